Background: an optimization exercise with open tools, aiming at small area. Do not read the settings as production practice. RTL that was checked went through simulation tests only; none was proved equivalent to the original. The runs stand in the order in which they began. Some may have run side by side, so a run need not build on the results above it, and the first need not be the original design. Some runs may be left out. An edit can pass the tests and still lose a function that they never use. Function not checked in runs 11, 12 and 18: the RTL went through the layout flow alone. In runs 17 to 19 the design's own scripts or RTL, not TritonCTS, make the clock network. The clock input has no modelled driver; a real chip could not lean on it and would need a root buffer or a full tree.

==> design.v <==
`timescale 1ns / 100ps
module top(
     input wire clk, reset,
     input wire start, si,
     output wire [3:0] an,
     output wire [7:0] sseg
    );
wire [4:0] dig3_in, dig2_in, dig1_in, dig0_in;
wire [4:0] dig3_out, dig2_out, dig1_out, dig0_out;
LF_counter top_unit
(.clk(clk), .reset(reset), .start(start), .si(si),
.dig3(dig3_in), .dig2(dig2_in), .dig1(dig1_in), .dig0(dig0_in));
my_register register_unit
(.clk(clk), .reset(reset), .data3_in(dig3_in), .data2_in(dig2_in), .data1_in(dig1_in), .data0_in(dig0_in), 
.data3_out(dig3_out), .data2_out(dig2_out), .data1_out(dig1_out), .data0_out(dig0_out));
seg7 seg7_unit
(.clk(clk), .reset(reset), .sseg(sseg), .an(an),
.in3(dig3_out), .in2(dig2_out), .in1(dig1_out), .in0(dig0_out));  
endmodule
`timescale 1ns / 100ps
module LF_counter(
     input wire clk, reset,
     input wire start, si,
     output wire [4:0] dig3, dig2, dig1, dig0
    );
reg [2:0] state_reg, state_next;
wire [15:0] prd;
wire [19:0] dvnd, dvsr, quo;
reg prd_start, div_start, b2b_start, adj_start;
wire prd_done_tick, div_done_tick, b2b_done_tick, adj_done_tick;
wire [3:0]  bcd10, bcd9, bcd8, bcd7, bcd6, bcd5, bcd4, bcd3, bcd2, bcd1, bcd0;
localparam [2:0] idle = 3'b000,
                 count = 3'b001,
                 frq = 3'b010,
                 b2b = 3'b011,
                 adjust = 3'b100;
counter counter_unit
(.clk(clk), .reset(reset), .start(prd_start), .si(si), .ready(),
.done_tick(prd_done_tick), .prd(prd));
division #(.W(20), .CBIT(6)) div_unit
(.clk(clk), .reset(reset), .start(div_start), .dvnd(dvnd), .dvsr(dvsr),
.quo(quo), .rmd(), .ready(), .done_tick(div_done_tick));
BCD b2b_unit
(.clk(clk), .reset(reset), .start(b2b_start), .bin(quo[19:0]), .ready(),
.done_tick(b2b_done_tick), .bcd10(bcd10), .bcd9(bcd9), .bcd8(bcd8), .bcd7(bcd7), .bcd6(bcd6), 
.bcd5(bcd5), .bcd4(bcd4),  .bcd3(bcd3), .bcd2(bcd2), .bcd1(bcd1), .bcd0(bcd0));
adjust adjust_unit
(.clk(clk), .reset(reset), .bcd10(bcd10), .bcd9(bcd9), .bcd8(bcd8), .bcd7(bcd7), .bcd6(bcd6),
.bcd5(bcd5), .bcd4(bcd4),  .bcd3(bcd3), .bcd2(bcd2), .bcd1(bcd1), .bcd0(bcd0), .done_tick(adj_done_tick), .start(adj_start),
.dig3(dig3), .dig2(dig2), .dig1(dig1), .dig0(dig0));
assign dvnd = 20'd1000000;  
assign dvsr =  prd;
always @(posedge clk)
  if (reset)
    state_reg <= idle;
  else
    state_reg <= state_next;
always @*
  begin
    state_next = state_reg;
    prd_start = 1'b0;
    div_start = 1'b0;
    b2b_start = 1'b0;
    adj_start = 1'b0;
      case (state_reg)
        idle: if (start) begin
              prd_start = 1'b1;
              state_next = count; end
        count: if (prd_done_tick) begin
               div_start = 1'b1;
               state_next = frq; end
        frq: if (div_done_tick) begin
             b2b_start = 1'b1;
             state_next = b2b; end
        b2b: if (b2b_done_tick) begin
             adj_start = 1'b1;
             state_next = adjust; end
        adjust: if (adj_done_tick)
                state_next = idle;
        default: state_next = idle;
      endcase
  end 
endmodule
`timescale 1ns / 100ps
module counter(
    input wire clk, reset,
    input wire start, si,
    output reg ready, done_tick,
    output wire [19:0] prd
    );
localparam [15:0] MAX_COUNTER_NUMBER = 50;  
reg [1:0] state_reg, state_next;
reg [6:0] t_reg, t_next;  
reg [19:0] p_reg, p_next;  
reg delay_reg;
wire edg;   
localparam [1:0] idle = 2'b00,
                 waite = 2'b01, 
                 count = 2'b10,
                 done = 2'b11;
always @(posedge clk)
  if (reset)
    begin
      state_reg <= idle;
      t_reg <= 0;
      p_reg <= 0;
      delay_reg <= 0;
    end
  else
    begin
      state_reg <= state_next;
      t_reg <= t_next;
      p_reg <= p_next;
      delay_reg <= si; 
    end
 assign edg = ~delay_reg & si;
always @*
  begin
    state_next = state_reg;
    ready = 1'b0;
    done_tick = 1'b0;
    t_next = t_reg;
    p_next = p_reg;
    case (state_reg)
      idle: begin ready = 1'b1;
              if (start == 1)
                state_next = waite;
            end
      waite: if (edg == 1) begin  
             state_next = count;
             t_next = 0;
             p_next = 0; end
      count: if (edg == 1)  
               state_next = done;
             else begin  
               t_next = t_reg + 1;
                 if (t_reg == MAX_COUNTER_NUMBER - 1) begin
                   t_next = 0;
                   p_next = p_reg + 1; end
               end
       done: begin done_tick = 1'b1;
               state_next = idle; end
       default: state_next = idle;
     endcase
  end
assign prd = p_reg;
endmodule
`timescale 1ns / 100ps
module division
#(
parameter W = 8,
         CBIT = 4  
 )
(
    input wire clk, reset,
    input wire start,
    input wire [W-1:0] dvsr, dvnd,
    output reg ready, done_tick,
    output wire [W-1:0] quo, rmd
    );
reg [1:0] state_reg, state_next;
reg [W-1:0] rh_reg, rh_next, rl_reg, rl_next, rh_tmp;
reg [W-1:0] d_reg, d_next;
reg [CBIT-1:0] n_reg, n_next;
reg q_bit;
localparam [1:0] idle = 2'b00,
                 op = 2'b01,
                 last = 2'b10,
                 done = 2'b11;
always @(posedge clk)
  if (reset)
    begin
      state_reg <= idle;
      rh_reg <= 0;
      rl_reg <= 0;
      n_reg <= 0;
      d_reg <= 0;
    end
  else
    begin
      state_reg <= state_next;
      rh_reg <= rh_next;
      rl_reg <= rl_next;
      d_reg <= d_next;
      n_reg <= n_next;
    end
always @*
  begin
    ready = 1'b0;
    done_tick = 1'b0;
    state_next = state_reg;
    n_next = n_reg;
    d_next = d_reg;
    rh_next = rh_reg;
    rl_next = rl_reg;
    case (state_reg)
      idle: begin ready = 1'b1;
              if (start) begin
                rh_next = 0;
                rl_next = dvnd;  
                d_next = dvsr;  
                n_next = W;  
                state_next = op; end end
      op: begin  
          rl_next = {rl_reg [W-2:0], q_bit};
          rh_next = {rh_tmp [W-2:0], rl_reg[W-1]};
          n_next = n_reg - 1;
            if (n_reg == 1) state_next = last;
          end
      last: begin
              rl_next = {rl_reg[W-2:0], q_bit};
              rh_next = rh_tmp;
              state_next = done; end
      done: begin 
              done_tick = 1'b1;
              state_next = idle; end
      default: state_next = idle;
   endcase
  end
always @*
  if (rh_reg >= d_reg) begin
    rh_tmp = rh_reg - d_reg;
    q_bit = 1'b1; end
  else begin
    rh_tmp = rh_reg;
    q_bit = 1'b0; end
assign quo = rl_reg;
assign rmd = rh_reg;
endmodule
`timescale 1ns / 100ps
module BCD(
    input wire [19:0] bin,
    input wire clk, reset, start,
    output reg ready, done_tick,
    output wire [3:0] bcd10, bcd9, bcd8, bcd7, bcd6, bcd5, bcd4, bcd3, bcd2, bcd1, bcd0
    );
reg [19:0] p2s_reg, p2s_next;  
reg [1:0] state_reg, state_next;
reg [3:0] bcd10_reg, bcd9_reg, bcd8_reg, bcd7_reg, bcd6_reg, bcd5_reg, bcd4_reg, bcd3_reg, bcd2_reg, bcd1_reg, bcd0_reg;
wire [3:0] bcd10_tmp, bcd9_tmp, bcd8_tmp, bcd7_tmp, bcd6_tmp, bcd5_tmp, bcd4_tmp, bcd3_tmp, bcd2_tmp, bcd1_tmp, bcd0_tmp;
reg [3:0] bcd10_next, bcd9_next, bcd8_next, bcd7_next, bcd6_next, bcd5_next, bcd4_next, bcd3_next, bcd2_next, bcd1_next, bcd0_next;
reg [6:0] n_reg, n_next;  
 localparam [1:0] idle = 2'b00,
                  op = 2'b01,
                  done = 2'b10;
always @(posedge clk)
  begin
    if (reset)
      begin
        p2s_reg <= 0;
        state_reg <= idle;
        n_reg <= 0;
        bcd10_reg <= 0;
        bcd9_reg <= 0;
        bcd8_reg <= 0;
        bcd7_reg <= 0;
        bcd6_reg <= 0;
        bcd5_reg <= 0;
        bcd4_reg <= 0;
        bcd3_reg <= 0;
        bcd2_reg <= 0;
        bcd1_reg <= 0;
        bcd0_reg <= 0;
      end
    else
      begin
         p2s_reg <= p2s_next;
         state_reg <= state_next;
         n_reg <= n_next;
         bcd10_reg <= bcd10_next;
         bcd9_reg <= bcd9_next;
         bcd8_reg <= bcd8_next;
         bcd7_reg <= bcd7_next;
         bcd6_reg <= bcd6_next;
         bcd5_reg <= bcd5_next;
         bcd4_reg <= bcd4_next;
         bcd3_reg <= bcd3_next;
         bcd2_reg <= bcd2_next;
         bcd1_reg <= bcd1_next;
         bcd0_reg <= bcd0_next;
       end
   end
always @*
  begin
    state_next = state_reg;
    p2s_next = p2s_reg;
    n_next = n_reg;
    bcd10_next = bcd10_reg;
    bcd9_next = bcd9_reg;
    bcd8_next = bcd8_reg;
    bcd7_next = bcd7_reg;
    bcd6_next = bcd6_reg;
    bcd5_next = bcd5_reg;
    bcd4_next = bcd4_reg;
    bcd3_next = bcd3_reg;
    bcd2_next = bcd2_reg;
    bcd1_next = bcd1_reg;
    bcd0_next = bcd0_reg;
    ready = 1'b0;
    done_tick = 1'b0;
      case (state_reg)
        idle: begin ready = 1'b1;
               if (start == 1'b1) begin
               state_next = op;
               n_next = 6'b010100;  
               bcd10_next = 0;
               bcd9_next = 0;
               bcd8_next = 0;
               bcd7_next = 0;
               bcd6_next = 0;
               bcd5_next = 0;
               bcd4_next = 0;
               bcd3_next = 0;
               bcd2_next = 0;
               bcd1_next = 0;
               bcd0_next = 0;
               p2s_next = bin; end end
        op: begin p2s_next = p2s_reg << 1;
            bcd0_next = {bcd0_tmp [2:0], p2s_reg [19]};
            bcd1_next = {bcd1_tmp [2:0], bcd0_tmp [3]};
            bcd2_next = {bcd2_tmp [2:0], bcd1_tmp [3]};
            bcd3_next = {bcd3_tmp [2:0], bcd2_tmp [3]};
            bcd4_next = {bcd4_tmp [2:0], bcd3_tmp [3]};
            bcd5_next = {bcd5_tmp [2:0], bcd4_tmp [3]};
            bcd6_next = {bcd6_tmp [2:0], bcd5_tmp [3]};
            bcd7_next = {bcd7_tmp [2:0], bcd6_tmp [3]};
            bcd8_next = {bcd8_tmp [2:0], bcd7_tmp [3]};
            bcd9_next = {bcd9_tmp [2:0], bcd8_tmp [3]};
            bcd10_next = {bcd10_tmp [2:0], bcd9_tmp [3]};
            n_next = n_reg - 1;
              if (n_next == 0)
                state_next = done;
            end
        done: begin done_tick = 1'b1;
              state_next = idle; end
        default: state_next = idle;
      endcase
  end
assign bcd0_tmp = (bcd0_reg > 4) ? bcd0_reg + 3 : bcd0_reg;
assign bcd1_tmp = (bcd1_reg > 4) ? bcd1_reg + 3 : bcd1_reg;
assign bcd2_tmp = (bcd2_reg > 4) ? bcd2_reg + 3 : bcd2_reg;
assign bcd3_tmp = (bcd3_reg > 4) ? bcd3_reg + 3 : bcd3_reg;
assign bcd4_tmp = (bcd4_reg > 4) ? bcd4_reg + 3 : bcd4_reg;
assign bcd5_tmp = (bcd5_reg > 4) ? bcd5_reg + 3 : bcd5_reg;
assign bcd6_tmp = (bcd6_reg > 4) ? bcd6_reg + 3 : bcd6_reg;
assign bcd7_tmp = (bcd7_reg > 4) ? bcd7_reg + 3 : bcd7_reg;
assign bcd8_tmp = (bcd8_reg > 4) ? bcd8_reg + 3 : bcd8_reg;
assign bcd9_tmp = (bcd9_reg > 4) ? bcd9_reg + 3 : bcd9_reg;
assign bcd10_tmp = (bcd10_reg > 4) ? bcd10_reg + 3 : bcd10_reg;
assign bcd10 = bcd10_reg;
assign bcd9 = bcd9_reg;
assign bcd8 = bcd8_reg;
assign bcd7 = bcd7_reg;
assign bcd6 = bcd6_reg;
assign bcd5 = bcd5_reg;
assign bcd4 = bcd4_reg;
assign bcd3 = bcd3_reg;
assign bcd2 = bcd2_reg;
assign bcd1 = bcd1_reg;
assign bcd0 = bcd0_reg;
endmodule
`timescale 1ns / 100ps
module adjust(
    input wire clk, reset,
    input wire start,
    input wire [3:0] bcd10, bcd9, bcd8, bcd7, bcd6, bcd5, bcd4, bcd3, bcd2, bcd1, bcd0,
    output wire [4:0] dig3, dig2, dig1, dig0,
    output reg done_tick, ready
    );
reg [1:0] state_reg, state_next;
reg [4:0] bcd10_reg, bcd9_reg, bcd8_reg, bcd7_reg, bcd6_reg, bcd5_reg, bcd4_reg, bcd3_reg, bcd2_reg, bcd1_reg, bcd0_reg;
reg [4:0] bcd10_next, bcd9_next, bcd8_next, bcd7_next, bcd6_next, bcd5_next, bcd4_next, bcd3_next, bcd2_next, bcd1_next, bcd0_next;
localparam [1:0] idle = 2'b00,
                 op = 2'b01,
                 done = 2'b10;
always @(posedge clk)
  if (reset)
    begin
      state_reg <= 0;
      bcd0_reg <= 0;
      bcd1_reg <= 0;
      bcd2_reg <= 0;
      bcd3_reg <= 0;
      bcd4_reg <= 0;
      bcd5_reg <= 0;
      bcd6_reg <= 0;
      bcd7_reg <= 0;
      bcd8_reg <= 0;
      bcd9_reg <= 0;
      bcd10_reg <= 0;
    end
  else
    begin
      state_reg <= state_next;
      bcd0_reg <= bcd0_next;
      bcd1_reg <= bcd1_next;
      bcd2_reg <= bcd2_next;
      bcd3_reg <= bcd3_next;
      bcd4_reg <= bcd4_next;
      bcd5_reg <= bcd5_next;
      bcd6_reg <= bcd6_next;
      bcd7_reg <= bcd7_next;
      bcd8_reg <= bcd8_next;
      bcd9_reg <= bcd9_next;
      bcd10_reg <= bcd10_next;
    end
always @*
  begin
    state_next = state_reg;
    bcd0_next = bcd0_reg;
    bcd1_next = bcd1_reg;
    bcd2_next = bcd2_reg;
    bcd3_next = bcd3_reg;
    bcd4_next = bcd4_reg;
    bcd5_next = bcd5_reg;
    bcd6_next = bcd6_reg;
    bcd7_next = bcd7_reg;
    bcd8_next = bcd8_reg;
    bcd9_next = bcd9_reg;
    bcd10_next = bcd10_reg;
    done_tick = 1'b0;
    ready = 1'b0;
      case (state_reg) idle: begin ready = 1'b1;
                               if (start == 1'b1) begin
                               bcd0_next = {1'b1, bcd0};
                               bcd1_next = {1'b0, bcd1};
                               bcd2_next = {1'b0, bcd2};
                               bcd3_next = {1'b0, bcd3};
                               bcd4_next = {1'b0, bcd4};
                               bcd5_next = {1'b0, bcd5};
                               bcd6_next = {1'b0, bcd6};
                               bcd7_next = {1'b0, bcd7};
                               bcd8_next = {1'b0, bcd8};
                               bcd9_next = {1'b0, bcd9};
                               bcd10_next = {1'b0, bcd10};
                               state_next = op; end
                             else state_next = idle; end
                       op: if (bcd10_next == 0) begin
                             {bcd10_next, bcd9_next, bcd8_next, bcd7_next, bcd6_next, bcd5_next, bcd4_next, bcd3_next, bcd2_next, bcd1_next, bcd0_next} =
                             {bcd10_next, bcd9_next, bcd8_next, bcd7_next, bcd6_next, bcd5_next, bcd4_next, bcd3_next, bcd2_next, bcd1_next, bcd0_next} << 5;
                             end
                           else
                             state_next = done;
                      done: begin done_tick = 1'b1;
                            state_next = idle; end
                      default: state_next = idle;
        endcase
  end
assign dig3 = bcd10_reg;
assign dig2 = bcd9_reg;
assign dig1 = bcd8_reg;
assign dig0 = bcd7_reg; 
endmodule
`timescale 1ns / 100ps
module my_register(
    input wire clk, reset,
    input wire [4:0] data3_in, data2_in, data1_in, data0_in,
    output reg [4:0] data3_out, data2_out, data1_out, data0_out
    );
always @(posedge clk)
  if (reset)
    begin
      data3_out <= 0; 
      data2_out <= 0;  
      data1_out <= 0;  
      data0_out <= 0;
    end
  else
    begin
      data3_out <= data3_in;   
      data2_out <= data2_in; 
      data1_out <= data1_in; 
      data0_out <= data0_in;   
    end
endmodule
`timescale 1ns / 100ps
module seg7(
    input wire clk, reset,
    input wire [4:0] in3, in2, in1, in0,
    output reg [3:0] an,  
    output reg [7:0] sseg  
    );
localparam N = 18;
reg [N-1:0] q_reg;
wire [N-1:0] q_next;
reg [3:0] hex_in;
wire [3:0] digit3, digit2, digit1, digit0;
wire  dot3, dot2, dot1, dot0;
reg dot;
assign digit3 = in3 [3:0];
assign digit2 = in2 [3:0];
assign digit1 = in1 [3:0];
assign digit0 = in0 [3:0];
assign dot3 = in3 [4];
assign dot2 = in2 [4];
assign dot1 = in1 [4];
assign dot0 = in0 [4];
always @(posedge clk)
  if (reset)
    q_reg <= 0; 
  else
    q_reg <= q_next;
assign q_next = q_reg + 1;
always @*
begin
  case (q_reg[N-1:N-2])
    2'b00:
      begin
        an = 4'b1110;
        hex_in = digit0;
        dot = dot0;
      end
    2'b01:
      begin
        an = 4'b1101;
        hex_in = digit1;
        dot = dot1;
      end
    2'b10:
      begin
        an = 4'b1011;
        hex_in = digit2;
        dot = dot2;
      end
    default:
      begin
        an = 4'b0111;
        hex_in = digit3;
        dot = dot3;
      end
    endcase
end
always @*
  begin
    case (hex_in)
      4'h0: sseg [6:0] = 7'b1111110;
      4'h1: sseg [6:0] = 7'b0110000;
      4'h2: sseg [6:0] = 7'b1101101;
      4'h3: sseg [6:0] = 7'b1111001;
      4'h4: sseg [6:0] = 7'b0110011;
      4'h5: sseg [6:0] = 7'b1011011;
      4'h6: sseg [6:0] = 7'b1011111;
      4'h7: sseg [6:0] = 7'b1110000;
      4'h8: sseg [6:0] = 7'b1111111;
      4'h9: sseg [6:0] = 7'b1111011;
      4'ha: sseg [6:0] = 7'b1110111;
      4'hb: sseg [6:0] = 7'b0011111;
      4'hc: sseg [6:0] = 7'b1001110;
      4'hd: sseg [6:0] = 7'b0111101;
      4'he: sseg [6:0] = 7'b1001111;
      default: sseg [6:0] =  7'b1000111;  
    endcase
    sseg[7] = dot;
  end
endmodule
==> run.sh <==
#!/bin/bash
# synth_recipe.tcl (not shown) runs the flow's synth.tcl, then flattens the netlist and writes it again
# the make line also repeats each setting of config.mk as NAME=value (left out here)
make -C /OpenROAD-flow-scripts/flow DESIGN_CONFIG=/design/flow/config.mk WORK_HOME=/design/flow/orfs CLKGATE_MAP_FILE= SYNTH_SCRIPT=/design/flow/synth_recipe.tcl finish
==> config.mk <==
export PLATFORM = sky130hd
export DESIGN_NAME = top
export DESIGN_NICKNAME = top
export VERILOG_FILES = /design/flow/design.v
export SDC_FILE = /design/flow/constraint.sdc
export NUM_CORES = 4
export LEC_CHECK = 0
export CAP_MARGIN = 20
export CORE_MARGIN = 2
export CORE_UTILIZATION = 40
export SLEW_MARGIN = 20
==> constraint.sdc <==
create_clock -name core_clock -period 10.0 [get_ports {clk}]
set_input_delay 2.0000 -clock core_clock [delete_from_list [all_inputs] [get_ports {clk}]]
set_output_delay 2.0000 -clock core_clock [all_outputs]
set_load 0.01 [all_outputs]
==> flow_summary.json, run 1 <==
{
  "antenna-diode-count": 0,
  "r2r_end": "top_unit.div_unit.rh_reg[15]",
  "syn_inst": 1523,
  "first_pass_iters": 5,
  "cap_violations": 0,
  "yosysTopAreaCell": "dfxtp_1",
  "synth.most_common_cell": "dfxtp_1",
  "yosys-top-cells-count": "dfxtp_1, nand2_1, nor2_1",
  "maxSlewHeadroom": 0.329,
  "status": "finished clean",
  "drt-initial-drc-count": 666,
  "wirelength_um": 26500,
  "synthSimpleGateAreaFrac": 0.214,
  "min_period_over_period": 0.522,
  "fin_tns_setup_ns": 0,
  "worstSkewPairLatency_ns": 0.56,
  "ff2ff_path_depth": 11,
  "r2r_slack_ns": 6.68,
  "synth_compound_area_frac": 0.191,
  "ant_nets": 0,
  "synthAdderAreaFrac": 0.0525,
  "grt_pass1_vias": 9666,
  "drc": 0,
  "num_rows": 64,
  "ys.flop_type": "dfxtp_1",
  "muxShareOfSynthArea": 0.0360,
  "antenna_found_initial": 0,
  "post-cts-setup-buffers": 0,
  "start_util": 0.408,
  "hold_path.class": "flop to flop",
  "finalSetupViolations": 0,
  "ys_ff_latch": 261,
  "cts_resized": 0,
  "async_flop_share": 0,
  "crit_path_end": "sseg[3]",
  "clk_pin_slew_ns": 0.06,
  "ys_seq_area_frac": 0.417,
  "gp_congestion": 0.820,
  "wl_per_cell_um": 13.9,
  "finClkSkew_ns": 0.0136,
  "drive_above_1_share": 0.0570,
  "worstSetupPathType": "flop to output port",
  "grt_overflow_total": 0,
  "drv_slew": 0,
  "cts_buffers": 29,
  "timing.fmax_mhz": 192,
  "crit_start": "seg7_unit.q_reg[16]",
  "dieHeight_um": 181,
  "vias_per_cell": 5.37,
  "io_buffers": 15,
  "synthTopCellsByArea": "dfxtp_1, nand2_1, nor2_1, ha_1, a21oi_1",
  "hold_violations": 0,
  "place_area_sq_um": 12900,
  "rsz0062_at_grt": "no",
  "core_sq_um": 30700,
  "postLayoutCellArea_sq_um": 13900,
  "synth_top_family_by_area": "simple AND/OR/NAND/NOR gates",
  "holdBufCountCts": 0,
  "grt_max_degree": 86,
  "die_w_um": 181,
  "synthXorXnorAreaFrac": 0.0356,
  "synth_cell_types": 72,
  "syn-num-nets": 1579,
  "avgSynthCellArea_sq_um": 8.23,
  "cts_tree": "yes",
  "numClockSinks": 261,
  "dp_hpwl_um": 17000,
  "area_delta_synth_final_pct": 11.2,
  "synth_top_cell_area_share": 0.417,
  "clock-root-buffer": "clkbuf_16",
  "whs_ns": 0.453,
  "finalNetCount": 1544,
  "synth_area_sq_um": 12500,
  "reg2reg_from": "top_unit.div_unit.rh_reg[0]",
  "htreeDepth": 1,
  "grt_usage": 0.162,
  "grt_pass1_wl_um": 46200,
  "dr_total_vias": 10224,
  "hp-start": "top_unit.div_unit.d_reg[7]",
  "die_area_sq_um": 32800,
  "pin_count": 16,
  "worst_setup_path_end_kind": "output port",
  "cp-start-kind": "flop",
  "yosys_warnings": 8,
  "max_slew.worst_pin.slew_ns": 1.01,
  "path_max_fanout": 11,
  "synth_edf_count": 0,
  "critPathRequiredTime_ns": 8.00,
  "min_period_ns": 5.22,
  "cp.arrival_ns": 3.22,
  "clockBufferDepth": 3,
  "n_fill_cell": 3053
}
==> area by class of cell <==
type / count / area [sq um] / share of cell area
clock buffer: 38 / 800 / 0.0574
clock inverter: 13 / 230 / 0.0165
inverter: 77 / 289 / 0.0207
multi-input combinational: 1093 / 6670 / 0.478
sequential: 261 / 5230 / 0.375
tap: 396 / 495 / 0.0355
timing repair buffer: 26 / 234 / 0.0168
==> metrics by stage <==
step	util	setup WS [ns]	std cells
final	0.453	4.78	1904
after CTS	0.453	4.72	1904
after global routing	0.453	4.60	1904
after floorplan	-	6.00	1523
after global placement	0.420	5.36	1853
after detailed placement	0.420	5.33	1853
==> critical path, cell delays in order (launching register included) <==
cell,delay (ns)
dfxtp_1,0.63
mux4_2,0.65
ha_1,0.32
inv_1,0.05
mux4_2,0.44
inv_1,0.06
clkdlybuf4s50_1,0.52
==> cell families (layout without fill, tap and decap cells) <==
kind of cell / count (synthesis) / count (layout)
muxes: 36 / 36
buffers and inverters: 169 / 154
and+or+nand+nor: 584 / 584
DFF: 261 / 261
xor gates and xnor gates: 51 / 51
adders and majority gates: 52 / 52
AOI/OAI and AO/OA: 370 / 370
==> worst min-delay path by stage <==
stage / to / slack, ns / cells past startpoint
floorplan: seg7_unit.q_reg[0] / 0.43 / 1
CTS: top_unit.div_unit.d_reg[15] / 0.45 / 2
global placement: seg7_unit.q_reg[0] / 0.44 / 1
finish: top_unit.div_unit.d_reg[7] / 0.45 / 2
global route: top_unit.b2b_unit.p2s_reg[10] / 0.48 / 2
detailed placement: top_unit.div_unit.d_reg[15] / 0.45 / 2
==> metal layers <==
metal / wire length [um] / GRT usage
met5: 0 / 0
met4: 385 / 0.0377
met3: 885 / 0.0230
met2: 11800 / 0.269
met1: 13400 / 0.223
==> placed cells by master, fill, tap and decap left out, types with 6 or more instances in the layout <==
master             n
nor2b_1           24
a31oi_1            7
nor3_1            34
and3_1             8
nand2_1          206
nor2_1           171
a21oi_1          117
buf_4             11
mux4_2             7
a22oi_1           48
dfxtp_1          261
bufinv_16          6
or3_1             27
clkinv_2           6
ha_1              51
clkbuf_16         29
a21o_1             6
o21a_1             7
a311oi_1          46
nand3b_1           7
mux2i_1           26
clkdlybuf4s50_1   14
o21ai_0           76
xor2_1            22
nand2b_1          11
xnor2_1           29
nor3b_1            9
nand3_1           38
a2bb2oi_1         16
inv_1             77
nand4_1           14
Power of run 1 is not shown: the default activity estimate is doubtful for this run.
==> inputs of run 2 (changes only) <==
==> design.v (replaced) <==
`timescale 1ns / 100ps
module top(
     input wire clk, reset,
     input wire start, si,
     output reg [3:0] an,
     output reg [7:0] sseg
    );
localparam [2:0] IDLE = 3'd0, WAIT = 3'd1, CNT = 3'd2, FIN = 3'd3,
                 DIV = 3'd4, PAD = 3'd5;
reg [2:0] state;
reg [17:0] scan;           
reg si_d;
reg [5:0] t;               
reg z;                     
reg pend;                  
reg c;                     
reg s;                     
reg d;                     
reg [15:0] p;              
reg [15:0] r;              
reg [15:0] dsp;            
reg [1:0] dotp;            
wire [3:0] ph = scan[3:0];
wire ph0 = (ph == 4'd0);
wire ph15 = (ph == 4'd15);
wire edg = si & ~si_d;
wire div = (state == DIV);
wire first = (t == 6'd0);
wire tick = (state == CNT) & ~edg & (t == 6'd49);
wire le1 = z | (p[15:1] == 15'd0);
wire le10 = (p[15:4] == 12'd0) & (p[3:0] <= 4'd10);
wire le100 = (p[15:7] == 9'd0) & (p[6:0] <= 7'd100);
wire pz = z | (p == 16'd0);
wire [19:0] dvnd = le1 ? 20'd1000 : le10 ? 20'd10000 : le100 ? 20'd100000 : 20'd1000000;
wire [19:0] zq = 20'd1048;   
wire [4:0] bi = 5'd19 - t[4:0];
wire sub = div & ~s;
wire rb = r[0] & ~(div & first);
wire pb = p[0] & ~z;
wire a = div & (ph0 ? dvnd[bi] : d);
wire bx = pb ^ sub;
wire cin = ph0 ? (div ? sub : pend) : c;
wire sum = a ^ bx ^ cin;
wire cout = (a & bx) | (a & cin) | (bx & cin);
wire sgn = rb ^ sub ^ cout;    
wire q = pz ? zq[bi] : ~sgn;
function [3:0] adj(input [3:0] x);
  adj = (x >= 4'd5) ? x + 4'd3 : x;
endfunction
wire pad = (state == PAD);
wire [15:0] dd = pad ? dsp : {dsp[15:12], adj(dsp[11:8]), adj(dsp[7:4]), adj(dsp[3:0])};
wire top0 = (dsp[15:12] == 4'd0);
wire shift = (div & ph15) | (pad & ~(ph[1:0] == 2'd0 & ~top0));
always @(posedge clk)
  if (reset)
    begin
      state <= IDLE;
      scan <= 0;
      si_d <= 0;
      t <= 0;
      pend <= 0;
    end
  else
    begin
      scan <= scan + 1'b1;
      si_d <= si;
      pend <= tick | (pend & ~ph0);
      case (state)
        IDLE: if (start) state <= WAIT;
        WAIT: if (edg) state <= CNT;
        CNT: if (edg) state <= FIN;
        FIN: if (ph15 & ~pend) state <= DIV;
        DIV: if (ph15 & (t == 6'd19)) state <= PAD;
        PAD: if (ph[1:0] == 2'd0 & ~top0) state <= IDLE;
        default: state <= IDLE;
      endcase
      if (state == CNT)
        t <= (edg | (t == 6'd49)) ? 6'd0 : t + 1'b1;
      else if (div)
        t <= t + ph15;
      else
        t <= 0;
    end
always @(posedge clk)
  begin
    if (state == IDLE || state == WAIT)
      z <= 1'b1;
    else if (tick)
      z <= 1'b0;
    c <= cout;
    d <= rb;
    if (div & ph15)
      s <= sgn;
    else if (!div)
      s <= 1'b0;
    p <= {(state == CNT || state == FIN) ? (sum & ~z) : p[0], p[15:1]};
    r <= {sum, r[15:1]};
  end
always @(posedge clk)
  if (reset || state == FIN)
    begin
      dsp <= 0;
      dotp <= 0;
    end
  else
    begin
      if (shift)
        dsp <= {dd[14:0], div & q};
      if (div & first & ph0)
        dotp <= {1'b0, ~le1 & ~le100};
      else if (pad & (ph[1:0] == 2'd0) & top0)
        dotp <= dotp + 1'b1;
    end
reg [3:0] hex;
reg dot;
always @*
  begin
    case (scan[17:16])
      2'd0: begin an = 4'b1110; hex = dsp[3:0]; dot = (dotp == 2'd1); end
      2'd1: begin an = 4'b1101; hex = dsp[7:4]; dot = (dotp == 2'd2); end
      2'd2: begin an = 4'b1011; hex = dsp[11:8]; dot = (dotp == 2'd3); end
      default: begin an = 4'b0111; hex = dsp[15:12]; dot = 1'b0; end
    endcase
    case (hex)
      4'h0: sseg[6:0] = 7'b1111110;
      4'h1: sseg[6:0] = 7'b0110000;
      4'h2: sseg[6:0] = 7'b1101101;
      4'h3: sseg[6:0] = 7'b1111001;
      4'h4: sseg[6:0] = 7'b0110011;
      4'h5: sseg[6:0] = 7'b1011011;
      4'h6: sseg[6:0] = 7'b1011111;
      4'h7: sseg[6:0] = 7'b1110000;
      4'h8: sseg[6:0] = 7'b1111111;
      default: sseg[6:0] = 7'b1111011;
    endcase
    sseg[7] = dot;
  end
endmodule
==> run 2 against run 1 <==
Clock skew down 0.0047 ns. First-iteration DRC count fell by 80%. Highest routed layer unchanged. Sequential share of layout area is 0.087 points higher.
==> flow_summary.json, run 2 <==
{
  "synth_compound_area_frac": 0.178,
  "timing.fmax_mhz": 193,
  "grt_pass1_vias": 2987,
  "dieHeight_um": 105,
  "post-cts-setup-buffers": 0,
  "path_cells": "inv_1 > ha_1 > a222oi_1 > nand2_1 > o21ai_0 > inv_1 > ha_1 > o21ai_0 > a21o_1 > clkdlybuf4s50_1",
  "synth_area_sq_um": 4080,
  "max_slew.worst_pin.slew_ns": 0.698,
  "seqCellArea_sq_um": 1670,
  "largest_reg_flops": 18,
  "critPathBufInv": 3,
  "gp_congestion": 0.787,
  "yosys-top-cells-count": "dfxtp_1, nor2_1, nand2_1",
  "hold_path.class": "flop to flop",
  "critPathMaxStageDelay_ns": 0.53,
  "num_rows": 36,
  "htreeDepth": 3,
  "hold_violations": 0,
  "core_sq_um": 9820,
  "worstSkewPairLatency_ns": 0.35,
  "finClkSkew_ns": 0.00892,
  "drc": 0,
  "area_delta_synth_final_pct": 9.08,
  "wirelength_um": 7890,
  "clk_pin_slew_ns": 0.08,
  "worstSetupPathType": "flop to output port",
  "cts_tree": "yes",
  "grt_usage": 0.151,
  "avgSynthCellArea_sq_um": 8.81,
  "cp-start-kind": "flop",
  "postLayoutCellArea_sq_um": 4450,
  "drt-initial-drc-count": 130,
  "slowest_stage": "clkdlybuf4s50_1",
  "clock-root-buffer": "clkbuf_8",
  "synthAdderAreaFrac": 0.0847,
  "critPathRequiredTime_ns": 8.00,
  "ys_ff_latch": 83,
  "grt_max_degree": 30,
  "multi_input_area_sq_um": 2170,
  "mostFrequentLayoutCell": "dfxtp_1",
  "die_w_um": 105,
  "muxShareOfSynthArea": 0.00736,
  "grt_overflow_total": 0,
  "io_buffers": 15,
  "synth_top_family_by_area": "simple AND/OR/NAND/NOR gates",
  "first_pass_iters": 6,
  "worst_setup_path_end_kind": "output port",
  "grt_pass1_wl_um": 13700,
  "synthXorXnorAreaFrac": 0.0580,
  "pin_count": 16,
  "fin_ws_ns": 4.82,
  "clockBufferDepth": 2,
  "syn_inst": 463,
  "rsz0062_at_grt": "no",
  "synth_cell_types": 64,
  "synth_top_cell_area_share": 0.402,
  "min_period_over_period": 0.518,
  "syn-num-nets": 494,
  "holdBufCountCts": 0,
  "path_max_fanout": 5,
  "antenna-diode-count": 0,
  "drive_above_1_share": 0.0549,
  "synth_edf_count": 1,
  "antenna_found_initial": 0,
  "die_area_sq_um": 11000,
  "finalSetupViolations": 0,
  "cp.arrival_ns": 3.18,
  "cp_top_family": "compound AO/OA/AOI/OAI gates",
  "synth.most_common_cell": "dfxtp_1",
  "finalNetCount": 500,
  "whs_ns": 0.330,
  "regMostFlops": "scan",
  "yosys_warnings": 1,
  "n_fill_cell": 1006,
  "wl_per_cell_um": 13.0,
  "status": "finished clean",
  "ys_seq_area_frac": 0.410,
  "fin_tns_setup_ns": 0,
  "synthSimpleGateAreaFrac": 0.205,
  "yosysTopAreaCell": "dfxtp_1",
  "start_util": 0.415,
  "min_period_ns": 5.18,
  "ant_nets": 0,
  "cts_buffers": 9,
  "dp_slack_ns": 5.21,
  "dp_hpwl_um": 5610,
  "synthTopCellsByArea": "dfxtp_1, ha_1, nor2_1, nand2_1, a21oi_1",
  "ys.flop_type": "dfxtp_1",
  "cts_resized": 0,
  "dr_total_vias": 3141,
  "vias_per_cell": 5.17,
  "place_area_sq_um": 4270,
  "async_flop_share": 0,
  "drv_slew": 0,
  "numClockSinks": 83,
  "cap_violations": 0,
  "layout_common_cells": "dfxtp_1, nor2_1, nand2_1",
  "maxSlewHeadroom": 0.533
}
[run 2: cell count changes after synthesis, moves of 25 or more]
cell      before  now
a21oi_1      118   28
a22oi_1       48    3
a311oi_1      46    1
clkbuf_1      73    7
dfxtp_1      261   82
ha_1          51   26
inv_1         77   26
nand2_1      206   42
nor2_1       172   48
o21ai_0       76   19
[run 2: area by class of cell]
class                      instances  share of cell area
clock buffer                      11              0.0318
tap                              133              0.0374
clock inverter                     5             0.00816
multi-input combinational        332               0.489
sequential                        83               0.376
timing repair buffer              16              0.0354
inverter                          27              0.0228
[run 2: stage by stage]
| stage | instances | util |
|---|---|---|
| after detailed placement | 591 | 0.435 |
| after CTS | 607 | 0.453 |
| final | 607 | 0.453 |
| after global routing | 607 | 0.453 |
| after floorplan | 463 | - |
| after global placement | 591 | 0.435 |
[run 2: final timing paths]
| check | from | end | slack (ns) | depth (start not counted) |
|---|---|---|---|---|
| worst min register to register | r[11] | r[10] | 0.33 | 0 |
| worst max-delay path | scan[16] | sseg[1] | 4.82 | 10 |
| worst max register to register | t[2] | dsp[0] | 6.47 | 14 |
| worst min-delay path | r[11] | r[10] | 0.33 | 0 |
[run 2: layer usage]
metal / routed length, um / up-vias / GRT usage / part of all wire
li1: - / 1626 / - / -
met1: 4020 / 1461 / 0.199 / 0.51
met4: 94 / 0 / 0.0562 / 0.012
met2: 3550 / 41 / 0.244 / 0.45
met5: 0 / - / 0 / 0
met3: 226 / 13 / 0.0299 / 0.029
[run 2: logic make-up (layout without fill, tap and decap cells)]
kind of cell	count (synthesis)	in the layout
buffers and inverters	48	59
flip-flops	83	83
AND/OR/NAND/NOR	167	167
XOR/XNOR	27	27
adder cells (fa/ha/maj)	27	27
AO/OA/AOI/OAI	108	108
multiplexers	3	3
Power of run 2 is not shown: the default activity estimate is doubtful for this run.
==> inputs of run 3 (changes only) <==
--- a/config.mk
+++ b/config.mk
@@ -5,6 +5,7 @@
 export SDC_FILE = /design/flow/constraint.sdc
 export NUM_CORES = 4
 export LEC_CHECK = 0
+export ABC_AREA = 1
 export CAP_MARGIN = 20
 export CORE_MARGIN = 2
 export CORE_UTILIZATION = 40
==> run 3 against run 2 <==
Area after synthesis increased by 1.6%. Worst hold slack got worse by 0.0056 ns. Sequential cell count unchanged. Synthesized cell count increased by 16%. Utilization about the same. Worst setup slack improved by 0.15 ns. Fmax increased by 2.9%. Final area increased by 3.7%. Sequential share of layout area decreased by 1.3 points. Clock-buffer cell count increased by 2. Non-clock buffer count decreased by 1. Routed wire length increased by 3.8%.
==> flow_summary.json, run 3 <==
{
  "syn-num-nets": 570,
  "status": "finished clean",
  "holdPathEnd": "r[12]",
  "timing.fmax_mhz": 199,
  "wl_per_cell_um": 11.8,
  "rsz0062_at_grt": "no",
  "ys_ff_latch": 83,
  "synth.most_common_cell": "dfxtp_1",
  "synth_edf_count": 1,
  "reg2reg_from": "t[2]",
  "wirelength_um": 8190,
  "antenna-diode-count": 0,
  "first_pass_iters": 4,
  "die_area_sq_um": 11200,
  "synthTopCellsByArea": "dfxtp_1, ha_1, nand2_1, inv_1, o21ai_0",
  "cap_violations": 0,
  "layout_common_cells": "dfxtp_1, nand2_1, inv_1",
  "r2r_slack_ns": 7.14,
  "htreeDepth": 3,
  "min_period_ns": 5.03,
  "finalSetupViolations": 0,
  "yosys-top-cells-count": "dfxtp_1, nand2_1, inv_1",
  "holdBufCountCts": 0,
  "cts_tree": "yes",
  "synth_area_sq_um": 4140,
  "post-cts-setup-buffers": 0,
  "cts_buffers": 9,
  "clk_pin_slew_ns": 0.09,
  "path_max_fanout": 6,
  "drt-initial-drc-count": 146,
  "antenna_found_initial": 0,
  "hold_depth": 0,
  "worst_setup_path_end_kind": "output port",
  "mostFrequentLayoutCell": "dfxtp_1",
  "syn_inst": 539,
  "hold_path.class": "flop to flop",
  "ys_seq_area_frac": 0.404,
  "yosys_warnings": 1,
  "clockBufferDepth": 2,
  "hp-start": "r[13]",
  "r2r_end": "dsp[0]",
  "fin_tns_setup_ns": 0,
  "numClockSinks": 83,
  "grt_max_degree": 31,
  "critPathRequiredTime_ns": 8.00,
  "start_util": 0.407,
  "async_flop_share": 0,
  "core_sq_um": 10200,
  "worstSetupPathType": "flop to output port",
  "regMostFlops": "scan",
  "cp-start-kind": "flop",
  "cp.arrival_ns": 3.03,
  "dp_hpwl_um": 6030,
  "largest_reg_flops": 18,
  "gp_congestion": 0.857,
  "finalNetCount": 586,
  "cts_resized": 0,
  "grt_usage": 0.158,
  "drive_above_1_share": 0.0786,
  "area_delta_synth_final_pct": 11.3,
  "pin_count": 16,
  "maxSlewHeadroom": 0.409,
  "ant_nets": 0,
  "vias_per_cell": 4.84,
  "drc": 0,
  "grt_pass1_wl_um": 14400,
  "synth_cell_types": 51,
  "finClkSkew_ns": 0.0130,
  "hold_violations": 0,
  "ff2ff_path_depth": 14,
  "grt_overflow_total": 0,
  "clock-root-buffer": "clkbuf_8",
  "drv_slew": 0,
  "yosysTopAreaCell": "dfxtp_1",
  "max_slew.worst_pin.slew_ns": 0.883,
  "synth_top_cell_area_share": 0.396,
  "num_rows": 37,
  "avgSynthCellArea_sq_um": 7.69,
  "grt_pass1_vias": 3192,
  "fin_ws_ns": 4.97,
  "dp_slack_ns": 5.34,
  "io_buffers": 15,
  "dieHeight_um": 106,
  "dr_total_vias": 3371,
  "ys.flop_type": "dfxtp_1",
  "die_w_um": 106,
  "worstSkewPairLatency_ns": 0.35,
  "min_period_over_period": 0.503
}
## run 3: cell count changes after synthesis, sizes merged, moves of 8 or more
cell	before	now
inv	26	80
xnor2	16	2
nand3	14	31
nand2b	12	0
a21oi	29	44
nor2	48	66
o21ai	26	50
nor2b	8	0
nand2	42	82
## run 3: per-layer routing
layer | GRT usage | up-vias | part of all wire
li1 | - | 1801 | -
met1 | 0.201 | 1529 | 0.49
met2 | 0.262 | 31 | 0.47
met3 | 0.0383 | 10 | 0.028
met4 | 0.0498 | 0 | 0.015
met5 | 0 | - | 0
## run 3: logic make-up (layout without fill, tap and decap cells)
group / count (synthesis) / count (layout) / synth area share
simple gates: 206 / 206 / 0.236
flops: 83 / 83 / 0.404
xor+xnor: 11 / 11 / 0.0251
buf+inv: 90 / 111 / 0.0837
fa+ha+maj: 27 / 27 / 0.0834
mux: 3 / 3 / 0.00815
compound gates: 119 / 119 / 0.161
## run 3: per-stage QoR
| stage | hold WS [ns] | area (sq um) | cells | utilization |
|---|---|---|---|---|
| 6_report | 0.325 | 4610 | 696 | 0.453 |
| 5_1_grt | 0.320 | 4610 | 696 | 0.453 |
| 4_1_cts | 0.325 | 4610 | 696 | 0.453 |
| 3_5_place_dp | 0.312 | 4420 | 680 | 0.434 |
| 3_3_place_gp | 0.310 | 4420 | 680 | 0.434 |
| 2_1_floorplan | 0.310 | 4140 | 539 | - |
## run 3: worst max-delay path: stages, from the launching register on
cell and delay, ns:
dfxtp_1 0.41, inv_1 0.12, ha_1 0.23, inv_1 0.09, o21ai_0 0.08, o22ai_1 0.42
inv_1 0.14, ha_1 0.22, or2_2 0.30, o211ai_1 0.09, clkdlybuf4s50_1 0.57
## run 3: how the worst max path moves through the flow
stage	startpoint	endpoint	slack, ns	cells past startpoint
after floorplan	scan[16]	sseg[0]	6.05	9
after global placement	scan[16]	sseg[0]	5.46	10
after detailed placement	scan[16]	sseg[6]	5.34	10
after CTS	scan[16]	sseg[6]	4.93	10
after global routing	scan[16]	sseg[6]	4.73	10
final	scan[16]	sseg[6]	4.97	10
## run 3: cell type report
type / count / area [sq um]
well taps: 136 / 170
repair buffers: 15 / 150
fillers: 1036 / 5570
clock inverters: 3 / 46.3
clock buffers: 13 / 149
flip-flops and latches: 83 / 1670
multi-input cells: 366 / 2120
inverters: 80 / 300
Power of run 3 is not shown: the default activity estimate is doubtful for this run.
==> inputs of run 4 (changes only) <==
--- a/config.mk
+++ b/config.mk
@@ -5,8 +5,9 @@
 export SDC_FILE = /design/flow/constraint.sdc
 export NUM_CORES = 4
 export LEC_CHECK = 0
-export ABC_AREA = 1
 export CAP_MARGIN = 20
 export CORE_MARGIN = 2
 export CORE_UTILIZATION = 40
+export CTS_CLUSTER_DIAMETER = 100
+export CTS_CLUSTER_SIZE = 40
 export SLEW_MARGIN = 20
==> run 4 against run 3 <==
Critical endpoint is now sseg[1]. Register-to-register slack worse by 0.67 ns. Final area down 3.5%. Fmax down 2.9%. Highest routed layer unchanged. Still clean on timing, DRC and antenna. Sequential cell count unchanged. Worst setup slack worse by 0.15 ns. Worst hold slack better by 0.0056 ns. First-iteration DRC count down 11%. Global-route usage down 0.67 points. Synthesized cell count down 14%. Final cell count down 13%. Utilization about the same. Non-clock buffer count up 1.
==> flow_summary.json, run 4 <==
{
  "grt_usage": 0.151,
  "min_period_ns": 5.18,
  "post-cts-setup-buffers": 0,
  "pin_count": 16,
  "syn-num-nets": 494,
  "syn_inst": 463,
  "ys.flop_type": "dfxtp_1",
  "ys_ff_latch": 83,
  "avgSynthCellArea_sq_um": 8.81,
  "yosys-top-cells-count": "dfxtp_1, nor2_1, nand2_1",
  "wl_per_cell_um": 13.0,
  "hold_violations": 0,
  "drt-initial-drc-count": 130,
  "antenna-diode-count": 0,
  "worstSetupPathType": "flop to output port",
  "maxSlewHeadroom": 0.533,
  "hold_depth": 0,
  "die_w_um": 105,
  "wl_met2_um": 3550,
  "yosysTopAreaCell": "dfxtp_1",
  "max_slew.worst_pin.slew_ns": 0.698,
  "cap_violations": 0,
  "ys_seq_area_frac": 0.410,
  "r2r_slack_ns": 6.47,
  "clock-root-buffer": "clkbuf_8",
  "worst_setup_path_end_kind": "output port",
  "min_period_over_period": 0.518,
  "fin_tns_setup_ns": 0,
  "synth.most_common_cell": "dfxtp_1",
  "antenna_found_initial": 0,
  "mostFrequentLayoutCell": "dfxtp_1",
  "grt_max_degree": 30,
  "cts_buffers": 9,
  "yosys_warnings": 1,
  "r2r_end": "dsp[0]",
  "worstSkewPairLatency_ns": 0.35,
  "status": "finished clean",
  "route.met3.wl_um": 226,
  "clk_pin_slew_ns": 0.08,
  "io_buffers": 15,
  "grt_overflow_total": 0,
  "ff2ff_path_depth": 14,
  "regMostFlops": "scan",
  "drc": 0,
  "dr_total_vias": 3141,
  "cp-start-kind": "flop",
  "drv_slew": 0,
  "dr.max_layer_used": "met4",
  "wirelength_um": 7890,
  "hp-start": "r[11]",
  "whs_ns": 0.330,
  "core_sq_um": 9820,
  "place_area_sq_um": 4270,
  "synthTopCellsByArea": "dfxtp_1, ha_1, nor2_1, nand2_1, a21oi_1",
  "holdPathEnd": "r[10]",
  "holdBufCountCts": 0,
  "num_rows": 36,
  "path_max_fanout": 5,
  "postLayoutCellArea_sq_um": 4450,
  "grt_pass1_vias": 2987,
  "area_delta_synth_final_pct": 9.08,
  "numClockSinks": 83,
  "drive_above_1_share": 0.0549,
  "rsz0062_at_grt": "no",
  "synth_area_sq_um": 4080,
  "met1_length_um": 4020,
  "cts_tree": "yes",
  "dieHeight_um": 105,
  "vias_per_cell": 5.17,
  "first_pass_iters": 6,
  "synth_edf_count": 1,
  "post-route-util": 0.453,
  "start_util": 0.415,
  "finClkSkew_ns": 0.00892,
  "layout_common_cells": "dfxtp_1, nor2_1, nand2_1",
  "async_flop_share": 0,
  "crit_start": "scan[16]",
  "clockBufferDepth": 2,
  "reg2reg_from": "t[2]",
  "htreeDepth": 3,
  "hold_path.class": "flop to flop",
  "critPathRequiredTime_ns": 8.00,
  "gp_congestion": 0.787,
  "largest_reg_flops": 18,
  "finalNetCount": 500,
  "synth_top_cell_area_share": 0.402,
  "cp.arrival_ns": 3.18,
  "cts_resized": 0,
  "finalSetupViolations": 0,
  "ant_nets": 0,
  "die_area_sq_um": 11000,
  "dp_hpwl_um": 5610,
  "synth_cell_types": 64,
  "grt_pass1_wl_um": 13700,
  "timing.fmax_mhz": 193
}
## run 4: changes by cell type after synthesis, sizes merged, moves of 8 or more
cell | previous run | this run
nor2b | 0 | 8
nor2 | 66 | 48
nand3 | 31 | 14
nand2 | 82 | 42
o21ai | 50 | 26
nand2b | 0 | 12
a21oi | 44 | 29
inv | 80 | 26
xnor2 | 2 | 16
## run 4: area by class of cell
class / count / area [sq um]
clock buffers: 11 / 141
clock inverters: 5 / 36.3
fillers: 1006 / 5370
inverters: 27 / 101
multi-input cells: 332 / 2170
flip-flops and latches: 83 / 1670
well taps: 133 / 166
repair buffers: 16 / 158
## run 4: cells by family after synthesis
logic type / share of synthesized area
adders and majority gates: 0.0847
and+or+nand+nor: 0.205
buffers and inverters: 0.0571
DFF: 0.410
xor gates and xnor gates: 0.0580
muxes: 0.00736
AOI/OAI and AO/OA: 0.178
## run 4: routing by layer
layer	track usage	vias up
li1	-	1626
met1	0.199	1461
met2	0.244	41
met3	0.0299	13
met4	0.0562	0
met5	0	-
## run 4: worst max path at each step
stage	end	slack, ns	cells past startpoint
floorplan	sseg[3]	6.00	9
global placement	sseg[1]	5.40	10
detailed placement	sseg[1]	5.21	10
CTS	sseg[1]	4.80	10
global route	sseg[1]	4.53	10
finish	sseg[1]	4.82	10
## run 4: per-stage QoR
step                cells  worst slack, ns
finish                607             4.82
CTS                   607             4.80
global route          607             4.53
global placement      591             5.40
floorplan             463             6.00
detailed placement    591             5.21
## run 4: critical path, stage by stage (launching register included)
cell,delay (ns)
dfxtp_1,0.41
inv_1,0.12
ha_1,0.27
a222oi_1,0.38
nand2_1,0.08
o21ai_0,0.23
inv_1,0.17
ha_1,0.23
o21ai_0,0.26
a21o_1,0.13
clkdlybuf4s50_1,0.53
Power of run 4 is not shown: the default activity estimate is doubtful for this run.
==> inputs of run 5 (changes only) <==
--- a/config.mk
+++ b/config.mk
@@ -5,9 +5,8 @@
 export SDC_FILE = /design/flow/constraint.sdc
 export NUM_CORES = 4
 export LEC_CHECK = 0
+export ABC_CLOCK_PERIOD_IN_PS = 100000
 export CAP_MARGIN = 20
 export CORE_MARGIN = 2
 export CORE_UTILIZATION = 40
-export CTS_CLUSTER_DIAMETER = 100
-export CTS_CLUSTER_SIZE = 40
 export SLEW_MARGIN = 20
==> run 5 against run 4 <==
Largest cell class unchanged. Worst setup slack unchanged. Non-clock buffer count unchanged. Critical path type unchanged. Routed wire length unchanged. Final cell count unchanged.
==> flow_summary.json, run 5 <==
{
  "critPathMaxStageDelay_ns": 0.53,
  "critPathBufInv": 3,
  "cp_top_family": "compound AO/OA/AOI/OAI gates",
  "finalNetCount": 500,
  "synth_compound_area_frac": 0.178,
  "synth_edf_count": 1,
  "synth_area_sq_um": 4080,
  "grt_usage": 0.151,
  "rsz0062_at_grt": "no",
  "yosys_warnings": 1,
  "finClkSkew_ns": 0.00892,
  "cts_buffers": 9,
  "core_sq_um": 9820,
  "synth.most_common_cell": "dfxtp_1",
  "ys.flop_type": "dfxtp_1",
  "dp_hpwl_um": 5610,
  "worstSetupPathType": "flop to output port",
  "synth_top_cell_area_share": 0.402,
  "pin_count": 16,
  "cp.arrival_ns": 3.18,
  "drv_slew": 0,
  "finalSetupViolations": 0,
  "min_period_ns": 5.18,
  "die_w_um": 105,
  "grt_max_degree": 30,
  "yosys-top-cells-count": "dfxtp_1, nor2_1, nand2_1",
  "regMostFlops": "scan",
  "worstSkewPairLatency_ns": 0.35,
  "critPathRequiredTime_ns": 8.00,
  "grt_overflow_total": 0,
  "slowest_stage": "clkdlybuf4s50_1",
  "synthSimpleGateAreaFrac": 0.205,
  "synth_cell_types": 64,
  "ys_ff_latch": 83,
  "status": "finished clean",
  "io_buffers": 15,
  "synthTopCellsByArea": "dfxtp_1, ha_1, nor2_1, nand2_1, a21oi_1",
  "synth_top_family_by_area": "simple AND/OR/NAND/NOR gates",
  "ant_nets": 0,
  "largest_reg_flops": 18,
  "worst_setup_path_end_kind": "output port",
  "clk_pin_slew_ns": 0.08,
  "post-cts-setup-buffers": 0,
  "syn-num-nets": 494,
  "wirelength_um": 7890,
  "drc": 0,
  "timing.fmax_mhz": 193,
  "htreeDepth": 3,
  "cap_violations": 0,
  "yosysTopAreaCell": "dfxtp_1",
  "wl_per_cell_um": 13.0,
  "r2r_slack_ns": 6.47,
  "async_flop_share": 0,
  "max_slew.worst_pin.slew_ns": 0.698,
  "drive_above_1_share": 0.0549,
  "dieHeight_um": 105,
  "num_rows": 36,
  "syn_inst": 463,
  "clockBufferDepth": 2,
  "die_area_sq_um": 11000,
  "numClockSinks": 83,
  "path_cells": "inv_1 > ha_1 > a222oi_1 > nand2_1 > o21ai_0 > inv_1 > ha_1 > o21ai_0 > a21o_1 > clkdlybuf4s50_1",
  "clock-root-buffer": "clkbuf_8",
  "dr_total_vias": 3141,
  "area_delta_synth_final_pct": 9.08,
  "drt-initial-drc-count": 130,
  "post-route-util": 0.453,
  "first_pass_iters": 6,
  "path_max_fanout": 5,
  "grt_pass1_vias": 2987,
  "fin_tns_setup_ns": 0,
  "hold_path.class": "flop to flop",
  "cts_tree": "yes",
  "mostFrequentLayoutCell": "dfxtp_1",
  "vias_per_cell": 5.17,
  "start_util": 0.415,
  "min_period_over_period": 0.518,
  "layout_common_cells": "dfxtp_1, nor2_1, nand2_1",
  "ys_seq_area_frac": 0.410,
  "cp-start-kind": "flop",
  "cts_resized": 0,
  "synthAdderAreaFrac": 0.0847,
  "holdBufCountCts": 0,
  "maxSlewHeadroom": 0.533,
  "synthXorXnorAreaFrac": 0.0580,
  "grt_pass1_wl_um": 13700,
  "gp_congestion": 0.787,
  "antenna-diode-count": 0,
  "antenna_found_initial": 0,
  "avgSynthCellArea_sq_um": 8.81,
  "hold_violations": 0,
  "muxShareOfSynthArea": 0.00736
}
==> run 5: cell counts after synthesis <==
No cell type changed its count.
==> run 5: cell families after synthesis <==
| kind of cell | after synthesis |
|---|---|
| xor gates and xnor gates | 27 |
| DFF | 83 |
| AOI/OAI and AO/OA | 108 |
| buffers and inverters | 48 |
| muxes | 3 |
| and+or+nand+nor | 167 |
| adders and majority gates | 27 |
==> run 5: per-layer routing <==
metal  global-route usage  part of all wire
met5                    0                 0
met2                0.244              0.45
met3               0.0299             0.029
met1                0.199              0.51
met4               0.0562             0.012
==> run 5: final cells by class <==
class                           count  area, sq um
Fill cell                        1006         5370
Multi-Input combinational cell    332         2170
Sequential cell                    83         1670
Tap cell                          133          166
Timing Repair Buffer               16          158
Clock buffer                       11          141
Inverter                           27          101
Clock inverter                      5         36.3
==> run 5: worst reg2reg max path, stage by stage (launching register included) <==
cell,delay (ns)
dfxtp_1,0.52
inv_1,0.16
ha_1,0.26
xor2_1,0.21
a211o_1,0.32
a211oi_1,0.24
a211oi_1,0.08
nor4_1,0.20
a21oi_1,0.15
fa_1,0.47
xor2_1,0.20
xnor2_1,0.17
nand2_1,0.07
a211o_1,0.28
a21oi_2,0.13
==> run 5: path summary, 6_finish.rpt <==
check	startpoint	endpoint	cells past startpoint
worst min-delay path	r[11]	r[10]	0
worst max register to register	t[2]	dsp[0]	14
worst max-delay path	scan[16]	sseg[1]	10
worst min register to register	r[11]	r[10]	0
==> run 5: metrics by stage <==
| step | cells | hold WS [ns] | worst slack, ns | cell area, sq um |
|---|---|---|---|---|
| floorplan | 463 | 0.310 | 6.00 | 4080 |
| global placement | 591 | 0.312 | 5.40 | 4270 |
| detailed placement | 591 | 0.312 | 5.21 | 4270 |
| CTS | 607 | 0.331 | 4.80 | 4450 |
| global route | 607 | 0.337 | 4.53 | 4450 |
| finish | 607 | 0.330 | 4.82 | 4450 |
Power of run 5 is not shown: the default activity estimate is doubtful for this run.
==> inputs of run 6 (changes only) <==
--- a/config.mk
+++ b/config.mk
@@ -5,8 +5,8 @@
 export SDC_FILE = /design/flow/constraint.sdc
 export NUM_CORES = 4
 export LEC_CHECK = 0
-export ABC_CLOCK_PERIOD_IN_PS = 100000
 export CAP_MARGIN = 20
 export CORE_MARGIN = 2
 export CORE_UTILIZATION = 40
+export CTS_BUF_LIST = sky130_fd_sc_hd__clkbuf_8
 export SLEW_MARGIN = 20
==> run 6 against run 5 <==
Still clean on timing, DRC and antenna. Global-route usage is the same. First-iteration DRC count unchanged. Via count is 0.25% higher. Die area unchanged. Worst setup slack worse by 0.0018 ns. Largest cell class unchanged.
==> flow_summary.json, run 6 <==
{
  "antenna-diode-count": 0,
  "antenna_found_initial": 0,
  "min_period_ns": 5.18,
  "gp_congestion": 0.787,
  "status": "finished clean",
  "die_w_um": 105,
  "finalSetupViolations": 0,
  "avgSynthCellArea_sq_um": 8.81,
  "synthTopCellsByArea": "dfxtp_1, ha_1, nor2_1, nand2_1, a21oi_1",
  "fin_tns_setup_ns": 0,
  "max_slew.worst_pin.slew_ns": 0.699,
  "cp-start-kind": "flop",
  "yosysTopAreaCell": "dfxtp_1",
  "fin_ws_ns": 4.82,
  "clock-root-buffer": "clkbuf_8",
  "grt-busiest-layer": "met2",
  "cp.arrival_ns": 3.18,
  "hp-start": "r[11]",
  "cap_violations": 0,
  "drive_above_1_share": 0.0549,
  "die_area_sq_um": 11000,
  "syn_inst": 463,
  "holdBufCountCts": 0,
  "clk_pin_slew_ns": 0.08,
  "core_sq_um": 9820,
  "hold_violations": 0,
  "grt_pass1_vias": 2987,
  "reg2reg_from": "t[2]",
  "ys_ff_latch": 83,
  "worstSkewPairLatency_ns": 0.35,
  "clockBufferDepth": 2,
  "synth_area_sq_um": 4080,
  "cts_buffers": 9,
  "start_util": 0.415,
  "ys.flop_type": "dfxtp_1",
  "regMostFlops": "scan",
  "drc": 0,
  "vias_per_cell": 5.19,
  "io_buffers": 15,
  "layout_common_cells": "dfxtp_1, nor2_1, nand2_1",
  "cts_tree": "yes",
  "critPathMaxStageDelay_ns": 0.53,
  "synth_edf_count": 1,
  "area_delta_synth_final_pct": 9.08,
  "slowest_stage": "clkdlybuf4s50_1",
  "crit_start": "scan[16]",
  "synth_top_cell_area_share": 0.402,
  "dp_slack_ns": 5.21,
  "syn-num-nets": 494,
  "dp_hpwl_um": 5610,
  "grt_overflow_total": 0,
  "timing.fmax_mhz": 193,
  "min_period_over_period": 0.518,
  "path_max_fanout": 5,
  "worstSetupPathType": "flop to output port",
  "grt_usage": 0.151,
  "dieHeight_um": 105,
  "cp.depth": 10,
  "drt-initial-drc-count": 130,
  "critPathBufInv": 3,
  "grt.met3_usage": 0.0299,
  "mostFrequentLayoutCell": "dfxtp_1",
  "grt_max_degree": 30,
  "dr_total_vias": 3149,
  "cp_top_family": "compound AO/OA/AOI/OAI gates",
  "grt_pass1_wl_um": 13700,
  "finalNetCount": 500,
  "hold_path.class": "flop to flop",
  "wirelength_um": 7900,
  "wl_per_cell_um": 13.0,
  "ff2ff_path_depth": 14,
  "critPathRequiredTime_ns": 8.00,
  "first_pass_iters": 6,
  "synth_cell_types": 64,
  "hold_depth": 0,
  "dp.cells": 591,
  "ys_seq_area_frac": 0.410,
  "path_cells": "inv_1 > ha_1 > a222oi_1 > nand2_1 > o21ai_0 > inv_1 > ha_1 > o21ai_0 > a21o_1 > clkdlybuf4s50_1",
  "yosys-top-cells-count": "dfxtp_1, nor2_1, nand2_1",
  "final_cell_count_no_fill": 607,
  "use_met1": 0.199,
  "num_rows": 36,
  "ant_nets": 0,
  "largest_reg_flops": 18,
  "synth.most_common_cell": "dfxtp_1",
  "numClockSinks": 83,
  "async_flop_share": 0,
  "pin_count": 16,
  "yosys_warnings": 1,
  "cts_resized": 0,
  "htreeDepth": 3,
  "post-route-util": 0.453,
  "grt_use_met2": 0.244,
  "drv_slew": 0,
  "post-cts-setup-buffers": 0,
  "rsz0062_at_grt": "no",
  "worst_setup_path_end_kind": "output port",
  "maxSlewHeadroom": 0.533,
  "finClkSkew_ns": 0.00883
}
-- run 6: cell types whose count changed in the layout (fill, tap and decap cells not counted) --
cell,previous run,this run
clkbuf_1,1,0
inv_1,26,27
-- run 6: kinds of logic after synthesis --
kind of cell,synth area share
fa+ha+maj,0.0847
flops,0.410
xor+xnor,0.0580
buf+inv,0.0571
mux,0.00736
simple gates,0.205
compound gates,0.178
-- run 6: area by class of cell --
cell class,instances,area (sq um)
tap,133,166
clock inverter,6,40.0
inverter,27,101
clock buffer,10,138
multi-input combinational,332,2170
sequential,83,1670
timing repair buffer,16,158
fill,1006,5370
-- run 6: per-stage QoR --
stage | hold slack, ns | cell area [sq um]
after floorplan | 0.310 | 4080
after global placement | 0.312 | 4270
after detailed placement | 0.312 | 4270
after CTS | 0.331 | 4450
after global routing | 0.337 | 4450
final | 0.330 | 4450
-- run 6: path summary, 6_finish.rpt --
check / to / slack [ns]
setup / recovery: sseg[1] / 4.82
hold / removal: r[10] / 0.33
setup reg to reg: dsp[0] / 6.47
hold reg to reg: r[10] / 0.33
-- run 6: routing by layer --
| metal | vias up | wire length [um] |
|---|---|---|
| li1 | 1625 | - |
| met1 | 1479 | 4030 |
| met2 | 34 | 3560 |
| met3 | 11 | 220 |
| met4 | 0 | 90 |
| met5 | - | 0 |
Power of run 6 is not shown: the default activity estimate is doubtful for this run.
==> inputs of run 7 (changes only) <==
--- a/design.v
+++ b/design.v
@@ -6,7 +6,7 @@
      output reg [7:0] sseg
     );
 localparam [2:0] IDLE = 3'd0, WAIT = 3'd1, CNT = 3'd2, FIN = 3'd3,
-                 DIV = 3'd4, PAD = 3'd5;
+                 DIV = 3'd4, FMT = 3'd5;
 reg [2:0] state;
 reg [17:0] scan;           
 reg si_d;
@@ -47,10 +47,11 @@
 function [3:0] adj(input [3:0] x);
   adj = (x >= 4'd5) ? x + 4'd3 : x;
 endfunction
-wire pad = (state == PAD);
-wire [15:0] dd = pad ? dsp : {dsp[15:12], adj(dsp[11:8]), adj(dsp[7:4]), adj(dsp[3:0])};
-wire top0 = (dsp[15:12] == 4'd0);
-wire shift = (div & ph15) | (pad & ~(ph[1:0] == 2'd0 & ~top0));
+wire [15:0] dd = {dsp[15:12], adj(dsp[11:8]), adj(dsp[7:4]), adj(dsp[3:0])};
+wire shift = div & ph15;
+wire m6 = ~le1 & ~le100;
+wire d3z = (dsp[15:12] == 4'd0);
+wire d2z = (dsp[11:8] == 4'd0);
 always @(posedge clk)
   if (reset)
     begin
@@ -70,8 +71,8 @@
         WAIT: if (edg) state <= CNT;
         CNT: if (edg) state <= FIN;
         FIN: if (ph15 & ~pend) state <= DIV;
-        DIV: if (ph15 & (t == 6'd19)) state <= PAD;
-        PAD: if (ph[1:0] == 2'd0 & ~top0) state <= IDLE;
+        DIV: if (ph15 & (t == 6'd19)) state <= FMT;
+        FMT: state <= IDLE;
         default: state <= IDLE;
       endcase
       if (state == CNT)
@@ -106,33 +107,41 @@
     begin
       if (shift)
         dsp <= {dd[14:0], div & q};
-      if (div & first & ph0)
-        dotp <= {1'b0, ~le1 & ~le100};
-      else if (pad & (ph[1:0] == 2'd0) & top0)
-        dotp <= dotp + 1'b1;
+      if (state == FMT)
+        dotp <= {m6 & d3z, m6 & (~d3z | d2z)};
     end
-reg [3:0] hex;
-reg dot;
+wire [1:0] sel = scan[17:16];
+wire [1:0] sh = {dotp[1] & dotp[0], dotp[1] & ~dotp[0]};
+wire [1:0] idx = sel - sh;
+wire blank = (sel < sh);
+reg [3:0] h;
 always @*
   begin
-    case (scan[17:16])
-      2'd0: begin an = 4'b1110; hex = dsp[3:0]; dot = (dotp == 2'd1); end
-      2'd1: begin an = 4'b1101; hex = dsp[7:4]; dot = (dotp == 2'd2); end
-      2'd2: begin an = 4'b1011; hex = dsp[11:8]; dot = (dotp == 2'd3); end
-      default: begin an = 4'b0111; hex = dsp[15:12]; dot = 1'b0; end
+    case (sel)
+      2'd0: an = 4'b1110;
+      2'd1: an = 4'b1101;
+      2'd2: an = 4'b1011;
+      default: an = 4'b0111;
     endcase
-    case (hex)
-      4'h0: sseg[6:0] = 7'b1111110;
-      4'h1: sseg[6:0] = 7'b0110000;
-      4'h2: sseg[6:0] = 7'b1101101;
-      4'h3: sseg[6:0] = 7'b1111001;
-      4'h4: sseg[6:0] = 7'b0110011;
-      4'h5: sseg[6:0] = 7'b1011011;
-      4'h6: sseg[6:0] = 7'b1011111;
-      4'h7: sseg[6:0] = 7'b1110000;
-      4'h8: sseg[6:0] = 7'b1111111;
-      default: sseg[6:0] = 7'b1111011;
+    case (idx)
+      2'd0: h = dsp[3:0];
+      2'd1: h = dsp[7:4];
+      2'd2: h = dsp[11:8];
+      default: h = dsp[15:12];
     endcase
-    sseg[7] = dot;
+    if (blank)
+      h = 4'd0;
+  end
+wire A = h[3], B = h[2], C = h[1], D = h[0];
+always @*
+  begin
+    sseg[6] = A | C | ~(B ^ D);
+    sseg[5] = ~B | ~(C ^ D);
+    sseg[4] = ~C | D | B;
+    sseg[3] = A | (~B & ~D) | (~B & C) | (C & ~D) | (B & ~C & D);
+    sseg[2] = ~D & (~B | C);
+    sseg[1] = A | (~C & ~D) | (B & ~(C & D));
+    sseg[0] = A | (B ^ C) | (C & ~D);
+    sseg[7] = (dotp != 2'd0) & (sel == sh);
   end
 endmodule
--- a/config.mk
+++ b/config.mk
@@ -8,5 +8,4 @@
 export CAP_MARGIN = 20
 export CORE_MARGIN = 2
 export CORE_UTILIZATION = 40
-export CTS_BUF_LIST = sky130_fd_sc_hd__clkbuf_8
 export SLEW_MARGIN = 20
==> run 7 against run 6 <==
Still clean. Die area fell by 6.4%. Largest cell class unchanged. Critical path type unchanged. Critical path depth rose by 1. Fmax fell by 3.8%.
==> flow_summary.json, run 7 <==
{
  "clockBufferDepth": 2,
  "ys.flop_type": "dfxtp_1",
  "synth_cell_types": 58,
  "die_w_um": 102,
  "synth.most_common_cell": "dfxtp_1",
  "grt_pass1_wl_um": 13100,
  "max_slew.worst_pin.slew_ns": 0.711,
  "vias_per_cell": 5.17,
  "worstSkewPairLatency_ns": 0.34,
  "grt_overflow_total": 0,
  "gp_congestion": 0.920,
  "die_area_sq_um": 10300,
  "numClockSinks": 83,
  "min_period_ns": 5.39,
  "syn_inst": 420,
  "drc": 0,
  "path_max_fanout": 4,
  "htreeDepth": 3,
  "clock-root-buffer": "clkbuf_8",
  "hold_violations": 0,
  "dp_hpwl_um": 5350,
  "cp.arrival_ns": 3.39,
  "dieHeight_um": 102,
  "yosys-top-cells-count": "dfxtp_1, nand2_1, nor2_1",
  "cp-start-kind": "flop",
  "drive_above_1_share": 0.0776,
  "status": "finished clean",
  "yosysTopAreaCell": "dfxtp_1",
  "synth_top_cell_area_share": 0.431,
  "maxSlewHeadroom": 0.526,
  "mostFrequentLayoutCell": "dfxtp_1",
  "regMostFlops": "scan",
  "critPathRequiredTime_ns": 8.00,
  "grt_usage": 0.158,
  "synth_area_sq_um": 3810,
  "rsz0062_at_grt": "no",
  "first_pass_iters": 4,
  "post-cts-setup-buffers": 0,
  "drt-initial-drc-count": 147,
  "avgSynthCellArea_sq_um": 9.07,
  "holdBufCountCts": 0,
  "grt_max_degree": 31,
  "syn-num-nets": 449,
  "synthTopCellsByArea": "dfxtp_1, ha_1, nand2_1, a21oi_1, nor2_1",
  "start_util": 0.412,
  "cts_resized": 0,
  "drv_slew": 0,
  "ys_seq_area_frac": 0.439,
  "clk_pin_slew_ns": 0.08,
  "worst_setup_path_end_kind": "output port",
  "antenna_found_initial": 0,
  "async_flop_share": 0,
  "wl_per_cell_um": 13.2,
  "yosys_warnings": 1,
  "num_rows": 35,
  "cts_tree": "yes",
  "layout_common_cells": "dfxtp_1, nand2_1, nor2_1",
  "synth_edf_count": 1,
  "cap_violations": 0,
  "antenna-diode-count": 0,
  "core_sq_um": 9240,
  "ant_nets": 0,
  "wirelength_um": 7470,
  "grt_pass1_vias": 2870,
  "ys_ff_latch": 83,
  "dr_total_vias": 2929,
  "cts_buffers": 9,
  "hold_path.class": "flop to flop",
  "finalNetCount": 462,
  "timing.fmax_mhz": 186,
  "min_period_over_period": 0.539,
  "finalSetupViolations": 0,
  "largest_reg_flops": 18,
  "area_delta_synth_final_pct": 13.2,
  "io_buffers": 15,
  "fin_tns_setup_ns": 0,
  "finClkSkew_ns": 0.00738,
  "worstSetupPathType": "flop to output port",
  "pin_count": 16
}
==> run 7: cells by family (layout without fill, tap and decap cells) <==
kind of cell / Yosys count / count (layout) / share of synthesized area
and+or+nand+nor: 163 / 163 / 0.214
adders and majority gates: 25 / 25 / 0.0861
buffers and inverters: 36 / 54 / 0.0368
DFF: 83 / 83 / 0.439
xor gates and xnor gates: 25 / 25 / 0.0575
muxes: 5 / 5 / 0.0263
AOI/OAI and AO/OA: 83 / 83 / 0.141
==> run 7: area by class of cell <==
type	instances	area (sq um)
inverters	22	82.6
clock inverters	6	114
clock buffers	10	128
fillers	921	4930
well taps	129	161
repair buffers	16	158
multi-input cells	301	2000
flip-flops and latches	83	1670
==> run 7: routing by layer <==
metal,GRT usage,vias up,wire (um),share of wire
li1,-,1482,-,-
met1,0.206,1384,3670,0.49
met2,0.251,53,3400,0.45
met3,0.0497,10,265,0.035
met4,0.0499,0,138,0.018
met5,0,-,0,0
==> run 7: worst max-delay path, cell delays in order, from the launching register on <==
cell and delay, ns:
dfxtp_1 0.36, nor2b_1 0.15, ha_1 0.14, inv_1 0.04
fa_1 0.63, mux4_2 0.52, and2_1 0.21, inv_1 0.12
ha_1 0.18, a21oi_1 0.06, nand3_1 0.09, clkdlybuf4s50_1 0.53
==> run 7: through the flow <==
step / std cells / cell area (sq um) / util / setup slack [ns] / hold WS [ns]
3_5_place_dp: 551 / 4070 / 0.440 / 4.98 / 0.315
4_1_cts: 567 / 4310 / 0.467 / 4.59 / 0.330
5_1_grt: 567 / 4310 / 0.467 / 4.36 / 0.331
6_report: 567 / 4310 / 0.467 / 4.61 / 0.326
2_1_floorplan: 420 / 3810 / - / 5.56 / 0.310
3_3_place_gp: 551 / 4070 / 0.440 / 5.04 / 0.312
==> run 7: path summary, 6_finish.rpt <==
| check | end | slack, ns | cells past startpoint | start |
|---|---|---|---|---|
| worst max-delay path | sseg[3] | 4.61 | 11 | dotp[1] |
| worst min-delay path | r[4] | 0.33 | 0 | r[5] |
| worst max register to register | dsp[0] | 6.62 | 11 | t[2] |
| worst min register to register | r[4] | 0.33 | 0 | r[5] |
Power of run 7 is not shown: the default activity estimate is doubtful for this run.
==> inputs of run 8 (changes only) <==
==> flow/run.sh (new file) <==
#!/bin/bash
# Own flow: the standard synthesis, then the combinational logic is mapped
# again by ABC for area (flip-flops kept as they are), then the standard layout.
set -euo pipefail
W=$(pwd)
R=$W/orfs/results/$FLOW_PLATFORM/top/base
bash standard.sh synth > $W/flow_synth.log 2>&1
cp $R/1_2_yosys.v $W/std_synth.v
export REMAP_LIB=$FLOW_HOME/platforms/$FLOW_PLATFORM/lib/sky130_fd_sc_hd__tt_025C_1v80.lib
export REMAP_IN=$W/std_synth.v
export REMAP_OUT=$W/remap.v
export REMAP_ABC=$W/flow/area.abc
export REMAP_DONTUSE="$(grep -o 'sky130_fd_sc_hd__[a-z0-9_]*' $FLOW_HOME/platforms/$FLOW_PLATFORM/config.mk | sort -u | tr '\n' ' ')"
yosys -c $W/flow/remap.tcl > $W/flow_remap.log 2>&1
cp $W/remap.v $R/1_2_yosys.v
bash standard.sh \
  "BUFFER_PORTS_ARGS=-buffer_cell sky130_fd_sc_hd__buf_1" \
  "CTS_ARGS=-sink_clustering_enable -repair_clock_nets -dont_use_dummy_load" \
  finish > $W/flow_finish.log 2>&1
==> flow/area.abc (new file) <==
strash
&get -n
&deepsyn -T 30 -S 1
&put
dch -f
amap
topo
==> flow/remap.tcl (new file) <==
# Map the combinational cells of the standard synthesis again, for area.
yosys read_liberty -ignore_miss_func $::env(REMAP_LIB)
yosys read_verilog $::env(REMAP_IN)
yosys hierarchy -top top
set seq {}
foreach m [split [exec grep -o {sky130_fd_sc_hd__[a-z0-9_]*} $::env(REMAP_IN)] "\n"] {
  if {[regexp {__(s?df|s?edf|dl|sdl)} $m]} { lappend seq $m }
}
set seq [lsort -unique $seq]
foreach m $seq { yosys setattr -mod -set keep_hierarchy 1 $m }
yosys flatten
yosys delete t:\$scopeinfo
yosys opt_clean
set du {}
foreach c $::env(REMAP_DONTUSE) { lappend du -dont_use $c }
yosys abc -liberty $::env(REMAP_LIB) {*}$du -script $::env(REMAP_ABC)
yosys opt_clean -purge
yosys hilomap -singleton -hicell sky130_fd_sc_hd__conb_1 HI -locell sky130_fd_sc_hd__conb_1 LO
yosys setundef -zero
yosys splitnets
yosys opt_clean -purge
yosys rename -enumerate -pattern remap_% w:*:* w:*/*
yosys stat -liberty $::env(REMAP_LIB)
foreach m $seq { yosys blackbox $m }
yosys hierarchy -top top
yosys write_verilog -noattr -noexpr -nohex -nodec $::env(REMAP_OUT)
==> standard.sh (new file) <==
#!/bin/bash
# synth_recipe.tcl (not shown) runs the flow's synth.tcl, then flattens the netlist and writes it again
# the make line also repeats each setting of config.mk as NAME=value (left out here)
make -C /OpenROAD-flow-scripts/flow DESIGN_CONFIG=/design/flow/config.mk WORK_HOME=/design/flow/orfs CLKGATE_MAP_FILE= SYNTH_SCRIPT=/design/flow/synth_recipe.tcl "${@:-finish}"
removed: run.sh
==> run 8 against run 7 <==
Register-to-register slack lost 0.81 ns. Routed wire length shrank 19%. Final cell count shrank 11%. Via count shrank 11%. Worst hold slack gained 0.0015 ns. Critical path depth grew 3. Clock skew grew 0.014 ns. Final area shrank 20%. Area after synthesis shrank 18%. Non-clock buffer count is the same. Synthesized cell count shrank 10%.
==> flow_summary.json, run 8 <==
{
  "cap_violations": 0,
  "grt_overflow_total": 0,
  "grt_max_degree": 27,
  "drt-initial-drc-count": 143,
  "timing.fmax_mhz": 181,
  "wl_per_cell_um": 12.0,
  "max_slew.worst_pin.slew_ns": 0.929,
  "fin_tns_setup_ns": 0,
  "finClkSkew_ns": 0.0212,
  "worstSkewPairLatency_ns": 0.35,
  "ant_nets": 0,
  "start_util": 0.410,
  "hold_path.class": "flop to flop",
  "gp_congestion": 0.864,
  "holdBufCountCts": 0,
  "dp.cells": 494,
  "rsz0062_at_grt": "no",
  "largest_reg_flops": 18,
  "syn_inst": 376,
  "avgSynthCellArea_sq_um": 8.34,
  "cts_resized": 0,
  "area_delta_synth_final_pct": 10.1,
  "cp.arrival_ns": 3.53,
  "die_area_sq_um": 8570,
  "hold_violations": 0,
  "status": "finished clean",
  "post-cts-setup-buffers": 0,
  "worstSetupPathType": "flop to output port",
  "cp-start-kind": "flop",
  "io_buffers": 15,
  "synth_area_sq_um": 3140,
  "wirelength_um": 6040,
  "clockBufferDepth": 2,
  "die_w_um": 92.6,
  "maxSlewHeadroom": 0.381,
  "cts_buffers": 9,
  "grt_usage": 0.155,
  "yosys_warnings": 1,
  "regMostFlops": "scan",
  "core_sq_um": 7650,
  "drive_above_1_share": 0.0249,
  "antenna-diode-count": 0,
  "grt_pass1_wl_um": 10600,
  "vias_per_cell": 5.17,
  "grt_pass1_vias": 2467,
  "min_period_over_period": 0.553,
  "drc": 0,
  "first_pass_iters": 4,
  "dr_total_vias": 2600,
  "layout_common_cells": "dfxtp_1, nor2_1, clkinv_1",
  "antenna_found_initial": 0,
  "mostFrequentLayoutCell": "dfxtp_1",
  "critPathRequiredTime_ns": 8.00,
  "pin_count": 16,
  "htreeDepth": 3,
  "numClockSinks": 83,
  "finalNetCount": 407,
  "cts_tree": "yes",
  "num_rows": 32,
  "clk_pin_slew_ns": 0.08,
  "finalSetupViolations": 0,
  "path_max_fanout": 7,
  "clock-root-buffer": "clkbuf_8",
  "min_period_ns": 5.53,
  "final_cell_count_no_fill": 503,
  "worst_setup_path_end_kind": "output port",
  "dp_hpwl_um": 4520,
  "dieHeight_um": 92.6,
  "drv_slew": 0,
  "syn-num-nets": 380
}
-- run 8: cell count changes in the layout (fill, tap and decap cells not counted), moves of 15 or more --
cell	delta
xor2_1	-15
o22ai_1	+21
nand3_1	-15
nor2_1	+31
nand2_1	-24
clkdlybuf4s50_1	-15
inv_1	-21
buf_1	+15
clkinv_1	+51
ha_1	-23
-- run 8: path summary, 6_finish.rpt --
path / endpoint / depth (start not counted) / slack (ns) / startpoint
min reg2reg: r[5] / 0 / 0.33 / r[6]
max reg2reg: dsp[0] / 16 / 5.81 / p[8]
max: sseg[6] / 14 / 4.47 / scan[16]
min: r[5] / 0 / 0.33 / r[6]
-- run 8: layout make-up --
type / instances / area [sq um]
multi-input combinational: 242 / 1270
tap: 102 / 128
sequential: 83 / 1670
clock buffer: 9 / 124
inverter: 51 / 191
timing repair buffer: 16 / 63.8
fill: 779 / 4200
-- run 8: per-stage QoR --
step                      setup slack, ns  cell area, sq um  utilization  hold slack, ns
final                                4.47              3450        0.451           0.328
after global routing                 4.06              3450        0.451           0.334
after CTS                            4.48              3450        0.451           0.330
after detailed placement             4.86              3330        0.435           0.315
after global placement               5.07              3330        0.435           0.311
after floorplan                      5.21              3140            -           0.310
-- run 8: layer usage --
metal  track usage  part of all wire
met1         0.191              0.48
met5             0                 0
met2         0.248              0.45
met4        0.0771             0.024
met3        0.0439             0.042
-- run 8: worst max-delay path, cell delays in order (launching register included) --
cell and delay, ns:
dfxtp_1 0.37, clkinv_1 0.18, o21ai_0 0.61, clkinv_1 0.19, nor2_1 0.27, nand2_1 0.08, o221ai_1 0.15, clkinv_1 0.19
nor2_1 0.16, a21oi_1 0.05, nand2_1 0.10, o211ai_1 0.13, or3_1 0.38, or2_0 0.20, buf_1 0.13
Power of run 8 is not shown: the default activity estimate is doubtful for this run.
==> inputs of run 9 (changes only) <==
--- a/flow/run.sh
+++ b/flow/run.sh
@@ -15,5 +15,5 @@
 cp $W/remap.v $R/1_2_yosys.v
 bash standard.sh \
   "BUFFER_PORTS_ARGS=-buffer_cell sky130_fd_sc_hd__buf_1" \
-  "CTS_ARGS=-sink_clustering_enable -repair_clock_nets -dont_use_dummy_load" \
+  "CTS_ARGS=$(cat $W/flow/cts_args.txt)" \
   finish > $W/flow_finish.log 2>&1
==> flow/cts_args.txt (new file) <==
-sink_clustering_enable -repair_clock_nets -dont_use_dummy_load
==> run 9 against run 8 <==
Clock skew shrank 0.0061 ns. Critical endpoint unchanged. Highest routed layer unchanged. Synthesized cell count is the same. Final cell count is the same. Die area grew 0.18%. Routed wire length grew 1.6%. Register-to-register slack gained 0.25 ns. Non-clock buffer count is the same. Still clean on timing, DRC and antenna. Sequential share of layout area shrank 0.088 points. Fmax grew 7.9%. Final area grew 0.18%. Via count grew 0.96%.
==> flow_summary.json, run 9 <==
{
  "drv_slew": 0,
  "maxSlewHeadroom": 0.504,
  "syn_inst": 376,
  "area_delta_synth_final_pct": 10.0,
  "syn-num-nets": 380,
  "dieHeight_um": 92.6,
  "regMostFlops": "scan",
  "htreeDepth": 3,
  "drive_above_1_share": 0.0249,
  "slowest_stage": "a221oi_1",
  "pin_count": 16,
  "status": "finished clean",
  "r2r_slack_ns": 6.06,
  "num_rows": 32,
  "io_buffers": 15,
  "critPathRequiredTime_ns": 8.00,
  "die_area_sq_um": 8580,
  "ant_nets": 0,
  "crit_path_end": "sseg[6]",
  "antenna-diode-count": 0,
  "rsz0062_at_grt": "no",
  "antenna_found_initial": 0,
  "timing.fmax_mhz": 195,
  "whs_ns": 0.326,
  "clockBufferDepth": 2,
  "hold_violations": 0,
  "layout_common_cells": "dfxtp_1, nor2_1, clkinv_1",
  "finClkSkew_ns": 0.0151,
  "cpMostUsedCell": "a21oi_1",
  "numClockSinks": 83,
  "min_period_over_period": 0.513,
  "post-cts-setup-buffers": 0,
  "max_slew.worst_pin.slew_ns": 0.743,
  "path_cells": "clkinv_1 > nand2_1 > a31oi_1 > a21oi_1 > a221oi_1 > nor2_1 > a211o_1 > o211ai_1 > a21oi_1 > o21ai_0 > or2_0 > buf_1",
  "holdBufCountCts": 0,
  "drt-initial-drc-count": 115,
  "cp-start-kind": "flop",
  "clk_pin_slew_ns": 0.07,
  "synth_area_sq_um": 3140,
  "finalSetupViolations": 0,
  "finalNetCount": 407,
  "reg2reg_from": "p[8]",
  "first_pass_iters": 4,
  "grt_pass1_vias": 2384,
  "vias_per_cell": 5.22,
  "largest_reg_flops": 18,
  "cts_resized": 0,
  "min_period_ns": 5.13,
  "grt_pass1_wl_um": 10700,
  "wl_per_cell_um": 12.2,
  "cap_violations": 0,
  "yosys_warnings": 1,
  "critPathMaxStageDelay_ns": 0.69,
  "crit_start": "scan[17]",
  "start_util": 0.409,
  "grt_usage": 0.158,
  "dr_total_vias": 2625,
  "hold_path.class": "flop to flop",
  "cts_tree": "yes",
  "wirelength_um": 6140,
  "fin_tns_setup_ns": 0,
  "grt_overflow_total": 0,
  "worst_setup_path_end_kind": "output port",
  "clock-root-buffer": "clkbuf_8",
  "die_w_um": 92.6,
  "grt_max_degree": 27,
  "dp_hpwl_um": 4510,
  "drc": 0,
  "avgSynthCellArea_sq_um": 8.36,
  "worstSetupPathType": "flop to output port",
  "r2r_end": "dsp[0]",
  "mostFrequentLayoutCell": "dfxtp_1",
  "cp.arrival_ns": 3.13,
  "ff2ff_path_depth": 14,
  "cts_buffers": 9,
  "core_sq_um": 7690,
  "worstSkewPairLatency_ns": 0.35,
  "path_max_fanout": 7,
  "gp_congestion": 0.911
}
## run 9: stage by stage
| step | utilization | setup slack, ns | instance area [sq um] | instances |
|---|---|---|---|---|
| after floorplan | - | 5.49 | 3140 | 376 |
| after global placement | 0.434 | 5.41 | 3330 | 494 |
| after detailed placement | 0.434 | 5.24 | 3330 | 494 |
| after CTS | 0.450 | 4.84 | 3460 | 503 |
| after global routing | 0.450 | 4.45 | 3460 | 503 |
| final | 0.450 | 4.87 | 3460 | 503 |
## run 9: worst min path at each step
stage               depth (start not counted)  start  slack (ns)   end
floorplan                                   0   r[1]        0.31  r[0]
detailed placement                          0   r[7]        0.31  r[6]
CTS                                         0   r[2]        0.33  r[1]
global route                                0   r[2]        0.34  r[1]
finish                                      0   r[2]        0.33  r[1]
global placement                            0   r[2]        0.31  r[1]
## run 9: layout make-up
cell class	count	area, sq um
Fill cell	812	4230
Timing Repair Buffer	16	63.8
Sequential cell	83	1670
Tap cell	102	128
Clock buffer	9	124
Inverter	44	165
Multi-Input combinational cell	249	1310
## run 9: worst max-delay path: cells and delay by family (launching register included)
kind | cells | cell delay (ns)
compound gates | 7 | 1.84
simple gates | 3 | 0.36
flops | 1 | 0.33
buf+inv | 2 | 0.25
## run 9: metal layers
metal / track usage / wire length [um]
met1: 0.204 / 3060
met2: 0.243 / 2660
met3: 0.0496 / 278
met4: 0.0699 / 132
met5: 0 / 0
Power of run 9 is not shown: the default activity estimate is doubtful for this run.
==> inputs of run 10 (changes only) <==
==> flow/cts_args.txt (replaced) <==
-sink_clustering_enable -repair_clock_nets -dont_use_dummy_load -sink_clustering_size 20 -sink_clustering_max_diameter 60 -buf_list sky130_fd_sc_hd__clkbuf_4
==> run 10 against run 9 <==
Die area unchanged. Clock skew is 0.014 ns higher. Via count decreased by 0.46%. Final cell count is the same. Worst setup slack lost 0.091 ns. Clock-buffer cell count is the same. Area after synthesis stayed put. Register-to-register slack worse by 0.03 ns. Utilization is 0.73 points lower.
==> flow_summary.json, run 10 <==
{
  "status": "finished clean",
  "dp_slack_ns": 5.24,
  "hold_depth": 0,
  "finalSetupViolations": 0,
  "n_fill_cell": 815,
  "core_sq_um": 7690,
  "dr_total_vias": 2613,
  "cp-start-kind": "flop",
  "worstSetupPathType": "flop to output port",
  "num_rows": 32,
  "area_delta_synth_final_pct": 8.24,
  "r2r_slack_ns": 6.03,
  "grt_max_degree": 27,
  "drc": 0,
  "clockBufferDepth": 2,
  "fin_tns_setup_ns": 0,
  "pin_count": 16,
  "syn_inst": 376,
  "io_buffers": 15,
  "drv_slew": 0,
  "min_period_over_period": 0.522,
  "timing.fmax_mhz": 192,
  "holdPathEnd": "r[2]",
  "min_period_ns": 5.22,
  "grt_pass1_vias": 2368,
  "dieHeight_um": 92.6,
  "multi_input_area_sq_um": 1310,
  "seqCellArea_sq_um": 1670,
  "gp_congestion": 0.911,
  "hp-start": "r[3]",
  "post-cts-setup-buffers": 0,
  "vias_per_cell": 5.19,
  "hold_path.class": "flop to flop",
  "wl_per_cell_um": 12.2,
  "antenna-diode-count": 0,
  "path_max_fanout": 7,
  "finalNetCount": 407,
  "drive_above_1_share": 0.0249,
  "regMostFlops": "scan",
  "holdBufCountCts": 0,
  "clk_pin_slew_ns": 0.12,
  "worstSkewPairLatency_ns": 0.42,
  "layout_common_cells": "dfxtp_1, nor2_1, clkinv_1",
  "wirelength_um": 6140,
  "ff2ff_path_depth": 14,
  "antenna_found_initial": 0,
  "avgSynthCellArea_sq_um": 8.36,
  "grt_usage": 0.154,
  "cts_resized": 0,
  "worst_setup_path_end_kind": "output port",
  "cts_buffers": 9,
  "reg2reg_from": "p[8]",
  "dp_hpwl_um": 4510,
  "rsz0062_at_grt": "no",
  "fin_ws_ns": 4.78,
  "die_w_um": 92.6,
  "largest_reg_flops": 18,
  "critPathRequiredTime_ns": 8.00,
  "hold_violations": 0,
  "r2r_end": "dsp[0]",
  "start_util": 0.409,
  "mostFrequentLayoutCell": "dfxtp_1",
  "yosys_warnings": 1,
  "clock-root-buffer": "clkbuf_4",
  "finClkSkew_ns": 0.0292,
  "drt-initial-drc-count": 107,
  "max_slew.worst_pin.slew_ns": 0.746,
  "die_area_sq_um": 8580,
  "first_pass_iters": 4,
  "htreeDepth": 3,
  "numClockSinks": 83,
  "syn-num-nets": 380,
  "cap_violations": 0,
  "whs_ns": 0.334,
  "grt_overflow_total": 0,
  "synth_area_sq_um": 3140,
  "cts_tree": "yes",
  "grt_pass1_wl_um": 10600,
  "cp.arrival_ns": 3.22,
  "maxSlewHeadroom": 0.502,
  "ant_nets": 0
}
## run 10: cell count changes in the layout (fill, tap and decap cells not counted)
| cell | change |
|---|---|
| clkbuf_4 | +9 |
| clkbuf_8 | -9 |
## run 10: per-layer routing
metal / share of wire / track usage / vias up
met5: 0 / 0 / -
met4: 0.017 / 0.0502 / 0
met3: 0.052 / 0.0537 / 11
met2: 0.42 / 0.240 / 48
met1: 0.51 / 0.202 / 1178
li1: - / - / 1376
## run 10: metrics by stage
| step | util | std cells | area [sq um] |
|---|---|---|---|
| final | 0.443 | 503 | 3400 |
| after global routing | 0.443 | 503 | 3400 |
| after CTS | 0.443 | 503 | 3400 |
| after detailed placement | 0.434 | 494 | 3330 |
| after global placement | 0.434 | 494 | 3330 |
| after floorplan | - | 376 | 3140 |
## run 10: how the worst max path moves through the flow
stage                  start  endpoint  slack (ns)  cells after the start
floorplan            dotp[0]   sseg[6]        5.49                     12
global placement    scan[16]   sseg[6]        5.41                     11
detailed placement   dotp[0]   sseg[6]        5.24                     13
CTS                 scan[16]   sseg[6]        4.76                     11
global route        scan[16]   sseg[6]        4.36                     11
finish              scan[17]   sseg[6]        4.78                     12
## run 10: cell type report
cell class              count  share of cell area
well taps                 102              0.0375
multi-input cells         249               0.384
inverters                  44              0.0485
clock buffers               9              0.0199
flip-flops and latches     83               0.491
repair buffers             16              0.0188
## run 10: critical path: stages (launching register included)
cell	delay, ns
dfxtp_1	0.35
clkinv_1	0.10
nand2_1	0.09
a31oi_1	0.36
a21oi_1	0.15
a221oi_1	0.69
nor2_1	0.13
a211o_1	0.31
o211ai_1	0.11
a21oi_1	0.08
o21ai_0	0.14
or2_0	0.14
buf_1	0.15
Power of run 10 is not shown: the default activity estimate is doubtful for this run.
==> inputs of run 11 (changes only) <==
--- a/design.v
+++ b/design.v
@@ -5,8 +5,8 @@
      output reg [3:0] an,
      output reg [7:0] sseg
     );
-localparam [2:0] IDLE = 3'd0, WAIT = 3'd1, CNT = 3'd2, FIN = 3'd3,
-                 DIV = 3'd4, FMT = 3'd5;
+localparam [2:0] IDLE = 3'b000, WAIT = 3'b001, CNT = 3'b011, FIN = 3'b010,
+                 DIV = 3'b110, FMT = 3'b100;
 reg [2:0] state;
 reg [17:0] scan;           
 reg si_d;
@@ -25,15 +25,16 @@
 wire ph15 = (ph == 4'd15);
 wire edg = si & ~si_d;
 wire div = (state == DIV);
-wire first = (t == 6'd0);
-wire tick = (state == CNT) & ~edg & (t == 6'd49);
+wire [4:0] pass = scan[8:4];
+wire first = (pass == 5'd0);
+wire tick = (state == CNT) & ~edg & (t == 6'd26);
 wire le1 = z | (p[15:1] == 15'd0);
 wire le10 = (p[15:4] == 12'd0) & (p[3:0] <= 4'd10);
 wire le100 = (p[15:7] == 9'd0) & (p[6:0] <= 7'd100);
 wire pz = z | (p == 16'd0);
 wire [19:0] dvnd = le1 ? 20'd1000 : le10 ? 20'd10000 : le100 ? 20'd100000 : 20'd1000000;
 wire [19:0] zq = 20'd1048;   
-wire [4:0] bi = 5'd19 - t[4:0];
+wire [4:0] bi = 5'd19 - pass;
 wire sub = div & ~s;
 wire rb = r[0] & ~(div & first);
 wire pb = p[0] & ~z;
@@ -57,31 +58,29 @@
     begin
       state <= IDLE;
       scan <= 0;
-      si_d <= 0;
-      t <= 0;
-      pend <= 0;
     end
   else
     begin
       scan <= scan + 1'b1;
-      si_d <= si;
-      pend <= tick | (pend & ~ph0);
       case (state)
         IDLE: if (start) state <= WAIT;
         WAIT: if (edg) state <= CNT;
         CNT: if (edg) state <= FIN;
-        FIN: if (ph15 & ~pend) state <= DIV;
-        DIV: if (ph15 & (t == 6'd19)) state <= FMT;
+        FIN: if (ph15 & (pass == 5'd31) & ~pend) state <= DIV;
+        DIV: if (ph15 & (pass == 5'd19)) state <= FMT;
         FMT: state <= IDLE;
         default: state <= IDLE;
       endcase
-      if (state == CNT)
-        t <= (edg | (t == 6'd49)) ? 6'd0 : t + 1'b1;
-      else if (div)
-        t <= t + ph15;
-      else
-        t <= 0;
     end
+always @(posedge clk)
+  begin
+    si_d <= si;
+    pend <= tick | (pend & ~ph0);
+    if (state == CNT && !edg && t != 6'd26)
+      t <= {t[4:0], t[5] ^ t[4]};
+    else
+      t <= 6'd1;
+  end
 always @(posedge clk)
   begin
     if (state == IDLE || state == WAIT)
==> flow/run.sh (replaced) <==
#!/bin/bash
# Own flow: the standard synthesis, then the combinational logic is mapped
# again by ABC for area (flip-flops kept as they are, same names and cells),
# then the standard layout with small port buffers and a lighter clock tree.
set -euo pipefail
W=$(pwd)
R=$W/orfs/results/$FLOW_PLATFORM/top/base
bash standard.sh synth > $W/flow_synth.log 2>&1
cp $R/1_2_yosys.v $W/std_synth.v
export REMAP_LIB=$FLOW_HOME/platforms/$FLOW_PLATFORM/lib/sky130_fd_sc_hd__tt_025C_1v80.lib
export REMAP_IN=$W/std_synth.v
export REMAP_DONTUSE="$(grep -o 'sky130_fd_sc_hd__[a-z0-9_]*' $FLOW_HOME/platforms/$FLOW_PLATFORM/config.mk | sort -u | tr '\n' ' ')"
# several ABC seeds in parallel; keep the smallest result
for s in 1 2 3 4; do
  sed "s/@SEED@/$s/" $W/flow/area.abc.in > $W/area_$s.abc
  REMAP_ABC=$W/area_$s.abc REMAP_OUT=$W/remap_$s.v \
    yosys -c $W/flow/remap.tcl > $W/flow_remap_$s.log 2>&1 &
done
wait
best=""; besta=""
for s in 1 2 3 4; do
  a=$(grep 'Chip area for top module' $W/flow_remap_$s.log | tail -1 | awk '{print $NF}')
  [[ -n "$a" && -s $W/remap_$s.v ]] || continue
  if [[ -z "$best" ]] || awk -v a="$a" -v b="$besta" 'BEGIN{exit !(a<b)}'; then best=$s; besta=$a; fi
done
echo "remap: seed $best, area $besta" > $W/flow_remap_choice.log
cp $W/remap_$best.v $R/1_2_yosys.v
bash standard.sh \
  "BUFFER_PORTS_ARGS=-buffer_cell sky130_fd_sc_hd__buf_1" \
  "CTS_ARGS=$(cat $W/flow/cts_args.txt)" \
  finish > $W/flow_finish.log 2>&1
==> flow/area.abc.in (new file) <==
strash
&get -n
&deepsyn -T 30 -S @SEED@
&put
dch -f
amap
topo
==> flow/cts_args.txt (replaced) <==
-sink_clustering_enable -repair_clock_nets -dont_use_dummy_load -buf_list sky130_fd_sc_hd__clkbuf_4 sky130_fd_sc_hd__clkbuf_8
--- a/flow/remap.tcl
+++ b/flow/remap.tcl
@@ -4,7 +4,7 @@
 yosys hierarchy -top top
 set seq {}
 foreach m [split [exec grep -o {sky130_fd_sc_hd__[a-z0-9_]*} $::env(REMAP_IN)] "\n"] {
-  if {[regexp {__(s?df|s?edf|dl|sdl)} $m]} { lappend seq $m }
+  if {[regexp {__(s?df|s?edf|dlx|dlr|dlclk|sdlclk)} $m]} { lappend seq $m }
 }
 set seq [lsort -unique $seq]
 foreach m $seq { yosys setattr -mod -set keep_hierarchy 1 $m }
removed: flow/area.abc
==> run 11 against run 10 <==
The run now fails in clock tree synthesis. Area after synthesis is 2.4% lower. Synthesized cell count down 3.7%.
==> flow_summary.json, run 11 <==
{
  "syn_inst": 362,
  "pin_count": 16,
  "dp_hpwl_um": 4240,
  "dieHeight_um": 91.6,
  "gp_congestion": 0.794,
  "avgSynthCellArea_sq_um": 8.47,
  "synth_area_sq_um": 3070,
  "tool.error": "[ERROR STA-0564] clock_tree_synthesis positional arguments not supported.",
  "yosys_warnings": 1,
  "lastStage": "clock tree synthesis",
  "num_rows": 31,
  "die_w_um": 91.6,
  "start_util": 0.418,
  "dp_slack_ns": 4.91,
  "status": "aborted with a tool error",
  "io_buffers": 15,
  "syn-num-nets": 366
}
-- run 11: how the worst min path moves through the flow --
stage / from / to / slack, ns / depth (start not counted)
after detailed placement: r[8] / r[7] / 0.32 / 0
after global placement: r[15] / r[14] / 0.31 / 0
after floorplan: r[1] / r[0] / 0.31 / 0
-- run 11: stage by stage --
stage	util	std cells	hold slack [ns]	instance area (sq um)
3_5_place_dp	0.445	478	0.316	3260
3_3_place_gp	0.445	478	0.312	3260
2_1_floorplan	-	362	0.310	3070
==> inputs of run 12 (changes only) <==
--- a/flow/run.sh
+++ b/flow/run.sh
@@ -28,4 +28,5 @@
 bash standard.sh \
   "BUFFER_PORTS_ARGS=-buffer_cell sky130_fd_sc_hd__buf_1" \
   "CTS_ARGS=$(cat $W/flow/cts_args.txt)" \
+  "POST_CTS_TCL=$W/flow/post_cts.tcl" \
   finish > $W/flow_finish.log 2>&1
==> flow/cts_args.txt (replaced) <==
-sink_clustering_enable -repair_clock_nets -dont_use_dummy_load -buf_list sky130_fd_sc_hd__clkbuf_4
==> flow/post_cts.tcl (new file) <==
# After clock tree synthesis: a clock buffer that drives many flip-flops is
# upsized so that the slew at their clock pins stays well inside the limit.
set block [ord::get_db_block]
set changed 0
foreach inst [$block getInsts] {
  if {[[$inst getMaster] getName] != "sky130_fd_sc_hd__clkbuf_4"} { continue }
  set out [$inst findITerm X]
  set net [$out getNet]
  if {$net == "NULL"} { continue }
  set fanout [expr {[llength [$net getITerms]] - 1}]
  if {$fanout > 10} {
    replace_cell [$inst getName] sky130_fd_sc_hd__clkbuf_8
    incr changed
    puts "post_cts: [$inst getName] drives $fanout pins, now clkbuf_8"
  }
}
if {$changed > 0} {
  detailed_placement
  check_placement -verbose
  estimate_parasitics -placement
}
==> run 12 against run 11 <==
The run now finishes clean. Area after synthesis stayed put. Synthesized cell count stayed put.
==> flow_summary.json, run 12 <==
{
  "status": "finished clean",
  "clk_pin_slew_ns": 0.09,
  "syn_inst": 362,
  "synth_area_sq_um": 3070,
  "grt_pass1_wl_um": 10100,
  "cap_violations": 0,
  "multi_input_area_sq_um": 1210,
  "min_period_over_period": 0.554,
  "mostFrequentLayoutCell": "dfxtp_1",
  "dr_total_vias": 2474,
  "cp.arrival_ns": 3.54,
  "rsz0062_at_grt": "no",
  "worstSetupPathType": "flop to output port",
  "layout_common_cells": "dfxtp_1, nor2_1, clkinv_1",
  "path_cells": "clkinv_1 > o21ai_0 > clkinv_1 > a21oi_1 > clkinv_1 > o21ai_0 > o22ai_1 > a21oi_1 > a21oi_1 > nor2b_1 > or3_1 > or2_0 > buf_1",
  "antenna_found_initial": 0,
  "yosys_warnings": 1,
  "critPathBufInv": 4,
  "vias_per_cell": 5.08,
  "timing.fmax_mhz": 180,
  "finClkSkew_ns": 0.0385,
  "dp_hpwl_um": 4240,
  "min_period_ns": 5.54,
  "grt.met3_usage": 0.0548,
  "critPathRequiredTime_ns": 8.00,
  "drt-initial-drc-count": 140,
  "grt-busiest-layer": "met2",
  "slowest_stage": "dfxtp_1",
  "grt_pass1_vias": 2249,
  "finalSetupViolations": 0,
  "critPathMaxStageDelay_ns": 0.37,
  "largest_reg_flops": 18,
  "drive_above_1_share": 0.0284,
  "wl_per_cell_um": 11.9,
  "pin_count": 16,
  "worst_setup_path_end_kind": "output port",
  "grt_max_degree": 22,
  "regMostFlops": "scan",
  "hold_violations": 0,
  "max_slew.worst_pin.slew_ns": 0.811,
  "cts_tree": "yes",
  "use_met1": 0.202,
  "dieHeight_um": 91.6,
  "cp_top_family": "compound AO/OA/AOI/OAI gates",
  "start_util": 0.418,
  "syn-num-nets": 366,
  "seqCellArea_sq_um": 1670,
  "num_rows": 31,
  "io_buffers": 15,
  "worstSkewPairLatency_ns": 0.42,
  "cp-start-kind": "flop",
  "grt_use_met2": 0.227,
  "fin_tns_setup_ns": 0,
  "n_fill_cell": 717,
  "grt_overflow_total": 0,
  "area_delta_synth_final_pct": 9.18,
  "first_pass_iters": 4,
  "wirelength_um": 5800,
  "numClockSinks": 83,
  "drc": 0,
  "avgSynthCellArea_sq_um": 8.47,
  "gp_congestion": 0.794,
  "hold_path.class": "flop to flop",
  "grt_usage": 0.152,
  "path_max_fanout": 7,
  "drv_slew": 0,
  "ant_nets": 0,
  "core_sq_um": 7330,
  "die_area_sq_um": 8380,
  "finalNetCount": 394,
  "die_w_um": 91.6,
  "maxSlewHeadroom": 0.454,
  "antenna-diode-count": 0
}
==> run 12: worst paths after layout <==
| kind | start | end | slack (ns) | cells past startpoint |
|---|---|---|---|---|
| min reg2reg | r[13] | r[12] | 0.32 | 0 |
| max | scan[16] | sseg[6] | 4.46 | 13 |
| max reg2reg | p[11] | dsp[0] | 6.36 | 15 |
| min | r[13] | r[12] | 0.32 | 0 |
==> run 12: metrics by stage <==
step	std cells	instance area [sq um]	worst slack [ns]	hold slack, ns	utilization
detailed placement	478	3260	4.91	0.316	0.445
floorplan	362	3070	5.30	0.310	-
finish	487	3350	4.46	0.324	0.457
global route	487	3350	4.04	0.339	0.457
global placement	478	3260	5.12	0.312	0.445
==> run 12: layout make-up <==
class                   instances  share of cell area
clock buffers                   9              0.0258
inverters                      50              0.0561
multi-input cells             229               0.361
flip-flops and latches         83               0.499
well taps                      99              0.0370
repair buffers                 17              0.0213
==> run 12: worst register-to-register path, cell delays in order, from the launching register on <==
cell and delay [ns]:
dfxtp_1 0.31, or4_1 0.52, nor4_1 0.35, o21ai_0 0.24, nor2b_1 0.36, nor2_1 0.09, a211oi_1 0.33, a211oi_1 0.10
o221ai_1 0.26, clkinv_1 0.17, nor2_1 0.11, a21oi_1 0.04, o21ai_0 0.22, nor2_1 0.08, a211oi_1 0.24, o21ai_0 0.12
==> run 12: per-layer routing <==
metal / vias up / part of all wire
met4: 0 / 0.012
met5: - / 0
met2: 22 / 0.43
li1: 1319 / -
met1: 1127 / 0.52
met3: 6 / 0.033
Power of run 12 is not shown: the default activity estimate is doubtful for this run.
==> inputs of run 13 (changes only) <==
--- a/design.v
+++ b/design.v
@@ -19,7 +19,7 @@
 reg [15:0] p;              
 reg [15:0] r;              
 reg [15:0] dsp;            
-reg [1:0] dotp;            
+reg pt;                    
 wire [3:0] ph = scan[3:0];
 wire ph0 = (ph == 4'd0);
 wire ph15 = (ph == 4'd15);
@@ -100,17 +100,17 @@
   if (reset || state == FIN)
     begin
       dsp <= 0;
-      dotp <= 0;
+      pt <= 0;
     end
   else
     begin
       if (shift)
         dsp <= {dd[14:0], div & q};
       if (state == FMT)
-        dotp <= {m6 & d3z, m6 & (~d3z | d2z)};
+        pt <= m6;
     end
 wire [1:0] sel = scan[17:16];
-wire [1:0] sh = {dotp[1] & dotp[0], dotp[1] & ~dotp[0]};
+wire [1:0] sh = {pt & d3z & d2z, pt & d3z & ~d2z};
 wire [1:0] idx = sel - sh;
 wire blank = (sel < sh);
 reg [3:0] h;
@@ -141,6 +141,6 @@
     sseg[2] = ~D & (~B | C);
     sseg[1] = A | (~C & ~D) | (B & ~(C & D));
     sseg[0] = A | (B ^ C) | (C & ~D);
-    sseg[7] = (dotp != 2'd0) & (sel == sh);
+    sseg[7] = pt & (sel == sh);
   end
 endmodule
==> run 13 against run 12 <==
Sequential share of layout area up 0.75 points. Worst setup slack better by 0.086 ns. Still clean. Non-clock buffer count down 1. Critical endpoint unchanged.
==> flow_summary.json, run 13 <==
{
  "die_w_um": 90.4,
  "die_area_sq_um": 8170,
  "hp-start": "r[7]",
  "hold_path.class": "flop to flop",
  "crit_start": "dsp[8]",
  "grt_usage": 0.151,
  "grt_pass1_vias": 2330,
  "grt_overflow_total": 0,
  "core_sq_um": 7250,
  "vias_per_cell": 5.04,
  "antenna-diode-count": 0,
  "maxSlewHeadroom": 0.369,
  "drt-initial-drc-count": 92,
  "hold_depth": 0,
  "finClkSkew_ns": 0.0191,
  "hold_violations": 0,
  "regMostFlops": "scan",
  "ff2ff_path_depth": 17,
  "ant_nets": 0,
  "syn-num-nets": 360,
  "holdPathEnd": "r[6]",
  "dieHeight_um": 90.4,
  "antenna_found_initial": 0,
  "clk_pin_slew_ns": 0.09,
  "cp-start-kind": "flop",
  "finalNetCount": 387,
  "fin_tns_setup_ns": 0,
  "pin_count": 16,
  "start_util": 0.412,
  "num_rows": 31,
  "gp_congestion": 0.869,
  "synth_area_sq_um": 2990,
  "cts_tree": "yes",
  "timing.fmax_mhz": 183,
  "rsz0062_at_grt": "no",
  "first_pass_iters": 4,
  "avgSynthCellArea_sq_um": 8.39,
  "io_buffers": 15,
  "cap_violations": 0,
  "yosys_warnings": 1,
  "syn_inst": 356,
  "r2r_end": "dsp[0]",
  "worst_setup_path_end_kind": "output port",
  "drc": 0,
  "dp_hpwl_um": 4140,
  "reg2reg_from": "p[11]",
  "max_slew.worst_pin.slew_ns": 0.947,
  "wirelength_um": 5660,
  "drv_slew": 0,
  "mostFrequentLayoutCell": "dfxtp_1",
  "cp.arrival_ns": 3.46,
  "finalSetupViolations": 0,
  "area_delta_synth_final_pct": 9.18,
  "worstSkewPairLatency_ns": 0.40,
  "min_period_ns": 5.46,
  "r2r_slack_ns": 6.52,
  "grt_max_degree": 21,
  "dr_total_vias": 2421,
  "numClockSinks": 82,
  "min_period_over_period": 0.546,
  "critPathRequiredTime_ns": 8.00,
  "drive_above_1_share": 0.0262,
  "grt_pass1_wl_um": 10000,
  "status": "finished clean",
  "worstSetupPathType": "flop to output port",
  "layout_common_cells": "dfxtp_1, nor2_1, clkinv_1",
  "largest_reg_flops": 18,
  "wl_per_cell_um": 11.8,
  "path_max_fanout": 6
}
[run 13: changes by cell type in the layout (fill, tap and decap cells not counted), sizes merged, moves of 3 or more]
| cell | change |
|---|---|
| a22o | +3 |
| or3 | -3 |
| o21ai | -5 |
| nor2 | +11 |
| o221ai | -3 |
| and3 | -3 |
| o32ai | -4 |
| a21oi | +10 |
| nor2b | +3 |
| clkinv | -7 |
| nor3 | -3 |
[run 13: worst max-delay path: stages (launching register included)]
cell and delay (ns):
dfxtp_1 0.37, nor4_1 0.37, nor2_1 0.08, nor2_1 0.17, nor2_1 0.06, a21oi_1 0.27, clkinv_1 0.15, nand2_1 0.18
o22ai_1 0.11, a31oi_1 0.13, o21ai_0 0.15, nor2_1 0.20, nor2_1 0.08, a21oi_1 0.13, o21ai_0 0.11, or3_1 0.35
buf_1 0.14
[run 13: worst max-delay path by stage]
| stage | slack, ns | end | depth (start not counted) |
|---|---|---|---|
| after global routing | 4.04 | sseg[6] | 16 |
| after detailed placement | 5.03 | sseg[6] | 16 |
| after floorplan | 5.39 | sseg[6] | 15 |
| after global placement | 5.16 | sseg[6] | 16 |
| final | 4.54 | sseg[6] | 16 |
[run 13: per-layer routing]
layer / up-vias / part of all wire / track usage
li1: 1283 / - / -
met1: 1096 / 0.51 / 0.197
met2: 38 / 0.44 / 0.232
met3: 4 / 0.043 / 0.0559
met4: 0 / 0.0081 / 0.0474
met5: - / 0 / 0
[run 13: final cells by class]
type	instances	area, sq um
sequential	82	1650
inverter	43	161
multi-input combinational	231	1170
fill	739	3990
timing repair buffer	16	63.8
clock buffer	9	86.3
tap	99	124
[run 13: through the flow]
| step | hold slack [ns] | instance area (sq um) | setup slack (ns) | std cells | utilization |
|---|---|---|---|---|---|
| 6_report | 0.327 | 3260 | 4.54 | 480 | 0.449 |
| 5_1_grt | 0.337 | 3260 | 4.04 | 480 | 0.449 |
| 3_5_place_dp | 0.314 | 3170 | 5.03 | 471 | 0.437 |
| 3_3_place_gp | 0.310 | 3170 | 5.16 | 471 | 0.437 |
| 2_1_floorplan | 0.310 | 2990 | 5.39 | 356 | - |
Power of run 13 is not shown: the default activity estimate is doubtful for this run.
==> inputs of run 14 (changes only) <==
--- a/design.v
+++ b/design.v
@@ -9,25 +9,23 @@
                  DIV = 3'b110, FMT = 3'b100;
 reg [2:0] state;
 reg [17:0] scan;           
-reg si_d;
 reg [5:0] t;               
 reg z;                     
-reg pend;                  
 reg c;                     
 reg s;                     
 reg d;                     
 reg [15:0] p;              
-reg [15:0] r;              
+reg [9:0] r;               
 reg [15:0] dsp;            
 reg pt;                    
 wire [3:0] ph = scan[3:0];
 wire ph0 = (ph == 4'd0);
 wire ph15 = (ph == 4'd15);
-wire edg = si & ~si_d;
+wire edg = si & ~d;
 wire div = (state == DIV);
 wire [4:0] pass = scan[8:4];
 wire first = (pass == 5'd0);
-wire tick = (state == CNT) & ~edg & (t == 6'd26);
+wire tick = (state == CNT) & ~edg & (t == 6'd44);
 wire le1 = z | (p[15:1] == 15'd0);
 wire le10 = (p[15:4] == 12'd0) & (p[3:0] <= 4'd10);
 wire le100 = (p[15:7] == 9'd0) & (p[6:0] <= 7'd100);
@@ -40,7 +38,7 @@
 wire pb = p[0] & ~z;
 wire a = div & (ph0 ? dvnd[bi] : d);
 wire bx = pb ^ sub;
-wire cin = ph0 ? (div ? sub : pend) : c;
+wire cin = ph0 ? (div ? sub : s) : c;
 wire sum = a ^ bx ^ cin;
 wire cout = (a & bx) | (a & cin) | (bx & cin);
 wire sgn = rb ^ sub ^ cout;    
@@ -66,7 +64,7 @@
         IDLE: if (start) state <= WAIT;
         WAIT: if (edg) state <= CNT;
         CNT: if (edg) state <= FIN;
-        FIN: if (ph15 & (pass == 5'd31) & ~pend) state <= DIV;
+        FIN: if (ph15 & (pass == 5'd31) & ~s) state <= DIV;
         DIV: if (ph15 & (pass == 5'd19)) state <= FMT;
         FMT: state <= IDLE;
         default: state <= IDLE;
@@ -74,10 +72,10 @@
     end
 always @(posedge clk)
   begin
-    si_d <= si;
-    pend <= tick | (pend & ~ph0);
-    if (state == CNT && !edg && t != 6'd26)
-      t <= {t[4:0], t[5] ^ t[4]};
+    if (state == CNT && !edg && t != 6'd44)
+      t <= {t[0] ^ t[1], t[5:1]};
+    else if (div)
+      t <= {sum, t[5:1]};
     else
       t <= 6'd1;
   end
@@ -88,13 +86,13 @@
     else if (tick)
       z <= 1'b0;
     c <= cout;
-    d <= rb;
-    if (div & ph15)
-      s <= sgn;
-    else if (!div)
-      s <= 1'b0;
+    d <= div ? rb : si;
+    if (div)
+      s <= ph15 ? sgn : s;
+    else
+      s <= tick | (s & ~ph0);
     p <= {(state == CNT || state == FIN) ? (sum & ~z) : p[0], p[15:1]};
-    r <= {sum, r[15:1]};
+    r <= {t[0], r[9:1]};
   end
 always @(posedge clk)
   if (reset || state == FIN)
==> run 14 against run 13 <==
Fmax increased by 9.9%. Worst hold slack better by 0.0015 ns. Non-clock buffer count is the same. Worst setup slack improved by 0.49 ns. Critical path depth is 5 lower. Synthesized cell count shrank 2.8%. Die area decreased by 4.6%. Utilization grew 0.52 points. Final cell count shrank 2.7%. First-iteration DRC count up 32%. Clock skew increased by 0.017 ns. Area after synthesis shrank 4.8%.
==> flow_summary.json, run 14 <==
{
  "layout_common_cells": "dfxtp_1, nor2_1, clkinv_1",
  "grt_pass1_vias": 2191,
  "gp_congestion": 0.844,
  "grt_max_degree": 20,
  "crit_start": "dsp[15]",
  "hold_path.class": "flop to flop",
  "area_delta_synth_final_pct": 9.29,
  "timing.fmax_mhz": 201,
  "status": "finished clean",
  "max_slew.worst_pin.slew_ns": 0.879,
  "wirelength_um": 5710,
  "numClockSinks": 74,
  "drv_slew": 0,
  "rsz0062_at_grt": "no",
  "finalNetCount": 377,
  "start_util": 0.416,
  "num_rows": 30,
  "drt-initial-drc-count": 121,
  "ff2ff_path_depth": 11,
  "n_fill_cell": 691,
  "pin_count": 16,
  "path_max_fanout": 5,
  "dp_slack_ns": 5.50,
  "worst_setup_path_end_kind": "output port",
  "grt_usage": 0.165,
  "cp-start-kind": "flop",
  "post-route-util": 0.455,
  "dr_total_vias": 2435,
  "avgSynthCellArea_sq_um": 8.21,
  "whs_ns": 0.328,
  "mostFrequentLayoutCell": "dfxtp_1",
  "hold_violations": 0,
  "yosys_warnings": 1,
  "core_sq_um": 6830,
  "cp.arrival_ns": 2.96,
  "vias_per_cell": 5.21,
  "antenna-diode-count": 0,
  "cts_tree": "yes",
  "min_period_ns": 4.96,
  "clk_pin_slew_ns": 0.09,
  "worstSetupPathType": "flop to output port",
  "grt_pass1_wl_um": 9870,
  "largest_reg_flops": 18,
  "io_buffers": 15,
  "reg2reg_from": "p[11]",
  "syn-num-nets": 350,
  "dieHeight_um": 88.3,
  "first_pass_iters": 4,
  "synth_area_sq_um": 2840,
  "syn_inst": 346,
  "wl_per_cell_um": 12.2,
  "dp_hpwl_um": 4210,
  "drive_above_1_share": 0.0270,
  "antenna_found_initial": 0,
  "hold_depth": 0,
  "fin_tns_setup_ns": 0,
  "ant_nets": 0,
  "min_period_over_period": 0.496,
  "drc": 0,
  "finalSetupViolations": 0,
  "fin_ws_ns": 5.04,
  "critPathRequiredTime_ns": 8.00,
  "grt_overflow_total": 0,
  "cap_violations": 0,
  "finClkSkew_ns": 0.0365,
  "die_area_sq_um": 7790,
  "hp-start": "r[1]",
  "regMostFlops": "scan",
  "maxSlewHeadroom": 0.414,
  "die_w_um": 88.3,
  "worstSkewPairLatency_ns": 0.41
}
## run 14: path summary, 6_finish.rpt
| path | to | slack, ns |
|---|---|---|
| worst max register to register | s | 5.94 |
| worst min-delay path | r[0] | 0.33 |
| worst max-delay path | sseg[1] | 5.04 |
| worst min register to register | r[0] | 0.33 |
## run 14: layer usage
layer,vias up,GRT usage,part of all wire
met5,-,0,0
li1,1278,-,-
met2,39,0.254,0.44
met1,1107,0.217,0.51
met4,0,0.0785,0.019
met3,11,0.0392,0.030
## run 14: worst max-delay path: stages, from the launching register on
cell and delay (ns):
dfxtp_1 0.34, nor3_1 0.18, nand3_1 0.12, a31oi_1 0.26, a211oi_1 0.11, a32oi_1 0.39, nor2_1 0.07, a21oi_1 0.14
o221ai_1 0.19, a21boi_0 0.20, or3_1 0.42, buf_1 0.14
## run 14: through the flow
stage	area, sq um	cells
global placement	3030	458
finish	3110	467
global route	3110	467
floorplan	2840	346
detailed placement	3030	458
## run 14: area by class of cell
class	instances	area [sq um]	share of cell area
Timing Repair Buffer	16	63.8	0.0205
Sequential cell	74	1490	0.480
Inverter	51	191	0.0616
Tap cell	96	120	0.0387
Multi-Input combinational cell	221	1160	0.373
Clock buffer	9	80.1	0.0258
Power of run 14 is not shown: the default activity estimate is doubtful for this run.
==> inputs of run 15 (changes only) <==
--- a/design.v
+++ b/design.v
@@ -5,12 +5,11 @@
      output reg [3:0] an,
      output reg [7:0] sseg
     );
-localparam [2:0] IDLE = 3'b000, WAIT = 3'b001, CNT = 3'b011, FIN = 3'b010,
-                 DIV = 3'b110, FMT = 3'b100;
+localparam [2:0] IDLE = 3'b000, WAIT = 3'b001, CNT = 3'b010, CNT0 = 3'b011,
+                 FIN = 3'b100, FIN0 = 3'b101, DIV = 3'b110, DIV0 = 3'b111;
 reg [2:0] state;
 reg [17:0] scan;           
 reg [5:0] t;               
-reg z;                     
 reg c;                     
 reg s;                     
 reg d;                     
@@ -22,10 +21,13 @@
 wire ph0 = (ph == 4'd0);
 wire ph15 = (ph == 4'd15);
 wire edg = si & ~d;
-wire div = (state == DIV);
+wire z = state[0];
+wire div = state[2] & state[1];
+wire cnt = ~state[2] & state[1];
+wire fin = state[2] & ~state[1];
 wire [4:0] pass = scan[8:4];
 wire first = (pass == 5'd0);
-wire tick = (state == CNT) & ~edg & (t == 6'd44);
+wire tick = cnt & ~edg & (t == 6'd44);
 wire le1 = z | (p[15:1] == 15'd0);
 wire le10 = (p[15:4] == 12'd0) & (p[3:0] <= 4'd10);
 wire le100 = (p[15:7] == 9'd0) & (p[6:0] <= 7'd100);
@@ -62,17 +64,16 @@
       scan <= scan + 1'b1;
       case (state)
         IDLE: if (start) state <= WAIT;
-        WAIT: if (edg) state <= CNT;
+        WAIT: if (edg) state <= CNT0;
+        CNT0: if (edg) state <= FIN0; else if (t == 6'd44) state <= CNT;
         CNT: if (edg) state <= FIN;
-        FIN: if (ph15 & (pass == 5'd31) & ~s) state <= DIV;
-        DIV: if (ph15 & (pass == 5'd19)) state <= FMT;
-        FMT: state <= IDLE;
-        default: state <= IDLE;
+        FIN, FIN0: if (ph15 & (pass == 5'd31) & ~s) state <= {2'b11, z};
+        default: if (ph15 & (pass == 5'd19)) state <= IDLE;
       endcase
     end
 always @(posedge clk)
   begin
-    if (state == CNT && !edg && t != 6'd44)
+    if (cnt && !edg && t != 6'd44)
       t <= {t[0] ^ t[1], t[5:1]};
     else if (div)
       t <= {sum, t[5:1]};
@@ -81,21 +82,17 @@
   end
 always @(posedge clk)
   begin
-    if (state == IDLE || state == WAIT)
-      z <= 1'b1;
-    else if (tick)
-      z <= 1'b0;
     c <= cout;
     d <= div ? rb : si;
     if (div)
       s <= ph15 ? sgn : s;
     else
       s <= tick | (s & ~ph0);
-    p <= {(state == CNT || state == FIN) ? (sum & ~z) : p[0], p[15:1]};
+    p <= {(cnt | fin) ? (sum & ~z) : p[0], p[15:1]};
     r <= {t[0], r[9:1]};
   end
 always @(posedge clk)
-  if (reset || state == FIN)
+  if (reset || fin)
     begin
       dsp <= 0;
       pt <= 0;
@@ -104,7 +101,7 @@
     begin
       if (shift)
         dsp <= {dd[14:0], div & q};
-      if (state == FMT)
+      if (div & first & ph0)
         pt <= m6;
     end
 wire [1:0] sel = scan[17:16];
==> run 15 against run 14 <==
Clock-buffer cell count stayed put. Register-to-register slack improved by 0.14 ns. Critical endpoint is now sseg[6]. Sequential share of layout area fell by 0.49 points. Area after synthesis barely moved. Via count is 2.7% lower. Final cell count increased by 0.43%. Synthesized cell count increased by 0.87%. Final area shrank 0.32%. First-iteration DRC count is 48% lower. Fmax up 1.1%. Clock skew decreased by 0.0088 ns. Die area about the same.
==> flow_summary.json, run 15 <==
{
  "min_period_ns": 4.91,
  "place_area_sq_um": 3020,
  "regMostFlops": "scan",
  "gp_congestion": 0.892,
  "die_area_sq_um": 7790,
  "critPathBufInv": 2,
  "dp_hpwl_um": 4180,
  "cp-start-kind": "flop",
  "wirelength_um": 5550,
  "timing.fmax_mhz": 204,
  "grt_max_degree": 18,
  "core_sq_um": 6830,
  "r2r_slack_ns": 6.08,
  "layout_common_cells": "dfxtp_1, nor2_1, clkinv_1",
  "io_buffers": 15,
  "path_max_fanout": 5,
  "rsz0062_at_grt": "no",
  "worst_setup_path_end_kind": "output port",
  "fin_tns_setup_ns": 0,
  "finalNetCount": 379,
  "clk_pin_slew_ns": 0.10,
  "start_util": 0.416,
  "die_w_um": 88.2,
  "min_period_over_period": 0.491,
  "grt_usage": 0.159,
  "grt_pass1_vias": 2196,
  "n_fill_cell": 697,
  "cap_violations": 0,
  "path_cells": "nor3_1 > nand3_1 > a21oi_1 > a211oi_1 > o22ai_1 > o22ai_1 > nor2_1 > clkinv_1 > a21boi_0 > o21ai_0 > nand3_1 > buf_1",
  "maxSlewHeadroom": 0.480,
  "hold_violations": 0,
  "dp_slack_ns": 5.54,
  "antenna-diode-count": 0,
  "largest_reg_flops": 18,
  "dieHeight_um": 88.2,
  "pin_count": 16,
  "yosys_warnings": 1,
  "finClkSkew_ns": 0.0276,
  "worstSkewPairLatency_ns": 0.41,
  "drt-initial-drc-count": 63,
  "ff2ff_path_depth": 13,
  "avgSynthCellArea_sq_um": 8.13,
  "hold_path.class": "flop to flop",
  "mostFrequentLayoutCell": "dfxtp_1",
  "cp.arrival_ns": 2.91,
  "ant_nets": 0,
  "critPathRequiredTime_ns": 8.00,
  "vias_per_cell": 5.05,
  "hp-start": "r[5]",
  "num_rows": 30,
  "postLayoutCellArea_sq_um": 3100,
  "grt_overflow_total": 0,
  "worstSetupPathType": "flop to output port",
  "drc": 0,
  "reg2reg_from": "p[12]",
  "grt_pass1_wl_um": 9670,
  "drv_slew": 0,
  "r2r_end": "dsp[0]",
  "finalSetupViolations": 0,
  "syn_inst": 349,
  "cts_tree": "yes",
  "slowest_stage": "dfxtp_1",
  "syn-num-nets": 353,
  "hold_depth": 0,
  "max_slew.worst_pin.slew_ns": 0.780,
  "first_pass_iters": 4,
  "status": "finished clean",
  "wl_per_cell_um": 11.8,
  "fin_ws_ns": 5.09,
  "whs_ns": 0.306,
  "drive_above_1_share": 0.0241,
  "critPathMaxStageDelay_ns": 0.34,
  "synth_area_sq_um": 2840,
  "dr_total_vias": 2369,
  "cp_top_family": "compound AO/OA/AOI/OAI gates",
  "holdPathEnd": "r[4]",
  "numClockSinks": 73,
  "area_delta_synth_final_pct": 9.03,
  "antenna_found_initial": 0
}
## run 15: cell type report
cell class	count	area [sq um]	area share
Sequential cell	73	1470	0.475
Multi-Input combinational cell	232	1200	0.388
Inverter	44	165	0.0534
Tap cell	96	120	0.0388
Clock buffer	9	80.1	0.0259
Timing Repair Buffer	15	56.3	0.0182
## run 15: worst register-to-register path, stage by stage, from the launching register on
cell      delay (ns)
dfxtp_1         0.31
or4_1           0.49
or4_1           0.49
or4_1           0.44
o31ai_1         0.37
clkinv_1        0.16
o21a_1          0.19
or3_1           0.36
a31oi_1         0.22
nor2_1          0.10
a21oi_1         0.22
o21ai_0         0.18
o221ai_1        0.17
o21ai_0         0.11
## run 15: per-layer routing
metal	global-route usage	up-vias	wire length (um)
li1	-	1272	-
met4	0.0620	0	87
met3	0.0625	9	200
met5	0	-	0
met2	0.255	37	2520
met1	0.193	1051	2740
## run 15: worst max-delay path by stage
stage,from,to,cells after the start
global route,dsp[12],sseg[6],12
global placement,dsp[15],sseg[6],12
detailed placement,dsp[15],sseg[6],12
finish,dsp[15],sseg[6],12
floorplan,dsp[15],sseg[6],10
## run 15: metrics by stage
stage | cells | utilization
3_5_place_dp | 460 | 0.441
5_1_grt | 469 | 0.453
6_report | 469 | 0.453
3_3_place_gp | 460 | 0.441
2_1_floorplan | 349 | -
Power of run 15 is not shown: the default activity estimate is doubtful for this run.
==> inputs of run 16 (changes only) <==
==> flow/run.sh (replaced) <==
#!/bin/bash
# Own flow: the standard synthesis, then the combinational logic is mapped
# again by ABC for area (flip-flops kept as they are, same names and cells),
# then the standard layout with small port buffers and a lighter clock tree.
set -euo pipefail
W=$(pwd)
R=$W/orfs/results/$FLOW_PLATFORM/top/base
bash standard.sh synth > $W/flow_synth.log 2>&1
cp $R/1_2_yosys.v $W/std_synth.v
export REMAP_LIB=$FLOW_HOME/platforms/$FLOW_PLATFORM/lib/sky130_fd_sc_hd__tt_025C_1v80.lib
export REMAP_IN=$W/std_synth.v
export REMAP_DONTUSE="$(grep -o 'sky130_fd_sc_hd__[a-z0-9_]*' $FLOW_HOME/platforms/$FLOW_PLATFORM/config.mk | sort -u | tr '\n' ' ')"
# several ABC scripts and seeds, four at a time; keep the smallest result
jobs="amap:1 amap:2 amap:3 amap:4 nf:1 nf:2 nf:3 nf:4"
n=0
for j in $jobs; do
  k=${j%%:*}; s=${j##*:}; tag=${k}_$s
  sed "s/@SEED@/$s/" $W/flow/area_$k.abc.in > $W/area_$tag.abc
  REMAP_ABC=$W/area_$tag.abc REMAP_OUT=$W/remap_$tag.v \
    yosys -c $W/flow/remap.tcl > $W/flow_remap_$tag.log 2>&1 &
  n=$((n + 1))
  if (( n % 4 == 0 )); then wait; fi
done
wait
best=""; besta=""
for j in $jobs; do
  tag=${j%%:*}_${j##*:}
  a=$(grep 'Chip area for top module' $W/flow_remap_$tag.log | tail -1 | awk '{print $NF}' || true)
  [[ -n "$a" && -s $W/remap_$tag.v ]] || continue
  if [[ -z "$best" ]] || awk -v a="$a" -v b="$besta" 'BEGIN{exit !(a<b)}'; then best=$tag; besta=$a; fi
done
echo "remap: $best, area $besta" > $W/flow_remap_choice.log
cp $W/remap_$best.v $R/1_2_yosys.v
bash standard.sh \
  "BUFFER_PORTS_ARGS=-buffer_cell sky130_fd_sc_hd__buf_1" \
  "CTS_ARGS=$(cat $W/flow/cts_args.txt)" \
  "POST_CTS_TCL=$W/flow/post_cts.tcl" \
  finish > $W/flow_finish.log 2>&1
==> flow/area_amap.abc.in (new file) <==
strash
&get -n
&deepsyn -T 30 -S @SEED@
&put
dch -f
amap
topo
==> flow/area_nf.abc.in (new file) <==
strash
&get -n
&deepsyn -T 30 -S @SEED@
&dch -f
&nf -R 1000 -a
&put
topo
removed: flow/area.abc.in
==> run 16 against run 15 <==
Final cell count unchanged. Sequential share of layout area is the same. Critical path type unchanged. Worst setup slack unchanged. Largest cell class unchanged.
==> flow_summary.json, run 16 <==
{
  "gp_congestion": 0.892,
  "status": "finished clean",
  "drive_above_1_share": 0.0241,
  "critPathRequiredTime_ns": 8.00,
  "vias_per_cell": 5.05,
  "syn_inst": 349,
  "first_pass_iters": 4,
  "layout_common_cells": "dfxtp_1, nor2_1, clkinv_1",
  "min_period_over_period": 0.491,
  "met1_length_um": 2740,
  "grt_max_degree": 18,
  "dp_hpwl_um": 4180,
  "cp.arrival_ns": 2.91,
  "synth_area_sq_um": 2840,
  "drv_slew": 0,
  "finalSetupViolations": 0,
  "largest_reg_flops": 18,
  "grt_overflow_total": 0,
  "grt_usage": 0.159,
  "dr.max_layer_used": "met4",
  "die_w_um": 88.2,
  "hold_path.class": "flop to flop",
  "antenna_found_initial": 0,
  "maxSlewHeadroom": 0.480,
  "critPathMaxStageDelay_ns": 0.34,
  "worst_setup_path_end_kind": "output port",
  "worstSkewPairLatency_ns": 0.41,
  "rsz0062_at_grt": "no",
  "antenna-diode-count": 0,
  "drc": 0,
  "cap_violations": 0,
  "wl_met2_um": 2520,
  "route.met3.wl_um": 200,
  "max_slew.worst_pin.slew_ns": 0.780,
  "critPathBufInv": 2,
  "grt_pass1_wl_um": 9670,
  "finClkSkew_ns": 0.0276,
  "wl_per_cell_um": 11.8,
  "grt_pass1_vias": 2196,
  "mostFrequentLayoutCell": "dfxtp_1",
  "ant_nets": 0,
  "core_sq_um": 6830,
  "timing.fmax_mhz": 204,
  "dieHeight_um": 88.2,
  "clk_pin_slew_ns": 0.10,
  "num_rows": 30,
  "wirelength_um": 5550,
  "area_delta_synth_final_pct": 9.03,
  "cp-start-kind": "flop",
  "drt-initial-drc-count": 63,
  "numClockSinks": 73,
  "die_area_sq_um": 7790,
  "path_max_fanout": 5,
  "io_buffers": 15,
  "slowest_stage": "dfxtp_1",
  "start_util": 0.416,
  "path_cells": "nor3_1 > nand3_1 > a21oi_1 > a211oi_1 > o22ai_1 > o22ai_1 > nor2_1 > clkinv_1 > a21boi_0 > o21ai_0 > nand3_1 > buf_1",
  "avgSynthCellArea_sq_um": 8.13,
  "cp_top_family": "compound AO/OA/AOI/OAI gates",
  "syn-num-nets": 353,
  "finalNetCount": 379,
  "worstSetupPathType": "flop to output port",
  "pin_count": 16,
  "min_period_ns": 4.91,
  "cts_tree": "yes",
  "hold_violations": 0,
  "yosys_warnings": 1,
  "regMostFlops": "scan",
  "dr_total_vias": 2369,
  "fin_tns_setup_ns": 0
}
run 16: layout make-up:
type / instances / area [sq um]
Inverter: 44 / 165
Sequential cell: 73 / 1470
Timing Repair Buffer: 15 / 56.3
Tap cell: 96 / 120
Multi-Input combinational cell: 232 / 1200
Fill cell: 697 / 3740
Clock buffer: 9 / 80.1
run 16: worst reg2reg max path: cells and delay by family (launching register included):
| family | cells | cell delay [ns] |
|---|---|---|
| AO/OA/AOI/OAI | 7 | 1.46 |
| buffers and inverters | 1 | 0.16 |
| flip-flops | 1 | 0.31 |
| AND/OR/NAND/NOR | 5 | 1.88 |
run 16: metal layers:
metal	track usage	vias to the layer above
met2	0.255	37
li1	-	1272
met5	0	-
met1	0.193	1051
met3	0.0625	9
met4	0.0620	0
run 16: per-stage QoR:
stage	area, sq um	hold slack, ns	utilization	worst slack, ns	instances
after floorplan	2840	0.310	-	5.78	349
after global placement	3020	0.310	0.441	5.65	460
after detailed placement	3020	0.312	0.441	5.54	460
after global routing	3100	0.313	0.453	4.69	469
final	3100	0.306	0.453	5.09	469
run 16: worst paths after layout:
check | start | endpoint | slack [ns] | cells past startpoint
worst min register to register | r[5] | r[4] | 0.31 | 0
worst min-delay path | r[5] | r[4] | 0.31 | 0
worst max-delay path | dsp[15] | sseg[6] | 5.09 | 12
worst max register to register | p[12] | dsp[0] | 6.08 | 13
Power of run 16 is not shown: the default activity estimate is doubtful for this run.
==> inputs of run 17 (changes only) <==
==> flow/post_cts.tcl (replaced) <==
# After clock tree synthesis: the tree is rebuilt as a single level. The flip-
# flops are split into four groups by place (halves by x, then halves by y),
# and each group is driven by one clock buffer at its centre, which the clock
# port drives directly. All flip-flops see the same buffer level.
set block [ord::get_db_block]
set db [ord::get_db]
set clk [$block findNet clk]
set bufm [$db findMaster sky130_fd_sc_hd__clkbuf_8]

# the flip-flops' clock pins, wherever the tree connects them now
set sinks {}
foreach inst [$block getInsts] {
  set m [[$inst getMaster] getName]
  if {![regexp {__(s?df|s?edf)} $m]} { continue }
  set it [$inst findITerm CLK]
  if {$it == "NULL"} { continue }
  set loc [$inst getLocation]
  lappend sinks [list [lindex $loc 0] [lindex $loc 1] $it]
}

# remove the tree's buffers and their nets (all found before any is removed)
set tree {}
foreach inst [$block getInsts] {
  set m [[$inst getMaster] getName]
  if {![regexp {__clk(buf|inv)_} $m]} { continue }
  set a [$inst findITerm A]
  if {$a == "NULL"} { continue }
  set n [$a getNet]
  if {$n == "NULL" || [$n getSigType] != "CLOCK"} { continue }
  lappend tree $inst
}
set dead {}
foreach inst $tree {
  foreach it [$inst getITerms] {
    if {[$it isOutputSignal] && [$it getNet] != "NULL" && [[$it getNet] getName] != "clk"} {
      lappend dead [$it getNet]
    }
  }
}
foreach inst $tree { odb::dbInst_destroy $inst }
foreach n [lsort -unique $dead] { odb::dbNet_destroy $n }
puts "post_cts: removed [llength $tree] buffers of the tree"

proc split2 {pts idx} {
  set s [lsort -integer -index $idx $pts]
  set h [expr {[llength $s] / 2}]
  return [list [lrange $s 0 [expr {$h - 1}]] [lrange $s $h end]]
}
set groups {}
foreach half [split2 $sinks 0] {
  foreach q [split2 $half 1] { lappend groups $q }
}

set k 0
foreach g $groups {
  set sx 0; set sy 0
  foreach p $g { incr sx [lindex $p 0]; incr sy [lindex $p 1] }
  set cx [expr {$sx / [llength $g]}]
  set cy [expr {$sy / [llength $g]}]
  set buf [odb::dbInst_create $block $bufm clkbuf_leaf_$k]
  set net [odb::dbNet_create $block clk_leaf_$k]
  $net setSigType CLOCK
  [$buf findITerm A] connect $clk
  [$buf findITerm X] connect $net
  foreach p $g {
    set it [lindex $p 2]
    $it disconnect
    $it connect $net
  }
  $buf setLocation $cx $cy
  $buf setPlacementStatus PLACED
  puts "post_cts: clkbuf_leaf_$k drives [llength $g] flip-flops"
  incr k
}
detailed_placement
check_placement -verbose
estimate_parasitics -placement
report_clock_skew
==> run 17 against run 16 <==
Routed wire length decreased by 2.8%. Clock skew fell by 0.012 ns. Critical path depth unchanged. Register-to-register slack hardly changed. Global-route usage fell by 1.0 points. First-iteration DRC count grew 16%. Sequential cell count is the same. Worst setup slack improved by 0.23 ns.
==> flow_summary.json, run 17 <==
{
  "maxSlewHeadroom": 0.484,
  "core_sq_um": 6830,
  "grt_usage": 0.149,
  "yosys_warnings": 1,
  "hold_violations": 0,
  "cap_violations": 0,
  "antenna-diode-count": 0,
  "num_rows": 30,
  "critPathMaxStageDelay_ns": 0.35,
  "regMostFlops": "scan",
  "finalNetCount": 374,
  "synth_area_sq_um": 2840,
  "ant_nets": 0,
  "status": "finished clean",
  "first_pass_iters": 4,
  "dieHeight_um": 88.2,
  "max_slew.worst_pin.slew_ns": 0.774,
  "dp.cells": 460,
  "min_period_ns": 4.68,
  "cp-start-kind": "flop",
  "grt_pass1_vias": 2154,
  "rsz0062_at_grt": "no",
  "die_area_sq_um": 7790,
  "path_max_fanout": 5,
  "worstSetupPathType": "flop to output port",
  "hold_path.class": "flop to flop",
  "finalSetupViolations": 0,
  "whs_ns": 0.325,
  "fin_ws_ns": 5.32,
  "wirelength_um": 5400,
  "critPathBufInv": 2,
  "clk_pin_slew_ns": 0.11,
  "area_delta_synth_final_pct": 8.15,
  "drv_slew": 0,
  "finClkSkew_ns": 0.0152,
  "syn-num-nets": 353,
  "drt-initial-drc-count": 73,
  "final_cell_count_no_fill": 464,
  "cp.arrival_ns": 2.68,
  "slowest_stage": "dfxtp_1",
  "drive_above_1_share": 0.0109,
  "io_buffers": 15,
  "grt_overflow_total": 0,
  "critPathRequiredTime_ns": 8.00,
  "start_util": 0.416,
  "gp_congestion": 0.892,
  "cp_top_family": "compound AO/OA/AOI/OAI gates",
  "syn_inst": 349,
  "wl_per_cell_um": 11.6,
  "pin_count": 16,
  "worstSkewPairLatency_ns": 0.17,
  "avgSynthCellArea_sq_um": 8.13,
  "dr_total_vias": 2344,
  "largest_reg_flops": 18,
  "layout_common_cells": "dfxtp_1, nor2_1, clkinv_1",
  "fin_tns_setup_ns": 0,
  "timing.fmax_mhz": 214,
  "grt_max_degree": 20,
  "path_cells": "nor3_1 > nand3_1 > a21oi_1 > a211oi_1 > o22ai_1 > o22ai_1 > nor2_1 > clkinv_1 > a21boi_0 > o21ai_0 > nand3_1 > buf_1",
  "worst_setup_path_end_kind": "output port",
  "drc": 0,
  "dp_hpwl_um": 4180,
  "grt_pass1_wl_um": 9380,
  "dp_slack_ns": 5.54,
  "vias_per_cell": 5.05,
  "antenna_found_initial": 0,
  "mostFrequentLayoutCell": "dfxtp_1",
  "die_w_um": 88.2,
  "min_period_over_period": 0.468,
  "numClockSinks": 73
}
## run 17: per-layer routing
layer | vias to the layer above | track usage | share of wire
met5 | - | 0 | 0
met4 | 0 | 0.0620 | 0.024
met3 | 11 | 0.0205 | 0.024
met2 | 27 | 0.248 | 0.45
met1 | 1038 | 0.195 | 0.50
li1 | 1268 | - | -
## run 17: final cells by class
class	instances	area [sq um]
Inverter	44	165
Buffer	4	55.1
Sequential cell	73	1470
Fill cell	700	3760
Tap cell	96	120
Multi-Input combinational cell	232	1200
Timing Repair Buffer	15	56.3
## run 17: through the flow
step                      cell area [sq um]  utilization
final                                  3070        0.449
after global routing                   3070        0.449
after detailed placement               3020        0.441
after global placement                 3020        0.441
after floorplan                        2840            -
## run 17: final timing paths
| check | start | to | slack (ns) | cells past startpoint |
|---|---|---|---|---|
| worst min register to register | r[2] | r[1] | 0.33 | 0 |
| worst max register to register | p[12] | dsp[0] | 6.07 | 13 |
| worst max-delay path | dsp[15] | sseg[6] | 5.32 | 12 |
| worst min-delay path | r[2] | r[1] | 0.33 | 0 |
Power of run 17 is not shown: the default activity estimate is doubtful for this run.
==> inputs of run 18 (changes only) <==
--- a/design.v
+++ b/design.v
@@ -31,7 +31,6 @@
 wire le1 = z | (p[15:1] == 15'd0);
 wire le10 = (p[15:4] == 12'd0) & (p[3:0] <= 4'd10);
 wire le100 = (p[15:7] == 9'd0) & (p[6:0] <= 7'd100);
-wire pz = z | (p == 16'd0);
 wire [19:0] dvnd = le1 ? 20'd1000 : le10 ? 20'd10000 : le100 ? 20'd100000 : 20'd1000000;
 wire [19:0] zq = 20'd1048;   
 wire [4:0] bi = 5'd19 - pass;
@@ -44,7 +43,7 @@
 wire sum = a ^ bx ^ cin;
 wire cout = (a & bx) | (a & cin) | (bx & cin);
 wire sgn = rb ^ sub ^ cout;    
-wire q = pz ? zq[bi] : ~sgn;
+wire q = z ? zq[bi] : ~sgn;
 function [3:0] adj(input [3:0] x);
   adj = (x >= 4'd5) ? x + 4'd3 : x;
 endfunction
@@ -66,8 +65,8 @@
         IDLE: if (start) state <= WAIT;
         WAIT: if (edg) state <= CNT0;
         CNT0: if (edg) state <= FIN0; else if (t == 6'd44) state <= CNT;
-        CNT: if (edg) state <= FIN;
-        FIN, FIN0: if (ph15 & (pass == 5'd31) & ~s) state <= {2'b11, z};
+        CNT: state <= {edg, ~edg, ph15 & cout};
+        FIN, FIN0: state <= {1'b1, ph15 & (pass == 5'd31) & ~s, z | (ph15 & cout)};
         default: if (ph15 & (pass == 5'd19)) state <= IDLE;
       endcase
     end
==> run 18 against run 17 <==
Final area rose by 0.24%. Global-route usage fell by 0.28 points. Highest routed layer unchanged. Clock skew barely moved. First-iteration DRC count rose by 73%. Area after synthesis fell by 0.18%. Register-to-register slack improved by 0.43 ns. Critical path depth did not move. Worst setup slack got worse by 0.17 ns.
==> flow_summary.json, run 18 <==
{
  "status": "finished clean",
  "pin_count": 16,
  "maxSlewHeadroom": 0.355,
  "timing.fmax_mhz": 206,
  "area_delta_synth_final_pct": 8.61,
  "reg2reg_from": "p[12]",
  "largest_reg_flops": 18,
  "dr_total_vias": 2239,
  "avgSynthCellArea_sq_um": 9.14,
  "clk_pin_slew_ns": 0.11,
  "vias_per_cell": 5.26,
  "cp-start-kind": "flop",
  "die_area_sq_um": 7770,
  "hold_depth": 0,
  "worstSkewPairLatency_ns": 0.17,
  "drive_above_1_share": 0.0182,
  "critPathRequiredTime_ns": 8.00,
  "worstSetupPathType": "flop to output port",
  "antenna-diode-count": 0,
  "wirelength_um": 5350,
  "first_pass_iters": 4,
  "cap_violations": 0,
  "r2r_slack_ns": 6.50,
  "syn-num-nets": 314,
  "grt_pass1_vias": 1972,
  "grt_overflow_total": 0,
  "yosys_warnings": 1,
  "fin_tns_setup_ns": 0,
  "io_buffers": 15,
  "n_fill_cell": 694,
  "core_sq_um": 6830,
  "min_period_over_period": 0.485,
  "antenna_found_initial": 0,
  "rsz0062_at_grt": "no",
  "r2r_end": "s",
  "gp_congestion": 0.848,
  "path_max_fanout": 6,
  "finalNetCount": 336,
  "synth_area_sq_um": 2830,
  "ff2ff_path_depth": 15,
  "ant_nets": 0,
  "die_w_um": 88.2,
  "hp-start": "r[3]",
  "cp.arrival_ns": 2.85,
  "max_slew.worst_pin.slew_ns": 0.968,
  "finalSetupViolations": 0,
  "finClkSkew_ns": 0.0149,
  "hold_violations": 0,
  "crit_start": "dsp[15]",
  "drv_slew": 0,
  "wl_per_cell_um": 12.6,
  "drc": 0,
  "start_util": 0.415,
  "min_period_ns": 4.85,
  "worst_setup_path_end_kind": "output port",
  "dp_hpwl_um": 3830,
  "post-route-util": 0.451,
  "holdPathEnd": "r[2]",
  "dieHeight_um": 88.2,
  "regMostFlops": "scan",
  "syn_inst": 310,
  "num_rows": 30,
  "grt_pass1_wl_um": 9050,
  "mostFrequentLayoutCell": "dfxtp_1",
  "layout_common_cells": "dfxtp_1, nand2_1, nor2_1",
  "grt_max_degree": 22,
  "hold_path.class": "flop to flop",
  "numClockSinks": 73,
  "grt_usage": 0.146,
  "drt-initial-drc-count": 126
}
[run 18: metrics by stage]
step                instances  worst slack [ns]  area (sq um)  hold slack (ns)
floorplan                 310              5.69          2830            0.310
global placement          422              5.56          3020            0.313
detailed placement        422              5.41          3020            0.312
global route              426              4.83          3080            0.329
finish                    426              5.15          3080            0.325
[run 18: how the worst max path moves through the flow]
stage | end | slack (ns) | cells after the start
6_report | sseg[6] | 5.15 | 12
5_1_grt | sseg[6] | 4.83 | 12
3_3_place_gp | sseg[6] | 5.56 | 12
2_1_floorplan | sseg[6] | 5.69 | 10
3_5_place_dp | sseg[6] | 5.41 | 12
[run 18: critical path, cell delays in order, from the launching register on]
cell and delay [ns]:
dfxtp_1 0.34, nand2b_1 0.14, nor4_1 0.42, nand3b_1 0.12
o21ai_0 0.13, a31o_1 0.24, nand2_1 0.13, o221ai_1 0.37
o21ai_0 0.22, nand2b_1 0.20, nand3b_1 0.10, nand2b_1 0.11
buf_1 0.15
[run 18: routing by layer]
metal	GRT usage	vias to the layer above	wire length (um)
li1	-	1168	-
met2	0.230	31	2400
met1	0.205	1035	2730
met4	0.0537	0	76
met5	0	-	0
met3	0.0207	5	144
[run 18: final cells by class]
type | instances | area (sq um) | area share
repair buffers | 16 | 63.8 | 0.0207
inverters | 5 | 18.8 | 0.00610
plain buffers | 4 | 55.1 | 0.0179
well taps | 96 | 120 | 0.0390
multi-input cells | 232 | 1350 | 0.438
flip-flops and latches | 73 | 1470 | 0.478
Power of run 18 is not shown: the default activity estimate is doubtful for this run.
==> inputs of run 19 (changes only) <==
--- a/design.v
+++ b/design.v
@@ -31,6 +31,7 @@
 wire le1 = z | (p[15:1] == 15'd0);
 wire le10 = (p[15:4] == 12'd0) & (p[3:0] <= 4'd10);
 wire le100 = (p[15:7] == 9'd0) & (p[6:0] <= 7'd100);
+wire pz = z | (p == 16'd0);
 wire [19:0] dvnd = le1 ? 20'd1000 : le10 ? 20'd10000 : le100 ? 20'd100000 : 20'd1000000;
 wire [19:0] zq = 20'd1048;   
 wire [4:0] bi = 5'd19 - pass;
@@ -43,7 +44,7 @@
 wire sum = a ^ bx ^ cin;
 wire cout = (a & bx) | (a & cin) | (bx & cin);
 wire sgn = rb ^ sub ^ cout;    
-wire q = z ? zq[bi] : ~sgn;
+wire q = pz ? zq[bi] : ~sgn;
 function [3:0] adj(input [3:0] x);
   adj = (x >= 4'd5) ? x + 4'd3 : x;
 endfunction
@@ -65,8 +66,8 @@
         IDLE: if (start) state <= WAIT;
         WAIT: if (edg) state <= CNT0;
         CNT0: if (edg) state <= FIN0; else if (t == 6'd44) state <= CNT;
-        CNT: state <= {edg, ~edg, ph15 & cout};
-        FIN, FIN0: state <= {1'b1, ph15 & (pass == 5'd31) & ~s, z | (ph15 & cout)};
+        CNT: if (edg) state <= FIN;
+        FIN, FIN0: if (ph15 & (pass == 5'd31) & ~s) state <= {2'b11, z};
         default: if (ph15 & (pass == 5'd19)) state <= IDLE;
       endcase
     end
--- a/flow/run.sh
+++ b/flow/run.sh
@@ -10,8 +10,8 @@
 export REMAP_LIB=$FLOW_HOME/platforms/$FLOW_PLATFORM/lib/sky130_fd_sc_hd__tt_025C_1v80.lib
 export REMAP_IN=$W/std_synth.v
 export REMAP_DONTUSE="$(grep -o 'sky130_fd_sc_hd__[a-z0-9_]*' $FLOW_HOME/platforms/$FLOW_PLATFORM/config.mk | sort -u | tr '\n' ' ')"
-# several ABC scripts and seeds, four at a time; keep the smallest result
-jobs="amap:1 amap:2 amap:3 amap:4 nf:1 nf:2 nf:3 nf:4"
+# several ABC scripts and seeds, four at a time; keep the smallest netlist
+jobs="$(for s in 1 2 3 4 5 6 7 8 9 10; do echo amap:$s dc2:$s; done)"
 n=0
 for j in $jobs; do
   k=${j%%:*}; s=${j##*:}; tag=${k}_$s
==> flow/area_dc2.abc.in (new file) <==
strash
dc2
&get -n
&deepsyn -T 30 -S @SEED@
&put
dch -f
amap
topo
removed: flow/area_nf.abc.in
==> run 19 against run 18 <==
Final cell count increased by 7.7%. Sequential share of layout area is 0.31 points higher. Routed wire length up 4.9%. Die area shrank 0.50%. Final area decreased by 0.65%. Via count up 5.0%. Clock skew up 0.0038 ns. Worst setup slack better by 0.077 ns. Critical path type unchanged. Critical endpoint unchanged. Largest cell class unchanged. Highest routed layer unchanged.
==> flow_summary.json, run 19 <==
{
  "status": "finished clean",
  "slowest_stage": "o22ai_1",
  "path_cells": "nor3_1 > nand3_1 > a21oi_1 > a211oi_1 > o22ai_1 > o22ai_1 > nor2_1 > clkinv_1 > a21boi_0 > o21ai_0 > nand3_1 > buf_1",
  "hold_path.class": "flop to flop",
  "start_util": 0.415,
  "dp.cells": 455,
  "worstSetupPathType": "flop to output port",
  "mostFrequentLayoutCell": "dfxtp_1",
  "drive_above_1_share": 0.0138,
  "cap_violations": 0,
  "drt-initial-drc-count": 96,
  "numClockSinks": 73,
  "cp_top_family": "compound AO/OA/AOI/OAI gates",
  "wl_per_cell_um": 12.2,
  "min_period_ns": 4.77,
  "fin_tns_setup_ns": 0,
  "final_cell_count_no_fill": 459,
  "antenna_found_initial": 0,
  "dp_hpwl_um": 4250,
  "hold_violations": 0,
  "cp-start-kind": "flop",
  "die_area_sq_um": 7740,
  "met1_length_um": 2850,
  "core_sq_um": 6790,
  "pin_count": 16,
  "route.met3.wl_um": 180,
  "drc": 0,
  "timing.fmax_mhz": 210,
  "dr.max_layer_used": "met4",
  "multi_input_area_sq_um": 1180,
  "area_delta_synth_final_pct": 8.48,
  "grt_max_degree": 20,
  "maxSlewHeadroom": 0.463,
  "cp.arrival_ns": 2.77,
  "dieHeight_um": 88.0,
  "finalNetCount": 369,
  "critPathMaxStageDelay_ns": 0.37,
  "max_slew.worst_pin.slew_ns": 0.805,
  "clk_pin_slew_ns": 0.11,
  "largest_reg_flops": 18,
  "avgSynthCellArea_sq_um": 8.22,
  "worst_setup_path_end_kind": "output port",
  "wl_met2_um": 2490,
  "synth_area_sq_um": 2820,
  "vias_per_cell": 5.12,
  "critPathBufInv": 2,
  "grt_usage": 0.156,
  "post-route-util": 0.450,
  "yosys_warnings": 1,
  "layout_common_cells": "dfxtp_1, nor2_1, clkinv_1",
  "drv_slew": 0,
  "n_fill_cell": 713,
  "finalSetupViolations": 0,
  "min_period_over_period": 0.477,
  "gp_congestion": 0.856,
  "syn_inst": 343,
  "path_max_fanout": 5,
  "seqCellArea_sq_um": 1470,
  "crit_start": "dsp[15]",
  "grt_pass1_vias": 2062,
  "antenna-diode-count": 0,
  "io_buffers": 15,
  "regMostFlops": "scan",
  "dr_total_vias": 2350,
  "syn-num-nets": 347,
  "critPathRequiredTime_ns": 8.00,
  "first_pass_iters": 4,
  "ant_nets": 0,
  "wirelength_um": 5610,
  "rsz0062_at_grt": "no",
  "num_rows": 30,
  "worstSkewPairLatency_ns": 0.17,
  "finClkSkew_ns": 0.0187,
  "grt_overflow_total": 0,
  "reg2reg_from": "p[12]",
  "die_w_um": 88.0,
  "hp-start": "r[4]",
  "grt_pass1_wl_um": 9560
}
[run 19: layer usage]
metal  GRT usage  up-vias
met5           0        -
met4      0.0378        0
met3      0.0368        8
met2       0.244       41
met1       0.218     1050
li1            -     1251
[run 19: final cells by class]
class | instances | area share
multi-input combinational | 225 | 0.385
inverter | 45 | 0.0552
sequential | 73 | 0.481
tap | 96 | 0.0393
timing repair buffer | 16 | 0.0209
buffer | 4 | 0.0180
[run 19: path summary, 6_finish.rpt]
kind         slack, ns      end  depth (start not counted)
min reg2reg       0.34     r[3]                          0
max               5.23  sseg[6]                         12
min               0.34     r[3]                          0
max reg2reg       6.50        s                         14
[run 19: worst register-to-register path: stages (launching register included)]
cell and delay [ns]:
dfxtp_1 0.32, or4_1 0.51, nor4_1 0.49, o211a_1 0.27, o21ai_0 0.09, a41o_1 0.26
o311a_1 0.11, o32ai_1 0.25, clkinv_1 0.14, nor2_1 0.22, nand2_1 0.07, o21ai_0 0.11
nor2_1 0.06, a21oi_1 0.22, o21ai_0 0.13
[run 19: per-stage QoR]
step / hold WS, ns / worst slack (ns) / cell area, sq um
after floorplan: 0.310 / 5.78 / 2820
after global placement: 0.311 / 5.61 / 3000
after detailed placement: 0.314 / 5.46 / 3000
after global routing: 0.346 / 4.90 / 3060
final: 0.338 / 5.23 / 3060
Power of run 19 is not shown: the default activity estimate is doubtful for this run.

afterwards: timing with drivers on the ports:
How much do the figures lean on ideal ports? The routed layouts below were timed once more, with nothing changed but the port constraints.
Step 1 sets driving cells, clkbuf_16 on the clock port and buf_2 on the other inputs (assumed; they add their load-dependent delay and slew).
Step 2 also shifts input and output timing later by t, the mid clock arrival at the registers, as if the neighbouring blocks saw the same clock.
Slacks: ideal ports / drivers / drivers and shift; pairs: ideal ports / drivers.
run	t, ns	slack for setup (ns)	hold slack, ns	latest minus earliest clock arrival (ns)	slew at the worst register clock pin (ns)
run 1	0.603	4.783 / 4.734 / 5.336	0.453 / 0.453 / 0.453	0.015 / 0.015	0.06 / 0.06
run 2	0.380	4.819 / 4.788 / 5.168	0.330 / 0.330 / 0.330	0.009 / 0.010	0.09 / 0.09
run 3	0.378	4.968 / 4.933 / 5.311	0.325 / 0.325 / 0.325	0.014 / 0.013	0.09 / 0.09
run 4	0.380	4.819 / 4.788 / 5.168	0.330 / 0.330 / 0.330	0.009 / 0.010	0.09 / 0.09
run 5	0.380	4.819 / 4.788 / 5.168	0.330 / 0.330 / 0.330	0.009 / 0.010	0.09 / 0.09
run 6	0.380	4.818 / 4.786 / 5.166	0.330 / 0.330 / 0.330	0.009 / 0.010	0.09 / 0.09
run 7	0.372	4.613 / 4.581 / 4.953	0.326 / 0.326 / 0.326	0.009 / 0.008	0.08 / 0.08
run 8	0.367	4.470 / 4.440 / 4.807	0.328 / 0.328 / 0.328	0.022 / 0.022	0.08 / 0.08
run 9	0.371	4.874 / 4.844 / 5.215	0.326 / 0.326 / 0.326	0.018 / 0.018	0.08 / 0.08
run 10	0.431	4.783 / 4.757 / 5.188	0.334 / 0.334 / 0.334	0.032 / 0.033	0.12 / 0.12
run 12	0.429	4.458 / 4.431 / 4.861	0.324 / 0.324 / 0.324	0.039 / 0.039	0.11 / 0.11
run 13	0.418	4.544 / 4.518 / 4.936	0.327 / 0.327 / 0.327	0.019 / 0.020	0.09 / 0.09
run 14	0.416	5.035 / 5.009 / 5.426	0.328 / 0.328 / 0.328	0.037 / 0.037	0.11 / 0.11
run 15	0.419	5.088 / 5.063 / 5.482	0.306 / 0.306 / 0.306	0.028 / 0.028	0.10 / 0.10
run 16	0.419	5.088 / 5.063 / 5.482	0.306 / 0.306 / 0.306	0.028 / 0.028	0.10 / 0.10
run 17	0.213	5.321 / 5.266 / 5.479	0.325 / 0.325 / 0.325	0.015 / 0.016	0.11 / 0.11
run 18	0.215	5.154 / 5.099 / 5.314	0.325 / 0.325 / 0.325	0.016 / 0.015	0.11 / 0.11
run 19	0.217	5.231 / 5.171 / 5.389	0.338 / 0.338 / 0.338	0.019 / 0.019	0.11 / 0.11
After both steps setup and hold are still met in every run listed.
